What follows belongs to an exercise in optimizing a design on an open flow for small area, a short achievable clock period and few clock cycles per item; a production flow would make more cautious choices.
RTL that was checked went through simulation tests only; none was proved equivalent to the original.
Runs are listed by start time; runs that overlapped did not see each other's results, and the first one shown may already differ from the original design.
The series may have gaps, and a smaller design here may also do less where the tests do not look.
The RTL of runs 3 to 9 and 11 was laid out without a check of its function.
The clock cells of runs 14 to 28 come from the design's own scripts or RTL, not from TritonCTS.
The flow treats the clock pin as an ideal source. Dropping or thinning the clock tree relies on that and would not hold on a real chip.
Power figures rest on the tool's default switching activity, not on a simulated workload.

`run.sh`:
```
#!/bin/bash
# synth_recipe.tcl (not shown) runs the flow's synth.tcl, then flattens the netlist and writes it again
# the make line also repeats each setting of config.mk as NAME=value (left out here)
make -C /OpenROAD-flow-scripts/flow DESIGN_CONFIG=/design/flow/config.mk WORK_HOME=/design/flow/orfs CLKGATE_MAP_FILE= SYNTH_SCRIPT=/design/flow/synth_recipe.tcl finish
```
`constraint.sdc`:
```
create_clock -name core_clock -period 4.0 [get_ports {CLK}]
set_input_delay 0.8000 -clock core_clock [delete_from_list [all_inputs] [get_ports {CLK}]]
set_output_delay 0.8000 -clock core_clock [all_outputs]
set_load 0.01 [all_outputs]
```
`design.v`:
```
`timescale 1ns / 1ps
module Int2Ieee754
#
(
	parameter	inputDataLength	=	32
)
(
    input 	CLK,
    input 	RST,
    input	[inputDataLength-1:0] 		IntInput,
    input	inputCS,
	 output	reg 	[31:0] 		Data754,
    output 	reg					outputCS
    );
reg per_inputCS;
always @(posedge CLK or negedge RST) begin
	if (!RST)
		per_inputCS <= 1'b0;
	else
		per_inputCS <= inputCS;
end
wire start = inputCS & ~per_inputCS;
always @(*) outputCS = start;
wire [31:0] x  = IntInput;
wire        z4 = ~|x[31:16];
wire [31:0] s4 = z4 ? {x[15:0], 16'd0} : x;
wire        z3 = ~|s4[31:24];
wire [31:0] s3 = z3 ? {s4[23:0], 8'd0} : s4;
wire        z2 = ~|s3[31:28];
wire [31:0] s2 = z2 ? {s3[27:0], 4'd0} : s3;
wire        z1 = ~|s2[31:30];
wire [31:0] s1 = z1 ? {s2[29:0], 2'd0} : s2;
wire        z0 = ~s1[31];
wire [31:0] s0 = z0 ? {s1[30:0], 1'd0} : s1;
wire        nz = s0[31];
wire [4:0]  lzc = {z4, z3, z2, z1, z0};
wire [7:0]  e   = nz ? (8'd158 - {3'd0, lzc}) : 8'd0;
wire [30:0] res = {e, s0[30:8]};
reg [30:0] r;
always @(posedge CLK) begin
	if (start)
		r <= res;
end
always @(*) Data754 = {1'b0, r};
endmodule
```
`config.mk`:
```
export PLATFORM = sky130hd
export DESIGN_NAME = Int2Ieee754
export DESIGN_NICKNAME = Int2Ieee754
export VERILOG_FILES = /design/flow/design.v
export SDC_FILE = /design/flow/constraint.sdc
export NUM_CORES = 4
export LEC_CHECK = 0
export CAP_MARGIN = 20
export CORE_MARGIN = 2
export CORE_UTILIZATION = 40
export SLEW_MARGIN = 20
```
==> results of run 1 <==
-- through the flow --
step / worst slack (ns) / util / instance area [µm²] / total power [mW]
floorplan: 0.440 / - / 2860 / 0.564
global placement: 0.00301 / 0.597 / 4100 / 0.726
detailed placement: -0.0646 / 0.597 / 4100 / 0.726
CTS: 0.238 / 0.614 / 4220 / 1.03
global route: 0.0839 / 0.614 / 4220 / 1.08
finish: 0.217 / 0.614 / 4220 / 1.03
-- worst min path at each step --
stage	endpoint	depth (start not counted)	slack (ns)
after CTS	per_inputCS	1	0.64
after floorplan	per_inputCS	0	0.50
after global routing	per_inputCS	1	0.64
final	per_inputCS	1	0.65
after detailed placement	r[30]	2	0.87
after global placement	r[23]	2	0.86
-- per-layer routing --
| layer | routed length, µm | global-route usage | up-vias |
|---|---|---|---|
| li1 | - | - | 1406 |
| met1 | 3990 | 0.325 | 1334 |
| met2 | 4330 | 0.403 | 141 |
| met3 | 672 | 0.0448 | 29 |
| met4 | 226 | 0.0716 | 0 |
| met5 | 0 | 0 | - |
-- Yosys cell counts, types with 3 or more instances --
master / instances / area share
a21oi_1: 20 / 0.035
a31oi_1: 17 / 0.037
and2_1: 4 / 0.0087
buf_2: 6 / 0.010
clkbuf_1: 13 / 0.017
edfxtp_1: 31 / 0.33
mux2_2: 29 / 0.11
mux2i_1: 29 / 0.10
nand2_1: 21 / 0.028
nand3_1: 11 / 0.019
nand4_1: 3 / 0.0066
nor2_1: 17 / 0.022
nor3_1: 3 / 0.0052
nor4_1: 5 / 0.011
o211ai_1: 6 / 0.016
o21ai_0: 23 / 0.040
o2bb2ai_1: 3 / 0.0092
o31ai_1: 4 / 0.010
or4_1: 5 / 0.013
-- report_power, final --
group	total, mW	internal (mW)	switching [mW]
logic	0.322	0.171	0.151
registers	0.399	0.395	0.00447
clock network	0.309	0.184	0.125
total	1.03	0.750	0.280
-- sequential cells by signal (all words and copies together) (netlist names) --
signal / count
per_inputCS: 1
r: 31
-- kinds of logic after synthesis --
logic type / Yosys count / share of synthesized area
AOI/OAI and AO/OA: 92 / 0.233
adders and majority gates: 1 / 0.00437
other: 1 / 0.00131
and+or+nand+nor: 80 / 0.151
muxes: 60 / 0.226
buffers and inverters: 27 / 0.0476
DFF: 32 / 0.334
xor gates and xnor gates: 1 / 0.00306
-- critical path, stage by stage --
cell and delay, ns:
clkdlybuf4s50_1 0.41, or4_1 0.64, buf_4 0.21, nor3_1 0.20, o311a_1 0.20, a311oi_2 0.05
buf_4 0.18, nor2_4 0.53, buf_4 0.28, mux2_2 0.33
-- layout make-up --
class,instances,share of cell area
clock buffer,5,0.0163
clock inverter,3,0.0101
inverter,2,0.00297
multi-input combinational,235,0.422
sequential,32,0.227
tap,96,0.0285
timing repair buffer,141,0.293
==> impl_metrics.tcl, run 1 <==
set metrics [dict create \
    outcome "no timing/DRC/antenna violations" \
    drive_gt1_frac 0.316 \
    grt_max_degree 32 \
    synth_ff_type "edfxtp_1" \
    layout.nets 453 \
    instances_no_fill 514 \
    gp_congestion 0.958 \
    dp_hpwl_mm 7.37 \
    cts_tree "built" \
    worstSetupPathType "input pin to flop" \
    clk_latency_ns 0.28 \
    die_y_um 88.6 \
    dieArea_um2 7850 \
    ys_ff_latch 32 \
    cp-start-kind "input pin" \
    clockBufferDepth 2 \
    cts_sinks 32 \
    fin_hold_ws_ns 0.646 \
    hold_buffers 0 \
    cts_setup_buffers 0 \
    min_period_over_period 0.946 \
    yosysWarnings 1 \
    grtUsageTotal 0.244 \
    vias 2910 \
    finalSetupViolCount 0 \
    die_w_um 88.6 \
    worstPathArrival_ns 3.83 \
    drc_errors 0 \
    worst_pin_slew_ns 0.670 \
    grt_pass1_wl_mm 14.5 \
    numCtsBuffers 5 \
    grt_pass1_vias 2851 \
    synthesis.area_um2 2860 \
    first_pass_iters 5 \
    leakagePower_nw 1.54 \
    peakVddDrop_mv 0.177 \
    wire_per_inst_um 17.9 \
    crit_path_end "r[4]" \
    layout_common_cells "buf_4 (74), clkdlybuf4s50_1 (66), edfxtp_1 (31), mux2i_1 (29), mux2_2 (29)" \
    syn_avg_cell_area_um2 9.74 \
    clkTransAtPathRegs_ns 0.07 \
    io_pins 68 \
    area_delta_synth_final_pct 47.2 \
    dp.cells 506 \
    start_util 0.417 \
    ctsResizeCount 0 \
    register_area_um2 956 \
    wl_mm 9.22 \
    max_freq_ghz 0.264 \
    multi_input_comb_area_um2 1780 \
    syn-num-nets 330 \
    ant_nets 0 \
    reg2reg_to "r[15]" \
    dr.first_iter.drc_count 332 \
    gr-total-overflow 0 \
    final_common_cell "buf_4" \
    period_minus_slack_ns 3.78 \
    synth_edf_count 31 \
    drv_slew 0 \
    synthArstFlopShare 0.0313 \
    critPathCaptureType "flop" \
    ys_types 53 \
    rows 30 \
    io_buffers 66 \
    cap_violations 0 \
    r2r_cells 2 \
    cts_root_buf "clkbuf_8" \
    hold_class "input pin to asynchronous set/reset pin" \
    cp_data_required_time_ns 4.04 \
    yosysSeqAreaShare 0.334 \
    slew_headroom 0.552 \
    rsz0062_at_grt "false" \
    synthCells 294 \
    antenna_found_initial 0 \
    htree_num_levels 2 \
    critPathMaxFanout 20 \
    r2r_setup_slack_ns 2.69 \
    setup-tns-final_ns 0 \
    core_area_um2 6870 \
    final-hold-violation-count 0 \
    finClkSkew_ns 0.00241 \
    nFillCells 604 \
    r2r-start "per_inputCS" \
    power.density_nw_per_um2 244 \
    diodes 0 \
    via_per_inst 5.66 \
    crit_start "IntInput[20]" \
]
Testbench counts, summed over its fixed seeds: cycles 4,800, items 2,400.
==> run 2: changes to the inputs <==
==> flow/run.sh (new file) <==
#!/bin/bash
cp standard.sh synth_recipe.tcl config.mk constraint.sdc out/ 2>/dev/null
export BUFFER_PORTS_ARGS="-buffer_cell sky130_fd_sc_hd__buf_1"
bash standard.sh > standard.log 2>&1
==> standard.sh (new file) <==
#!/bin/bash
# synth_recipe.tcl (not shown) runs the flow's synth.tcl, then flattens the netlist and writes it again
# the make line also repeats each setting of config.mk as NAME=value (left out here)
make -C /OpenROAD-flow-scripts/flow DESIGN_CONFIG=/design/flow/config.mk WORK_HOME=/design/flow/orfs CLKGATE_MAP_FILE= SYNTH_SCRIPT=/design/flow/synth_recipe.tcl "${@:-finish}"
--- a/config.mk
+++ b/config.mk
@@ -8,4 +8,5 @@
 export CAP_MARGIN = 20
 export CORE_MARGIN = 2
 export CORE_UTILIZATION = 40
+export GPL_TIMING_DRIVEN = 0
 export SLEW_MARGIN = 20
removed: run.sh
==> impl_metrics.tcl, run 2 <==
set metrics [dict create \
    outcome "no timing/DRC/antenna violations" \
    cap_violations 0 \
    final-hold-violation-count 0 \
    worstSetupPathType "input pin to flop" \
    synth_ff_type "edfxtp_1" \
    io_pins 68 \
    largest_reg_flops 31 \
    power.density_nw_per_um2 278 \
    grt_pass1_vias 2534 \
    wire_per_inst_um 17.6 \
    finClkSkew_ns 0.00909 \
    gr-total-overflow 0 \
    reg2reg_to "r[8]" \
    dpl_cell_area_um2 3250 \
    clk_latency_ns 0.28 \
    yosys-top-cells-count "edfxtp_1 (31), mux2_2 (29), mux2i_1 (29)" \
    syn-num-nets 330 \
    grtUsageTotal 0.214 \
    cp_data_required_time_ns 4.03 \
    ys_types 53 \
    slew_headroom 0.461 \
    synth_top_cell_by_area "edfxtp_1" \
    finalSetupViolCount 0 \
    synth_edf_count 31 \
    ys_ff_latch 32 \
    r2r_setup_slack_ns 2.73 \
    diodes 0 \
    final_common_cell "buf_1" \
    layout_common_cells "buf_1 (62), edfxtp_1 (31), mux2i_1 (29), mux2_2 (29), o21ai_0 (23)" \
    ant_nets 0 \
    area_delta_synth_final_pct 18.1 \
    hold_class "input pin to asynchronous set/reset pin" \
    leakagePower_nw 1.07 \
    numCtsBuffers 5 \
    synthCells 294 \
    core_area_um2 6870 \
    clkTransAtPathRegs_ns 0.07 \
    dp_hpwl_mm 6.14 \
    top_regs "r: 31 flops, per_inputCS: 1 flops" \
    clockBufferDepth 2 \
    drv_slew 0 \
    r2r_cells 2 \
    grt_pass1_wl_mm 13.0 \
    synthesis.area_um2 2860 \
    cp-start-kind "input pin" \
    cts_root_buf "clkbuf_8" \
    min_period_over_period 0.938 \
    synth_area_leaders "edfxtp_1 (33%), mux2_2 (11%), mux2i_1 (10%), o21ai_0 (4.0%), a31oi_1 (3.7%)" \
    final_area_um2 3380 \
    cts_tree "built" \
    r2r-start "per_inputCS" \
    first_pass_iters 5 \
    htree_num_levels 2 \
    via_per_inst 5.92 \
    max_freq_ghz 0.267 \
    worst_pin_slew_ns 0.802 \
    die_w_um 88.6 \
    critPathCaptureType "flop" \
    syn_avg_cell_area_um2 9.74 \
    rsz0062_at_grt "false" \
    io_buffers 60 \
    yosysMostFrequentCell "edfxtp_1" \
    fin_hold_ws_ns 0.263 \
    dr.first_iter.drc_count 212 \
    top_register "r" \
    critPathMaxFanout 10 \
    wl_mm 8.10 \
    synthArstFlopShare 0.0313 \
    layout.nets 399 \
    start_util 0.417 \
    grt_max_degree 21 \
    drive_gt1_frac 0.192 \
    vias 2722 \
    yosysSeqAreaShare 0.334 \
    worstPathArrival_ns 3.78 \
    dieArea_um2 7850 \
    rows 30 \
    die_y_um 88.6 \
    setup-tns-final_ns 0 \
    gp_congestion 0.978 \
    peakVddDrop_mv 0.254 \
    yosysWarnings 1 \
    drc_errors 0 \
    synth_top_area_share 0.325 \
    antenna_found_initial 0 \
    fin_util 0.492 \
    period_minus_slack_ns 3.75 \
    cts_sinks 32 \
]
-- run 2: worst max path at each step --
| stage | start | to | slack, ns | cells after the start |
|---|---|---|---|---|
| 6_report | IntInput[24] | r[27] | 0.25 | 13 |
| 5_1_grt | IntInput[29] | r[14] | 0.03 | 11 |
| 4_1_cts | IntInput[24] | r[25] | 0.21 | 11 |
| 3_5_place_dp | IntInput[24] | r[25] | -0.09 | 11 |
| 3_3_place_gp | IntInput[24] | r[25] | -0.10 | 11 |
| 2_1_floorplan | IntInput[24] | r[2] | 0.44 | 9 |
-- run 2: logic make-up after synthesis --
kind of cell,count (synthesis),share of synthesized area
fa+ha+maj,1,0.00437
flops,32,0.334
buf+inv,27,0.0476
xor+xnor,1,0.00306
simple gates,80,0.151
other cells,1,0.00131
mux,60,0.226
compound gates,92,0.233
-- run 2: layout make-up --
class / instances / area (µm²)
clock buffer: 5 / 68.8
buffer: 25 / 124
clock inverter: 3 / 42.5
fill: 674 / 3490
timing repair buffer: 62 / 260
tap: 96 / 120
sequential: 32 / 956
inverter: 2 / 12.5
multi-input combinational: 235 / 1800
-- run 2: repair_timing --
item | 4_1_cts | 5_1_grt
buffers inserted | 0 | 1
hold buffers | 0 | 0
resized for setup | 0 | 2
endpoints found under the setup margin | 0 | 14
-- run 2: layer usage --
metal	share of wire	wire length, µm	GRT usage
met5	0	0	0
met3	0.090	727	0.0392
met2	0.47	3780	0.337
met1	0.43	3510	0.302
met4	0.0091	74	0.0579
-- run 2: critical path, stage by stage --
cell	delay [ns]
buf_1	0.11
or4_1	0.53
buf_2	0.19
o41ai_2	0.55
a31oi_4	0.24
a21oi_2	0.40
o31ai_4	0.19
inv_6	0.14
buf_6	0.16
ha_1	0.21
nand3_1	0.08
nand2_1	0.09
o21ai_0	0.08
-- run 2: stage by stage --
step	total power, mW	cells	setup slack (ns)
after floorplan	0.564	294	0.440
after global placement	0.636	450	-0.104
after detailed placement	0.639	451	-0.0918
after CTS	0.942	459	0.205
after global routing	0.986	460	0.0262
final	0.940	460	0.248
-- run 2: power by group --
| group | total [mW] | internal, mW | switching (mW) |
|---|---|---|---|
| clock network | 0.302 | 0.184 | 0.117 |
| registers | 0.399 | 0.394 | 0.00426 |
| logic | 0.240 | 0.0968 | 0.143 |
| total | 0.940 | 0.675 | 0.265 |
==> run 3: changes to the inputs <==
--- a/design.v
+++ b/design.v
@@ -30,16 +30,23 @@
 wire [31:0] s2 = z2 ? {s3[27:0], 4'd0} : s3;
 wire        z1 = ~|s2[31:30];
 wire [31:0] s1 = z1 ? {s2[29:0], 2'd0} : s2;
-wire        z0 = ~s1[31];
-wire [31:0] s0 = z0 ? {s1[30:0], 1'd0} : s1;
-wire        nz = s0[31];
-wire [4:0]  lzc = {z4, z3, z2, z1, z0};
-wire [7:0]  e   = nz ? (8'd158 - {3'd0, lzc}) : 8'd0;
-wire [30:0] res = {e, s0[30:8]};
-reg [30:0] r;
+wire        h  = s1[31];             
+wire [3:0]  nl  = ~{z4, z3, z2, z1};
+wire [3:0]  nl1 = nl - 4'd1;
+wire [4:0]  q   = h ? {nl, 1'b0} : {nl1, 1'b1};
+wire        nz  = |x;
+wire        one = (x == 32'd1);
+wire [6:0]  e   = {nz & ~one, one, nz ? q : 5'd0};    
+reg         rh;
+reg  [23:0] rm;
+reg  [6:0]  re;
 always @(posedge CLK) begin
-	if (start)
-		r <= res;
+	if (start) begin
+		rh <= h;
+		rm <= s1[30:7];
+		re <= e;
+	end
 end
-always @(*) Data754 = {1'b0, r};
+wire [22:0] f = rh ? rm[23:1] : rm[22:0];
+always @(*) Data754 = {1'b0, re[6], re[5], re[5:0], f};
 endmodule
==> flow/run.sh (replaced) <==
#!/bin/bash
# The standard layout, with small buf_1 cells as the port buffers.
export BUFFER_PORTS_ARGS="-buffer_cell sky130_fd_sc_hd__buf_1"

bash standard.sh > standard.log 2>&1
==> impl_metrics.tcl, run 3 <==
set metrics [dict create \
    outcome "no timing/DRC/antenna violations" \
    synth_top_cell_by_area "edfxtp_1" \
    wire_per_inst_um 17.8 \
    cap_violations 0 \
    critPathMaxFanout 10 \
    fin_hold_ws_ns 0.267 \
    ys_ff_latch 33 \
    crit_path_frequent_cell "buf_2" \
    cp_data_required_time_ns 4.03 \
    clockBufferDepth 2 \
    cts_sinks 33 \
    leakagePower_nw 1.04 \
    vias 2659 \
    yosysMostFrequentCell "nand2_1" \
    layout_common_cells "buf_1 (68), nand2_1 (34), edfxtp_1 (32), a21oi_1 (26), mux2_2 (25)" \
    cp_slowest_cell "nor4_2" \
    worstPathArrival_ns 3.58 \
    clkTransAtPathRegs_ns 0.07 \
    worst_pin_slew_ns 0.784 \
    final_area_um2 3300 \
    synthCells 285 \
    io_buffers 66 \
    slowest_delay_ns 0.59 \
    r2r_cells 2 \
    dpl_cell_area_um2 3220 \
    drc_errors 0 \
    dr.first_iter.drc_count 226 \
    max_freq_ghz 0.282 \
    grt_pass1_vias 2344 \
    syn-num-nets 321 \
    clk_latency_ns 0.28 \
    yosys-top-cells-count "nand2_1 (34), edfxtp_1 (32), a21oi_1 (26)" \
    slew_headroom 0.473 \
    pre_cts_slack_ns 0.172 \
    peakVddDrop_mv 0.0951 \
    dp.cells 448 \
    cts_setup_buffers 0 \
    drive_gt1_frac 0.181 \
    htree_num_levels 2 \
    top_register "rm" \
    rsz0062_at_grt "false" \
    numCtsBuffers 5 \
    synth_area_leaders "edfxtp_1 (34%), mux2_2 (10%), mux2i_1 (7.8%), a21oi_1 (4.6%), nand2_1 (4.5%)" \
    antenna_found_initial 0 \
    grt_max_degree 23 \
    synthesis.area_um2 2810 \
    cts_root_buf "clkbuf_8" \
    cts_tree "built" \
    cp-start-kind "input pin" \
    grt_pass1_wl_mm 12.8 \
    synth_ff_type "edfxtp_1" \
    yosysWarnings 1 \
    worstSetupPathType "input pin to flop" \
    yosysSeqAreaShare 0.351 \
    first_pass_iters 4 \
    critPathCaptureType "flop" \
    finClkSkew_ns 0.00358 \
    path_delay_family "simple AND/OR/NAND/NOR gates" \
    gp_congestion 0.992 \
    final_common_cell "buf_1" \
    dp_hpwl_mm 6.57 \
    min_period_over_period 0.887 \
    ctsResizeCount 0 \
    dieArea_um2 7720 \
    rows 30 \
    ys_types 57 \
    io_pins 68 \
    die_y_um 87.9 \
    instances_no_fill 456 \
    largest_reg_flops 24 \
    syn_avg_cell_area_um2 9.87 \
    crit_buf_inv 5 \
    die_w_um 87.9 \
    power.density_nw_per_um2 257 \
    via_per_inst 5.83 \
    synth_edf_count 32 \
    hold_buffers 0 \
    drv_slew 0 \
    finalSetupViolCount 0 \
    area_delta_synth_final_pct 17.3 \
    diodes 0 \
    hold_class "input pin to asynchronous set/reset pin" \
    path_cells "buf_1, nor4_2, and2_1, buf_2, o211a_2, or2_1, buf_2, inv_6, a21boi_4, buf_2, ha_1, a21oi_1, a31o_1" \
    setup_ws_ns 0.454 \
    layout.nets 395 \
    synth_top_area_share 0.342 \
    ant_nets 0 \
    synthArstFlopShare 0.0303 \
    wl_mm 8.13 \
    core_area_um2 6790 \
    gr-total-overflow 0 \
    grtUsageTotal 0.216 \
    start_util 0.414 \
    final-hold-violation-count 0 \
    cp.depth 13 \
    top_regs "rm: 24 flops, re: 7 flops" \
    period_minus_slack_ns 3.55 \
    setup-tns-final_ns 0 \
]
run 3: layer usage:
metal  share of wire  GRT usage  vias up
li1                -          -     1271
met1            0.46      0.306     1240
met2            0.45      0.338      133
met3           0.069     0.0292       15
met4           0.024     0.0783        0
met5               0          0        -
run 3: final cells by class:
type	instances	area, µm²
buffer	19	104
clock buffer	6	72.6
clock inverter	2	10.0
fill	679	3500
inverter	3	16.3
multi-input combinational	230	1710
sequential	33	986
tap	96	120
timing repair buffer	67	275
run 3: worst paths after layout:
path | startpoint | to | slack [ns]
min in group core_clock | inputCS | per_inputCS | 0.64
setup / recovery | IntInput[25] | re[3] | 0.45
setup reg to reg | per_inputCS | rm[13] | 2.72
hold / removal | RST | per_inputCS | 0.27
max in group asynchronous | RST | per_inputCS | 3.64
hold reg to reg | per_inputCS | rm[21] | 0.66
run 3: power by group:
part	switching (mW)	leakage, nW	total (mW)	internal [mW]
Combinational	0.123	0.683	0.203	0.0797
Clock	0.116	0.0450	0.236	0.120
Sequential	0.00754	0.310	0.410	0.402
Total	0.247	1.04	0.849	0.602
run 3: metrics by stage:
step	power, mW	util
floorplan	0.540	-
global placement	0.612	0.468
detailed placement	0.617	0.473
CTS	0.853	0.485
global route	0.891	0.485
finish	0.849	0.485
run 3: worst register-to-register path, delay by kind of cell (launching register included):
kind                   cells  cell delay (ns)
buffers and inverters      1             0.22
AND/OR/NAND/NOR            1             0.37
flip-flops                 1             0.40
run 3: cells by family (layout without fill, tap and decap cells):
group | Yosys count | count (layout) | share of synthesized area
other | 1 | 1 | 0.00133
adders and majority gates | 1 | 1 | 0.00445
muxes | 50 | 50 | 0.190
and+or+nand+nor | 96 | 96 | 0.188
DFF | 33 | 33 | 0.351
AOI/OAI and AO/OA | 82 | 82 | 0.222
buffers and inverters | 22 | 97 | 0.0427
==> run 4: changes to the inputs <==
--- a/config.mk
+++ b/config.mk
@@ -9,4 +9,5 @@
 export CORE_MARGIN = 2
 export CORE_UTILIZATION = 40
 export GPL_TIMING_DRIVEN = 0
+export SETUP_SLACK_MARGIN = 1.5
 export SLEW_MARGIN = 20
==> impl_metrics.tcl, run 4 <==
set metrics [dict create \
    nFillCells 607 \
    register_area_um2 986 \
    worstSetupPathType "input pin to flop" \
    cap_violations 0 \
    first_pass_iters 5 \
    ant_nets 0 \
    syn-num-nets 321 \
    rows 30 \
    top_regs "rm: 24 flops, re: 7 flops" \
    wirelength_met1_mm 3.95 \
    vias 3005 \
    grt_pass1_wl_mm 14.0 \
    ys_ff_latch 33 \
    cts_tree "built" \
    io_buffers 66 \
    drc_errors 0 \
    core_area_um2 6790 \
    top_register "rm" \
    peakVddDrop_mv 0.121 \
    clkTransAtPathRegs_ns 0.07 \
    finalSetupViolCount 0 \
    synthArstFlopShare 0.0303 \
    p_total_mw 0.921 \
    cts_sinks 33 \
    period_minus_slack_ns 3.05 \
    htree_num_levels 2 \
    area_delta_synth_final_pct 47.1 \
    multi_input_comb_area_um2 2020 \
    top_layer "met4" \
    grtUsageTotal 0.240 \
    hold_class "input pin to asynchronous set/reset pin" \
    slew_headroom 0.424 \
    setup-tns-final_ns 0 \
    instances_no_fill 505 \
    clockBufferDepth 2 \
    synthCells 285 \
    final_common_cell "buf_1" \
    cts_root_buf "clkbuf_8" \
    cp_data_required_time_ns 4.05 \
    drive_gt1_frac 0.411 \
    synth_edf_count 32 \
    critPathMaxFanout 6 \
    min_period_over_period 0.762 \
    die_w_um 87.9 \
    synth_top_area_share 0.342 \
    grt_max_degree 18 \
    die_y_um 87.9 \
    yosysWarnings 1 \
    worstPathArrival_ns 3.10 \
    rsz0062_at_grt "true" \
    synth_top_cell_by_area "edfxtp_1" \
    gr-total-overflow 0 \
    critPathCaptureType "flop" \
    cp-start-kind "input pin" \
    synth_ff_type "edfxtp_1" \
    wl_met2_mm 4.46 \
    clk_latency_ns 0.29 \
    via_per_inst 5.95 \
    gp_congestion 0.978 \
    syn_avg_cell_area_um2 9.87 \
    wire_per_inst_um 18.6 \
    leakagePower_nw 1.43 \
    antenna_found_initial 0 \
    max_freq_ghz 0.328 \
    synth_area_leaders "edfxtp_1 (34%), mux2_2 (10%), mux2i_1 (7.8%), a21oi_1 (4.6%), nand2_1 (4.5%)" \
    synthesis.area_um2 2810 \
    dp_hpwl_mm 6.37 \
    yosysMostFrequentCell "nand2_1" \
    drv_slew 0 \
    ys_types 57 \
    numCtsBuffers 5 \
    yosysSeqAreaShare 0.351 \
    layout_common_cells "buf_1 (58), buf_4 (41), edfxtp_1 (32), nand2_1 (30), mux2_2 (24)" \
    hold_buffers 0 \
    largest_reg_flops 24 \
    final-hold-violation-count 0 \
    fin_hold_ws_ns 0.261 \
    power.density_nw_per_um2 223 \
    yosys-top-cells-count "nand2_1 (34), edfxtp_1 (32), a21oi_1 (26)" \
    layout.nets 444 \
    diodes 0 \
    grt_pass1_vias 2656 \
    worst_pin_slew_ns 0.860 \
    r2r_setup_slack_ns 2.50 \
    dp.cells 447 \
    dieArea_um2 7720 \
    start_util 0.414 \
    dr.first_iter.drc_count 198 \
    outcome "no timing/DRC/antenna violations" \
    finClkSkew_ns 0.00306 \
    detailroute.wirelength.met3_um 670 \
    wl_mm 9.41 \
    io_pins 68 \
]
-- run 4: final cells by class --
class | count | area share
Sequential cell | 33 | 0.238
Buffer | 19 | 0.0445
Clock inverter | 2 | 0.00242
Clock buffer | 6 | 0.0175
Inverter | 3 | 0.00575
Timing Repair Buffer | 114 | 0.174
Multi-Input combinational cell | 232 | 0.489
Tap cell | 96 | 0.0290
-- run 4: path summary, 6_finish.rpt --
kind                              start          end  depth (start not counted)
max                        IntInput[22]        re[3]                         11
min                                 RST  per_inputCS                          1
max reg2reg                 per_inputCS       rm[16]                          1
min reg2reg                 per_inputCS        rm[0]                          2
max in group asynchronous           RST  per_inputCS                          1
min in group core_clock         inputCS  per_inputCS                          1
-- run 4: timing repair --
action	CTS	global route
endpoints found under the hold margin	0	0
gates resized for setup	40	52
gates cloned	3	2
endpoints found under the setup margin	51	36
buffers inserted	28	17
pin swaps	20	15
-- run 4: layer usage --
layer  track usage  vias to the layer above
met5             0                        -
met2         0.406                      183
li1              -                     1369
met3        0.0302                       38
met1         0.317                     1415
met4        0.0825                        0
-- run 4: kinds of logic (layout without fill, tap and decap cells) --
kind of cell / Yosys count / in the layout / synth area share
other cells: 1 / 1 / 0.00133
buf+inv: 22 / 144 / 0.0427
compound gates: 82 / 82 / 0.222
flops: 33 / 33 / 0.351
fa+ha+maj: 1 / 1 / 0.00445
simple gates: 96 / 98 / 0.188
mux: 50 / 50 / 0.190
-- run 4: metrics by stage --
step / utilization / setup slack (ns) / instance area [µm²]
floorplan: - / 0.848 / 2950
finish: 0.609 / 0.950 / 4140
global route: 0.609 / 0.950 / 4140
detailed placement: 0.488 / 0.395 / 3320
CTS: 0.559 / 0.984 / 3800
global placement: 0.488 / 0.375 / 3320
-- run 4: power by group --
part	leakage, nW	internal (mW)	switching, mW	total [mW]
logic	1.08	0.121	0.147	0.268
clock network	0.0450	0.120	0.123	0.244
registers	0.310	0.402	0.00750	0.409
-- run 4: worst max-delay path, stage by stage --
cell	delay (ns)
buf_2	0.14
or4_4	0.48
buf_6	0.15
a211oi_4	0.32
or3_4	0.20
o2111a_2	0.24
a21boi_4	0.26
buf_6	0.16
ha_4	0.13
a21oi_2	0.05
a31o_1	0.17
==> run 5: changes to the inputs <==
==> design.v (replaced) <==
`timescale 1ns / 1ps
module Int2Ieee754
#
(
	parameter	inputDataLength	=	32
)
(
    input 	CLK,
    input 	RST,
    input	[inputDataLength-1:0] 		IntInput,
    input	inputCS,
	 output	reg 	[31:0] 		Data754,
    output 	reg					outputCS
    );
reg per_inputCS;
always @(posedge CLK or negedge RST) begin
	if (!RST)
		per_inputCS <= 1'b0;
	else
		per_inputCS <= inputCS;
end
wire start = inputCS & ~per_inputCS;
always @(*) outputCS = start;
wire [31:0] x = IntInput;
wire [7:0]  nzn;
genvar g;
generate for (g = 0; g < 8; g = g + 1) begin : nib
	assign nzn[g] = |x[4*g+3:4*g];
end endgenerate
wire [7:0] sel;
assign sel[7] = nzn[7];
generate for (g = 0; g < 7; g = g + 1) begin : one
	assign sel[g] = nzn[g] & ~|nzn[7:g+1];
end endgenerate
reg [31:0] c;
integer i;
always @(*) begin
	c = 32'd0;
	for (i = 0; i < 8; i = i + 1)
		c = c | ({32{sel[i]}} & (x << (28 - 4*i)));
end
wire [2:0] pi;
assign pi[2] = |nzn[7:4];
assign pi[1] = nzn[7] | nzn[6] | (~|nzn[5:4] & (nzn[3] | nzn[2]));
assign pi[0] = nzn[7] | (~nzn[6] & nzn[5]) | (~|nzn[6:4] & nzn[3]) | (~|nzn[6:2] & nzn[1]);
reg [26:0] rc;    
reg [2:0]  rp;
always @(posedge CLK) begin
	if (start) begin
		rc <= c[31:5];
		rp <= pi;
	end
end
wire        t3 = rc[26], t2 = rc[25], t1 = rc[24], t0 = rc[23];
wire        nz = t3 | t2 | t1 | t0;
reg  [22:0] f;
reg  [1:0]  pl;      
always @(*) begin
	if (t3)      begin f = rc[25:3]; pl = 2'd3; end
	else if (t2) begin f = rc[24:2]; pl = 2'd2; end
	else if (t1) begin f = rc[23:1]; pl = 2'd1; end
	else         begin f = rc[22:0]; pl = 2'd0; end
end
wire [4:0] p   = {rp, pl};
wire       p0  = (p == 5'd0);
wire [4:0] pm1 = p - 5'd1;
wire [7:0] e   = nz ? (p0 ? 8'd127 : {3'b100, pm1}) : 8'd0;
always @(*) Data754 = {1'b0, e, f};
endmodule
--- a/config.mk
+++ b/config.mk
@@ -9,5 +9,4 @@
 export CORE_MARGIN = 2
 export CORE_UTILIZATION = 40
 export GPL_TIMING_DRIVEN = 0
-export SETUP_SLACK_MARGIN = 1.5
 export SLEW_MARGIN = 20
==> impl_metrics.tcl, run 5 <==
set metrics [dict create \
    synthesis.area_um2 2980 \
    critPathMaxFanout 10 \
    syn-num-nets 401 \
    io_buffers 59 \
    grt_pass1_vias 2895 \
    rsz0062_at_grt "false" \
    hold_class "input pin to asynchronous set/reset pin" \
    ys_ff_latch 31 \
    diodes 0 \
    yosys-top-cells-count "o21ai_0 (45), nand2_1 (39), a21oi_1 (30), edfxtp_1 (30)" \
    drv_slew 0 \
    drive_gt1_frac 0.0670 \
    slew_headroom 0.239 \
    dp_hpwl_mm 6.80 \
    die_y_um 90.3 \
    gr-total-overflow 0 \
    yosysSeqAreaShare 0.311 \
    path_cells "clkbuf_1, buf_1, a21o_1, inv_1, ha_1, nand2b_1, or3_1, clkbuf_1, nor2_1, buf_4, buf_1" \
    grt_pass1_wl_mm 14.7 \
    synthArstFlopShare 0.0323 \
    critPathCaptureType "output port" \
    slowest_delay_ns 0.52 \
    instances_no_fill 532 \
    synth_ff_type "edfxtp_1" \
    grtUsageTotal 0.218 \
    reg2reg_to "rc[15]" \
    min_period_over_period 0.899 \
    largest_reg_flops 27 \
    ys_types 50 \
    grt_max_degree 30 \
    finalSetupViolCount 0 \
    cap_violations 0 \
    final-hold-violation-count 0 \
    cts_setup_buffers 0 \
    power.density_nw_per_um2 243 \
    syn_avg_cell_area_um2 8.17 \
    gp_congestion 0.960 \
    leakagePower_nw 1.17 \
    r2r-start "per_inputCS" \
    top_regs "rc: 27 flops, rp: 3 flops, per_inputCS: 1 flops" \
    ant_nets 0 \
    start_util 0.411 \
    outcome "no timing/DRC/antenna violations" \
    cp_data_required_time_ns 3.20 \
    die_w_um 90.3 \
    clk_latency_ns 0.28 \
    top_register "rc" \
    clockBufferDepth 2 \
    antenna_found_initial 0 \
    peakVddDrop_mv 0.124 \
    synth_top_cell_by_area "edfxtp_1" \
    drc_errors 0 \
    clkTransAtPathRegs_ns 0.06 \
    max_freq_ghz 0.278 \
    vias 3239 \
    rows 31 \
    dp.cells 524 \
    first_pass_iters 5 \
    synth_area_leaders "edfxtp_1 (30%), o21ai_0 (7.6%), mux2i_1 (7.0%), a21oi_1 (5.0%), nand2_1 (4.9%)" \
    dieArea_um2 8160 \
    wire_per_inst_um 17.2 \
    via_per_inst 6.09 \
    cp-start-kind "flop" \
    r2r_cells 2 \
    dr.first_iter.drc_count 204 \
    period_minus_slack_ns 3.60 \
    synthCells 365 \
    worstPathArrival_ns 2.80 \
    ctsResizeCount 0 \
    hold_buffers 0 \
    worst_pin_slew_ns 1.13 \
    layout_common_cells "buf_1 (60), o21ai_0 (45), nand2_1 (39), a21oi_1 (30), edfxtp_1 (30)" \
    io_pins 68 \
    area_delta_synth_final_pct 15.5 \
    wl_mm 9.16 \
    cts_root_buf "clkbuf_8" \
    layout.nets 468 \
    htree_num_levels 2 \
    cp_slowest_cell "clkbuf_1" \
    cts_sinks 31 \
    cts_tree "built" \
    yosysWarnings 1 \
    setup-tns-final_ns 0 \
    yosysMostFrequentCell "o21ai_0" \
    worstSetupPathType "flop to output port" \
    finClkSkew_ns 0.00911 \
    final_common_cell "buf_1" \
    core_area_um2 7250 \
    numCtsBuffers 5 \
    synth_top_area_share 0.302 \
    synth_edf_count 30 \
    r2r_setup_slack_ns 2.91 \
]
-- run 5: through the flow --
step / area [µm²] / utilization / worst slack (ns) / power, mW / hold slack, ns
2_1_floorplan: 2980 / - / 0.912 / 0.528 / 0.504
3_3_place_gp: 3330 / 0.459 / 0.227 / 0.605 / 0.562
3_5_place_dp: 3350 / 0.462 / 0.698 / 0.610 / 0.576
4_1_cts: 3440 / 0.474 / 0.378 / 0.842 / 0.274
5_1_grt: 3440 / 0.475 / 0.179 / 0.878 / 0.278
6_report: 3440 / 0.475 / 0.403 / 0.836 / 0.285
-- run 5: worst max path at each step --
stage            start     endpoint  slack, ns  cells past startpoint
2_1_floorplan  inputCS     outputCS       0.91                      1
3_3_place_gp   inputCS     outputCS       0.23                      3
3_5_place_dp    rc[24]  Data754[29]       0.70                     11
4_1_cts         rc[24]  Data754[29]       0.38                     11
5_1_grt         rc[24]  Data754[29]       0.18                     11
6_report        rc[24]  Data754[29]       0.40                     11
-- run 5: cell type report --
type	instances	area, µm²
Fill cell	779	3810
Buffer	40	180
Clock inverter	3	15.0
Clock buffer	5	68.8
Tap cell	99	124
Timing Repair Buffer	60	241
Multi-Input combinational cell	283	1850
Sequential cell	31	926
Inverter	11	41.3
-- run 5: critical path: cells and delay by family, from the launching register on --
| kind | cells | cell delay (ns) |
|---|---|---|
| fa+ha+maj | 1 | 0.19 |
| simple gates | 3 | 0.30 |
| buf+inv | 6 | 1.52 |
| compound gates | 1 | 0.20 |
| flops | 1 | 0.32 |
-- run 5: metal layers --
layer	wire [µm]	GRT usage	up-vias
li1	-	-	1550
met5	0	0	-
met2	4130	0.342	162
met1	4060	0.299	1498
met3	619	0.0267	29
met4	350	0.103	0
-- run 5: cell families after synthesis --
logic type,Yosys count,synth area share
buffers and inverters,51,0.0743
multiplexers,21,0.0705
AND/OR/NAND/NOR,106,0.193
other,1,0.00126
adder cells (fa/ha/maj),1,0.00420
AO/OA/AOI/OAI,154,0.346
flip-flops,31,0.311
-- run 5: power by group --
part | switching, mW | internal, mW
combinational | 0.140 | 0.0787
sequential | 0.0137 | 0.375
clock | 0.111 | 0.118
total | 0.265 | 0.571
==> run 6: changes to the inputs <==
--- a/design.v
+++ b/design.v
@@ -43,27 +43,28 @@
 assign pi[2] = |nzn[7:4];
 assign pi[1] = nzn[7] | nzn[6] | (~|nzn[5:4] & (nzn[3] | nzn[2]));
 assign pi[0] = nzn[7] | (~nzn[6] & nzn[5]) | (~|nzn[6:4] & nzn[3]) | (~|nzn[6:2] & nzn[1]);
+wire [2:0] pim1 = pi - 3'd1;
+wire       pi0  = ~|nzn[7:1];
 reg [26:0] rc;    
-reg [2:0]  rp;
+reg [2:0]  rp, rpm1;
+reg        rp0;
 always @(posedge CLK) begin
 	if (start) begin
-		rc <= c[31:5];
-		rp <= pi;
+		rc   <= c[31:5];
+		rp   <= pi;
+		rpm1 <= pim1;
+		rp0  <= pi0;
 	end
 end
 wire        t3 = rc[26], t2 = rc[25], t1 = rc[24], t0 = rc[23];
-wire        nz = t3 | t2 | t1 | t0;
 reg  [22:0] f;
-reg  [1:0]  pl;      
+reg  [7:0]  e;
 always @(*) begin
-	if (t3)      begin f = rc[25:3]; pl = 2'd3; end
-	else if (t2) begin f = rc[24:2]; pl = 2'd2; end
-	else if (t1) begin f = rc[23:1]; pl = 2'd1; end
-	else         begin f = rc[22:0]; pl = 2'd0; end
+	if (t3)      begin f = rc[25:3]; e = {3'b100, rp, 2'd2}; end
+	else if (t2) begin f = rc[24:2]; e = {3'b100, rp, 2'd1}; end
+	else if (t1) begin f = rc[23:1]; e = {3'b100, rp, 2'd0}; end
+	else if (t0) begin f = rc[22:0]; e = rp0 ? 8'd127 : {3'b100, rpm1, 2'd3}; end
+	else         begin f = rc[22:0]; e = 8'd0; end
 end
-wire [4:0] p   = {rp, pl};
-wire       p0  = (p == 5'd0);
-wire [4:0] pm1 = p - 5'd1;
-wire [7:0] e   = nz ? (p0 ? 8'd127 : {3'b100, pm1}) : 8'd0;
 always @(*) Data754 = {1'b0, e, f};
 endmodule
--- a/config.mk
+++ b/config.mk
@@ -9,4 +9,5 @@
 export CORE_MARGIN = 2
 export CORE_UTILIZATION = 40
 export GPL_TIMING_DRIVEN = 0
+export SETUP_SLACK_MARGIN = 1.4
 export SLEW_MARGIN = 20
==> impl_metrics.tcl, run 6 <==
set metrics [dict create \
    outcome "no timing/DRC/antenna violations" \
    die_w_um 92.3 \
    critPathCaptureType "flop" \
    drive_gt1_frac 0.109 \
    synth_top_cell_by_area "edfxtp_1" \
    synth_edf_count 34 \
    grt_pass1_vias 2870 \
    wirelength_met1_mm 4.40 \
    finClkSkew_ns 0.00768 \
    layout_common_cells "buf_1 (58), nor2_1 (51), a21oi_1 (48), nand2_1 (42), o21ai_0 (41)" \
    cp_data_required_time_ns 4.14 \
    cts_sinks 35 \
    top_layer "met4" \
    rows 32 \
    synth_top_area_share 0.327 \
    htree_num_levels 2 \
    worstPathArrival_ns 2.69 \
    ant_nets 0 \
    core_area_um2 7650 \
    slowest_delay_ns 0.58 \
    ys_ff_latch 35 \
    cts_tree "built" \
    setup-tns-final_ns 0 \
    cap_violations 0 \
    power.clock.fraction 0.267 \
    cts_root_buf "clkbuf_8" \
    hold_buffers 0 \
    syn-num-nets 432 \
    ys_types 40 \
    detailroute.wirelength.met3_um 657 \
    via_per_inst 5.91 \
    yosys-top-cells-count "nor2_1 (52), a21oi_1 (48), nand2_1 (42), o21ai_0 (42), edfxtp_1 (34)" \
    clk_latency_ns 0.28 \
    synthCells 396 \
    peakVddDrop_mv 0.110 \
    dp_hpwl_mm 7.19 \
    dr.first_iter.drc_count 317 \
    min_period_over_period 0.638 \
    worst_pin_slew_ns 0.813 \
    cp-start-kind "input pin" \
    critPathMaxFanout 10 \
    clockBufferDepth 2 \
    synthesis.area_um2 3120 \
    combinationalPowerShare 0.249 \
    grt_max_degree 19 \
    p_total_mw 0.900 \
    synthArstFlopShare 0.0286 \
    yosysWarnings 1 \
    hold_class "input pin to asynchronous set/reset pin" \
    finalSetupViolCount 0 \
    seq_power_share 0.484 \
    gr-total-overflow 0 \
    cp_slowest_cell "nor4_2" \
    fin_util 0.482 \
    grtUsageTotal 0.229 \
    switching_share 0.307 \
    slew_headroom 0.455 \
    gp_congestion 0.983 \
    die_y_um 92.3 \
    layout.nets 505 \
    synth_area_leaders "edfxtp_1 (33%), a21oi_1 (7.7%), mux2i_1 (6.7%), o21ai_0 (6.7%), nor2_1 (6.3%)" \
    numCtsBuffers 5 \
    final_common_cell "buf_1" \
    power.density_nw_per_um2 244 \
    diodes 0 \
    first_pass_iters 4 \
    p_sw_mw 0.276 \
    dieArea_um2 8520 \
    final-hold-violation-count 0 \
    worstSetupPathType "input pin to flop" \
    rsz0062_at_grt "false" \
    drc_errors 0 \
    io_buffers 60 \
    vias 3378 \
    top_register "rc" \
    dpl_cell_area_um2 3490 \
    yosysSeqAreaShare 0.335 \
    wire_per_inst_um 17.2 \
    p_int_mw 0.624 \
    period_minus_slack_ns 2.55 \
    antenna_found_initial 0 \
    syn_avg_cell_area_um2 7.88 \
    wl_mm 9.81 \
    top_regs "rc: 27 flops, rp: 3 flops, rpm1: 3 flops" \
    io_pins 68 \
    start_util 0.408 \
    drv_slew 0 \
    nFillCells 787 \
    area_delta_synth_final_pct 18.2 \
    leakagePower_nw 1.29 \
    largest_reg_flops 27 \
    max_freq_ghz 0.392 \
    final_area_um2 3690 \
    path_cells "buf_1, nor4_2, nand4_1, buf_2, a211oi_1, a221o_1" \
    clkTransAtPathRegs_ns 0.07 \
    yosysMostFrequentCell "nor2_1" \
    wl_met2_mm 4.49 \
    grt_pass1_wl_mm 15.6 \
    synth_ff_type "edfxtp_1" \
]
==> run 6: changes by cell type after synthesis, moves of 6 or more <==
cell / before / now
a21oi_1: 30 / 48
a22oi_1: 17 / 1
inv_1: 10 / 4
nand3_1: 1 / 12
nor2_1: 29 / 52
nor3_1: 1 / 7
==> run 6: worst max-delay path, delay by kind of cell <==
family / cells / cell delay (ns)
AO/OA/AOI/OAI: 2 / 0.47
AND/OR/NAND/NOR: 2 / 0.94
buffers and inverters: 2 / 0.48
==> run 6: what timing repair did <==
action                                  in CTS  in global routing
cloned                                       1                  0
gates resized for setup                     13                 25
buffers inserted                             0                  5
endpoints found under the setup margin      35                 30
==> run 6: path summary, 6_finish.rpt <==
kind | start | to | slack (ns) | depth (start not counted)
worst max-delay path | IntInput[16] | rc[21] | 1.45 | 6
worst min-delay path | RST | per_inputCS | 0.27 | 1
worst max register to register | per_inputCS | rc[25] | 2.53 | 1
worst min register to register | per_inputCS | rc[17] | 0.77 | 1
max in group asynchronous | RST | per_inputCS | 3.64 | 1
min in group core_clock | inputCS | per_inputCS | 0.69 | 1
==> run 6: layer usage <==
layer / vias to the layer above / track usage
li1: 1640 / -
met1: 1571 / 0.337
met2: 151 / 0.351
met3: 16 / 0.0179
met4: 0 / 0.0883
met5: - / 0
==> run 6: kinds of logic (layout without fill, tap and decap cells) <==
logic type	Yosys count	in the layout	share of synthesized area
adders and majority gates	1	1	0.00401
and+or+nand+nor	138	139	0.211
DFF	35	35	0.335
muxes	21	21	0.0674
other	1	1	0.00120
xor gates and xnor gates	1	1	0.00281
buffers and inverters	51	124	0.0710
AOI/OAI and AO/OA	148	148	0.307
==> run 6: power by group through the flow <==
| stage | registers, mW | logic [mW] | clock network [mW] |
|---|---|---|---|
| after floorplan | 0.438 | 0.137 | 0 |
| after global placement | 0.442 | 0.210 | 0 |
| after detailed placement | 0.443 | 0.211 | 0 |
| after CTS | 0.435 | 0.215 | 0.244 |
| after global routing | 0.438 | 0.247 | 0.260 |
| final | 0.435 | 0.224 | 0.240 |
==> run 6: layout make-up <==
cell class,instances,area (µm²),share of cell area
clock buffers,6,72.6,0.0197
inverters,4,15.0,0.00407
clock inverters,2,12.5,0.00339
well taps,102,128,0.0346
repair buffers,65,267,0.0723
flip-flops and latches,35,1050,0.284
plain buffers,47,243,0.0658
multi-input cells,311,1900,0.516
==> run 6: metrics by stage <==
step | instances | setup WS, ns | hold slack, ns
2_1_floorplan | 396 | 1.45 | 0.504
3_3_place_gp | 558 | 1.01 | 0.562
3_5_place_dp | 558 | 1.05 | 0.567
4_1_cts | 567 | 1.41 | 0.263
5_1_grt | 572 | 1.40 | 0.257
6_report | 572 | 1.45 | 0.266
==> run 7: changes to the inputs <==
--- a/config.mk
+++ b/config.mk
@@ -9,5 +9,5 @@
 export CORE_MARGIN = 2
 export CORE_UTILIZATION = 40
 export GPL_TIMING_DRIVEN = 0
-export SETUP_SLACK_MARGIN = 1.4
+export SETUP_SLACK_MARGIN = 2.1
 export SLEW_MARGIN = 20
==> impl_metrics.tcl, run 7 <==
set metrics [dict create \
    wire_per_inst_um 19.4 \
    vias 3902 \
    io_buffers 60 \
    rows 32 \
    setup-tns-final_ns 0 \
    p_total_mw 1.04 \
    cts_sinks 35 \
    top_regs "rc: 27 flops, rp: 3 flops, rpm1: 3 flops" \
    synthesis.area_um2 3120 \
    final-hold-violation-count 0 \
    yosysSeqAreaShare 0.335 \
    setup_ws_ns 1.60 \
    hold_buffers 0 \
    start_util 0.408 \
    drc_errors 0 \
    die_y_um 92.3 \
    core_area_um2 7650 \
    grt_pass1_wl_mm 18.6 \
    grt_max_degree 18 \
    power.density_nw_per_um2 195 \
    synth_top_area_share 0.327 \
    syn-num-nets 432 \
    cts_tree "built" \
    ant_nets 0 \
    final_common_cell "nor2_1" \
    cts_root_buf "clkbuf_8" \
    synth_area_leaders "edfxtp_1 (33%), a21oi_1 (7.7%), mux2i_1 (6.7%), o21ai_0 (6.7%), nor2_1 (6.3%)" \
    clkTransAtPathRegs_ns 0.07 \
    finClkSkew_ns 0.00303 \
    layout.nets 561 \
    worstSetupPathType "flop to output port" \
    layout_common_cells "nor2_1 (46), buf_4 (45), edfxtp_1 (34), buf_6 (32), nand2_1 (31)" \
    dieArea_um2 8520 \
    synthArstFlopShare 0.0286 \
    numCtsBuffers 5 \
    critPathMaxFanout 8 \
    pre_cts_slack_ns 1.16 \
    first_pass_iters 6 \
    antenna_found_initial 0 \
    yosysMostFrequentCell "nor2_1" \
    grt_pass1_vias 3500 \
    register_area_um2 1050 \
    worst_pin_slew_ns 0.808 \
    gr-total-overflow 0 \
    top_register "rc" \
    synth_edf_count 34 \
    fin_util 0.696 \
    clk_latency_ns 0.28 \
    cap_violations 0 \
    gp_congestion 0.914 \
    synth_ff_type "edfxtp_1" \
    dr.first_iter.drc_count 383 \
    wl_mm 12.2 \
    finalSetupViolCount 0 \
    fin_hold_ws_ns 0.270 \
    peakVddDrop_mv 0.0981 \
    critPathCaptureType "output port" \
    clockBufferDepth 2 \
    largest_reg_flops 27 \
    drv_slew 0 \
    period_minus_slack_ns 2.40 \
    ys_ff_latch 35 \
    via_per_inst 6.21 \
    yosysWarnings 1 \
    multi_input_comb_area_um2 2460 \
    hold_class "input pin to asynchronous set/reset pin" \
    cp-start-kind "flop" \
    rsz0062_at_grt "true" \
    drive_gt1_frac 0.502 \
    cp_data_required_time_ns 3.20 \
    area_delta_synth_final_pct 70.5 \
    grtUsageTotal 0.277 \
    die_w_um 92.3 \
    yosys-top-cells-count "nor2_1 (52), a21oi_1 (48), nand2_1 (42), o21ai_0 (42), edfxtp_1 (34)" \
    outcome "no timing/DRC/antenna violations" \
    synthCells 396 \
    min_period_over_period 0.599 \
    synth_top_cell_by_area "edfxtp_1" \
    syn_avg_cell_area_um2 7.88 \
    io_pins 68 \
    leakagePower_nw 2.06 \
    nFillCells 588 \
    max_freq_ghz 0.417 \
    slew_headroom 0.459 \
    dp_hpwl_mm 7.54 \
    diodes 0 \
    htree_num_levels 2 \
    worstPathArrival_ns 1.60 \
    ys_types 40 \
]
==> run 7: cell counts after synthesis <==
No cell type changed its count.
==> run 7: worst max-delay path: stages, from the launching register on <==
cell,delay [ns]
edfxtp_1,0.44
or3_4,0.42
buf_12,0.16
nor2_4,0.10
buf_6,0.10
buf_6,0.08
==> run 7: path summary, 6_finish.rpt <==
| path | from | endpoint | slack [ns] | cells after the start |
|---|---|---|---|---|
| max | rc[25] | Data754[29] | 1.60 | 5 |
| min | RST | per_inputCS | 0.27 | 1 |
| max reg2reg | per_inputCS | rc[24] | 2.53 | 1 |
| min reg2reg | per_inputCS | rc[26] | 0.85 | 1 |
| max in group asynchronous | RST | per_inputCS | 3.63 | 1 |
| min in group core_clock | inputCS | per_inputCS | 0.72 | 2 |
==> run 7: layout make-up <==
| type | count | area share |
|---|---|---|
| sequential | 35 | 0.197 |
| buffer | 47 | 0.111 |
| clock buffer | 6 | 0.0136 |
| tap | 102 | 0.0240 |
| multi-input combinational | 311 | 0.463 |
| clock inverter | 2 | 0.00141 |
| timing repair buffer | 121 | 0.187 |
| inverter | 4 | 0.00282 |
==> run 7: power breakdown <==
group	total (mW)	internal [mW]	switching [mW]
clock	0.234	0.118	0.115
sequential	0.438	0.422	0.0153
combinational	0.365	0.170	0.195
total	1.04	0.711	0.325
==> run 7: cells by family (layout without fill, tap and decap cells) <==
logic type / count (synthesis) / count (layout) / synth area share
mux: 21 / 21 / 0.0674
other cells: 1 / 1 / 0.00120
compound gates: 148 / 148 / 0.307
fa+ha+maj: 1 / 1 / 0.00401
buf+inv: 51 / 180 / 0.0710
simple gates: 138 / 139 / 0.211
xor+xnor: 1 / 1 / 0.00281
flops: 35 / 35 / 0.335
==> run 7: routing by layer <==
metal  GRT usage  wire, µm  vias to the layer above
met5           0         0                        -
met4       0.118       472                        0
met3      0.0342       940                       50
met2       0.458      5950                      240
met1       0.365      4800                     1841
li1            -         -                     1771
==> run 7: repair_timing <==
item / 4_1_cts / 5_1_grt
endpoints found under the hold margin: 0 / 0
endpoints found under the setup margin: 66 / 65
pin swaps: 38 / 29
gates resized for setup: 142 / 91
setup buffers: 37 / 18
gates cloned: 7 / 0
==> run 7: metrics by stage <==
step / area [µm²] / cells
final: 5320 / 628
after global routing: 5320 / 628
after CTS: 4920 / 610
after detailed placement: 3940 / 558
after global placement: 3940 / 558
after floorplan: 3590 / 396
==> run 8: changes to the inputs <==
--- a/config.mk
+++ b/config.mk
@@ -9,5 +9,5 @@
 export CORE_MARGIN = 2
 export CORE_UTILIZATION = 40
 export GPL_TIMING_DRIVEN = 0
-export SETUP_SLACK_MARGIN = 2.1
+export SETUP_SLACK_MARGIN = 1.8
 export SLEW_MARGIN = 20
==> impl_metrics.tcl, run 8 <==
set metrics [dict create \
    outcome "no timing/DRC/antenna violations" \
    synthCells 396 \
    worstPathArrival_ns 1.67 \
    multi_input_comb_area_um2 2220 \
    yosysSeqAreaShare 0.335 \
    cp_data_required_time_ns 3.20 \
    grt_pass1_vias 3377 \
    yosysWarnings 1 \
    grt_max_degree 18 \
    synth_ff_type "edfxtp_1" \
    min_period_over_period 0.618 \
    ys_types 40 \
    r2r_cells 1 \
    final_common_cell "nor2_1" \
    syn-num-nets 432 \
    wire_per_inst_um 17.8 \
    nFillCells 681 \
    clkTransAtPathRegs_ns 0.07 \
    slew_headroom 0.456 \
    clockBufferDepth 2 \
    reg2reg_to "rp0" \
    dpl_cell_area_um2 3630 \
    cts_sinks 35 \
    wl_mm 10.8 \
    path_delay_family "buffers and inverters" \
    cp_slowest_cell "edfxtp_1" \
    top_register "rc" \
    yosys-top-cells-count "nor2_1 (52), a21oi_1 (48), nand2_1 (42), o21ai_0 (42), edfxtp_1 (34)" \
    largest_reg_flops 27 \
    grt_pass1_wl_mm 17.2 \
    io_pins 68 \
    hold_buffers 0 \
    gr-total-overflow 0 \
    cp.depth 7 \
    cp-start-kind "flop" \
    htree_num_levels 2 \
    p_total_mw 0.977 \
    register_area_um2 1050 \
    layout_common_cells "nor2_1 (49), a21oi_1 (43), nand2_1 (37), buf_4 (36), edfxtp_1 (34)" \
    top_regs "rc: 27 flops, rp: 3 flops, rpm1: 3 flops" \
    core_area_um2 7650 \
    cts_root_buf "clkbuf_8" \
    critPathMaxFanout 5 \
    layout.nets 541 \
    setup-tns-final_ns 0 \
    leakagePower_nw 1.80 \
    first_pass_iters 5 \
    rsz0062_at_grt "true" \
    dieArea_um2 8520 \
    finalSetupViolCount 0 \
    final-hold-violation-count 0 \
    start_util 0.408 \
    synthArstFlopShare 0.0286 \
    finClkSkew_ns 0.00852 \
    synth_edf_count 34 \
    ant_nets 0 \
    cts_tree "built" \
    path_cells "buf_8, bufbuf_16, mux2i_1, nor2_1, a21oi_1, o21ai_1, buf_2" \
    io_buffers 60 \
    slowest_delay_ns 0.41 \
    crit_start "rc[24]" \
    final_area_um2 4690 \
    crit_buf_inv 3 \
    rows 32 \
    r2r-start "per_inputCS" \
    worstSetupPathType "flop to output port" \
    synth_area_leaders "edfxtp_1 (33%), a21oi_1 (7.7%), mux2i_1 (6.7%), o21ai_0 (6.7%), nor2_1 (6.3%)" \
    die_y_um 92.3 \
    gp_congestion 1.01 \
    drv_slew 0 \
    diodes 0 \
    yosysMostFrequentCell "nor2_1" \
    cap_violations 0 \
    synth_top_cell_by_area "edfxtp_1" \
    clk_latency_ns 0.28 \
    via_per_inst 6.02 \
    die_w_um 92.3 \
    drc_errors 0 \
    instances_no_fill 608 \
    synth_top_area_share 0.327 \
    power.density_nw_per_um2 208 \
    ys_ff_latch 35 \
    drive_gt1_frac 0.358 \
    period_minus_slack_ns 2.47 \
    critPathCaptureType "output port" \
    numCtsBuffers 5 \
    syn_avg_cell_area_um2 7.88 \
    worst_pin_slew_ns 0.812 \
    grtUsageTotal 0.249 \
    hold_class "input pin to asynchronous set/reset pin" \
    max_freq_ghz 0.404 \
    crit_path_end "Data754[19]" \
    antenna_found_initial 0 \
    dr.first_iter.drc_count 324 \
    r2r_setup_slack_ns 2.52 \
    dp_hpwl_mm 7.35 \
    dp.cells 558 \
    peakVddDrop_mv 0.101 \
    vias 3662 \
    fin_hold_ws_ns 0.270 \
    synthesis.area_um2 3120 \
    area_delta_synth_final_pct 50.2 \
]
-- run 8: worst min-delay path by stage --
stage / end / start / depth (start not counted) / slack [ns]
2_1_floorplan: per_inputCS / RST / 0 / 0.50
3_3_place_gp: per_inputCS / RST / 1 / 0.56
3_5_place_dp: per_inputCS / RST / 1 / 0.57
4_1_cts: per_inputCS / RST / 1 / 0.27
5_1_grt: per_inputCS / RST / 1 / 0.26
6_report: per_inputCS / RST / 1 / 0.27
-- run 8: power by group --
group / internal (mW) / switching, mW / leakage (nW)
Combinational: 0.135 / 0.172 / 1.43
Clock: 0.124 / 0.111 / 0.0395
Sequential: 0.422 / 0.0131 / 0.328
-- run 8: metal layers --
metal | vias to the layer above | wire (µm) | track usage
li1 | 1716 | - | -
met1 | 1678 | 4460 | 0.329
met2 | 222 | 5130 | 0.414
met3 | 46 | 840 | 0.0260
met4 | 0 | 395 | 0.108
met5 | - | 0 | 0
-- run 8: what timing repair did --
| item | CTS | global route |
|---|---|---|
| buffers inserted | 27 | 12 |
| endpoints found under the setup margin | 64 | 57 |
| cloned | 3 | 0 |
| gates resized for setup | 122 | 79 |
| hold endpoints to repair | 0 | 0 |
| pin swaps | 44 | 29 |
-- run 8: kinds of logic (layout without fill, tap and decap cells) --
kind of cell,count (synthesis),after routing,synth area share
compound gates,148,148,0.307
simple gates,138,139,0.211
buf+inv,51,160,0.0710
flops,35,35,0.335
mux,21,21,0.0674
fa+ha+maj,1,1,0.00401
other cells,1,1,0.00120
xor+xnor,1,1,0.00281
-- run 8: layout make-up --
type,instances,area share
multi-input cells,311,0.474
flip-flops and latches,35,0.223
repair buffers,101,0.158
plain buffers,47,0.0969
well taps,102,0.0272
clock buffers,8,0.0171
inverters,4,0.00320
-- run 8: through the flow --
stage                     worst slack (ns)   util
final                                 1.53  0.613
after CTS                             1.54  0.573
after global placement               0.977  0.475
after global routing                  1.45  0.613
after floorplan                       1.59      -
after detailed placement             0.894  0.475
==> run 9: changes to the inputs <==
==> design.v (replaced) <==
`timescale 1ns / 1ps
module Int2Ieee754
#
(
	parameter	inputDataLength	=	32
)
(
    input 	CLK,
    input 	RST,
    input	[inputDataLength-1:0] 		IntInput,
    input	inputCS,
	 output	reg 	[31:0] 		Data754,
    output 	reg					outputCS
    );
reg per_inputCS;
always @(posedge CLK or negedge RST) begin
	if (!RST)
		per_inputCS <= 1'b0;
	else
		per_inputCS <= inputCS;
end
wire start = inputCS & ~per_inputCS;
always @(*) outputCS = start;
wire [31:0] x  = IntInput;
wire        z4 = ~|x[31:16];
wire [31:0] s4 = z4 ? {x[15:0], 16'd0} : x;
wire        z3 = ~|s4[31:24];
wire [31:0] s3 = z3 ? {s4[23:0], 8'd0} : s4;
wire        z2 = ~|s3[31:28];
wire [31:0] c  = z2 ? {s3[27:0], 4'd0} : s3;
wire [2:0]  pi = ~{z4, z3, z2};
reg [26:0] rc;    
reg [2:0]  rp;
always @(posedge CLK) begin
	if (start) begin
		rc   <= c[31:5];
		rp   <= pi;
	end
end
wire        t3 = rc[26], t2 = rc[25], t1 = rc[24], t0 = rc[23];
wire [2:0]  rpm1 = rp - 3'd1;
wire        rp0  = ~|rp;
reg  [22:0] f;
reg  [7:0]  e;
always @(*) begin
	if (t3)      begin f = rc[25:3]; e = {3'b100, rp, 2'd2}; end
	else if (t2) begin f = rc[24:2]; e = {3'b100, rp, 2'd1}; end
	else if (t1) begin f = rc[23:1]; e = {3'b100, rp, 2'd0}; end
	else if (t0) begin f = rc[22:0]; e = rp0 ? 8'd127 : {3'b100, rpm1, 2'd3}; end
	else         begin f = rc[22:0]; e = 8'd0; end
end
always @(*) Data754 = {1'b0, e, f};
endmodule
--- a/config.mk
+++ b/config.mk
@@ -9,5 +9,5 @@
 export CORE_MARGIN = 2
 export CORE_UTILIZATION = 40
 export GPL_TIMING_DRIVEN = 0
-export SETUP_SLACK_MARGIN = 1.8
+export SETUP_SLACK_MARGIN = 1.2
 export SLEW_MARGIN = 20
==> impl_metrics.tcl, run 9 <==
set metrics [dict create \
    outcome "no timing/DRC/antenna violations" \
    ys_ff_latch 31 \
    core_area_um2 6760 \
    cts_root_buf "clkbuf_8" \
    cp_data_required_time_ns 4.02 \
    hold_class "input pin to asynchronous set/reset pin" \
    rows 30 \
    synthArstFlopShare 0.0323 \
    synthCells 337 \
    grt_pass1_wl_mm 13.9 \
    layout.nets 450 \
    synth_top_cell_by_area "edfxtp_1" \
    antenna_found_initial 0 \
    ys_types 48 \
    die_y_um 87.3 \
    gp_congestion 0.955 \
    power.density_nw_per_um2 246 \
    via_per_inst 6.06 \
    yosys-top-cells-count "a21oi_1 (51), nor2_1 (42), nand2_1 (35)" \
    clk_latency_ns 0.28 \
    final_common_cell "buf_1" \
    dr.first_iter.drc_count 217 \
    drive_gt1_frac 0.111 \
    cp-start-kind "input pin" \
    nFillCells 702 \
    dieArea_um2 7630 \
    cap_violations 0 \
    synth_top_area_share 0.324 \
    yosysMostFrequentCell "a21oi_1" \
    min_period_over_period 0.670 \
    gr-total-overflow 0 \
    cts_sinks 31 \
    yosysSeqAreaShare 0.333 \
    die_w_um 87.3 \
    worstSetupPathType "input pin to flop" \
    grt_pass1_vias 2716 \
    clkTransAtPathRegs_ns 0.06 \
    htree_num_levels 2 \
    layout_common_cells "buf_1 (66), a21oi_1 (50), nor2_1 (41), nand2_1 (35), edfxtp_1 (30)" \
    dp_hpwl_mm 6.76 \
    finalSetupViolCount 0 \
    synth_edf_count 30 \
    drv_slew 0 \
    clockBufferDepth 2 \
    top_register "rc" \
    peakVddDrop_mv 0.123 \
    critPathMaxFanout 6 \
    syn-num-nets 374 \
    synthesis.area_um2 2780 \
    largest_reg_flops 27 \
    ant_nets 0 \
    top_regs "rc: 27 flops, rp: 3 flops, per_inputCS: 1 flops" \
    slew_headroom 0.466 \
    max_freq_ghz 0.373 \
    final_area_um2 3280 \
    dpl_cell_area_um2 3130 \
    finClkSkew_ns 0.00250 \
    area_delta_synth_final_pct 18.2 \
    critPathCaptureType "flop" \
    cts_tree "built" \
    final-hold-violation-count 0 \
    drc_errors 0 \
    setup-tns-final_ns 0 \
    hold_buffers 0 \
    first_pass_iters 4 \
    synth_area_leaders "edfxtp_1 (32%), mux2i_1 (10%), a21oi_1 (9.2%), nor2_1 (5.7%), o21ai_0 (4.9%)" \
    vias 2995 \
    wire_per_inst_um 17.7 \
    wl_mm 8.75 \
    worstPathArrival_ns 2.70 \
    synth_ff_type "edfxtp_1" \
    leakagePower_nw 1.17 \
    yosysWarnings 1 \
    syn_avg_cell_area_um2 8.24 \
    start_util 0.411 \
    period_minus_slack_ns 2.68 \
    numCtsBuffers 5 \
    io_buffers 66 \
    diodes 0 \
    grtUsageTotal 0.234 \
    io_pins 68 \
    grt_max_degree 32 \
    rsz0062_at_grt "true" \
    worst_pin_slew_ns 0.799 \
]
run 9: cell families (layout without fill, tap and decap cells):
kind of cell,Yosys count,count (layout),share of synthesized area
AO/OA/AOI/OAI,132,132,0.300
adder cells (fa/ha/maj),2,2,0.00901
buffers and inverters,35,112,0.0577
flip-flops,31,31,0.333
multiplexers,29,29,0.105
other,1,1,0.00135
AND/OR/NAND/NOR,107,107,0.194
run 9: final timing paths:
kind,cells past startpoint,start,slack [ns],to
max,6,IntInput[9],1.32,rc[23]
min,1,RST,0.27,per_inputCS
max reg2reg,1,per_inputCS,2.59,rp[0]
min reg2reg,1,per_inputCS,0.73,rc[15]
max in group asynchronous,1,RST,3.63,per_inputCS
min in group core_clock,1,inputCS,0.65,per_inputCS
run 9: repair_timing:
action,CTS,global route
buffers inserted,2,0
pin swaps,2,0
setup endpoints to repair,25,40
resized for setup,4,15
run 9: cell type report:
| class | count | area (µm²) | share of cell area |
|---|---|---|---|
| Buffer | 26 | 136 | 0.0415 |
| Clock buffer | 5 | 68.8 | 0.0210 |
| Clock inverter | 3 | 15.0 | 0.00457 |
| Inverter | 9 | 36.3 | 0.0110 |
| Multi-Input combinational cell | 271 | 1730 | 0.528 |
| Sequential cell | 31 | 926 | 0.282 |
| Tap cell | 80 | 100 | 0.0305 |
| Timing Repair Buffer | 69 | 268 | 0.0815 |
run 9: worst max-delay path: stages:
cell	delay [ns]
buf_1	0.18
or4_1	0.56
o211ai_1	0.27
nand2_1	0.23
a21bo_2	0.24
a2111o_1	0.41
run 9: metal layers:
| layer | GRT usage | up-vias | share of wire |
|---|---|---|---|
| met5 | 0 | - | 0 |
| met4 | 0.0923 | 0 | 0.032 |
| met3 | 0.0209 | 21 | 0.070 |
| met2 | 0.394 | 123 | 0.48 |
| met1 | 0.309 | 1386 | 0.42 |
| li1 | - | 1465 | - |
run 9: per-stage QoR:
| step | worst slack, ns | instances | hold WS, ns | total power [mW] | utilization |
|---|---|---|---|---|---|
| final | 1.32 | 494 | 0.275 | 0.809 | 0.486 |
| after global routing | 1.19 | 494 | 0.265 | 0.854 | 0.486 |
| after CTS | 1.19 | 493 | 0.266 | 0.810 | 0.480 |
| after detailed placement | 0.807 | 483 | 0.565 | 0.584 | 0.464 |
| after global placement | 0.779 | 483 | 0.563 | 0.582 | 0.463 |
| after floorplan | 1.23 | 337 | 0.504 | 0.506 | - |
run 9: where the power goes:
part           switching, mW  leakage [nW]  internal, mW  total (mW)
clock                  0.107        0.0477         0.119       0.225
sequential            0.0128         0.291         0.375       0.388
combinational          0.126         0.830        0.0701       0.196
total                  0.245          1.17         0.564       0.809
==> run 10: changes to the inputs <==
--- a/design.v
+++ b/design.v
@@ -21,14 +21,28 @@
 end
 wire start = inputCS & ~per_inputCS;
 always @(*) outputCS = start;
-wire [31:0] x  = IntInput;
-wire        z4 = ~|x[31:16];
-wire [31:0] s4 = z4 ? {x[15:0], 16'd0} : x;
-wire        z3 = ~|s4[31:24];
-wire [31:0] s3 = z3 ? {s4[23:0], 8'd0} : s4;
-wire        z2 = ~|s3[31:28];
-wire [31:0] c  = z2 ? {s3[27:0], 4'd0} : s3;
-wire [2:0]  pi = ~{z4, z3, z2};
+wire [31:0] x = IntInput;
+wire [7:0]  nzn;
+genvar g;
+generate for (g = 0; g < 8; g = g + 1) begin : nib
+	assign nzn[g] = |x[4*g+3:4*g];
+end endgenerate
+wire [7:0] sel;
+assign sel[7] = nzn[7];
+generate for (g = 0; g < 7; g = g + 1) begin : one
+	assign sel[g] = nzn[g] & ~|nzn[7:g+1];
+end endgenerate
+reg [31:0] c;
+integer i;
+always @(*) begin
+	c = 32'd0;
+	for (i = 0; i < 8; i = i + 1)
+		c = c | ({32{sel[i]}} & (x << (28 - 4*i)));
+end
+wire [2:0] pi;
+assign pi[2] = |nzn[7:4];
+assign pi[1] = nzn[7] | nzn[6] | (~|nzn[5:4] & (nzn[3] | nzn[2]));
+assign pi[0] = nzn[7] | (~nzn[6] & nzn[5]) | (~|nzn[6:4] & nzn[3]) | (~|nzn[6:2] & nzn[1]);
 reg [26:0] rc;    
 reg [2:0]  rp;
 always @(posedge CLK) begin
--- a/config.mk
+++ b/config.mk
@@ -9,5 +9,5 @@
 export CORE_MARGIN = 2
 export CORE_UTILIZATION = 40
 export GPL_TIMING_DRIVEN = 0
-export SETUP_SLACK_MARGIN = 1.2
+export SETUP_SLACK_MARGIN = 1.3
 export SLEW_MARGIN = 20
==> impl_metrics.tcl, run 10 <==
set metrics [dict create \
    outcome "no timing/DRC/antenna violations" \
    p_total_mw 0.875 \
    cts_root_buf "clkbuf_8" \
    ant_nets 0 \
    crit_start "rc[24]" \
    dpl_cell_area_um2 3370 \
    final_common_cell "buf_1" \
    path_delay_family "simple AND/OR/NAND/NOR gates" \
    ys_ff_latch 31 \
    grt_pass1_vias 2907 \
    antenna_found_initial 0 \
    clk_latency_ns 0.27 \
    r2r-start "per_inputCS" \
    finClkSkew_ns 0.00699 \
    cp_data_required_time_ns 3.20 \
    top_layer "met4" \
    dieArea_um2 8280 \
    finalSetupViolCount 0 \
    layout_common_cells "buf_1 (55), nand2_1 (44), o21ai_0 (37), nor2_1 (33), a21oi_1 (32)" \
    syn_avg_cell_area_um2 7.91 \
    slowest_delay_ns 0.46 \
    yosys-top-cells-count "nand2_1 (44), o21ai_0 (37), nor2_1 (33)" \
    first_pass_iters 5 \
    synthMuxAreaShare 0.0694 \
    area_delta_synth_final_pct 16.0 \
    fin_hold_ws_ns 0.280 \
    min_period_over_period 0.650 \
    clkTransAtPathRegs_ns 0.06 \
    cp_slowest_cell "or3_1" \
    final-hold-violation-count 0 \
    critPathMaxFanout 10 \
    start_util 0.415 \
    worst_pin_slew_ns 0.780 \
    synthAdderAreaFrac 0.00826 \
    grt_max_degree 32 \
    path_cells "clkbuf_4, or3_1, nor3_2, buf_4, buf_1" \
    numCtsBuffers 5 \
    wire_per_inst_um 17.6 \
    dr.first_iter.drc_count 302 \
    synth_compound_area_frac 0.345 \
    synthCells 383 \
    yosysSeqAreaShare 0.306 \
    io_buffers 55 \
    diodes 0 \
    crit_buf_inv 3 \
    largest_reg_flops 27 \
    max_freq_ghz 0.385 \
    synth_area_leaders "edfxtp_1 (30%), mux2i_1 (6.9%), o21ai_0 (6.1%), nand2_1 (5.5%), a21oi_1 (5.3%)" \
    slew_headroom 0.479 \
    cts_setup_buffers 0 \
    yosysMostFrequentCell "nand2_1" \
    synth_top_cell_by_area "edfxtp_1" \
    setup-tns-final_ns 0 \
    rows 31 \
    synth_edf_count 30 \
    rsz0062_at_grt "false" \
    clockBufferDepth 2 \
    vias 3303 \
    synth-xor-area-share 0 \
    detailroute.wirelength.met3_um 748 \
    r2r_cells 1 \
    wl_met2_mm 4.19 \
    worstSetupPathType "flop to output port" \
    wl_mm 9.59 \
    via_per_inst 6.06 \
    critPathCaptureType "output port" \
    leakagePower_nw 1.24 \
    hold_class "input pin to asynchronous set/reset pin" \
    die_y_um 91.0 \
    synth_ff_type "edfxtp_1" \
    cts_tree "built" \
    die_w_um 91.0 \
    cp-start-kind "flop" \
    yosys.area_share.simple 0.189 \
    power.density_nw_per_um2 249 \
    wirelength_met1_mm 4.23 \
    drv_slew 0 \
    final_area_um2 3510 \
    worstPathArrival_ns 1.80 \
    synthesis.area_um2 3030 \
    cts_sinks 31 \
    yosysWarnings 1 \
    synth_top_family_by_area "compound AO/OA/AOI/OAI gates" \
    ys_types 46 \
    top_regs "rc: 27 flops, rp: 3 flops, per_inputCS: 1 flops" \
    io_pins 68 \
    core_area_um2 7290 \
    nFillCells 781 \
    grt_pass1_wl_mm 15.2 \
    period_minus_slack_ns 2.60 \
    htree_num_levels 2 \
    dp_hpwl_mm 7.32 \
    top_register "rc" \
    r2r_setup_slack_ns 2.59 \
    reg2reg_to "rc[12]" \
    synth_top_area_share 0.298 \
    peakVddDrop_mv 0.119 \
    drive_gt1_frac 0.0964 \
    layout.nets 482 \
    synthArstFlopShare 0.0323 \
    drc_errors 0 \
    grtUsageTotal 0.226 \
    cap_violations 0 \
    syn-num-nets 420 \
    gp_congestion 0.894 \
    gr-total-overflow 0 \
]
[run 10: changes by cell type in the layout (fill, tap and decap cells not counted), sizes merged, moves of 7 or more]
cell | previous run | this run
a21oi | 51 | 32
a31oi | 2 | 9
buf | 78 | 71
clkbuf | 22 | 36
mux2i | 29 | 21
nand2 | 35 | 44
nor2 | 42 | 34
nor3 | 1 | 10
o21ai | 27 | 41
o311ai | 0 | 8
o41a | 0 | 8
[run 10: cell type report]
type	instances	area (µm²)	share of cell area
multi-input cells	295	1900	0.540
flip-flops and latches	31	926	0.264
plain buffers	44	211	0.0602
repair buffers	55	206	0.0588
well taps	99	124	0.0353
clock buffers	8	100	0.0285
inverters	13	48.8	0.0139
[run 10: report_power, final]
part	internal (mW)	leakage, nW	switching, mW
clock network	0.157	0.0515	0.104
logic	0.0781	0.895	0.148
registers	0.375	0.291	0.0136
total	0.610	1.24	0.265
[run 10: worst max path at each step]
stage / end / cells after the start
after floorplan: outputCS / 1
after global placement: outputCS / 3
after detailed placement: rc[22] / 5
after CTS: Data754[8] / 5
after global routing: Data754[27] / 6
final: Data754[29] / 5
[run 10: per-stage QoR]
stage          worst slack (ns)  cells  utilization
2_1_floorplan              1.49    383            -
3_3_place_gp              0.997    537        0.461
3_5_place_dp               1.11    537        0.462
4_1_cts                    1.30    545        0.476
5_1_grt                    1.30    545        0.482
6_report                   1.40    545        0.482
[run 10: layer usage]
layer  vias to the layer above  GRT usage
met2                       189      0.344
li1                       1599          -
met3                        30     0.0183
met5                         -          0
met1                      1485      0.322
met4                         0      0.110
[run 10: kinds of logic after synthesis]
kind of cell	after synthesis
mux	21
flops	31
other cells	1
compound gates	154
fa+ha+maj	2
simple gates	117
buf+inv	57
[run 10: repair_timing]
| action | in CTS | in global routing |
|---|---|---|
| setup endpoints to repair | 11 | 27 |
| gates resized for setup | 4 | 16 |
| hold buffers | 0 | 0 |
Testbench counts for the RTL of run 10, summed over its fixed seeds: cycles 4,800, items 2,400.
==> run 11: changes to the inputs <==
--- a/design.v
+++ b/design.v
@@ -21,28 +21,14 @@
 end
 wire start = inputCS & ~per_inputCS;
 always @(*) outputCS = start;
-wire [31:0] x = IntInput;
-wire [7:0]  nzn;
-genvar g;
-generate for (g = 0; g < 8; g = g + 1) begin : nib
-	assign nzn[g] = |x[4*g+3:4*g];
-end endgenerate
-wire [7:0] sel;
-assign sel[7] = nzn[7];
-generate for (g = 0; g < 7; g = g + 1) begin : one
-	assign sel[g] = nzn[g] & ~|nzn[7:g+1];
-end endgenerate
-reg [31:0] c;
-integer i;
-always @(*) begin
-	c = 32'd0;
-	for (i = 0; i < 8; i = i + 1)
-		c = c | ({32{sel[i]}} & (x << (28 - 4*i)));
-end
-wire [2:0] pi;
-assign pi[2] = |nzn[7:4];
-assign pi[1] = nzn[7] | nzn[6] | (~|nzn[5:4] & (nzn[3] | nzn[2]));
-assign pi[0] = nzn[7] | (~nzn[6] & nzn[5]) | (~|nzn[6:4] & nzn[3]) | (~|nzn[6:2] & nzn[1]);
+wire [31:0] x  = IntInput;
+wire        z4 = ~|x[31:16];
+wire [31:0] s4 = z4 ? {x[15:0], 16'd0} : x;
+wire        z3 = ~|s4[31:24];
+wire [31:0] s3 = z3 ? {s4[23:0], 8'd0} : s4;
+wire        z2 = ~|s3[31:28];
+wire [31:0] c  = z2 ? {s3[27:0], 4'd0} : s3;
+wire [2:0]  pi = ~{z4, z3, z2};
 reg [26:0] rc;    
 reg [2:0]  rp;
 always @(posedge CLK) begin
==> flow/run.sh (replaced) <==
#!/bin/bash
# The standard layout (standard.sh), with two changes:
#  - the port buffers are small buf_1 cells;
#  - synthesis maps the logic with flow/abc.script (an area-oriented ABC script)
#    instead of ORFS's abc_speed.script. Everything else in synthesis is
#    synth_recipe.tcl unchanged, so the registers are the standard synthesis's.
set -e
here=$(pwd)
export BUFFER_PORTS_ARGS="-buffer_cell sky130_fd_sc_hd__buf_1"
{
  echo "proc abc {args} { set i [lsearch -exact \$args -script]; if {\$i >= 0} { lset args [expr {\$i + 1}] $here/flow/abc.script }; yosys abc {*}\$args }"
  cat synth_recipe.tcl
} > my_synth.tcl
sed "s#SYNTH_SCRIPT=[^ ]*#SYNTH_SCRIPT=$here/my_synth.tcl#" standard.sh > my_standard.sh
bash my_standard.sh > standard.log 2>&1
==> flow/abc.script (new file) <==
strash
&get -n
&st
&dch
&nf -R 1000
&put
topo
--- a/config.mk
+++ b/config.mk
@@ -9,5 +9,5 @@
 export CORE_MARGIN = 2
 export CORE_UTILIZATION = 40
 export GPL_TIMING_DRIVEN = 0
-export SETUP_SLACK_MARGIN = 1.3
+export SETUP_SLACK_MARGIN = 1.4
 export SLEW_MARGIN = 20
==> impl_metrics.tcl, run 11 <==
set metrics [dict create \
    pre_cts_slack_ns -0.594 \
    wire_per_inst_um 17.6 \
    synth_top_cell_by_area "edfxtp_1" \
    wl_mm 8.55 \
    slew_headroom 0.457 \
    crit_buf_inv 7 \
    grt_max_degree 34 \
    peakVddDrop_mv 0.120 \
    fin_util 0.659 \
    cp_slowest_cell "nor4_2" \
    cp-start-kind "input pin" \
    cp_data_required_time_ns 4.02 \
    die_y_um 81.7 \
    vias 2844 \
    detailroute.wirelength.met3_um 605 \
    final_common_cell "buf_1" \
    dp.cells 436 \
    synth_edf_count 30 \
    finalSetupViolCount 0 \
    slowest_delay_ns 0.27 \
    worstSetupPathType "input pin to flop" \
    clkTransAtPathRegs_ns 0.07 \
    grtUsageTotal 0.235 \
    grt_pass1_vias 2480 \
    period_minus_slack_ns 3.31 \
    drc_errors 0 \
    path_delay_family "simple AND/OR/NAND/NOR gates" \
    min_period_over_period 0.828 \
    top_layer "met4" \
    gr-total-overflow 0 \
    clockBufferDepth 2 \
    ys_ff_latch 31 \
    core_area_um2 5890 \
    layout_common_cells "buf_1 (52), mux2i_1 (34), nor2_1 (33), buf_4 (32)" \
    r2r-start "per_inputCS" \
    via_per_inst 5.85 \
    start_util 0.411 \
    setup_ws_ns 0.689 \
    dr.first_iter.drc_count 176 \
    switching_share 0.296 \
    yosys-top-cells-count "mux2i_1 (45), o21ai_0 (45), nor2_1 (40)" \
    wirelength_met1_mm 3.43 \
    max_freq_ghz 0.302 \
    crit_start "IntInput[31]" \
    cap_violations 0 \
    ys_types 22 \
    dpl_cell_area_um2 2940 \
    worstPathArrival_ns 3.33 \
    synth_area_leaders "edfxtp_1 (37%), mux2i_1 (19%), o21ai_0 (9.3%), a21oi_1 (6.8%), nor2_1 (6.2%)" \
    numCtsBuffers 5 \
    setup-tns-final_ns 0 \
    instances_no_fill 486 \
    largest_reg_flops 27 \
    yosysSeqAreaShare 0.383 \
    synthesis.area_um2 2420 \
    finClkSkew_ns 0.00284 \
    final_area_um2 3880 \
    wl_met2_mm 4.19 \
    combinationalPowerShare 0.266 \
    critPathMaxFanout 5 \
    cts_root_buf "clkbuf_8" \
    top_regs "rc: 27 flops, rp: 3 flops, per_inputCS: 1 flops" \
    p_sw_mw 0.259 \
    rows 28 \
    power.density_nw_per_um2 226 \
    rsz0062_at_grt "true" \
    yosysWarnings 1 \
    grt_pass1_wl_mm 11.9 \
    diodes 0 \
    syn_avg_cell_area_um2 8.45 \
    synth_ff_type "edfxtp_1" \
    io_pins 68 \
    clk_latency_ns 0.28 \
    power.clock.fraction 0.289 \
    syn-num-nets 323 \
    drv_slew 0 \
    outcome "no timing/DRC/antenna violations" \
    seq_power_share 0.445 \
    layout.nets 447 \
    synthCells 286 \
    ant_nets 0 \
    dp_hpwl_mm 4.64 \
    hold_class "input pin to asynchronous set/reset pin" \
    antenna_found_initial 0 \
    critPathCaptureType "flop" \
    hold_buffers 0 \
    synthArstFlopShare 0.0323 \
    cts_tree "built" \
    p_int_mw 0.617 \
    synth_top_area_share 0.373 \
    cts_sinks 31 \
    dieArea_um2 6680 \
    final-hold-violation-count 0 \
    area_delta_synth_final_pct 60.6 \
    worst_pin_slew_ns 0.811 \
    htree_num_levels 2 \
    top_register "rc" \
    drive_gt1_frac 0.299 \
    path_cells "buf_1, nor4_2, nand4_1, buf_8, buf_8, mux2i_4, nand4_1, nor2_4, clkinv_8, o21ai_4, nor4_4, buf_6, buf_12, buf_6, mux2i_2" \
    die_w_um 81.7 \
    gp_congestion 0.832 \
    leakagePower_nw 1.51 \
    io_buffers 66 \
    first_pass_iters 5 \
]
==> run 11: cell count changes after synthesis, moves of 12 or more <==
| cell | change |
|---|---|
| inv_1 | -13 |
| clkbuf_1 | -26 |
| mux2i_1 | +24 |
| nand2_1 | -14 |
| a221oi_1 | -14 |
| buf_2 | -12 |
==> run 11: path summary, 6_finish.rpt <==
path	slack, ns	cells after the start	end
setup / recovery	0.69	15	rc[9]
setup reg to reg	2.52	1	rc[11]
min in group core_clock	0.71	1	per_inputCS
max in group asynchronous	3.63	1	per_inputCS
hold / removal	0.27	1	per_inputCS
hold reg to reg	0.78	1	rp[2]
==> run 11: layout make-up <==
class / instances / area, µm²
buffer: 2 / 15.0
clock inverter: 1 / 5.00
timing repair buffer: 114 / 863
tap: 75 / 93.8
timing repair inverter: 1 / 8.76
fill: 462 / 2000
sequential: 31 / 926
multi-input combinational: 250 / 1850
inverter: 5 / 31.3
clock buffer: 7 / 86.3
==> run 11: per-layer routing <==
| layer | global-route usage | vias up |
|---|---|---|
| met2 | 0.398 | 134 |
| li1 | - | 1343 |
| met5 | 0 | - |
| met3 | 0.0418 | 27 |
| met1 | 0.305 | 1340 |
| met4 | 0.0717 | 0 |
==> run 11: logic make-up (layout without fill, tap and decap cells) <==
logic type      Yosys count  count (layout)  synth area share
simple gates            102             104             0.187
flops                    31              31             0.383
fa+ha+maj                 2               2            0.0104
compound gates           98              98             0.218
mux                      45              45             0.186
other cells               1               1           0.00155
buf+inv                   7             130            0.0140
==> run 11: what timing repair did <==
action | in CTS | in global routing
gates cloned | 6 | 2
endpoints found under the setup margin | 50 | 39
resized for setup | 66 | 57
endpoints found under the hold margin | 0 | 0
pin swaps | 14 | 13
setup buffers | 31 | 3
==> run 11: metrics by stage <==
step	hold WS (ns)	power, mW
2_1_floorplan	0.504	0.494
3_3_place_gp	0.564	0.550
3_5_place_dp	0.567	0.557
4_1_cts	0.273	0.841
5_1_grt	0.267	0.911
6_report	0.271	0.876
==> run 11: power by group through the flow <==
stage               clock network [mW]  logic (mW)  registers [mW]
floorplan                            0      0.0927           0.401
global placement                     0       0.141           0.408
detailed placement                   0       0.156           0.401
CTS                              0.251       0.200           0.389
global route                     0.267       0.252           0.392
finish                           0.253       0.233           0.390
==> run 12: changes to the inputs <==
--- a/design.v
+++ b/design.v
@@ -21,14 +21,28 @@
 end
 wire start = inputCS & ~per_inputCS;
 always @(*) outputCS = start;
-wire [31:0] x  = IntInput;
-wire        z4 = ~|x[31:16];
-wire [31:0] s4 = z4 ? {x[15:0], 16'd0} : x;
-wire        z3 = ~|s4[31:24];
-wire [31:0] s3 = z3 ? {s4[23:0], 8'd0} : s4;
-wire        z2 = ~|s3[31:28];
-wire [31:0] c  = z2 ? {s3[27:0], 4'd0} : s3;
-wire [2:0]  pi = ~{z4, z3, z2};
+wire [31:0] x = IntInput;
+wire [7:0]  nzn;
+genvar g;
+generate for (g = 0; g < 8; g = g + 1) begin : nib
+	assign nzn[g] = |x[4*g+3:4*g];
+end endgenerate
+wire [7:0] sel;
+assign sel[7] = nzn[7];
+generate for (g = 0; g < 7; g = g + 1) begin : one
+	assign sel[g] = nzn[g] & ~|nzn[7:g+1];
+end endgenerate
+reg [31:0] c;
+integer i;
+always @(*) begin
+	c = 32'd0;
+	for (i = 0; i < 8; i = i + 1)
+		c = c | ({32{sel[i]}} & (x << (28 - 4*i)));
+end
+wire [2:0] pi;
+assign pi[2] = |nzn[7:4];
+assign pi[1] = nzn[7] | nzn[6] | (~|nzn[5:4] & (nzn[3] | nzn[2]));
+assign pi[0] = nzn[7] | (~nzn[6] & nzn[5]) | (~|nzn[6:4] & nzn[3]) | (~|nzn[6:2] & nzn[1]);
 reg [26:0] rc;    
 reg [2:0]  rp;
 always @(posedge CLK) begin
--- a/config.mk
+++ b/config.mk
@@ -9,5 +9,5 @@
 export CORE_MARGIN = 2
 export CORE_UTILIZATION = 40
 export GPL_TIMING_DRIVEN = 0
-export SETUP_SLACK_MARGIN = 1.4
+export SETUP_SLACK_MARGIN = 1.5
 export SLEW_MARGIN = 20
==> impl_metrics.tcl, run 12 <==
set metrics [dict create \
    outcome "no timing/DRC/antenna violations" \
    pre_cts_slack_ns 0.947 \
    synth_top_cell_by_area "edfxtp_1" \
    worstSetupPathType "flop to output port" \
    synth_top_area_share 0.377 \
    cp_slowest_cell "edfxtp_1" \
    synthesis.area_um2 2390 \
    rows 28 \
    wl_mm 8.37 \
    dp_hpwl_mm 5.04 \
    io_pins 68 \
    finalSetupViolCount 0 \
    drv_slew 0 \
    leakagePower_nw 1.14 \
    yosysMostFrequentCell "nand2_1" \
    wire_per_inst_um 19.1 \
    p_total_mw 0.809 \
    ys_types 32 \
    die_y_um 81.3 \
    syn_avg_cell_area_um2 9.27 \
    setup_ws_ns 1.55 \
    dp.cells 400 \
    path_delay_family "flip-flops" \
    grtUsageTotal 0.245 \
    hold_class "input pin to asynchronous set/reset pin" \
    path_cells "buf_12, or3_4, a22o_1, clkbuf_2" \
    synth_area_leaders "edfxtp_1 (38%), a22oi_1 (12%), mux2i_1 (8.8%), nand2_1 (8.5%), a222oi_1 (7.9%)" \
    critPathCaptureType "output port" \
    ys_ff_latch 31 \
    htree_num_levels 2 \
    syn-num-nets 295 \
    worst_pin_slew_ns 0.862 \
    final-hold-violation-count 0 \
    clk_latency_ns 0.29 \
    final_common_cell "buf_1" \
    slowest_delay_ns 0.46 \
    synth_edf_count 30 \
    cts_tree "built" \
    numCtsBuffers 5 \
    yosysWarnings 1 \
    crit_buf_inv 2 \
    cp-start-kind "flop" \
    start_util 0.409 \
    yosysSeqAreaShare 0.387 \
    min_period_over_period 0.612 \
    cts_sinks 31 \
    worstPathArrival_ns 1.65 \
    period_minus_slack_ns 2.45 \
    synth_ff_type "edfxtp_1" \
    setup-tns-final_ns 0 \
    peakVddDrop_mv 0.119 \
    drc_errors 0 \
    grt_pass1_wl_mm 12.3 \
    power.density_nw_per_um2 248 \
    antenna_found_initial 0 \
    first_pass_iters 7 \
    dieArea_um2 6620 \
    largest_reg_flops 27 \
    dpl_cell_area_um2 2860 \
    rsz0062_at_grt "false" \
    layout_common_cells "buf_1 (63), nand2_1 (52), a22oi_1 (36), edfxtp_1 (30)" \
    top_register "rc" \
    cts_root_buf "clkbuf_8" \
    die_w_um 81.3 \
    cp_data_required_time_ns 3.20 \
    grt_max_degree 29 \
    dr.first_iter.drc_count 392 \
    slew_headroom 0.423 \
    instances_no_fill 437 \
    synthCells 258 \
    layout.nets 398 \
    via_per_inst 6.40 \
    drive_gt1_frac 0.177 \
    top_regs "rc: 27 flops, rp: 3 flops, per_inputCS: 1 flops" \
    clkTransAtPathRegs_ns 0.06 \
    core_area_um2 5850 \
    final_area_um2 3260 \
    clockBufferDepth 2 \
    gr-total-overflow 0 \
    finClkSkew_ns 0.00454 \
    diodes 0 \
    vias 2795 \
    ant_nets 0 \
    critPathMaxFanout 5 \
    cap_violations 0 \
    area_delta_synth_final_pct 36.1 \
    yosys-top-cells-count "nand2_1 (54), a22oi_1 (37), edfxtp_1 (30)" \
    io_buffers 66 \
    max_freq_ghz 0.409 \
    grt_pass1_vias 2284 \
    synthArstFlopShare 0.0323 \
    gp_congestion 0.889 \
]
[run 12: changes by cell type after synthesis, moves of 8 or more]
cell	before	now
a21oi_1	33	3
a221oi_1	0	8
a222oi_1	0	19
a22oi_1	0	37
a31oi_1	12	0
mux2i_1	45	21
nand2_1	30	54
nor2_1	40	7
o21ai_0	45	25
[run 12: path summary, 6_finish.rpt]
| path | from | endpoint | slack (ns) | cells after the start |
|---|---|---|---|---|
| worst max register to register | per_inputCS | rc[7] | 2.48 | 1 |
| worst min register to register | per_inputCS | rc[26] | 0.86 | 1 |
| worst max-delay path | rc[24] | Data754[27] | 1.55 | 4 |
| worst min-delay path | RST | per_inputCS | 0.27 | 1 |
| min in group core_clock | inputCS | per_inputCS | 0.69 | 1 |
| max in group asynchronous | RST | per_inputCS | 3.63 | 1 |
[run 12: routing by layer]
layer	track usage	routed length (µm)	vias up
met2	0.389	3860	173
met3	0.0344	748	17
met4	0.0746	144	0
met1	0.347	3620	1304
met5	0	0	-
li1	-	-	1301
[run 12: cell families after synthesis]
| kind of cell | share of synthesized area |
|---|---|
| adders and majority gates | 0.0105 |
| muxes | 0.0879 |
| and+or+nand+nor | 0.165 |
| DFF | 0.387 |
| buffers and inverters | 0.0141 |
| AOI/OAI and AO/OA | 0.331 |
| xor gates and xnor gates | 0.00366 |
| other | 0.00157 |
[run 12: stage by stage]
step,hold slack [ns],utilization
after floorplan,0.504,-
after global placement,0.563,0.486
after detailed placement,0.566,0.489
after CTS,0.260,0.539
after global routing,0.258,0.556
final,0.268,0.556
[run 12: repair_timing]
action                                  4_1_cts  5_1_grt
pin swaps                                     1        7
hold buffers                                  0        0
buffers inserted                             17        7
endpoints found under the setup margin       46       32
cloned                                        3        2
gates resized for setup                      10       10
[run 12: report_power, final]
part           internal, mW  switching (mW)
registers             0.375          0.0139
logic                0.0725           0.115
clock network         0.122           0.111
[run 12: layout make-up]
class                   count  area (µm²)
well taps                  75        93.8
plain buffers               2        15.0
inverters                   5        20.0
fillers                   536        2590
multi-input cells         225        1650
flip-flops and latches     31         926
repair buffers             91         468
clock inverters             1        5.00
clock buffers               7        76.3
Testbench counts for the RTL of run 12, summed over its fixed seeds: cycles 4,800, items 2,400.
==> run 13: changes to the inputs <==
--- a/config.mk
+++ b/config.mk
@@ -9,5 +9,5 @@
 export CORE_MARGIN = 2
 export CORE_UTILIZATION = 40
 export GPL_TIMING_DRIVEN = 0
-export SETUP_SLACK_MARGIN = 1.5
+export SETUP_SLACK_MARGIN = 1.8
 export SLEW_MARGIN = 20
==> impl_metrics.tcl, run 13 <==
set metrics [dict create \
    rows 28 \
    dp_hpwl_mm 5.16 \
    yosysWarnings 1 \
    fin_util 0.704 \
    via_per_inst 6.61 \
    top_register "rc" \
    synth_top_area_share 0.377 \
    gr-total-overflow 0 \
    nFillCells 426 \
    antenna_found_initial 0 \
    die_w_um 81.3 \
    cp-start-kind "flop" \
    gp_congestion 0.901 \
    worstPathArrival_ns 1.71 \
    cts_sinks 31 \
    leakagePower_nw 1.59 \
    syn_avg_cell_area_um2 9.27 \
    ys_types 32 \
    largest_reg_flops 27 \
    outcome "no timing/DRC/antenna violations" \
    grt_max_degree 16 \
    wl_mm 9.96 \
    wire_per_inst_um 21.1 \
    diodes 0 \
    vias 3111 \
    dr.first_iter.drc_count 403 \
    io_buffers 66 \
    synth_edf_count 30 \
    final_common_cell "nand2_1" \
    grt_pass1_vias 2684 \
    ys_ff_latch 31 \
    area_delta_synth_final_pct 72.2 \
    layout.nets 432 \
    io_pins 68 \
    layout_common_cells "nand2_1 (47), buf_1 (31), buf_4 (30), edfxtp_1 (30), a22oi_2 (28)" \
    yosysMostFrequentCell "nand2_1" \
    critPathMaxFanout 5 \
    path_cells "buf_4, or3_4, a22o_1, clkbuf_2" \
    worstSetupPathType "flop to output port" \
    drc_errors 0 \
    hold_class "input pin to asynchronous set/reset pin" \
    path_delay_family "flip-flops" \
    first_pass_iters 6 \
    critPathCaptureType "output port" \
    final-hold-violation-count 0 \
    period_minus_slack_ns 2.51 \
    synth_top_cell_by_area "edfxtp_1" \
    start_util 0.409 \
    top_regs "rc: 27 flops, rp: 3 flops, per_inputCS: 1 flops" \
    core_area_um2 5850 \
    cp_data_required_time_ns 3.20 \
    power.density_nw_per_um2 232 \
    grtUsageTotal 0.287 \
    yosys-top-cells-count "nand2_1 (54), a22oi_1 (37), edfxtp_1 (30)" \
    slowest_delay_ns 0.47 \
    clkTransAtPathRegs_ns 0.07 \
    hold_buffers 0 \
    cp_slowest_cell "edfxtp_1" \
    cts_root_buf "clkbuf_8" \
    worst_pin_slew_ns 0.865 \
    synthArstFlopShare 0.0323 \
    syn-num-nets 295 \
    crit_buf_inv 2 \
    setup-tns-final_ns 0 \
    die_y_um 81.3 \
    synthesis.area_um2 2390 \
    finClkSkew_ns 0.00738 \
    peakVddDrop_mv 0.174 \
    grt_pass1_wl_mm 14.3 \
    synth_area_leaders "edfxtp_1 (38%), a22oi_1 (12%), mux2i_1 (8.8%), nand2_1 (8.5%), a222oi_1 (7.9%)" \
    ant_nets 0 \
    clk_latency_ns 0.29 \
    cap_violations 0 \
    synthCells 258 \
    synth_ff_type "edfxtp_1" \
    clockBufferDepth 2 \
    rsz0062_at_grt "true" \
    min_period_over_period 0.628 \
    finalSetupViolCount 0 \
    yosysSeqAreaShare 0.387 \
    max_freq_ghz 0.398 \
    slew_headroom 0.421 \
    cts_tree "built" \
    dieArea_um2 6620 \
    numCtsBuffers 5 \
    htree_num_levels 2 \
    drv_slew 0 \
    drive_gt1_frac 0.460 \
]
## run 13: cell counts after synthesis
Identical to the previous run, type by type.
## run 13: layout make-up
cell class | instances | area (µm²) | area share
Multi-Input combinational cell | 230 | 2030 | 0.492
Sequential cell | 31 | 926 | 0.225
Buffer | 2 | 18.8 | 0.00456
Inverter | 5 | 23.8 | 0.00577
Clock inverter | 3 | 38.8 | 0.00941
Timing Repair Buffer | 120 | 925 | 0.224
Tap cell | 75 | 93.8 | 0.0228
Clock buffer | 5 | 68.8 | 0.0167
## run 13: logic make-up after synthesis
group / synth area share
AO/OA/AOI/OAI: 0.331
XOR/XNOR: 0.00366
adder cells (fa/ha/maj): 0.0105
buffers and inverters: 0.0141
flip-flops: 0.387
multiplexers: 0.0879
other: 0.00157
AND/OR/NAND/NOR: 0.165
## run 13: where the power goes
group	total, mW	switching (mW)	internal (mW)	leakage (nW)
clock network	0.305	0.122	0.182	0.0556
logic	0.258	0.142	0.117	1.25
registers	0.393	0.0183	0.375	0.291
## run 13: timing repair
| action | 4_1_cts | 5_1_grt |
|---|---|---|
| resized for setup | 74 | 56 |
| hold endpoints to repair | 0 | 0 |
| gates cloned | 10 | 3 |
| pin swaps | 32 | 35 |
| setup buffers | 40 | 10 |
| endpoints found under the setup margin | 60 | 56 |
## run 13: final timing paths
check | slack, ns | depth (start not counted) | to | from
max | 1.49 | 4 | Data754[27] | rc[26]
max reg2reg | 2.48 | 1 | rc[25] | per_inputCS
min in group core_clock | 0.68 | 1 | per_inputCS | inputCS
max in group asynchronous | 3.64 | 1 | per_inputCS | RST
min reg2reg | 0.85 | 1 | rc[3] | per_inputCS
min | 0.26 | 1 | per_inputCS | RST
## run 13: metrics by stage
stage | power [mW] | cell area, µm² | hold WS (ns) | worst slack (ns) | std cells
2_1_floorplan | 0.494 | 2590 | 0.504 | 1.53 | 258
3_3_place_gp | 0.565 | 2930 | 0.563 | 1.00 | 399
3_5_place_dp | 0.567 | 2940 | 0.570 | 0.983 | 400
4_1_cts | 0.913 | 3750 | 0.266 | 1.51 | 458
5_1_grt | 0.988 | 4120 | 0.264 | 1.45 | 471
6_report | 0.956 | 4120 | 0.260 | 1.49 | 471
## run 13: metal layers
metal / global-route usage / vias to the layer above / wire length, µm
met5: 0 / - / 0
met4: 0.105 / 0 / 303
met3: 0.0589 / 37 / 940
met2: 0.447 / 232 / 4730
met1: 0.395 / 1473 / 3980
li1: - / 1369 / -
==> run 14: changes to the inputs <==
--- a/design.v
+++ b/design.v
@@ -28,9 +28,9 @@
 	assign nzn[g] = |x[4*g+3:4*g];
 end endgenerate
 wire [7:0] sel;
-assign sel[7] = nzn[7];
+assign sel[7] = start & nzn[7];
 generate for (g = 0; g < 7; g = g + 1) begin : one
-	assign sel[g] = nzn[g] & ~|nzn[7:g+1];
+	assign sel[g] = start & nzn[g] & ~|nzn[7:g+1];
 end endgenerate
 reg [31:0] c;
 integer i;
@@ -43,25 +43,24 @@
 assign pi[2] = |nzn[7:4];
 assign pi[1] = nzn[7] | nzn[6] | (~|nzn[5:4] & (nzn[3] | nzn[2]));
 assign pi[0] = nzn[7] | (~nzn[6] & nzn[5]) | (~|nzn[6:4] & nzn[3]) | (~|nzn[6:2] & nzn[1]);
+wire       hold = ~start;
 reg [26:0] rc;    
 reg [2:0]  rp;
 always @(posedge CLK) begin
-	if (start) begin
-		rc   <= c[31:5];
-		rp   <= pi;
-	end
+	rc <= c[31:5] | ({27{hold}} & rc);
+	if (start)
+		rp <= pi;
 end
 wire        t3 = rc[26], t2 = rc[25], t1 = rc[24], t0 = rc[23];
 wire [2:0]  rpm1 = rp - 3'd1;
 wire        rp0  = ~|rp;
-reg  [22:0] f;
-reg  [7:0]  e;
-always @(*) begin
-	if (t3)      begin f = rc[25:3]; e = {3'b100, rp, 2'd2}; end
-	else if (t2) begin f = rc[24:2]; e = {3'b100, rp, 2'd1}; end
-	else if (t1) begin f = rc[23:1]; e = {3'b100, rp, 2'd0}; end
-	else if (t0) begin f = rc[22:0]; e = rp0 ? 8'd127 : {3'b100, rpm1, 2'd3}; end
-	else         begin f = rc[22:0]; e = 8'd0; end
-end
+wire        s3 = t3, s2 = ~t3 & t2, s1 = ~t3 & ~t2 & t1, s0 = ~t3 & ~t2 & ~t1;
+wire [22:0] f = ({23{s3}} & rc[25:3]) | ({23{s2}} & rc[24:2]) |
+                ({23{s1}} & rc[23:1]) | ({23{s0}} & rc[22:0]);
+wire        u  = t3 | t2 | t1;
+wire        z0 = s0 & t0;               
+wire [7:0]  e  = {u | (z0 & ~rp0), {2{z0 & rp0}},
+                  ({3{u}} & rp) | ({3{z0 & ~rp0}} & rpm1) | {3{z0 & rp0}},
+                  s3 | z0, s2 | z0};
 always @(*) Data754 = {1'b0, e, f};
 endmodule
==> flow/run.sh (replaced) <==
#!/bin/bash
# The standard layout (standard.sh), with three changes:
#  - the port buffers are small buf_1 cells;
#  - synthesis maps the logic with flow/abc.script (an area-oriented ABC script)
#    instead of ORFS's abc_speed.script, and keeps ABC off the slow wide
#    gates listed in flow/abc_dont_use.txt. Everything else in synthesis is
#    synth_recipe.tcl unchanged, so the registers are the standard synthesis's;
#  - the clock is distributed by flow/clock.tcl (a few clock buffers, each
#    driving the flip-flops near it) instead of TritonCTS's H-tree.
# Tool output goes to standard.log here and to the ORFS logs under orfs/logs.
set -e
here=$(pwd)
export BUFFER_PORTS_ARGS="-buffer_cell sky130_fd_sc_hd__buf_1"
export PRE_CTS_TCL=$here/flow/clock.tcl
{
  echo "proc abc {args} { set i [lsearch -exact \$args -script]; if {\$i >= 0} { lset args [expr {\$i + 1}] $here/flow/abc.script }; foreach c [list $(cat flow/abc_dont_use.txt)] { lappend args -dont_use \$c }; yosys abc {*}\$args }"
  cat synth_recipe.tcl
} > my_synth.tcl
sed "s#SYNTH_SCRIPT=[^ ]*#SYNTH_SCRIPT=$here/my_synth.tcl#" standard.sh > my_standard.sh
bash my_standard.sh > standard.log 2>&1
==> flow/abc.script (replaced) <==
strash
dc2
&get -n
&st
&dch
&nf -R 1000
&put
topo
==> flow/abc_dont_use.txt (new file) <==
sky130_fd_sc_hd__or4_* sky130_fd_sc_hd__nor4_* sky130_fd_sc_hd__or3_* sky130_fd_sc_hd__nor3_* sky130_fd_sc_hd__and4_* sky130_fd_sc_hd__nand4_*
==> flow/clock.tcl (new file) <==
# Clock distribution for this small design, in place of TritonCTS's H-tree:
# the clock sinks are split into two halves by position, and each half is
# driven by one clock buffer at its centroid; the clock port drives the two
# buffers. One buffer level, no dummy loads.
proc my_clock_buffers { clk_port buf_master nparts } {
  set block [ord::get_db_block]
  set master [[ord::get_db] findMaster $buf_master]
  set clknet [$block findNet $clk_port]
  set sinks [list]
  foreach it [$clknet getITerms] {
    set loc [[$it getInst] getLocation]
    lappend sinks [list $it [lindex $loc 0] [lindex $loc 1]]
  }
  # split along the wider axis
  set xs [lmap s $sinks {lindex $s 1}]
  set ys [lmap s $sinks {lindex $s 2}]
  set dx [expr {[tcl::mathfunc::max {*}$xs] - [tcl::mathfunc::min {*}$xs]}]
  set dy [expr {[tcl::mathfunc::max {*}$ys] - [tcl::mathfunc::min {*}$ys]}]
  set key [expr {$dx >= $dy ? 1 : 2}]
  set sorted [lsort -integer -index $key $sinks]
  set n [llength $sorted]
  for {set p 0} {$p < $nparts} {incr p} {
    set lo [expr {($p * $n) / $nparts}]
    set hi [expr {(($p + 1) * $n) / $nparts - 1}]
    set part [lrange $sorted $lo $hi]
    set sx 0; set sy 0
    foreach s $part { set sx [expr {$sx + [lindex $s 1]}]; set sy [expr {$sy + [lindex $s 2]}] }
    set m [llength $part]
    set inst [odb::dbInst_create $block $master clkbuf_leaf_$p]
    set net [odb::dbNet_create $block clknet_leaf_$p]
    $net setSigType CLOCK
    foreach s $part { set it [lindex $s 0]; $it disconnect; $it connect $net }
    [$inst findITerm A] connect $clknet
    [$inst findITerm X] connect $net
    $inst setLocation [expr {$sx / $m}] [expr {$sy / $m}]
    $inst setPlacementStatus PLACED
    puts "clock buffer clkbuf_leaf_$p ($buf_master) drives $m sinks"
  }
  $clknet setSigType CLOCK
}

my_clock_buffers CLK sky130_fd_sc_hd__clkbuf_8 3

# The clock buffers are in place; the CTS step keeps its repair and placement
# legalisation, but builds no tree of its own.
proc clock_tree_synthesis { args } {
  puts "clock_tree_synthesis: clock buffers placed by flow/clock.tcl"
  set_propagated_clock [all_clocks]
}
--- a/config.mk
+++ b/config.mk
@@ -7,7 +7,7 @@
 export LEC_CHECK = 0
 export CAP_MARGIN = 20
 export CORE_MARGIN = 2
-export CORE_UTILIZATION = 40
+export CORE_UTILIZATION = 30
 export GPL_TIMING_DRIVEN = 0
-export SETUP_SLACK_MARGIN = 1.8
+export SETUP_SLACK_MARGIN = 1.55
 export SLEW_MARGIN = 20
==> impl_metrics.tcl, run 14 <==
set metrics [dict create \
    use_met2 0.349 \
    final_area_um2 3100 \
    die_w_um 89.1 \
    layout.nets 425 \
    period_minus_slack_ns 2.44 \
    leakagePower_nw 1.17 \
    final_common_cell "nand2_1" \
    synth_compound_area_frac 0.397 \
    yosysWarnings 1 \
    largest_reg_flops 27 \
    dpl_cell_area_um2 2600 \
    cp_data_required_time_ns 4.09 \
    grt_pass1_vias 2672 \
    max_freq_ghz 0.410 \
    grtUsageMet1 0.303 \
    grt_max_degree 34 \
    ant_nets 0 \
    clkTransAtPathRegs_ns 0.08 \
    critPathMaxFanout 10 \
    first_pass_iters 9 \
    grt_use_met3 0.0166 \
    dp_hpwl_mm 5.52 \
    cap_violations 0 \
    dieArea_um2 7940 \
    critPathCaptureType "flop" \
    synthAdderAreaFrac 0.0115 \
    start_util 0.305 \
    power.density_nw_per_um2 301 \
    finalSetupViolCount 0 \
    dr.first_iter.drc_count 637 \
    grtUsageTotal 0.215 \
    setup-tns-final_ns 0 \
    worst_pin_slew_ns 0.629 \
    synthesis.area_um2 2170 \
    drive_gt1_frac 0.189 \
    ys_types 27 \
    synthArstFlopShare 0.0323 \
    synth_top_area_share 0.249 \
    core_area_um2 7140 \
    ys_ff_latch 31 \
    yosysMostFrequentCell "nand2_1" \
    rows 31 \
    synth-xor-area-share 0.00403 \
    grt-busiest-layer "met2" \
    top_register "rc" \
    io_buffers 66 \
    synth_edf_count 3 \
    synth_area_leaders "dfxtp_1 (25%), a222oi_1 (24%), nand2_1 (16%), a22oi_1 (5.2%), edfxtp_1 (4.1%)" \
    io_pins 68 \
    layout_common_cells "nand2_1 (87), buf_1 (62), a222oi_1 (52), dfxtp_1 (24), buf_4 (23)" \
    yosysSeqAreaShare 0.302 \
    via_per_inst 6.29 \
    drv_slew 0 \
    instances_no_fill 485 \
    min_period_over_period 0.610 \
    drc_errors 0 \
    top_regs "rc: 27 flops, rp: 3 flops, per_inputCS: 1 flops" \
    yosys.area_share.simple 0.265 \
    synthMuxAreaShare 0 \
    area_delta_synth_final_pct 42.8 \
    wire_per_inst_um 19.3 \
    synth_top_family_by_area "compound AO/OA/AOI/OAI gates" \
    worstPathArrival_ns 2.53 \
    syn-num-nets 321 \
    cp-start-kind "input pin" \
    wl_mm 9.38 \
    hold_buffers 0 \
    antenna_found_initial 0 \
    yosys-top-cells-count "nand2_1 (91), a222oi_1 (52), dfxtp_1 (27)" \
    synth_top_cell_by_area "dfxtp_1" \
    synth_ff_type "dfxtp_1" \
    outcome "no timing/DRC/antenna violations" \
    gp_congestion 0.825 \
    slew_headroom 0.576 \
    syn_avg_cell_area_um2 7.65 \
    synthCells 284 \
    hold_class "input pin to asynchronous set/reset pin" \
    finClkSkew_ns 0.00559 \
    worstSetupPathType "input pin to flop" \
    die_y_um 89.1 \
    dp.cells 450 \
    r2r_setup_slack_ns 2.17 \
    rsz0062_at_grt "false" \
    gr-total-overflow 0 \
    grt_pass1_wl_mm 13.8 \
    final-hold-violation-count 0 \
    diodes 0 \
    r2r_cells 7 \
    vias 3051 \
    clk_latency_ns 0.14 \
    peakVddDrop_mv 0.117 \
]
[run 14: cell types whose count changed in the layout (fill, tap and decap cells not counted), moves of 7 or more]
cell      before  now
a22oi_2       28    0
a222oi_1      19   52
edfxtp_1      30    3
buf_6         19    3
nand2_1       47   87
buf_1         31   62
buf_2         27    0
buf_4         30   23
mux2i_1       20    0
dfxtp_1        0   24
nor2_1         2   13
o21ai_1       20    0
a21oi_1        2   12
[run 14: report_power, final]
| part | internal, mW | switching [mW] |
|---|---|---|
| clock network | 0.0687 | 0.0898 |
| logic | 0.156 | 0.197 |
| registers | 0.355 | 0.0666 |
| total | 0.580 | 0.354 |
[run 14: cell type report]
| type | instances | area (µm²) |
|---|---|---|
| flip-flops and latches | 31 | 662 |
| fillers | 743 | 4030 |
| plain buffers | 5 | 56.3 |
| inverters | 7 | 27.5 |
| multi-input cells | 252 | 1760 |
| well taps | 99 | 124 |
| repair buffers | 91 | 479 |
[run 14: routing by layer]
metal / wire, µm / vias up
met5: 0 / -
met4: 241 / 0
met3: 898 / 30
met2: 4390 / 214
met1: 3850 / 1422
li1: - / 1385
[run 14: worst max-delay path: stages]
cell and delay (ns):
buf_4 0.13, nor2_4 0.10, nor3b_4 0.22, buf_4 0.14
and2_0 0.31, nand2_4 0.16, nor2_4 0.31, a22oi_1 0.14
nand2_1 0.10, a221o_1 0.10
[run 14: worst paths after layout]
check                             startpoint           to
worst max-delay path            IntInput[25]       rc[16]
worst min register to register         rc[0]        rc[0]
max in group asynchronous                RST  per_inputCS
worst min-delay path                     RST  per_inputCS
min in group core_clock                rc[0]        rc[0]
worst max register to register   per_inputCS       rc[16]
[run 14: metrics by stage]
| stage | setup WS, ns | utilization | total power, mW | hold slack (ns) |
|---|---|---|---|---|
| 6_report | 1.56 | 0.435 | 0.933 | 0.403 |
| 3_5_place_dp | 0.947 | 0.364 | 0.720 | 0.480 |
| 3_3_place_gp | 0.797 | 0.362 | 0.715 | 0.471 |
| 2_1_floorplan | 1.58 | - | 0.595 | 0.455 |
| 5_1_grt | 1.48 | 0.435 | 0.987 | 0.398 |
| 4_1_cts | 1.56 | 0.400 | 0.900 | 0.407 |
[run 14: kinds of logic (layout without fill, tap and decap cells)]
logic type,Yosys count,after routing
AOI/OAI and AO/OA,102,102
and+or+nand+nor,138,146
xor gates and xnor gates,1,1
DFF,31,31
adders and majority gates,2,2
other,1,1
buffers and inverters,9,103
[run 14: repair_timing]
action	CTS	global route
pin swaps	5	14
gates cloned	5	3
endpoints found under the setup margin	58	50
buffers inserted	7	17
gates resized for setup	23	26
Testbench counts for the RTL of run 14, summed over its fixed seeds: cycles 4,800, items 2,400.
==> run 15: changes to the inputs <==
==> flow/run.sh (replaced) <==
#!/bin/bash
# The standard layout (standard.sh), with three changes:
#  - the port buffers are small buf_1 cells;
#  - synthesis maps the logic with flow/abc.script (an area-oriented ABC script)
#    instead of ORFS's abc_speed.script. Everything else in synthesis is
#    synth_recipe.tcl unchanged, so the registers are the standard synthesis's;
#  - the clock is distributed by flow/clock.tcl (a few clock buffers, each
#    driving the flip-flops near it) instead of TritonCTS's H-tree.
# Tool output goes to standard.log here and to the ORFS logs under orfs/logs.
set -e
here=$(pwd)
export BUFFER_PORTS_ARGS="-buffer_cell sky130_fd_sc_hd__buf_1"
export PRE_CTS_TCL=$here/flow/clock.tcl
{
  echo "proc abc {args} { set i [lsearch -exact \$args -script]; if {\$i >= 0} { lset args [expr {\$i + 1}] $here/flow/abc.script }; yosys abc {*}\$args }"
  cat synth_recipe.tcl
} > my_synth.tcl
sed "s#SYNTH_SCRIPT=[^ ]*#SYNTH_SCRIPT=$here/my_synth.tcl#" standard.sh > my_standard.sh
bash my_standard.sh > standard.log 2>&1
--- a/config.mk
+++ b/config.mk
@@ -9,5 +9,5 @@
 export CORE_MARGIN = 2
 export CORE_UTILIZATION = 30
 export GPL_TIMING_DRIVEN = 0
-export SETUP_SLACK_MARGIN = 1.55
+export SETUP_SLACK_MARGIN = 1.45
 export SLEW_MARGIN = 20
removed: flow/abc_dont_use.txt
==> impl_metrics.tcl, run 15 <==
set metrics [dict create \
    gr-total-overflow 0 \
    final_area_um2 2980 \
    critPathCaptureType "flop" \
    io_buffers 66 \
    wl_mm 9.21 \
    die_y_um 88.4 \
    power.density_nw_per_um2 310 \
    yosysWarnings 1 \
    final_common_cell "nand2_1" \
    layout_common_cells "nand2_1 (89), buf_1 (66), a222oi_1 (52), dfxtp_1 (25), a22oi_1 (15)" \
    finalSetupViolCount 0 \
    slew_headroom 0.600 \
    multi_input_comb_area_um2 1730 \
    dp_hpwl_mm 5.51 \
    power.clock.fraction 0.176 \
    min_period_over_period 0.619 \
    clkTransAtPathRegs_ns 0.08 \
    drive_gt1_frac 0.135 \
    max_freq_ghz 0.404 \
    grt_pass1_wl_mm 14.2 \
    gp_congestion 0.844 \
    syn-num-nets 312 \
    top_regs "rc: 27 flops, rp: 3 flops, per_inputCS: 1 flops" \
    synth_area_leaders "dfxtp_1 (25%), a222oi_1 (24%), nand2_1 (16%), a22oi_1 (5.3%), edfxtp_1 (4.2%)" \
    leakagePower_nw 1.06 \
    io_pins 68 \
    peakVddDrop_mv 0.139 \
    yosysSeqAreaShare 0.307 \
    ys_ff_latch 31 \
    dieArea_um2 7810 \
    synth_top_cell_by_area "dfxtp_1" \
    synth_top_area_share 0.253 \
    dr.first_iter.drc_count 661 \
    r2r_setup_slack_ns 1.94 \
    synthArstFlopShare 0.0323 \
    grt_max_degree 34 \
    finClkSkew_ns 0.00635 \
    antenna_found_initial 0 \
    setup-tns-final_ns 0 \
    diodes 0 \
    critPathMaxFanout 8 \
    final-hold-violation-count 0 \
    synth_edf_count 3 \
    synthCells 275 \
    yosysMostFrequentCell "nand2_1" \
    rows 30 \
    drc_errors 0 \
    ys_types 29 \
    dpl_cell_area_um2 2600 \
    combinationalPowerShare 0.353 \
    period_minus_slack_ns 2.47 \
    first_pass_iters 10 \
    p_int_mw 0.567 \
    die_w_um 88.4 \
    ant_nets 0 \
    worstPathArrival_ns 2.56 \
    start_util 0.312 \
    cp-start-kind "input pin" \
    rsz0062_at_grt "true" \
    switching_share 0.388 \
    grt_pass1_vias 2656 \
    area_delta_synth_final_pct 39.8 \
    cap_violations 0 \
    vias 2956 \
    outcome "no timing/DRC/antenna violations" \
    via_per_inst 6.43 \
    wire_per_inst_um 20.0 \
    cp_data_required_time_ns 4.09 \
    worst_pin_slew_ns 0.598 \
    worstSetupPathType "input pin to flop" \
    drv_slew 0 \
    largest_reg_flops 27 \
    grtUsageTotal 0.227 \
    layout.nets 403 \
    synth_ff_type "dfxtp_1" \
    register_area_um2 661 \
    hold_class "input pin to asynchronous set/reset pin" \
    synthesis.area_um2 2130 \
    hold_buffers 0 \
    r2r_cells 8 \
    nFillCells 717 \
    clk_latency_ns 0.15 \
    yosys-top-cells-count "nand2_1 (91), a222oi_1 (52), dfxtp_1 (27)" \
    seq_power_share 0.470 \
    syn_avg_cell_area_um2 7.76 \
    p_sw_mw 0.359 \
    core_area_um2 6830 \
    top_register "rc" \
]
[run 15: cell count changes after synthesis, moves of 3 or more]
cell | previous run | this run
nor3_1 | 0 | 3
nor3b_1 | 6 | 2
nor2_1 | 23 | 12
nor4_1 | 0 | 8
or4_1 | 0 | 3
[run 15: per-stage QoR]
step	util	setup slack, ns	total power, mW	hold slack [ns]	std cells
finish	0.437	1.53	0.926	0.406	460
global route	0.437	1.41	0.978	0.406	460
CTS	0.423	1.45	0.904	0.409	453
detailed placement	0.381	0.784	0.724	0.482	438
global placement	0.377	0.825	0.717	0.472	437
floorplan	-	1.40	0.596	0.455	275
[run 15: worst max-delay path, cell delays in order]
cell and delay (ns):
buf_1 0.13, nor4_4 0.40, and2_2 0.27, nand4_1 0.09
buf_4 0.19, nor3b_4 0.37, a222oi_1 0.21, nand2_1 0.10
[run 15: path summary, 6_finish.rpt]
check / from / endpoint
setup / recovery: IntInput[28] / rc[21]
hold / removal: RST / per_inputCS
setup reg to reg: per_inputCS / rc[16]
hold reg to reg: rc[0] / rc[0]
max in group asynchronous: RST / per_inputCS
min in group core_clock: rc[0] / rc[0]
[run 15: layer usage]
metal	wire length [µm]	global-route usage	vias to the layer above	part of all wire
met4	140	0.0606	0	0.015
met1	3700	0.323	1393	0.40
met5	0	0	-	0
li1	-	-	1348	-
met3	964	0.0261	17	0.10
met2	4400	0.364	198	0.48
[run 15: cell type report]
class | instances | area share
Inverter | 6 | 0.00797
Sequential cell | 31 | 0.221
Timing Repair Buffer | 80 | 0.133
Multi-Input combinational cell | 242 | 0.578
Tap cell | 96 | 0.0403
Buffer | 5 | 0.0189
[run 15: power groups by stage]
stage / registers (mW) / clock network (mW) / logic, mW
after floorplan: 0.404 / 0 / 0.192
after global placement: 0.427 / 0 / 0.290
after detailed placement: 0.429 / 0 / 0.295
after CTS: 0.430 / 0.159 / 0.315
after global routing: 0.443 / 0.173 / 0.362
final: 0.435 / 0.163 / 0.327
[run 15: what timing repair did]
action | in CTS | in global routing
buffers inserted | 7 | 6
endpoints found under the hold margin | 0 | 0
resized for setup | 22 | 7
endpoints found under the setup margin | 58 | 39
gates cloned | 5 | 1
pin swaps | 7 | 3
[run 15: logic make-up after synthesis]
family / Yosys count / share of synthesized area
and+or+nand+nor: 134 / 0.270
AOI/OAI and AO/OA: 98 / 0.388
DFF: 31 / 0.307
buffers and inverters: 8 / 0.0176
adders and majority gates: 2 / 0.0117
xor gates and xnor gates: 1 / 0.00410
other: 1 / 0.00176
==> run 16: changes to the inputs <==
--- a/config.mk
+++ b/config.mk
@@ -9,5 +9,6 @@
 export CORE_MARGIN = 2
 export CORE_UTILIZATION = 30
 export GPL_TIMING_DRIVEN = 0
-export SETUP_SLACK_MARGIN = 1.45
+export SETUP_SLACK_MARGIN = 1.6
 export SLEW_MARGIN = 20
+export TNS_END_PERCENT = 0
==> impl_metrics.tcl, run 16 <==
set metrics [dict create \
    worst_pin_slew_ns 0.609 \
    io_buffers 66 \
    setup_ws_ns 1.58 \
    max_freq_ghz 0.413 \
    io_pins 68 \
    ant_nets 0 \
    rows 30 \
    synthArstFlopShare 0.0323 \
    drv_slew 0 \
    gr-total-overflow 0 \
    grt_max_degree 34 \
    via_per_inst 6.54 \
    hold_buffers 0 \
    layout_common_cells "nand2_1 (89), buf_1 (65), a222oi_1 (52), dfxtp_1 (24), buf_4 (21)" \
    dieArea_um2 7810 \
    synth_top_area_share 0.253 \
    yosys-top-cells-count "nand2_1 (91), a222oi_1 (52), dfxtp_1 (27)" \
    synth_edf_count 3 \
    min_period_over_period 0.606 \
    syn_avg_cell_area_um2 7.76 \
    grt_pass1_wl_mm 14.7 \
    finalSetupViolCount 0 \
    cp_data_required_time_ns 4.08 \
    synth_area_leaders "dfxtp_1 (25%), a222oi_1 (24%), nand2_1 (16%), a22oi_1 (5.3%), edfxtp_1 (4.2%)" \
    clkTransAtPathRegs_ns 0.07 \
    cp-start-kind "input pin" \
    vias 3079 \
    largest_reg_flops 27 \
    hold_class "input pin to asynchronous set/reset pin" \
    p_total_mw 0.939 \
    die_y_um 88.4 \
    synth_ff_type "dfxtp_1" \
    slew_headroom 0.593 \
    core_area_um2 6830 \
    r2r_setup_slack_ns 2.08 \
    power.density_nw_per_um2 305 \
    dp_hpwl_mm 5.56 \
    diodes 0 \
    fin_util 0.451 \
    synth_top_cell_by_area "dfxtp_1" \
    drc_errors 0 \
    area_delta_synth_final_pct 44.3 \
    drive_gt1_frac 0.165 \
    pre_cts_slack_ns 0.948 \
    final-hold-violation-count 0 \
    leakagePower_nw 1.13 \
    critPathCaptureType "flop" \
    period_minus_slack_ns 2.42 \
    r2r-start "per_inputCS" \
    final_common_cell "nand2_1" \
    worstPathArrival_ns 2.51 \
    grtUsageTotal 0.235 \
    first_pass_iters 13 \
    yosysMostFrequentCell "nand2_1" \
    critPathMaxFanout 8 \
    setup-tns-final_ns 0 \
    antenna_found_initial 0 \
    layout.nets 414 \
    crit_start "IntInput[18]" \
    grt_pass1_vias 2795 \
    worstSetupPathType "input pin to flop" \
    start_util 0.312 \
    top_register "rc" \
    rsz0062_at_grt "true" \
    outcome "no timing/DRC/antenna violations" \
    r2r_cells 7 \
    ys_ff_latch 31 \
    dr.first_iter.drc_count 643 \
    cap_violations 0 \
    yosysSeqAreaShare 0.307 \
    yosysWarnings 1 \
    top_regs "rc: 27 flops, rp: 3 flops, per_inputCS: 1 flops" \
    ys_types 29 \
    synthCells 275 \
    finClkSkew_ns 0.00537 \
    gp_congestion 0.878 \
    reg2reg_to "rc[21]" \
    peakVddDrop_mv 0.113 \
    syn-num-nets 312 \
    wire_per_inst_um 20.8 \
    clk_latency_ns 0.14 \
    wl_mm 9.79 \
    synthesis.area_um2 2130 \
    die_w_um 88.4 \
]
==> run 16: logic make-up after synthesis <==
family	count (synthesis)	synth area share
simple gates	134	0.270
buf+inv	8	0.0176
fa+ha+maj	2	0.0117
other cells	1	0.00176
xor+xnor	1	0.00410
compound gates	98	0.388
flops	31	0.307
==> run 16: repair_timing <==
action | CTS | global route
cloned | 7 | 0
endpoints found under the setup margin | 58 | 51
endpoints found under the hold margin | 0 | 0
resized for setup | 19 | 9
pin swaps | 8 | 6
setup buffers | 9 | 14
==> run 16: worst max-delay path: stages <==
cell and delay (ns):
buf_1 0.22, nor4_4 0.31, buf_4 0.19, nand4_1 0.13, buf_6 0.18, nor3b_4 0.37, a222oi_1 0.21, nand2_1 0.10
==> run 16: through the flow <==
step / instance area, µm² / cells / hold WS [ns]
global route: 3080 / 471 / 0.416
finish: 3080 / 471 / 0.409
CTS: 2920 / 457 / 0.409
global placement: 2600 / 437 / 0.471
detailed placement: 2630 / 438 / 0.484
floorplan: 2230 / 275 / 0.455
==> run 16: how the worst max path moves through the flow <==
stage | endpoint | cells after the start
2_1_floorplan | Data754[29] | 4
3_3_place_gp | rc[22] | 7
3_5_place_dp | rc[23] | 9
4_1_cts | rc[21] | 7
5_1_grt | rc[21] | 8
6_report | rc[21] | 8
==> run 16: report_power, final <==
| part | internal (mW) | switching [mW] |
|---|---|---|
| Clock | 0.0687 | 0.0882 |
| Sequential | 0.355 | 0.0702 |
| Combinational | 0.152 | 0.204 |
| Total | 0.576 | 0.363 |
==> run 16: cell type report <==
cell class / count / area, µm²
tap: 96 / 120
multi-input combinational: 243 / 1750
inverter: 6 / 25.0
buffer: 5 / 56.3
fill: 740 / 3750
timing repair buffer: 90 / 469
sequential: 31 / 662
==> run 16: metal layers <==
metal  track usage  part of all wire
met4        0.0702             0.027
met3        0.0326              0.10
met2         0.392              0.48
met1         0.315              0.39
met5             0                 0
==> run 17: changes to the inputs <==
--- a/config.mk
+++ b/config.mk
@@ -9,6 +9,6 @@
 export CORE_MARGIN = 2
 export CORE_UTILIZATION = 30
 export GPL_TIMING_DRIVEN = 0
-export SETUP_SLACK_MARGIN = 1.6
+export SETUP_SLACK_MARGIN = 1.75
 export SLEW_MARGIN = 20
 export TNS_END_PERCENT = 0
==> impl_metrics.tcl, run 17 <==
set metrics [dict create \
    outcome "no timing/DRC/antenna violations" \
    first_pass_iters 8 \
    finClkSkew_ns 0.00168 \
    yosys-top-cells-count "nand2_1 (91), a222oi_1 (52), dfxtp_1 (27)" \
    core_area_um2 6830 \
    grt_max_degree 19 \
    synth_edf_count 3 \
    synth_ff_type "dfxtp_1" \
    critPathCaptureType "flop" \
    gp_congestion 0.817 \
    ant_nets 0 \
    ys_ff_latch 31 \
    layout_common_cells "nand2_1 (88), buf_1 (60), a222oi_1 (52), buf_4 (26), dfxtp_1 (24)" \
    cap_violations 0 \
    synthesis.area_um2 2130 \
    final_area_um2 3200 \
    slowest_delay_ns 0.53 \
    cp_data_required_time_ns 4.01 \
    wl_mm 9.60 \
    power.density_nw_per_um2 298 \
    dp_hpwl_mm 5.52 \
    dieArea_um2 7810 \
    vias 3035 \
    period_minus_slack_ns 2.32 \
    io_buffers 66 \
    drv_slew 0 \
    hold_class "input pin to asynchronous set/reset pin" \
    synth_area_leaders "dfxtp_1 (25%), a222oi_1 (24%), nand2_1 (16%), a22oi_1 (5.3%), edfxtp_1 (4.2%)" \
    synthArstFlopShare 0.0323 \
    slew_headroom 0.617 \
    via_per_inst 6.34 \
    antenna_found_initial 0 \
    drc_errors 0 \
    largest_reg_flops 27 \
    gr-total-overflow 0 \
    synthCells 275 \
    clk_latency_ns 0.14 \
    io_pins 68 \
    wire_per_inst_um 20.1 \
    yosysMostFrequentCell "nand2_1" \
    start_util 0.312 \
    synth_top_area_share 0.253 \
    syn_avg_cell_area_um2 7.76 \
    peakVddDrop_mv 0.135 \
    min_period_over_period 0.579 \
    diodes 0 \
    leakagePower_nw 1.20 \
    max_freq_ghz 0.432 \
    rows 30 \
    top_regs "rc: 27 flops, rp: 3 flops, per_inputCS: 1 flops" \
    cp_slowest_cell "or4_4" \
    critPathMaxFanout 8 \
    syn-num-nets 312 \
    finalSetupViolCount 0 \
    cp-start-kind "input pin" \
    ys_types 29 \
    grt_pass1_wl_mm 14.8 \
    top_register "rc" \
    path_cells "clkbuf_2, or4_4, nor3b_4, buf_6, a222oi_1, nand2_1" \
    dpl_cell_area_um2 2640 \
    die_w_um 88.4 \
    worst_pin_slew_ns 0.574 \
    dr.first_iter.drc_count 649 \
    drive_gt1_frac 0.206 \
    setup-tns-final_ns 0 \
    yosysSeqAreaShare 0.307 \
    worstPathArrival_ns 2.33 \
    p_total_mw 0.954 \
    die_y_um 88.4 \
    final-hold-violation-count 0 \
    clkTransAtPathRegs_ns 0.08 \
    rsz0062_at_grt "true" \
    area_delta_synth_final_pct 50.1 \
    final_common_cell "nand2_1" \
    grtUsageTotal 0.236 \
    yosysWarnings 1 \
    grt_pass1_vias 2784 \
    worstSetupPathType "input pin to flop" \
    layout.nets 422 \
    synth_top_cell_by_area "dfxtp_1" \
]
-- run 17: area by class of cell --
| type | count | area, µm² |
|---|---|---|
| Fill cell | 693 | 3630 |
| Multi-Input combinational cell | 243 | 1760 |
| Sequential cell | 31 | 667 |
| Timing Repair Buffer | 98 | 576 |
| Tap cell | 96 | 120 |
| Buffer | 5 | 56.3 |
| Inverter | 6 | 25.0 |
-- run 17: stage by stage --
stage | hold slack (ns) | utilization | setup slack, ns | cells
2_1_floorplan | 0.455 | - | 1.64 | 275
3_3_place_gp | 0.482 | 0.383 | 0.919 | 437
3_5_place_dp | 0.479 | 0.386 | 1.11 | 438
4_1_cts | 0.409 | 0.444 | 1.66 | 465
5_1_grt | 0.402 | 0.469 | 1.66 | 479
6_report | 0.405 | 0.469 | 1.68 | 479
-- run 17: cell families (layout without fill, tap and decap cells) --
| family | count (synthesis) | after routing | share of synthesized area |
|---|---|---|---|
| buffers and inverters | 8 | 109 | 0.0176 |
| AOI/OAI and AO/OA | 98 | 98 | 0.388 |
| xor gates and xnor gates | 1 | 1 | 0.00410 |
| DFF | 31 | 31 | 0.307 |
| adders and majority gates | 2 | 2 | 0.0117 |
| other | 1 | 1 | 0.00176 |
| and+or+nand+nor | 134 | 141 | 0.270 |
-- run 17: routing by layer --
layer | global-route usage | share of wire | vias up
met5 | 0 | 0 | -
met4 | 0.0634 | 0.022 | 0
met3 | 0.0373 | 0.12 | 22
met2 | 0.397 | 0.48 | 205
met1 | 0.315 | 0.38 | 1427
li1 | - | - | 1381
-- run 17: critical path: cells and delay by family --
kind / cells / cell delay, ns
buffers and inverters: 2 / 0.31
AND/OR/NAND/NOR: 3 / 0.82
AO/OA/AOI/OAI: 1 / 0.39
-- run 17: path summary, 6_finish.rpt --
| kind | startpoint | to | slack [ns] | cells past startpoint |
|---|---|---|---|---|
| setup / recovery | IntInput[6] | rc[20] | 1.68 | 6 |
| hold / removal | RST | per_inputCS | 0.41 | 1 |
| setup reg to reg | per_inputCS | rc[20] | 2.07 | 8 |
| hold reg to reg | rc[0] | rc[0] | 0.50 | 2 |
| max in group asynchronous | RST | per_inputCS | 3.50 | 1 |
| min in group core_clock | rc[0] | rc[0] | 0.50 | 2 |
-- run 17: power by group --
| group | switching, mW | internal, mW | total (mW) |
|---|---|---|---|
| clock network | 0.0911 | 0.0687 | 0.160 |
| logic | 0.206 | 0.163 | 0.369 |
| registers | 0.0698 | 0.356 | 0.425 |
-- run 17: repair_timing --
action,4_1_cts,5_1_grt
pin swaps,12,14
cloned,7,1
hold buffers,0,0
gates resized for setup,23,19
setup buffers,17,13
endpoints found under the setup margin,59,53
hold endpoints to repair,0,0
==> run 18: changes to the inputs <==
--- a/config.mk
+++ b/config.mk
@@ -9,6 +9,6 @@
 export CORE_MARGIN = 2
 export CORE_UTILIZATION = 30
 export GPL_TIMING_DRIVEN = 0
-export SETUP_SLACK_MARGIN = 1.75
+export SETUP_SLACK_MARGIN = 1.9
 export SLEW_MARGIN = 20
 export TNS_END_PERCENT = 0
==> impl_metrics.tcl, run 18 <==
set metrics [dict create \
    gr-total-overflow 0 \
    worst_pin_slew_ns 0.554 \
    fin_util 0.464 \
    setup_ws_ns 1.71 \
    switching_share 0.387 \
    syn-num-nets 312 \
    yosysMostFrequentCell "nand2_1" \
    top_regs "rc: 27 flops, rp: 3 flops, per_inputCS: 1 flops" \
    rows 30 \
    finalSetupViolCount 0 \
    synthArstFlopShare 0.0323 \
    final_common_cell "nand2_1" \
    clkTransAtPathRegs_ns 0.08 \
    yosysSeqAreaShare 0.307 \
    slowest_delay_ns 0.37 \
    yosys-top-cells-count "nand2_1 (91), a222oi_1 (52), dfxtp_1 (27)" \
    power.density_nw_per_um2 299 \
    synth_top_cell_by_area "dfxtp_1" \
    period_minus_slack_ns 2.29 \
    largest_reg_flops 27 \
    wl_mm 9.77 \
    fin_hold_ws_ns 0.402 \
    cap_violations 0 \
    cp-start-kind "input pin" \
    hold_class "input pin to asynchronous set/reset pin" \
    critPathMaxFanout 8 \
    synthCells 275 \
    grt_max_degree 17 \
    syn_avg_cell_area_um2 7.76 \
    die_w_um 88.4 \
    cp_data_required_time_ns 4.09 \
    layout_common_cells "nand2_1 (87), buf_1 (60), a222oi_1 (52), dfxtp_1 (24), buf_4 (21)" \
    core_area_um2 6830 \
    crit_path_frequent_cell "buf_6" \
    worstSetupPathType "input pin to flop" \
    power.clock.fraction 0.169 \
    synthesis.area_um2 2130 \
    synth_ff_type "dfxtp_1" \
    reg2reg_to "rc[15]" \
    first_pass_iters 8 \
    diodes 0 \
    vias 3064 \
    top_register "rc" \
    synth_top_area_share 0.253 \
    leakagePower_nw 1.18 \
    worstPathArrival_ns 2.38 \
    crit_buf_inv 3 \
    grtUsageTotal 0.249 \
    grt_pass1_wl_mm 15.4 \
    area_delta_synth_final_pct 48.6 \
    path_cells "buf_2, nor4_4, and2_4, nand4_1, buf_6, nor3b_4, buf_6, a222oi_1, nand2_1" \
    ant_nets 0 \
    path_delay_family "simple AND/OR/NAND/NOR gates" \
    drv_slew 0 \
    rsz0062_at_grt "true" \
    io_buffers 66 \
    max_freq_ghz 0.436 \
    seq_power_share 0.449 \
    wire_per_inst_um 20.6 \
    drive_gt1_frac 0.203 \
    via_per_inst 6.45 \
    dr.first_iter.drc_count 732 \
    synth_edf_count 3 \
    antenna_found_initial 0 \
    start_util 0.312 \
    dieArea_um2 7810 \
    peakVddDrop_mv 0.132 \
    finClkSkew_ns 0.00469 \
    layout.nets 418 \
    io_pins 68 \
    ys_ff_latch 31 \
    combinationalPowerShare 0.381 \
    p_int_mw 0.582 \
    setup-tns-final_ns 0 \
    final-hold-violation-count 0 \
    ys_types 29 \
    pre_cts_slack_ns 1.08 \
    r2r_setup_slack_ns 2.21 \
    nFillCells 704 \
    drc_errors 0 \
    r2r_cells 8 \
    critPathCaptureType "flop" \
    clk_latency_ns 0.14 \
    r2r-start "per_inputCS" \
    min_period_over_period 0.573 \
    synth_area_leaders "dfxtp_1 (25%), a222oi_1 (24%), nand2_1 (16%), a22oi_1 (5.3%), edfxtp_1 (4.2%)" \
    yosysWarnings 1 \
    die_y_um 88.4 \
    gp_congestion 0.828 \
    hold_buffers 0 \
    p_sw_mw 0.368 \
    slew_headroom 0.627 \
    dp_hpwl_mm 5.64 \
    outcome "no timing/DRC/antenna violations" \
    grt_pass1_vias 2775 \
    cp_slowest_cell "nor4_4" \
]
run 18: cell families (layout without fill, tap and decap cells):
logic type	count (synthesis)	count (layout)	synth area share
xor gates and xnor gates	1	1	0.00410
AOI/OAI and AO/OA	98	98	0.388
DFF	31	31	0.307
and+or+nand+nor	134	141	0.270
adders and majority gates	2	2	0.0117
other	1	1	0.00176
buffers and inverters	8	105	0.0176
run 18: worst max path at each step:
stage	slack [ns]	cells after the start	from	end
2_1_floorplan	1.66	6	IntInput[27]	rc[17]
3_3_place_gp	0.91	7	inputCS	rc[22]
3_5_place_dp	1.08	9	inputCS	rc[22]
4_1_cts	1.76	9	IntInput[29]	rc[21]
5_1_grt	1.64	9	IntInput[29]	rc[19]
6_report	1.71	9	IntInput[29]	rc[20]
run 18: metrics by stage:
stage,power [mW],std cells,instance area [µm²]
after floorplan,0.599,275,2260
after global placement,0.721,437,2630
after detailed placement,0.729,438,2650
after CTS,0.937,473,3150
after global routing,1.00,475,3170
final,0.950,475,3170
run 18: repair_timing:
item,CTS,global route
cloned,7,0
setup buffers,25,2
setup endpoints to repair,61,60
pin swaps,24,7
resized for setup,38,2
run 18: power groups by stage:
stage | Sequential (mW) | Combinational [mW] | Clock [mW]
floorplan | 0.405 | 0.194 | 0
global placement | 0.428 | 0.293 | 0
detailed placement | 0.431 | 0.298 | 0
global route | 0.433 | 0.398 | 0.170
CTS | 0.423 | 0.358 | 0.157
finish | 0.427 | 0.362 | 0.161
run 18: layout make-up:
type,count,area [µm²],share of cell area
Buffer,5,56.3,0.0178
Inverter,6,27.5,0.00868
Multi-Input combinational cell,243,1760,0.555
Sequential cell,31,664,0.209
Tap cell,96,120,0.0379
Timing Repair Buffer,94,542,0.171
run 18: per-layer routing:
metal	share of wire	wire (µm)	global-route usage	up-vias
met2	0.50	4860	0.424	205
met4	0.016	154	0.0386	0
met5	0	0	0	-
met1	0.39	3810	0.348	1461
li1	-	-	-	1379
met3	0.097	948	0.0271	19
run 18: worst register-to-register path: stages, from the launching register on:
cell and delay [ns]:
dfrtp_1 0.43, nand2b_4 0.18, buf_4 0.23, nor2_2 0.13, buf_8 0.18, a222oi_1 0.25, nand2_1 0.09, a21oi_1 0.13
nand2_1 0.06
==> run 19: changes to the inputs <==
--- a/config.mk
+++ b/config.mk
@@ -7,8 +7,7 @@
 export LEC_CHECK = 0
 export CAP_MARGIN = 20
 export CORE_MARGIN = 2
-export CORE_UTILIZATION = 30
+export CORE_UTILIZATION = 35
 export GPL_TIMING_DRIVEN = 0
-export SETUP_SLACK_MARGIN = 1.9
+export SETUP_SLACK_MARGIN = 1.45
 export SLEW_MARGIN = 20
-export TNS_END_PERCENT = 0
==> impl_metrics.tcl, run 19 <==
set metrics [dict create \
    synthesis.area_um2 2130 \
    die_y_um 82.1 \
    syn-num-nets 312 \
    drive_gt1_frac 0.135 \
    synth_ff_type "dfxtp_1" \
    fin_util 0.493 \
    diodes 0 \
    power.density_nw_per_um2 316 \
    final_area_um2 2920 \
    start_util 0.361 \
    yosysMostFrequentCell "nand2_1" \
    dr.first_iter.drc_count 682 \
    layout.nets 403 \
    worst_pin_slew_ns 0.600 \
    via_per_inst 6.69 \
    yosys-top-cells-count "nand2_1 (91), a222oi_1 (52), dfxtp_1 (27)" \
    reg2reg_to "rc[16]" \
    first_pass_iters 13 \
    crit_start "IntInput[20]" \
    worstPathArrival_ns 2.54 \
    gp_congestion 0.829 \
    hold_buffers 0 \
    synthCells 275 \
    dpl_cell_area_um2 2570 \
    combinationalPowerShare 0.351 \
    antenna_found_initial 0 \
    synthArstFlopShare 0.0323 \
    final-hold-violation-count 0 \
    die_w_um 82.1 \
    min_period_over_period 0.616 \
    top_register "rc" \
    layout_common_cells "nand2_1 (89), buf_1 (66), a222oi_1 (52), dfxtp_1 (25), a22oi_1 (15)" \
    gr-total-overflow 0 \
    wl_mm 9.10 \
    rsz0062_at_grt "false" \
    p_int_mw 0.565 \
    dieArea_um2 6740 \
    io_pins 68 \
    p_sw_mw 0.358 \
    r2r_setup_slack_ns 1.99 \
    area_delta_synth_final_pct 36.8 \
    worstSetupPathType "input pin to flop" \
    top_regs "rc: 27 flops, rp: 3 flops, per_inputCS: 1 flops" \
    critPathMaxFanout 5 \
    vias 2935 \
    switching_share 0.388 \
    grt_pass1_vias 2542 \
    grt_pass1_wl_mm 13.7 \
    cp_data_required_time_ns 4.08 \
    rows 28 \
    grtUsageTotal 0.260 \
    final_common_cell "nand2_1" \
    synth_area_leaders "dfxtp_1 (25%), a222oi_1 (24%), nand2_1 (16%), a22oi_1 (5.3%), edfxtp_1 (4.2%)" \
    seq_power_share 0.472 \
    syn_avg_cell_area_um2 7.76 \
    cp-start-kind "input pin" \
    power.clock.fraction 0.177 \
    leakagePower_nw 1.05 \
    r2r_cells 8 \
    slew_headroom 0.599 \
    drc_errors 0 \
    synth_top_cell_by_area "dfxtp_1" \
    finClkSkew_ns 0.00742 \
    drv_slew 0 \
    clkTransAtPathRegs_ns 0.08 \
    ys_ff_latch 31 \
    period_minus_slack_ns 2.46 \
    core_area_um2 5920 \
    dp.cells 417 \
    cap_violations 0 \
    largest_reg_flops 27 \
    grt_max_degree 34 \
    ant_nets 0 \
    outcome "no timing/DRC/antenna violations" \
    finalSetupViolCount 0 \
    hold_class "input pin to asynchronous set/reset pin" \
    wire_per_inst_um 20.7 \
    yosysWarnings 1 \
    setup-tns-final_ns 0 \
    instances_no_fill 439 \
    critPathCaptureType "flop" \
    io_buffers 66 \
    ys_types 29 \
    synth_edf_count 3 \
    yosysSeqAreaShare 0.307 \
    synth_top_area_share 0.253 \
    dp_hpwl_mm 5.43 \
    peakVddDrop_mv 0.145 \
    max_freq_ghz 0.406 \
    clk_latency_ns 0.15 \
    r2r-start "per_inputCS" \
]
==> run 19: cell counts after synthesis <==
No cell type changed its count.
==> run 19: logic make-up after synthesis <==
group                      synth area share
and+or+nand+nor                       0.270
AOI/OAI and AO/OA                     0.388
DFF                                   0.307
buffers and inverters                0.0176
adders and majority gates            0.0117
xor gates and xnor gates            0.00410
other                               0.00176
==> run 19: worst max-delay path, cell delays in order <==
cell and delay, ns:
buf_1 0.16, nor4_4 0.57, nand4_1 0.15, buf_4 0.20, nor4_4 0.35, a222oi_1 0.19
nand2_1 0.12
==> run 19: how the worst max path moves through the flow <==
stage          slack, ns          end  cells after the start
3_5_place_dp        0.78       rc[21]                      7
5_1_grt             1.45  Data754[11]                      5
2_1_floorplan       1.40  Data754[29]                      4
3_3_place_gp        0.81       rc[20]                      7
6_report            1.54       rc[25]                      7
4_1_cts             1.46       rc[25]                      8
==> run 19: power groups by stage <==
stage                     combinational [mW]  clock [mW]  sequential [mW]
after floorplan                        0.192           0            0.404
after global placement                 0.289           0            0.427
after detailed placement               0.293           0            0.429
after CTS                              0.312       0.163            0.431
after global routing                   0.360       0.180            0.441
final                                  0.324       0.164            0.435
==> run 19: layer usage <==
layer  track usage  part of all wire
met1         0.392              0.40
met2         0.407              0.47
met3        0.0250              0.11
met4        0.0433             0.012
met5             0                 0
==> run 19: layout make-up <==
type | instances | area [µm²]
fillers | 627 | 3000
multi-input cells | 243 | 1720
flip-flops and latches | 31 | 661
repair buffers | 79 | 362
well taps | 75 | 93.8
plain buffers | 5 | 56.3
inverters | 6 | 23.8
==> run 19: per-stage QoR <==
step	total power [mW]	hold slack (ns)	setup WS [ns]
global route	0.982	0.402	1.45
CTS	0.905	0.407	1.46
global placement	0.716	0.475	0.806
detailed placement	0.722	0.480	0.778
floorplan	0.596	0.455	1.40
finish	0.923	0.405	1.54
==> run 19: what timing repair did <==
item	4_1_cts	5_1_grt
resized for setup	22	6
setup buffers	6	6
gates cloned	5	2
pin swaps	7	4
endpoints found under the setup margin	58	37
==> run 20: changes to the inputs <==
--- a/config.mk
+++ b/config.mk
@@ -7,7 +7,7 @@
 export LEC_CHECK = 0
 export CAP_MARGIN = 20
 export CORE_MARGIN = 2
-export CORE_UTILIZATION = 35
-export GPL_TIMING_DRIVEN = 0
+export CORE_UTILIZATION = 30
+export GPL_TIMING_DRIVEN = 1
 export SETUP_SLACK_MARGIN = 1.45
 export SLEW_MARGIN = 20
==> impl_metrics.tcl, run 20 <==
set metrics [dict create \
    grt-busiest-layer "met2" \
    yosys.area_share.simple 0.270 \
    synth_top_cell_by_area "dfxtp_1" \
    yosysSeqAreaShare 0.307 \
    grt_pass1_wl_mm 13.4 \
    yosysMostFrequentCell "nand2_1" \
    worstSetupPathType "input pin to flop" \
    grt_use_met3 0.0177 \
    synth_edf_count 3 \
    synthesis.area_um2 2130 \
    synth_compound_area_frac 0.388 \
    clk_latency_ns 0.14 \
    clkTransAtPathRegs_ns 0.08 \
    final_common_cell "nand2_1" \
    largest_reg_flops 27 \
    fin_util 0.427 \
    synth-xor-area-share 0.00410 \
    worstPathArrival_ns 2.48 \
    peakVddDrop_mv 0.107 \
    critPathCaptureType "flop" \
    rows 30 \
    cp-start-kind "input pin" \
    io_pins 68 \
    io_buffers 66 \
    max_freq_ghz 0.410 \
    diodes 0 \
    dp_hpwl_mm 5.65 \
    r2r_setup_slack_ns 2.14 \
    ant_nets 0 \
    die_y_um 88.4 \
    period_minus_slack_ns 2.44 \
    top_register "rc" \
    vias 2915 \
    grt_pass1_vias 2559 \
    via_per_inst 6.34 \
    final-hold-violation-count 0 \
    synth_top_area_share 0.253 \
    leakagePower_nw 1.04 \
    drc_errors 0 \
    instances_no_fill 460 \
    hold_buffers 0 \
    cp_data_required_time_ns 4.03 \
    outcome "no timing/DRC/antenna violations" \
    synth_top_family_by_area "compound AO/OA/AOI/OAI gates" \
    drv_slew 0 \
    synthCells 275 \
    gp_congestion 0.876 \
    wire_per_inst_um 19.1 \
    top_regs "rc: 27 flops, rp: 3 flops, per_inputCS: 1 flops" \
    p_total_mw 0.900 \
    power.density_nw_per_um2 309 \
    ys_types 29 \
    die_w_um 88.4 \
    dr.first_iter.drc_count 567 \
    dp.cells 441 \
    gr-total-overflow 0 \
    grtUsageTotal 0.211 \
    synthAdderAreaFrac 0.0117 \
    min_period_over_period 0.610 \
    antenna_found_initial 0 \
    first_pass_iters 10 \
    layout_common_cells "nand2_1 (90), buf_1 (65), a222oi_1 (52), dfxtp_1 (26), buf_4 (17)" \
    slew_headroom 0.622 \
    hold_class "input pin to asynchronous set/reset pin" \
    cap_violations 0 \
    synth_area_leaders "dfxtp_1 (25%), a222oi_1 (24%), nand2_1 (16%), a22oi_1 (5.3%), edfxtp_1 (4.2%)" \
    yosys-top-cells-count "nand2_1 (91), a222oi_1 (52), dfxtp_1 (27)" \
    setup-tns-final_ns 0 \
    syn-num-nets 312 \
    synth_ff_type "dfxtp_1" \
    finClkSkew_ns 0.00225 \
    finalSetupViolCount 0 \
    synthMuxAreaShare 0 \
    layout.nets 403 \
    worst_pin_slew_ns 0.565 \
    start_util 0.312 \
    critPathMaxFanout 15 \
    rsz0062_at_grt "false" \
    dieArea_um2 7810 \
    yosysWarnings 1 \
    area_delta_synth_final_pct 36.5 \
    synthArstFlopShare 0.0323 \
    core_area_um2 6830 \
    wl_mm 8.80 \
    drive_gt1_frac 0.126 \
    ys_ff_latch 31 \
    grtUsageMet1 0.302 \
    grt_max_degree 32 \
    syn_avg_cell_area_um2 7.76 \
    use_met2 0.351 \
]
-- run 20: cell counts after synthesis --
Identical to the previous run, type by type.
-- run 20: final timing paths --
path                               from     endpoint  depth (start not counted)
setup / recovery           IntInput[27]       rc[16]                          8
hold / removal                      RST  per_inputCS                          1
setup reg to reg            per_inputCS       rc[16]                          8
hold reg to reg                   rc[0]        rc[0]                          2
max in group asynchronous           RST  per_inputCS                          1
min in group core_clock           rc[0]        rc[0]                          2
-- run 20: worst max-delay path: stages --
cell	delay (ns)
clkbuf_2	0.13
nor4_4	0.41
buf_4	0.20
nor2_4	0.06
buf_4	0.21
a222oi_1	0.29
nand2_1	0.10
a221o_1	0.26
-- run 20: layer usage --
| layer | share of wire | routed length (µm) | vias up |
|---|---|---|---|
| li1 | - | - | 1331 |
| met1 | 0.41 | 3620 | 1385 |
| met2 | 0.47 | 4140 | 183 |
| met3 | 0.098 | 866 | 16 |
| met4 | 0.020 | 177 | 0 |
| met5 | 0 | 0 | - |
-- run 20: cell type report --
cell class,count,area (µm²)
inverters,6,23.8
fillers,733,3920
multi-input cells,238,1640
flip-flops and latches,31,659
well taps,96,120
repair buffers,86,428
plain buffers,3,41.3
-- run 20: logic make-up (layout without fill, tap and decap cells) --
family / Yosys count / count (layout)
AOI/OAI and AO/OA: 98 / 98
DFF: 31 / 31
buffers and inverters: 8 / 95
xor gates and xnor gates: 1 / 1
other: 1 / 1
adders and majority gates: 2 / 2
and+or+nand+nor: 134 / 136
-- run 20: power by group --
part	switching [mW]	leakage [nW]	total [mW]	internal [mW]
clock	0.0911	0.0216	0.160	0.0687
combinational	0.181	0.758	0.313	0.132
sequential	0.0728	0.265	0.427	0.355
total	0.345	1.04	0.900	0.555
-- run 20: per-stage QoR --
stage	hold slack [ns]	setup WS [ns]	cell area, µm²
finish	0.408	1.56	2910
global route	0.411	1.46	2910
CTS	0.412	1.45	2830
detailed placement	0.478	0.863	2600
global placement	0.483	0.949	2600
floorplan	0.455	1.40	2210
-- run 20: repair_timing --
| action | CTS | global route |
|---|---|---|
| gates resized for setup | 14 | 10 |
| setup buffers | 8 | 6 |
| pin swaps | 6 | 7 |
| endpoints found under the setup margin | 54 | 23 |
| gates cloned | 2 | 0 |
==> run 21: changes to the inputs <==
--- a/config.mk
+++ b/config.mk
@@ -9,5 +9,6 @@
 export CORE_MARGIN = 2
 export CORE_UTILIZATION = 30
 export GPL_TIMING_DRIVEN = 1
-export SETUP_SLACK_MARGIN = 1.45
+export SETUP_SLACK_MARGIN = 1.75
 export SLEW_MARGIN = 20
+export TNS_END_PERCENT = 0
==> impl_metrics.tcl, run 21 <==
set metrics [dict create \
    core_area_um2 6830 \
    via_per_inst 6.43 \
    period_minus_slack_ns 2.30 \
    path_delay_family "simple AND/OR/NAND/NOR gates" \
    die_y_um 88.4 \
    gr-total-overflow 0 \
    ant_nets 0 \
    start_util 0.312 \
    layout_common_cells "nand2_1 (88), buf_1 (59), a222oi_1 (52), buf_4 (29), dfxtp_1 (24)" \
    hold_buffers 0 \
    synthArstFlopShare 0.0323 \
    layout.nets 423 \
    final_area_um2 3180 \
    antenna_found_initial 0 \
    nFillCells 709 \
    p_total_mw 0.929 \
    grt_pass1_vias 2766 \
    finClkSkew_ns 0.00861 \
    gp_congestion 0.856 \
    dpl_cell_area_um2 2620 \
    seq_power_share 0.455 \
    clk_latency_ns 0.14 \
    max_freq_ghz 0.434 \
    peakVddDrop_mv 0.122 \
    switching_share 0.384 \
    cap_violations 0 \
    drv_slew 0 \
    rsz0062_at_grt "true" \
    first_pass_iters 10 \
    worstPathArrival_ns 2.32 \
    pre_cts_slack_ns 1.15 \
    largest_reg_flops 27 \
    fin_util 0.465 \
    ys_ff_latch 31 \
    worstSetupPathType "input pin to flop" \
    grt_pass1_wl_mm 14.4 \
    yosysWarnings 1 \
    power.density_nw_per_um2 292 \
    min_period_over_period 0.576 \
    dieArea_um2 7810 \
    final_common_cell "nand2_1" \
    yosysMostFrequentCell "nand2_1" \
    synth_edf_count 3 \
    p_int_mw 0.573 \
    io_buffers 66 \
    crit_buf_inv 2 \
    combinationalPowerShare 0.374 \
    setup-tns-final_ns 0 \
    setup_ws_ns 1.70 \
    drive_gt1_frac 0.214 \
    die_w_um 88.4 \
    area_delta_synth_final_pct 48.9 \
    dp_hpwl_mm 5.66 \
    leakagePower_nw 1.22 \
    critPathMaxFanout 8 \
    cp-start-kind "input pin" \
    top_regs "rc: 27 flops, rp: 3 flops, per_inputCS: 1 flops" \
    diodes 0 \
    syn_avg_cell_area_um2 7.76 \
    critPathCaptureType "flop" \
    io_pins 68 \
    drc_errors 0 \
    wire_per_inst_um 19.3 \
    dp.cells 438 \
    final-hold-violation-count 0 \
    rows 30 \
    dr.first_iter.drc_count 744 \
    clkTransAtPathRegs_ns 0.07 \
    slowest_delay_ns 0.57 \
    synth_area_leaders "dfxtp_1 (25%), a222oi_1 (24%), nand2_1 (16%), a22oi_1 (5.3%), edfxtp_1 (4.2%)" \
    register_area_um2 664 \
    cp_data_required_time_ns 4.02 \
    synth_ff_type "dfxtp_1" \
    hold_class "input pin to asynchronous set/reset pin" \
    worst_pin_slew_ns 0.508 \
    syn-num-nets 312 \
    synth_top_area_share 0.253 \
    slew_headroom 0.662 \
    grt_max_degree 24 \
    top_register "rc" \
    p_sw_mw 0.356 \
    finalSetupViolCount 0 \
    synthCells 275 \
    yosysSeqAreaShare 0.307 \
    outcome "no timing/DRC/antenna violations" \
    power.clock.fraction 0.171 \
    synth_top_cell_by_area "dfxtp_1" \
    cp_slowest_cell "or4_4" \
    synthesis.area_um2 2130 \
    multi_input_comb_area_um2 1730 \
    yosys-top-cells-count "nand2_1 (91), a222oi_1 (52), dfxtp_1 (27)" \
    ys_types 29 \
    path_cells "clkbuf_4, or4_4, nor3b_4, buf_6, a222oi_1, nand2_1" \
    fin_hold_ws_ns 0.411 \
    wl_mm 9.26 \
    instances_no_fill 480 \
    grtUsageTotal 0.230 \
    vias 3087 \
]
## run 21: cell counts after synthesis
Identical to the previous run, type by type.
## run 21: area by class of cell
class | instances | share of cell area
multi-input combinational | 241 | 0.545
sequential | 31 | 0.209
timing repair buffer | 103 | 0.187
tap | 96 | 0.0378
buffer | 3 | 0.0130
inverter | 6 | 0.00748
## run 21: worst reg2reg max path, delay by kind of cell (launching register included)
kind                   cells  cell delay, ns
AOI/OAI and AO/OA          2            0.54
and+or+nand+nor            4            0.49
DFF                        1            0.44
buffers and inverters      2            0.33
## run 21: worst paths after layout
path                                  start          end  slack [ns]  cells after the start
worst min-delay path                    RST  per_inputCS        0.41                      1
max in group asynchronous               RST  per_inputCS        3.49                      1
worst max register to register  per_inputCS       rc[16]        2.11                      8
min in group core_clock               rc[0]        rc[0]        0.50                      2
worst max-delay path            IntInput[6]       rc[21]        1.70                      6
worst min register to register        rc[0]        rc[0]        0.50                      2
## run 21: kinds of logic after synthesis
group | synth area share
other | 0.00176
and+or+nand+nor | 0.270
DFF | 0.307
AOI/OAI and AO/OA | 0.388
xor gates and xnor gates | 0.00410
adders and majority gates | 0.0117
buffers and inverters | 0.0176
## run 21: timing repair
item / in CTS / in global routing
endpoints found under the setup margin: 58 / 48
pin swaps: 14 / 13
resized for setup: 28 / 15
buffers inserted: 24 / 9
gates cloned: 6 / 0
## run 21: layer usage
metal | part of all wire | track usage
met1 | 0.39 | 0.316
met2 | 0.48 | 0.381
met3 | 0.10 | 0.0224
met4 | 0.028 | 0.0730
met5 | 0 | 0
## run 21: power by group through the flow
stage / combinational [mW] / sequential [mW] / clock [mW]
after global placement: 0.295 / 0.428 / 0
after detailed placement: 0.296 / 0.428 / 0
after CTS: 0.328 / 0.424 / 0.156
after floorplan: 0.193 / 0.405 / 0
final: 0.347 / 0.423 / 0.159
after global routing: 0.382 / 0.430 / 0.170
==> run 22: changes to the inputs <==
--- a/config.mk
+++ b/config.mk
@@ -9,6 +9,5 @@
 export CORE_MARGIN = 2
 export CORE_UTILIZATION = 30
 export GPL_TIMING_DRIVEN = 1
-export SETUP_SLACK_MARGIN = 1.75
+export SETUP_SLACK_MARGIN = 1.6
 export SLEW_MARGIN = 20
-export TNS_END_PERCENT = 0
==> impl_metrics.tcl, run 22 <==
set metrics [dict create \
    drc_errors 0 \
    p_sw_mw 0.347 \
    crit_path_end "rc[24]" \
    slowest_delay_ns 0.36 \
    area_delta_synth_final_pct 37.5 \
    hold_buffers 0 \
    r2r-start "per_inputCS" \
    outcome "no timing/DRC/antenna violations" \
    largest_reg_flops 27 \
    io_pins 68 \
    antenna_found_initial 0 \
    min_period_over_period 0.588 \
    grt_use_met3 0.0326 \
    crit_start "IntInput[27]" \
    grtUsageTotal 0.215 \
    p_total_mw 0.911 \
    use_met2 0.344 \
    clk_latency_ns 0.14 \
    gp_congestion 0.894 \
    core_area_um2 6830 \
    switching_share 0.381 \
    gr-total-overflow 0 \
    drive_gt1_frac 0.140 \
    finalSetupViolCount 0 \
    yosys-top-cells-count "nand2_1 (91), a222oi_1 (52), dfxtp_1 (27)" \
    top_regs "rc: 27 flops, rp: 3 flops, per_inputCS: 1 flops" \
    wire_per_inst_um 19.5 \
    hold_class "input pin to asynchronous set/reset pin" \
    grt_pass1_wl_mm 13.4 \
    max_freq_ghz 0.426 \
    synthCells 275 \
    final_common_cell "nand2_1" \
    layout.nets 404 \
    diodes 0 \
    rows 30 \
    start_util 0.312 \
    grt_max_degree 31 \
    period_minus_slack_ns 2.35 \
    synth_ff_type "dfxtp_1" \
    synthesis.area_um2 2130 \
    yosysWarnings 1 \
    wl_mm 8.97 \
    r2r_setup_slack_ns 2.03 \
    vias 2941 \
    yosysMostFrequentCell "nand2_1" \
    ys_ff_latch 31 \
    syn_avg_cell_area_um2 7.76 \
    ys_types 29 \
    path_cells "buf_1, nor4_4, and2_4, nand4_1, buf_6, nor3b_4, a222oi_1, nand2_1" \
    peakVddDrop_mv 0.195 \
    drv_slew 0 \
    cp_slowest_cell "nor3b_4" \
    combinationalPowerShare 0.365 \
    worst_pin_slew_ns 0.552 \
    grt-busiest-layer "met2" \
    synth_area_leaders "dfxtp_1 (25%), a222oi_1 (24%), nand2_1 (16%), a22oi_1 (5.3%), edfxtp_1 (4.2%)" \
    cp-start-kind "input pin" \
    synthArstFlopShare 0.0323 \
    reg2reg_to "rc[13]" \
    final-hold-violation-count 0 \
    cp_data_required_time_ns 4.08 \
    syn-num-nets 312 \
    critPathMaxFanout 8 \
    synth_top_area_share 0.253 \
    clkTransAtPathRegs_ns 0.07 \
    worstSetupPathType "input pin to flop" \
    first_pass_iters 10 \
    r2r_cells 7 \
    grt_pass1_vias 2493 \
    dieArea_um2 7810 \
    via_per_inst 6.38 \
    slew_headroom 0.632 \
    top_register "rc" \
    p_int_mw 0.564 \
    cap_violations 0 \
    seq_power_share 0.460 \
    ant_nets 0 \
    grtUsageMet1 0.297 \
    dp_hpwl_mm 5.63 \
    leakagePower_nw 1.05 \
    layout_common_cells "nand2_1 (90), buf_1 (64), a222oi_1 (52), dfxtp_1 (24), buf_4 (17)" \
    die_y_um 88.4 \
    power.density_nw_per_um2 310 \
    synth_top_cell_by_area "dfxtp_1" \
    rsz0062_at_grt "true" \
    worstPathArrival_ns 2.43 \
    die_w_um 88.4 \
    yosysSeqAreaShare 0.307 \
    critPathCaptureType "flop" \
    setup-tns-final_ns 0 \
    power.clock.fraction 0.175 \
    io_buffers 66 \
    finClkSkew_ns 0.00428 \
    synth_edf_count 3 \
    dr.first_iter.drc_count 623 \
]
run 22: logic make-up after synthesis:
family,after synthesis,share of synthesized area
AND/OR/NAND/NOR,134,0.270
AO/OA/AOI/OAI,98,0.388
flip-flops,31,0.307
buffers and inverters,8,0.0176
adder cells (fa/ha/maj),2,0.0117
XOR/XNOR,1,0.00410
other,1,0.00176
run 22: layer usage:
metal / wire [µm] / share of wire
met5: 0 / 0
met4: 191 / 0.021
met3: 918 / 0.10
met2: 4280 / 0.48
met1: 3580 / 0.40
run 22: how the worst min path moves through the flow:
stage               start          end  slack (ns)
floorplan           rc[0]        rc[0]        0.45
global placement    rc[0]        rc[0]        0.48
detailed placement  rc[0]        rc[0]        0.48
CTS                   RST  per_inputCS        0.41
global route          RST  per_inputCS        0.41
finish                RST  per_inputCS        0.41
run 22: final cells by class:
cell class | instances | area [µm²]
fill | 732 | 3900
buffer | 3 | 41.3
inverter | 6 | 25.0
tap | 96 | 120
multi-input combinational | 239 | 1670
sequential | 31 | 662
timing repair buffer | 86 | 415
run 22: what timing repair did:
item	in CTS	in global routing
pin swaps	8	7
buffers inserted	11	4
gates resized for setup	15	11
endpoints found under the setup margin	54	35
cloned	3	0
run 22: power by group through the flow:
stage	Sequential (mW)	Clock (mW)	Combinational, mW
floorplan	0.405	0	0.192
global placement	0.428	0	0.296
detailed placement	0.428	0	0.298
CTS	0.422	0.160	0.308
global route	0.425	0.176	0.368
finish	0.419	0.160	0.332
run 22: worst max-delay path: cells and delay by family:
kind	cells	cell delay, ns
compound gates	1	0.17
simple gates	5	1.13
buf+inv	2	0.32
run 22: metrics by stage:
stage | utilization | area [µm²] | hold WS (ns) | setup WS (ns) | instances
final | 0.430 | 2940 | 0.409 | 1.65 | 461
after global routing | 0.430 | 2940 | 0.410 | 1.60 | 461
after CTS | 0.417 | 2850 | 0.408 | 1.60 | 457
after detailed placement | 0.384 | 2620 | 0.480 | 1.04 | 440
after global placement | 0.384 | 2620 | 0.476 | 1.06 | 440
after floorplan | - | 2230 | 0.455 | 1.60 | 275
==> run 23: changes to the inputs <==
--- a/config.mk
+++ b/config.mk
@@ -7,7 +7,7 @@
 export LEC_CHECK = 0
 export CAP_MARGIN = 20
 export CORE_MARGIN = 2
-export CORE_UTILIZATION = 30
+export CORE_UTILIZATION = 35
 export GPL_TIMING_DRIVEN = 1
 export SETUP_SLACK_MARGIN = 1.6
 export SLEW_MARGIN = 20
==> impl_metrics.tcl, run 23 <==
set metrics [dict create \
    p_total_mw 0.922 \
    critPathCaptureType "output port" \
    drc_errors 0 \
    io_pins 68 \
    final_common_cell "nand2_1" \
    yosysMostFrequentCell "nand2_1" \
    worstPathArrival_ns 1.55 \
    rsz0062_at_grt "true" \
    synth_top_area_share 0.253 \
    drv_slew 0 \
    hold_buffers 0 \
    layout.nets 411 \
    power.density_nw_per_um2 308 \
    synthAdderAreaFrac 0.0117 \
    critPathMaxFanout 16 \
    synth_area_leaders "dfxtp_1 (25%), a222oi_1 (24%), nand2_1 (16%), a22oi_1 (5.3%), edfxtp_1 (4.2%)" \
    synth_edf_count 3 \
    top_register "rc" \
    synth_top_cell_by_area "dfxtp_1" \
    synthCells 275 \
    ant_nets 0 \
    cp_data_required_time_ns 3.20 \
    worstSetupPathType "input pin to output port" \
    combinationalPowerShare 0.363 \
    top_regs "rc: 27 flops, rp: 3 flops, per_inputCS: 1 flops" \
    largest_reg_flops 27 \
    fin_util 0.505 \
    gp_congestion 0.950 \
    grtUsageTotal 0.256 \
    dieArea_um2 6740 \
    vias 3043 \
    dr.first_iter.drc_count 578 \
    synthArstFlopShare 0.0323 \
    p_sw_mw 0.356 \
    fin_hold_ws_ns 0.411 \
    syn_avg_cell_area_um2 7.76 \
    layout_common_cells "nand2_1 (89), buf_1 (64), a222oi_1 (52), dfxtp_1 (24), buf_4 (21)" \
    min_period_over_period 0.588 \
    period_minus_slack_ns 2.35 \
    clkTransAtPathRegs_ns 0.07 \
    rows 28 \
    switching_share 0.386 \
    dp_hpwl_mm 5.58 \
    final-hold-violation-count 0 \
    finalSetupViolCount 0 \
    grt_pass1_wl_mm 13.5 \
    p_int_mw 0.566 \
    cp-start-kind "input pin" \
    synth_ff_type "dfxtp_1" \
    finClkSkew_ns 0.00726 \
    outcome "no timing/DRC/antenna violations" \
    yosys.area_share.simple 0.270 \
    die_w_um 82.1 \
    io_buffers 66 \
    max_freq_ghz 0.425 \
    gr-total-overflow 0 \
    wl_mm 9.42 \
    pre_cts_slack_ns 1.11 \
    cap_violations 0 \
    synth_top_family_by_area "compound AO/OA/AOI/OAI gates" \
    synth-xor-area-share 0.00410 \
    diodes 0 \
    yosysSeqAreaShare 0.307 \
    first_pass_iters 9 \
    antenna_found_initial 0 \
    core_area_um2 5920 \
    peakVddDrop_mv 0.148 \
    seq_power_share 0.466 \
    yosysWarnings 1 \
    setup-tns-final_ns 0 \
    drive_gt1_frac 0.159 \
    synthMuxAreaShare 0 \
    synth_compound_area_frac 0.388 \
    via_per_inst 6.81 \
    ys_ff_latch 31 \
    nFillCells 601 \
    ys_types 29 \
    die_y_um 82.1 \
    setup_ws_ns 1.65 \
    synthesis.area_um2 2130 \
    grt_max_degree 33 \
    grt_pass1_vias 2512 \
    slew_headroom 0.600 \
    hold_class "input pin to asynchronous set/reset pin" \
    power.clock.fraction 0.171 \
    yosys-top-cells-count "nand2_1 (91), a222oi_1 (52), dfxtp_1 (27)" \
    leakagePower_nw 1.10 \
    start_util 0.361 \
    area_delta_synth_final_pct 40.2 \
    wire_per_inst_um 21.1 \
    worst_pin_slew_ns 0.598 \
    clk_latency_ns 0.14 \
    syn-num-nets 312 \
]
[run 23: cell counts after synthesis]
No cell type changed its count.
[run 23: area by class of cell]
class,count,area (µm²),area share
Multi-Input combinational cell,241,1700,0.569
Sequential cell,31,662,0.221
Timing Repair Buffer,91,470,0.157
Tap cell,75,93.8,0.0314
Buffer,3,41.3,0.0138
Inverter,6,23.8,0.00794
[run 23: kinds of logic after synthesis]
kind of cell	count (synthesis)
AND/OR/NAND/NOR	134
AO/OA/AOI/OAI	98
other	1
XOR/XNOR	1
adder cells (fa/ha/maj)	2
flip-flops	31
buffers and inverters	8
[run 23: power groups by stage]
stage	combinational [mW]	clock (mW)	sequential, mW
6_report	0.335	0.158	0.430
5_1_grt	0.368	0.166	0.434
4_1_cts	0.317	0.157	0.430
3_5_place_dp	0.295	0	0.430
3_3_place_gp	0.293	0	0.428
2_1_floorplan	0.192	0	0.405
[run 23: path summary, 6_finish.rpt]
check,start,end,slack (ns),depth (start not counted)
worst max register to register,per_inputCS,rc[16],2.03,7
min in group core_clock,rc[0],rc[0],0.51,2
max in group asynchronous,RST,per_inputCS,3.49,1
worst max-delay path,inputCS,outputCS,1.65,4
worst min register to register,rc[0],rc[0],0.51,2
worst min-delay path,RST,per_inputCS,0.41,1
[run 23: timing repair]
action,4_1_cts,5_1_grt
cloned,5,0
pin swaps,8,10
endpoints found under the setup margin,58,37
setup buffers,15,7
resized for setup,17,7
[run 23: stage by stage]
stage          cell area (µm²)  instances
3_3_place_gp              2580        417
4_1_cts                   2910        440
2_1_floorplan             2230        275
3_5_place_dp              2590        417
5_1_grt                   2990        447
6_report                  2990        447
[run 23: critical path, cell delays in order]
cell	delay (ns)
buf_2	0.15
nand2b_4	0.20
clkinv_2	0.22
buf_1	0.18
[run 23: metal layers]
layer  global-route usage  vias to the layer above  part of all wire
met5                    0                        -                 0
met4               0.0633                        0             0.022
met3               0.0217                       24              0.11
met2                0.406                      225              0.46
met1                0.374                     1433              0.40
li1                     -                     1361                 -
==> run 24: changes to the inputs <==
--- a/config.mk
+++ b/config.mk
@@ -7,7 +7,7 @@
 export LEC_CHECK = 0
 export CAP_MARGIN = 20
 export CORE_MARGIN = 2
-export CORE_UTILIZATION = 35
+export CORE_UTILIZATION = 30
 export GPL_TIMING_DRIVEN = 1
-export SETUP_SLACK_MARGIN = 1.6
+export SETUP_SLACK_MARGIN = 1.75
 export SLEW_MARGIN = 20
==> impl_metrics.tcl, run 24 <==
set metrics [dict create \
    grt_pass1_wl_mm 14.1 \
    diodes 0 \
    cp-start-kind "input pin" \
    r2r-start "per_inputCS" \
    dieArea_um2 7810 \
    gp_congestion 0.845 \
    gr-total-overflow 0 \
    area_delta_synth_final_pct 56.4 \
    drive_gt1_frac 0.259 \
    wire_per_inst_um 20.3 \
    fin_hold_ws_ns 0.398 \
    drv_slew 0 \
    rsz0062_at_grt "true" \
    cp_data_required_time_ns 4.09 \
    crit_start "IntInput[30]" \
    r2r_cells 8 \
    synth_ff_type "dfxtp_1" \
    slowest_delay_ns 0.36 \
    cp_slowest_cell "nor3b_4" \
    vias 3125 \
    clk_latency_ns 0.14 \
    die_w_um 88.4 \
    drc_errors 0 \
    largest_reg_flops 27 \
    top_register "rc" \
    dr.first_iter.drc_count 662 \
    yosys-top-cells-count "nand2_1 (91), a222oi_1 (52), dfxtp_1 (27)" \
    grtUsageMet1 0.336 \
    syn-num-nets 312 \
    dp_hpwl_mm 5.69 \
    antenna_found_initial 0 \
    slew_headroom 0.613 \
    first_pass_iters 14 \
    p_total_mw 0.984 \
    synth_area_leaders "dfxtp_1 (25%), a222oi_1 (24%), nand2_1 (16%), a22oi_1 (5.3%), edfxtp_1 (4.2%)" \
    clkTransAtPathRegs_ns 0.08 \
    top_regs "rc: 27 flops, rp: 3 flops, per_inputCS: 1 flops" \
    synth_top_area_share 0.253 \
    outcome "no timing/DRC/antenna violations" \
    grtUsageTotal 0.227 \
    setup-tns-final_ns 0 \
    grt_use_met3 0.0205 \
    critPathMaxFanout 8 \
    finClkSkew_ns 0.00338 \
    synth_top_cell_by_area "dfxtp_1" \
    finalSetupViolCount 0 \
    ys_types 29 \
    yosysWarnings 1 \
    start_util 0.312 \
    via_per_inst 6.43 \
    wl_mm 9.86 \
    layout_common_cells "nand2_1 (88), a222oi_1 (52), buf_1 (49), buf_4 (27), dfxtp_1 (24)" \
    grt_pass1_vias 2617 \
    io_pins 68 \
    power.density_nw_per_um2 295 \
    cp.depth 8 \
    synthCells 275 \
    worstSetupPathType "input pin to flop" \
    use_met2 0.360 \
    hold_class "input pin to asynchronous set/reset pin" \
    path_cells "buf_8, nor4_4, and2_4, nand4_1, buf_6, nor3b_4, a222oi_1, nand2_1" \
    ant_nets 0 \
    rows 30 \
    leakagePower_nw 1.31 \
    die_y_um 88.4 \
    final-hold-violation-count 0 \
    grt_max_degree 24 \
    yosysMostFrequentCell "nand2_1" \
    hold_buffers 0 \
    period_minus_slack_ns 2.30 \
    grt-busiest-layer "met2" \
    cap_violations 0 \
    worstPathArrival_ns 2.39 \
    ys_ff_latch 31 \
    core_area_um2 6830 \
    synthArstFlopShare 0.0323 \
    syn_avg_cell_area_um2 7.76 \
    max_freq_ghz 0.434 \
    worst_pin_slew_ns 0.581 \
    critPathCaptureType "flop" \
    synth_edf_count 3 \
    path_delay_family "simple AND/OR/NAND/NOR gates" \
    final_common_cell "nand2_1" \
    synthesis.area_um2 2130 \
    peakVddDrop_mv 0.165 \
    min_period_over_period 0.576 \
    io_buffers 66 \
    layout.nets 429 \
    crit_buf_inv 2 \
    yosysSeqAreaShare 0.307 \
]
==> run 24: cell types whose count changed in the layout (fill, tap and decap cells not counted), moves of 4 or more <==
| cell | delta |
|---|---|
| buf_1 | -15 |
| buf_6 | +8 |
| buf_2 | +7 |
| buf_4 | +6 |
| clkbuf_2 | +6 |
| buf_12 | +4 |
==> run 24: final cells by class <==
type | instances | area [µm²]
fillers | 674 | 3490
multi-input cells | 241 | 1760
repair buffers | 109 | 724
flip-flops and latches | 31 | 664
well taps | 96 | 120
plain buffers | 3 | 41.3
inverters | 6 | 23.8
==> run 24: report_power, final <==
part / internal, mW / leakage, nW / switching [mW] / total, mW
registers: 0.355 / 0.265 / 0.0659 / 0.421
logic: 0.185 / 1.02 / 0.216 / 0.401
clock network: 0.0688 / 0.0216 / 0.0928 / 0.162
==> run 24: logic make-up after synthesis <==
family,count (synthesis),share of synthesized area
fa+ha+maj,2,0.0117
simple gates,134,0.270
other cells,1,0.00176
compound gates,98,0.388
buf+inv,8,0.0176
flops,31,0.307
xor+xnor,1,0.00410
==> run 24: path summary, 6_finish.rpt <==
path	to	slack (ns)
hold reg to reg	rc[0]	0.51
setup reg to reg	rc[16]	2.16
min in group core_clock	rc[0]	0.51
max in group asynchronous	per_inputCS	3.51
hold / removal	per_inputCS	0.40
setup / recovery	rc[20]	1.70
==> run 24: layer usage <==
layer	vias to the layer above	wire [µm]
met5	-	0
met4	0	78
met3	12	1110
met2	247	4650
met1	1471	4020
li1	1395	-
==> run 24: stage by stage <==
stage	cell area, µm²	cells	worst slack, ns	util
global route	3340	486	1.64	0.489
global placement	2650	438	1.14	0.388
finish	3340	486	1.70	0.489
floorplan	2270	275	1.66	-
detailed placement	2650	438	1.18	0.388
CTS	3130	468	1.76	0.458
==> run 24: what timing repair did <==
item                                   in CTS  in global routing
setup buffers                              23                 13
resized for setup                          40                 32
pin swaps                                  19                 24
setup endpoints to repair                  52                 33
endpoints found under the hold margin       0                  0
cloned                                      4                  5
==> run 24: worst reg2reg max path: cells and delay by family, from the launching register on <==
kind / cells / cell delay, ns
AOI/OAI and AO/OA: 2 / 0.60
buffers and inverters: 2 / 0.29
DFF: 1 / 0.38
and+or+nand+nor: 4 / 0.47
==> run 25: changes to the inputs <==
--- a/config.mk
+++ b/config.mk
@@ -9,5 +9,6 @@
 export CORE_MARGIN = 2
 export CORE_UTILIZATION = 30
 export GPL_TIMING_DRIVEN = 1
-export SETUP_SLACK_MARGIN = 1.75
+export SETUP_SLACK_MARGIN = 1.6
 export SLEW_MARGIN = 20
+export TNS_END_PERCENT = 0
==> impl_metrics.tcl, run 25 <==
set metrics [dict create \
    setup_ws_ns 1.63 \
    synth_top_cell_by_area "dfxtp_1" \
    via_per_inst 6.37 \
    drive_gt1_frac 0.142 \
    start_util 0.312 \
    synth_edf_count 3 \
    worst_pin_slew_ns 0.514 \
    syn_avg_cell_area_um2 7.76 \
    switching_share 0.381 \
    finalSetupViolCount 0 \
    final_common_cell "nand2_1" \
    layout_common_cells "nand2_1 (89), buf_1 (64), a222oi_1 (52), dfxtp_1 (24), buf_4 (18)" \
    ys_ff_latch 31 \
    dr.first_iter.drc_count 571 \
    antenna_found_initial 0 \
    finClkSkew_ns 0.00285 \
    cp-start-kind "input pin" \
    rsz0062_at_grt "true" \
    cp_data_required_time_ns 3.20 \
    syn-num-nets 312 \
    power.clock.fraction 0.175 \
    gr-total-overflow 0 \
    p_int_mw 0.564 \
    synth_area_leaders "dfxtp_1 (25%), a222oi_1 (24%), nand2_1 (16%), a22oi_1 (5.3%), edfxtp_1 (4.2%)" \
    pre_cts_slack_ns 1.04 \
    min_period_over_period 0.593 \
    ys_types 29 \
    grtUsageTotal 0.213 \
    rows 30 \
    synthesis.area_um2 2130 \
    grt_pass1_vias 2480 \
    cap_violations 0 \
    period_minus_slack_ns 2.37 \
    seq_power_share 0.460 \
    die_w_um 88.4 \
    wire_per_inst_um 19.3 \
    wl_mm 8.91 \
    worstPathArrival_ns 1.57 \
    critPathMaxFanout 16 \
    setup-tns-final_ns 0 \
    power.density_nw_per_um2 309 \
    first_pass_iters 10 \
    critPathCaptureType "output port" \
    diodes 0 \
    max_freq_ghz 0.422 \
    combinationalPowerShare 0.365 \
    final_area_um2 2950 \
    synthCells 275 \
    die_y_um 88.4 \
    drc_errors 0 \
    core_area_um2 6830 \
    yosysWarnings 1 \
    hold_buffers 0 \
    p_total_mw 0.911 \
    peakVddDrop_mv 0.121 \
    layout.nets 405 \
    area_delta_synth_final_pct 38.0 \
    dieArea_um2 7810 \
    outcome "no timing/DRC/antenna violations" \
    vias 2943 \
    slew_headroom 0.654 \
    p_sw_mw 0.347 \
    yosysMostFrequentCell "nand2_1" \
    grt_pass1_wl_mm 13.3 \
    hold_class "input pin to asynchronous set/reset pin" \
    gp_congestion 0.894 \
    largest_reg_flops 27 \
    synth_top_area_share 0.253 \
    clk_latency_ns 0.14 \
    io_buffers 66 \
    yosys-top-cells-count "nand2_1 (91), a222oi_1 (52), dfxtp_1 (27)" \
    drv_slew 0 \
    synthArstFlopShare 0.0323 \
    io_pins 68 \
    ant_nets 0 \
    grt_max_degree 31 \
    dp_hpwl_mm 5.63 \
    synth_ff_type "dfxtp_1" \
    leakagePower_nw 1.06 \
    fin_util 0.431 \
    final-hold-violation-count 0 \
    top_register "rc" \
    top_regs "rc: 27 flops, rp: 3 flops, per_inputCS: 1 flops" \
    worstSetupPathType "input pin to output port" \
    yosysSeqAreaShare 0.307 \
    clkTransAtPathRegs_ns 0.08 \
    dpl_cell_area_um2 2620 \
]
run 25: cell counts after synthesis:
Identical to the previous run, type by type.
run 25: logic make-up (layout without fill, tap and decap cells):
kind of cell | after synthesis | in the layout | synth area share
buffers and inverters | 8 | 96 | 0.0176
xor gates and xnor gates | 1 | 1 | 0.00410
and+or+nand+nor | 134 | 137 | 0.270
other | 1 | 1 | 0.00176
AOI/OAI and AO/OA | 98 | 98 | 0.388
adders and majority gates | 2 | 2 | 0.0117
DFF | 31 | 31 | 0.307
run 25: timing repair:
item	4_1_cts	5_1_grt
gates cloned	3	0
setup buffers	10	6
pin swaps	7	10
setup endpoints to repair	54	44
resized for setup	14	12
run 25: metal layers:
layer / part of all wire / up-vias / track usage / wire, µm
met5: 0 / - / 0 / 0
met1: 0.40 / 1409 / 0.298 / 3590
li1: - / 1345 / - / -
met3: 0.10 / 11 / 0.0299 / 915
met4: 0.022 / 0 / 0.0551 / 193
met2: 0.47 / 178 / 0.344 / 4210
run 25: per-stage QoR:
step,cells,hold WS (ns)
floorplan,275,0.455
global placement,440,0.476
detailed placement,440,0.480
CTS,456,0.408
global route,462,0.407
finish,462,0.407
run 25: cell type report:
| type | count | area, µm² |
|---|---|---|
| fillers | 728 | 3890 |
| repair buffers | 87 | 428 |
| inverters | 6 | 23.8 |
| multi-input cells | 239 | 1670 |
| plain buffers | 3 | 41.3 |
| well taps | 96 | 120 |
| flip-flops and latches | 31 | 662 |
run 25: worst paths after layout:
kind | to | slack (ns) | start | cells after the start
max in group asynchronous | per_inputCS | 3.49 | RST | 1
worst max register to register | rc[16] | 1.99 | per_inputCS | 7
worst max-delay path | outputCS | 1.63 | inputCS | 4
worst min-delay path | per_inputCS | 0.41 | RST | 1
min in group core_clock | rc[0] | 0.51 | rc[0] | 2
worst min register to register | rc[0] | 0.51 | rc[0] | 2
run 25: critical path: stages:
cell      delay (ns)
buf_2           0.16
nand2b_4        0.21
clkinv_2        0.22
buf_1           0.18
run 25: power groups by stage:
stage	combinational, mW	clock [mW]	sequential (mW)
final	0.332	0.159	0.419
after global routing	0.368	0.176	0.425
after CTS	0.307	0.160	0.422
after detailed placement	0.298	0	0.428
after global placement	0.296	0	0.428
after floorplan	0.192	0	0.405
==> run 26: changes to the inputs <==
--- a/config.mk
+++ b/config.mk
@@ -9,6 +9,5 @@
 export CORE_MARGIN = 2
 export CORE_UTILIZATION = 30
 export GPL_TIMING_DRIVEN = 1
-export SETUP_SLACK_MARGIN = 1.6
+export SETUP_SLACK_MARGIN = 1.65
 export SLEW_MARGIN = 20
-export TNS_END_PERCENT = 0
==> impl_metrics.tcl, run 26 <==
set metrics [dict create \
    fin_util 0.449 \
    cp_slowest_cell "nor4_4" \
    dr.first_iter.drc_count 781 \
    synthesis.area_um2 2130 \
    hold_buffers 0 \
    synth_top_cell_by_area "dfxtp_1" \
    synth_top_area_share 0.253 \
    clkTransAtPathRegs_ns 0.08 \
    die_y_um 88.4 \
    worst_pin_slew_ns 0.545 \
    dieArea_um2 7810 \
    r2r_setup_slack_ns 2.04 \
    dp_hpwl_mm 5.68 \
    yosysWarnings 1 \
    setup-tns-final_ns 0 \
    crit_path_frequent_cell "buf_6" \
    max_freq_ghz 0.425 \
    antenna_found_initial 0 \
    r2r-start "per_inputCS" \
    diodes 0 \
    synth_ff_type "dfxtp_1" \
    hold_class "input pin to asynchronous set/reset pin" \
    yosys-top-cells-count "nand2_1 (91), a222oi_1 (52), dfxtp_1 (27)" \
    synth_area_leaders "dfxtp_1 (25%), a222oi_1 (24%), nand2_1 (16%), a22oi_1 (5.3%), edfxtp_1 (4.2%)" \
    grt_pass1_vias 2702 \
    layout_common_cells "nand2_1 (88), buf_1 (62), a222oi_1 (52), dfxtp_1 (24), buf_4 (23)" \
    outcome "no timing/DRC/antenna violations" \
    rows 30 \
    rsz0062_at_grt "true" \
    critPathMaxFanout 9 \
    first_pass_iters 9 \
    layout.nets 414 \
    yosysMostFrequentCell "nand2_1" \
    io_buffers 66 \
    min_period_over_period 0.589 \
    syn_avg_cell_area_um2 7.76 \
    cp_data_required_time_ns 4.08 \
    reg2reg_to "rc[16]" \
    worstPathArrival_ns 2.44 \
    synthArstFlopShare 0.0323 \
    critPathCaptureType "flop" \
    slowest_delay_ns 0.49 \
    finClkSkew_ns 0.00574 \
    fin_hold_ws_ns 0.401 \
    drive_gt1_frac 0.181 \
    power.density_nw_per_um2 304 \
    top_regs "rc: 27 flops, rp: 3 flops, per_inputCS: 1 flops" \
    ys_types 29 \
    slew_headroom 0.637 \
    final-hold-violation-count 0 \
    area_delta_synth_final_pct 43.6 \
    ys_ff_latch 31 \
    drc_errors 0 \
    gr-total-overflow 0 \
    path_cells "buf_1, nor4_4, nand4_1, buf_6, nor3_4, buf_6, a22oi_1, nand3_1" \
    final_common_cell "nand2_1" \
    peakVddDrop_mv 0.147 \
    cap_violations 0 \
    syn-num-nets 312 \
    io_pins 68 \
    grt_pass1_wl_mm 14.4 \
    clk_latency_ns 0.14 \
    leakagePower_nw 1.13 \
    vias 3053 \
    wl_mm 9.66 \
    ant_nets 0 \
    largest_reg_flops 27 \
    gp_congestion 0.887 \
    r2r_cells 8 \
    via_per_inst 6.48 \
    wire_per_inst_um 20.5 \
    synthCells 275 \
    grtUsageTotal 0.231 \
    core_area_um2 6830 \
    period_minus_slack_ns 2.35 \
    yosysSeqAreaShare 0.307 \
    finalSetupViolCount 0 \
    top_register "rc" \
    die_w_um 88.4 \
    worstSetupPathType "input pin to flop" \
    drv_slew 0 \
    start_util 0.312 \
    grt_max_degree 24 \
    cp-start-kind "input pin" \
    synth_edf_count 3 \
]
run 26: worst max-delay path, delay by kind of cell:
family	cells	cell delay, ns
AO/OA/AOI/OAI	1	0.09
AND/OR/NAND/NOR	4	1.00
buffers and inverters	3	0.56
run 26: metal layers:
layer,vias up,wire (µm),part of all wire,track usage
li1,1359,-,-,-
met1,1447,3710,0.38,0.333
met2,216,4520,0.47,0.364
met3,31,1090,0.11,0.0233
met4,0,343,0.036,0.0702
met5,-,0,0,0
run 26: cell type report:
| type | count | area (µm²) |
|---|---|---|
| flip-flops and latches | 31 | 664 |
| multi-input cells | 241 | 1720 |
| plain buffers | 3 | 41.3 |
| well taps | 96 | 120 |
| fillers | 715 | 3770 |
| repair buffers | 94 | 499 |
| inverters | 6 | 25.0 |
run 26: cell families (layout without fill, tap and decap cells):
logic type	Yosys count	count (layout)	share of synthesized area
AND/OR/NAND/NOR	134	139	0.270
AO/OA/AOI/OAI	98	98	0.388
flip-flops	31	31	0.307
buffers and inverters	8	103	0.0176
adder cells (fa/ha/maj)	2	2	0.0117
other	1	1	0.00176
XOR/XNOR	1	1	0.00410
run 26: metrics by stage:
step | instances | setup slack (ns) | instance area (µm²) | power [mW]
after floorplan | 275 | 1.65 | 2250 | 0.598
after global placement | 438 | 1.19 | 2630 | 0.724
after detailed placement | 438 | 1.16 | 2630 | 0.728
after CTS | 460 | 1.65 | 2910 | 0.906
after global routing | 471 | 1.57 | 3070 | 0.981
final | 471 | 1.65 | 3070 | 0.932
run 26: repair_timing:
action | 4_1_cts | 5_1_grt
endpoints found under the setup margin | 58 | 46
pin swaps | 8 | 9
resized for setup | 17 | 13
gates cloned | 5 | 0
setup buffers | 14 | 11
run 26: worst max-delay path by stage:
stage	start	slack [ns]	depth (start not counted)	end
floorplan	rc[26]	1.65	4	Data754[29]
global placement	IntInput[9]	1.19	6	rc[25]
detailed placement	rc[26]	1.16	5	Data754[25]
CTS	IntInput[20]	1.65	5	rc[24]
global route	IntInput[21]	1.57	8	rc[19]
finish	IntInput[21]	1.65	8	rc[17]
run 26: power breakdown:
group          leakage (nW)  switching [mW]  total, mW  internal, mW
logic                 0.843           0.201      0.346         0.145
registers             0.265          0.0710      0.426         0.355
clock network        0.0216          0.0908      0.160        0.0687
total                  1.13           0.363      0.932         0.569
==> run 27: changes to the inputs <==
--- a/config.mk
+++ b/config.mk
@@ -7,7 +7,7 @@
 export LEC_CHECK = 0
 export CAP_MARGIN = 20
 export CORE_MARGIN = 2
-export CORE_UTILIZATION = 30
+export CORE_UTILIZATION = 25
 export GPL_TIMING_DRIVEN = 1
-export SETUP_SLACK_MARGIN = 1.65
+export SETUP_SLACK_MARGIN = 1.6
 export SLEW_MARGIN = 20
==> impl_metrics.tcl, run 27 <==
set metrics [dict create \
    path_delay_family "simple AND/OR/NAND/NOR gates" \
    cp-start-kind "input pin" \
    instances_no_fill 481 \
    ys_types 29 \
    synthArstFlopShare 0.0323 \
    diodes 0 \
    worstPathArrival_ns 2.40 \
    drive_gt1_frac 0.176 \
    layout.nets 415 \
    setup_ws_ns 1.68 \
    synth_area_leaders "dfxtp_1 (25%), a222oi_1 (24%), nand2_1 (16%), a22oi_1 (5.3%), edfxtp_1 (4.2%)" \
    pre_cts_slack_ns 1.04 \
    max_freq_ghz 0.432 \
    synthCells 275 \
    critPathMaxFanout 5 \
    slew_headroom 0.588 \
    grtUsageTotal 0.203 \
    wire_per_inst_um 19.9 \
    peakVddDrop_mv 0.133 \
    p_total_mw 0.920 \
    clkTransAtPathRegs_ns 0.08 \
    antenna_found_initial 0 \
    period_minus_slack_ns 2.32 \
    core_area_um2 8260 \
    finClkSkew_ns 0.00531 \
    yosysSeqAreaShare 0.307 \
    first_pass_iters 10 \
    rsz0062_at_grt "false" \
    cap_violations 0 \
    area_delta_synth_final_pct 43.3 \
    path_cells "buf_1, nor4_4, buf_4, nand4_1, buf_4, nor4_4, a222oi_1, nand2_1" \
    yosysWarnings 1 \
    yosys-top-cells-count "nand2_1 (91), a222oi_1 (52), dfxtp_1 (27)" \
    ys_ff_latch 31 \
    drc_errors 0 \
    fin_util 0.370 \
    via_per_inst 6.30 \
    crit_buf_inv 3 \
    final-hold-violation-count 0 \
    synth_ff_type "dfxtp_1" \
    grtUsageMet1 0.285 \
    grt_max_degree 32 \
    dp.cells 448 \
    leakagePower_nw 1.12 \
    wl_mm 9.56 \
    synth_top_area_share 0.253 \
    hold_class "input pin to asynchronous set/reset pin" \
    io_buffers 66 \
    gr-total-overflow 0 \
    die_y_um 96.4 \
    setup-tns-final_ns 0 \
    yosysMostFrequentCell "nand2_1" \
    worstSetupPathType "input pin to flop" \
    dieArea_um2 9290 \
    final_common_cell "nand2_1" \
    top_regs "rc: 27 flops, rp: 3 flops, per_inputCS: 1 flops" \
    largest_reg_flops 27 \
    synth_top_cell_by_area "dfxtp_1" \
    grt_pass1_vias 2788 \
    finalSetupViolCount 0 \
    syn-num-nets 312 \
    vias 3028 \
    critPathCaptureType "flop" \
    rows 33 \
    min_period_over_period 0.579 \
    synthesis.area_um2 2130 \
    ant_nets 0 \
    outcome "no timing/DRC/antenna violations" \
    layout_common_cells "nand2_1 (89), buf_1 (62), a222oi_1 (52), buf_4 (26), dfxtp_1 (24)" \
    dp_hpwl_mm 6.05 \
    start_util 0.258 \
    dr.first_iter.drc_count 751 \
    die_w_um 96.4 \
    use_met2 0.332 \
    top_register "rc" \
    worst_pin_slew_ns 0.616 \
    power.density_nw_per_um2 301 \
    grt_pass1_wl_mm 14.9 \
    synth_edf_count 3 \
    syn_avg_cell_area_um2 7.76 \
    drv_slew 0 \
    gp_congestion 0.893 \
    clk_latency_ns 0.14 \
    cp_data_required_time_ns 4.08 \
    slowest_delay_ns 0.35 \
    io_pins 68 \
    grt_use_met3 0.0217 \
    cp_slowest_cell "nor4_4" \
    grt-busiest-layer "met2" \
    nFillCells 883 \
]
-- run 27: final cells by class --
cell class              instances  area, µm²  share of cell area
plain buffers                   3       41.3              0.0135
inverters                       6       23.8             0.00777
multi-input cells             240       1690               0.554
flip-flops and latches         31        662               0.216
well taps                     105        131              0.0430
repair buffers                 96        505               0.165
-- run 27: cell families after synthesis --
family	share of synthesized area
other	0.00176
flip-flops	0.307
AO/OA/AOI/OAI	0.388
buffers and inverters	0.0176
adder cells (fa/ha/maj)	0.0117
XOR/XNOR	0.00410
AND/OR/NAND/NOR	0.270
-- run 27: per-layer routing --
metal,up-vias,part of all wire
met5,-,0
met4,0,0.024
met3,28,0.11
met2,205,0.48
met1,1430,0.39
li1,1365,-
-- run 27: worst paths after layout --
| kind | startpoint | end | slack, ns | cells past startpoint |
|---|---|---|---|---|
| setup / recovery | IntInput[18] | rc[24] | 1.68 | 8 |
| hold / removal | RST | per_inputCS | 0.40 | 1 |
| setup reg to reg | per_inputCS | rc[23] | 2.17 | 9 |
| hold reg to reg | rc[0] | rc[0] | 0.52 | 2 |
| max in group asynchronous | RST | per_inputCS | 3.50 | 1 |
| min in group core_clock | rc[0] | rc[0] | 0.52 | 2 |
-- run 27: repair_timing --
item,CTS,global route
endpoints found under the hold margin,0,0
gates cloned,4,0
endpoints found under the setup margin,58,43
hold buffers,0,0
pin swaps,7,12
resized for setup,16,15
buffers inserted,13,13
-- run 27: metrics by stage --
stage,hold WS (ns),area (µm²)
after global routing,0.394,3060
after global placement,0.500,2630
final,0.401,3060
after floorplan,0.455,2230
after CTS,0.410,2920
after detailed placement,0.514,2630
-- run 27: power by group --
| group | leakage (nW) | internal (mW) | switching (mW) | total (mW) |
|---|---|---|---|---|
| logic | 0.833 | 0.140 | 0.199 | 0.339 |
| clock network | 0.0216 | 0.0687 | 0.0887 | 0.157 |
| registers | 0.264 | 0.355 | 0.0676 | 0.423 |
| total | 1.12 | 0.564 | 0.355 | 0.920 |
==> run 28: changes to the inputs <==
--- a/config.mk
+++ b/config.mk
@@ -7,7 +7,7 @@
 export LEC_CHECK = 0
 export CAP_MARGIN = 20
 export CORE_MARGIN = 2
-export CORE_UTILIZATION = 25
+export CORE_UTILIZATION = 30
 export GPL_TIMING_DRIVEN = 1
-export SETUP_SLACK_MARGIN = 1.6
+export SETUP_SLACK_MARGIN = 1.55
 export SLEW_MARGIN = 20
==> impl_metrics.tcl, run 28 <==
set metrics [dict create \
    crit_buf_inv 2 \
    drive_gt1_frac 0.142 \
    ant_nets 0 \
    area_delta_synth_final_pct 37.2 \
    dpl_cell_area_um2 2620 \
    finalSetupViolCount 0 \
    grt_pass1_vias 2545 \
    finClkSkew_ns 0.00405 \
    synthMuxAreaShare 0 \
    synth_top_cell_by_area "dfxtp_1" \
    start_util 0.312 \
    peakVddDrop_mv 0.138 \
    synth_ff_type "dfxtp_1" \
    clkTransAtPathRegs_ns 0.08 \
    yosys-top-cells-count "nand2_1 (91), a222oi_1 (52), dfxtp_1 (27)" \
    top_regs "rc: 27 flops, rp: 3 flops, per_inputCS: 1 flops" \
    cp_data_required_time_ns 4.08 \
    synth-xor-area-share 0.00410 \
    dieArea_um2 7810 \
    rows 30 \
    yosysSeqAreaShare 0.307 \
    max_freq_ghz 0.420 \
    period_minus_slack_ns 2.38 \
    setup-tns-final_ns 0 \
    largest_reg_flops 27 \
    clk_latency_ns 0.14 \
    synth_area_leaders "dfxtp_1 (25%), a222oi_1 (24%), nand2_1 (16%), a22oi_1 (5.3%), edfxtp_1 (4.2%)" \
    syn-num-nets 312 \
    outcome "no timing/DRC/antenna violations" \
    dr.first_iter.drc_count 656 \
    synthesis.area_um2 2130 \
    yosysMostFrequentCell "nand2_1" \
    top_register "rc" \
    power.density_nw_per_um2 307 \
    slowest_delay_ns 0.38 \
    path_cells "buf_1, nor4_4, and2_4, nand4_1, buf_4, nor4_4, a222oi_1, nand2_1" \
    syn_avg_cell_area_um2 7.76 \
    synthArstFlopShare 0.0323 \
    synth_compound_area_frac 0.388 \
    via_per_inst 6.32 \
    die_w_um 88.4 \
    critPathCaptureType "flop" \
    final-hold-violation-count 0 \
    layout.nets 406 \
    crit_path_frequent_cell "nor4_4" \
    grt_max_degree 31 \
    cap_violations 0 \
    worstPathArrival_ns 2.46 \
    grtUsageTotal 0.209 \
    synthAdderAreaFrac 0.0117 \
    io_pins 68 \
    gp_congestion 0.896 \
    diodes 0 \
    cp-start-kind "input pin" \
    die_y_um 88.4 \
    gr-total-overflow 0 \
    core_area_um2 6830 \
    drv_slew 0 \
    grt_pass1_wl_mm 13.2 \
    path_delay_family "simple AND/OR/NAND/NOR gates" \
    cp_slowest_cell "nor4_4" \
    hold_class "input pin to asynchronous set/reset pin" \
    hold_buffers 0 \
    antenna_found_initial 0 \
    slew_headroom 0.635 \
    io_buffers 66 \
    wire_per_inst_um 18.8 \
    worstSetupPathType "input pin to flop" \
    critPathMaxFanout 5 \
    synth_top_family_by_area "compound AO/OA/AOI/OAI gates" \
    layout_common_cells "nand2_1 (89), buf_1 (65), a222oi_1 (52), dfxtp_1 (25), buf_4 (20)" \
    first_pass_iters 8 \
    synth_top_area_share 0.253 \
    ys_ff_latch 31 \
    yosysWarnings 1 \
    yosys.area_share.simple 0.270 \
    wl_mm 8.72 \
    drc_errors 0 \
    worst_pin_slew_ns 0.547 \
    final_area_um2 2930 \
    synth_edf_count 3 \
    dp_hpwl_mm 5.65 \
    vias 2927 \
    min_period_over_period 0.595 \
    synthCells 275 \
    leakagePower_nw 1.06 \
    final_common_cell "nand2_1" \
    ys_types 29 \
    rsz0062_at_grt "false" \
]
==> run 28: final timing paths <==
path                            depth (start not counted)          from  slack (ns)          end
worst min register to register                          2         rc[0]        0.51        rc[0]
max in group asynchronous                               1           RST        3.50  per_inputCS
worst max-delay path                                    8  IntInput[30]        1.62       rc[24]
worst min-delay path                                    1           RST        0.41  per_inputCS
min in group core_clock                                 2         rc[0]        0.51        rc[0]
worst max register to register                          7   per_inputCS        2.19       rc[16]
==> run 28: cell type report <==
class / instances / area [µm²]
fillers: 731 / 3900
multi-input cells: 239 / 1660
flip-flops and latches: 31 / 661
repair buffers: 88 / 422
well taps: 96 / 120
plain buffers: 3 / 41.3
inverters: 6 / 23.8
==> run 28: where the power goes <==
part / switching, mW / internal (mW)
clock: 0.0858 / 0.0686
sequential: 0.0675 / 0.355
combinational: 0.187 / 0.135
total: 0.340 / 0.559
==> run 28: logic make-up after synthesis <==
logic type,after synthesis
flops,31
other cells,1
buf+inv,8
compound gates,98
simple gates,134
xor+xnor,1
fa+ha+maj,2
==> run 28: metal layers <==
| metal | wire [µm] | track usage | part of all wire |
|---|---|---|---|
| met1 | 3550 | 0.299 | 0.41 |
| met2 | 3990 | 0.336 | 0.46 |
| met3 | 961 | 0.0326 | 0.11 |
| met4 | 219 | 0.0441 | 0.025 |
| met5 | 0 | 0 | 0 |
==> run 28: what timing repair did <==
item / CTS / global route
setup buffers: 11 / 6
pin swaps: 7 / 8
endpoints found under the setup margin: 49 / 32
hold endpoints to repair: 0 / 0
gates cloned: 3 / 0
gates resized for setup: 13 / 10
==> run 28: through the flow <==
| step | worst slack (ns) | instances | total power, mW | utilization | hold slack, ns |
|---|---|---|---|---|---|
| 2_1_floorplan | 1.57 | 275 | 0.597 | - | 0.455 |
| 3_3_place_gp | 1.04 | 440 | 0.724 | 0.383 | 0.496 |
| 3_5_place_dp | 1.03 | 440 | 0.727 | 0.383 | 0.494 |
| 4_1_cts | 1.58 | 457 | 0.886 | 0.416 | 0.403 |
| 5_1_grt | 1.54 | 463 | 0.955 | 0.429 | 0.404 |
| 6_report | 1.62 | 463 | 0.900 | 0.429 | 0.405 |

separate check: timing with driven ports:
In the flow no input, the clock included, has a driving cell. The finished layouts below were timed again as built, in two steps.
Step 1 sets driving cells, clkbuf_16 on the clock port and buf_2 on the other inputs (assumed; they add their load-dependent delay and slew).
Step 2 times the ports against the registers' clock, not the clock port: input delays grow and output delays shrink by t, the midpoint of the rising clock arrivals with the driver on.
Slacks: ideal / step 1 / step 2; pairs: ideal / step 1.
run | t (ns) | setup WS [ns] | hold WS [ns] | slew at the worst register clock pin (ns) | pins driven straight from the clock port
run 1 | 0.312 | 0.217 / 0.216 / -0.097 | 0.646 / 0.644 / 0.878 | 0.07 / 0.07 | 1
run 2 | 0.303 | 0.248 / 0.254 / -0.049 | 0.263 / 0.262 / 0.565 | 0.07 / 0.07 | 1
run 3 | 0.305 | 0.454 / 0.460 / 0.154 | 0.267 / 0.263 / 0.568 | 0.07 / 0.07 | 1
run 4 | 0.314 | 0.950 / 0.943 / 0.629 | 0.261 / 0.259 / 0.573 | 0.07 / 0.07 | 1
run 5 | 0.302 | 0.403 / 0.376 / 0.678 | 0.285 / 0.279 / 0.581 | 0.07 / 0.07 | 1
run 6 | 0.300 | 1.446 / 1.450 / 1.149 | 0.266 / 0.265 / 0.566 | 0.07 / 0.07 | 1
run 7 | 0.308 | 1.604 / 1.574 / 1.350 | 0.270 / 0.265 / 0.573 | 0.07 / 0.07 | 1
run 8 | 0.298 | 1.527 / 1.500 / 1.330 | 0.270 / 0.267 / 0.566 | 0.07 / 0.07 | 1
run 9 | 0.303 | 1.321 / 1.329 / 1.026 | 0.275 / 0.269 / 0.572 | 0.06 / 0.06 | 1
run 10 | 0.291 | 1.402 / 1.376 / 1.143 | 0.280 / 0.278 / 0.569 | 0.06 / 0.06 | 1
run 11 | 0.302 | 0.689 / 0.685 / 0.383 | 0.271 / 0.266 / 0.569 | 0.07 / 0.07 | 1
run 12 | 0.309 | 1.553 / 1.525 / 1.274 | 0.268 / 0.261 / 0.570 | 0.07 / 0.07 | 1
run 13 | 0.312 | 1.487 / 1.457 / 1.280 | 0.260 / 0.251 / 0.564 | 0.07 / 0.07 | 1
run 14 | 0.185 | 1.561 / 1.587 / 1.402 | 0.403 / 0.378 / 0.504 | 0.08 / 0.08 | 3
run 15 | 0.192 | 1.525 / 1.539 / 1.364 | 0.406 / 0.379 / 0.505 | 0.09 / 0.09 | 3
run 16 | 0.188 | 1.577 / 1.605 / 1.417 | 0.409 / 0.384 / 0.509 | 0.08 / 0.08 | 3
run 17 | 0.189 | 1.684 / 1.682 / 1.521 | 0.405 / 0.378 / 0.495 | 0.08 / 0.08 | 3
run 18 | 0.192 | 1.707 / 1.709 / 1.549 | 0.402 / 0.372 / 0.503 | 0.08 / 0.08 | 3
run 19 | 0.191 | 1.536 / 1.538 / 1.372 | 0.405 / 0.380 / 0.495 | 0.09 / 0.09 | 3
run 20 | 0.191 | 1.558 / 1.524 / 1.397 | 0.408 / 0.380 / 0.498 | 0.08 / 0.08 | 3
run 21 | 0.186 | 1.697 / 1.723 / 1.537 | 0.411 / 0.387 / 0.500 | 0.08 / 0.08 | 3
run 22 | 0.187 | 1.650 / 1.659 / 1.491 | 0.409 / 0.383 / 0.509 | 0.08 / 0.08 | 3
run 23 | 0.186 | 1.650 / 1.632 / 1.502 | 0.411 / 0.388 / 0.508 | 0.08 / 0.08 | 3
run 24 | 0.189 | 1.697 / 1.657 / 1.510 | 0.398 / 0.377 / 0.510 | 0.08 / 0.08 | 3
run 25 | 0.184 | 1.630 / 1.612 / 1.480 | 0.407 / 0.385 / 0.510 | 0.08 / 0.08 | 3
run 26 | 0.192 | 1.645 / 1.660 / 1.485 | 0.401 / 0.371 / 0.518 | 0.08 / 0.08 | 3
run 27 | 0.185 | 1.683 / 1.684 / 1.519 | 0.401 / 0.376 / 0.520 | 0.08 / 0.08 | 3
run 28 | 0.185 | 1.618 / 1.647 / 1.462 | 0.405 / 0.382 / 0.507 | 0.08 / 0.08 | 3
With both steps, setup timing fails in run 1 and run 2, where it was met with ideal ports. For run 4, which loses most, drivers alone change the setup slack by -0.007 ns; drivers and shift together by -0.321 ns.
